This is an optimization exercise on Yosys and OpenROAD, whose aim is small area, not a production implementation.
The RTL was checked by simulation tests, not by an equivalence proof against the original design.
The runs stand in the order in which they began. Some may have run side by side, so a run need not build on the results above it, and the first need not be the original design.
Not every run is shown, and edits may drop behaviour that the tests do not exercise.
No activity file was given, so power comes from the tool's default toggle rates.

$ cat flow/constraint.sdc
create_clock -name core_clock -period 15.0 [get_ports {clk}]
set_input_delay 3.0000 -clock core_clock [delete_from_list [all_inputs] [get_ports {clk}]]
set_output_delay 3.0000 -clock core_clock [all_outputs]
set_load 0.01 [all_outputs]
$ cat flow/design.v
`timescale 1ns/10ps
module instr_fetch(
	clk,
	reset,
	data_input,
	fsm_if_en,
	fsm_if_pc_modify,
	address_bus_if,
	if_of_pc,
	of_if_pc,
	if_fsm_num_bytes,
	if_fsm_instr_finish,
	instruction
);
input clk;
input reset;
input [7:0] data_input;
input fsm_if_en;
input fsm_if_pc_modify;
output reg [15:0] address_bus_if;
input [15:0] of_if_pc;
output reg [15:0] if_of_pc;
output reg if_fsm_instr_finish;
output reg [2:0] if_fsm_num_bytes;
output reg [31:0] instruction;
reg clock_counter;
always @(posedge clk or negedge reset) begin
	if (!reset) begin
		clock_counter <= 1'b0;
	end
	else if(fsm_if_en) begin
		clock_counter <= ~clock_counter;
	end
end
reg [15:0] pc;
reg [15:0] pc_plus;
always @(posedge clk or negedge reset) begin
	if (!reset) begin
		pc_plus <= 16'h0000;
	end
	else if ((clock_counter == 1'b1) && (fsm_if_en == 1'b1)) begin
		pc_plus <= pc + 16'h0001;
	end 
	else if(fsm_if_pc_modify) begin
		pc_plus <= of_if_pc;
	end
end
always @* begin
	case(fsm_if_pc_modify)
		1'b1: pc = of_if_pc;
		1'b0: pc = pc_plus;
	endcase
end
always @(posedge clk or negedge reset) begin
	if (!reset) begin
		if_of_pc <= 16'h0000;
	end
	else begin
		if_of_pc <= pc;
	end
end
always @(pc) begin
	address_bus_if = pc;
end
reg [2:0] fetch_stage;
parameter FETCH_INST                   = 3'b000;
parameter TWO_BYTE_INST                = 3'b001;
parameter THRER_BYTE_INST_TEMP         = 3'b010;
parameter THRER_BYTE_INST              = 3'b011;
parameter FOUR_BYTE_INST_1             = 3'b100;
parameter FOUR_BYTE_INST_2             = 3'b101;
parameter TWO_BYTE_INST_OR_MORE        = 3'b110;
always @(posedge clk or negedge reset) begin
	if (!reset) begin
		fetch_stage <= FETCH_INST;
		if_fsm_instr_finish <= 1'b0;
		if_fsm_num_bytes <= 3'b0;
		instruction <= 32'h00000000;
	end
	else if(clock_counter  == 1'b1) begin
		case(fetch_stage)
			FETCH_INST:begin
				if_fsm_num_bytes <= 3'd1;
				instruction[7:0] <= data_input;
				instruction[31:8] <= 24'h000000;
				case(data_input)
					8'h3e, 8'h06, 8'h0e, 8'h16, 8'h1e, 8'h26, 8'h2e, 8'h36,
					8'hc6, 8'hce, 8'hd6, 8'hde, 8'he6, 8'hee, 8'hf6, 8'hfe,
					8'hcb, 8'h18, 8'h20, 8'h28, 8'h30, 8'h38, 8'h10, 8'hd3,
					8'hdb: begin  
						fetch_stage <= TWO_BYTE_INST;
						if_fsm_instr_finish <= 1'b0;
					end
					8'hdd, 8'hfd, 8'hed:begin                       
						fetch_stage <= TWO_BYTE_INST_OR_MORE;
						if_fsm_instr_finish <= 1'b0;
					end
					8'h32, 8'h3a, 8'h01, 8'h11, 8'h21, 8'h31, 8'h22, 8'h2a,
					8'hc3, 8'hc2, 8'hca, 8'hd2, 8'hda, 8'he2, 8'hea, 8'hf2, 8'hfa,
					8'hcd, 8'hc4, 8'hcc, 8'hd4, 8'hdc, 8'he4, 8'hec, 8'hf4, 8'hfc: begin         
						fetch_stage <= THRER_BYTE_INST_TEMP;
						if_fsm_instr_finish <= 1'b0;
					end
					default: begin                                                 
						if_fsm_instr_finish <= 1'b1;
						fetch_stage <= FETCH_INST;
					end
				endcase	
			end
			TWO_BYTE_INST :begin
				if_fsm_num_bytes <= 3'd2;
				instruction[15:8] <= data_input;
				if_fsm_instr_finish <= 1'b1;
				fetch_stage <= FETCH_INST;
			end		
			TWO_BYTE_INST_OR_MORE:begin
				if_fsm_num_bytes <= 3'd2;
				instruction[15:8] <= data_input;
				case(data_input)
					8'h57, 8'h5f, 8'h47, 8'h4f, 8'he1, 8'he5, 8'hf9, 8'he3,
					8'h09, 8'h19, 8'h29, 8'h39, 8'h4a, 8'h5a, 8'h6a, 8'h7a,
					8'h42, 8'h52, 8'h62, 8'h23, 8'h2b, 8'h44,   
					8'h6f, 8'h67, 8'he9, 8'h4d, 8'h45,
					8'h40, 8'h48, 8'h50, 8'h58, 8'h60, 8'h68, 8'h78, 8'ha2, 8'hb2, 8'haa, 8'hba,  
					8'h41, 8'h49, 8'h51, 8'h59, 8'h61, 8'h69, 8'h79, 8'ha3, 8'hb3, 8'hab, 8'hbb,  
					8'ha0, 8'hb0, 8'ha8, 8'hb8,                                                   
					8'ha1, 8'hb1, 8'ha9, 8'hb9:begin    
						if_fsm_instr_finish <= 1'b1;
						fetch_stage <= FETCH_INST;
					end
					8'h7e, 8'h4e, 8'h66, 8'h6e,             
					8'h77, 8'h70, 8'h71, 8'h73, 8'h74, 8'h75,   
					8'h86, 8'h8e, 8'h96, 8'h9e, 8'ha6, 8'hae,
					8'hb6, 8'hbe, 8'h34, 8'h35:begin  
						if_fsm_instr_finish <= 1'b0;
						fetch_stage <= THRER_BYTE_INST;
					end
					8'h72, 8'h46, 8'h56, 8'h5e:begin
						if(instruction[7:0] == 8'hed)begin     
							if_fsm_instr_finish <= 1'b1;
							fetch_stage <= FETCH_INST;							
						end
						else begin                             
							if_fsm_instr_finish <= 1'b0;       
							fetch_stage <= THRER_BYTE_INST;							
						end
					end
					default:begin
						if_fsm_instr_finish <= 1'b0;
						fetch_stage <= FOUR_BYTE_INST_1;	               
					end
				endcase		
			end	
			THRER_BYTE_INST_TEMP:begin
				if_fsm_num_bytes <= 3'd2;
				instruction[15:8] <= data_input;
				if_fsm_instr_finish <= 1'b0;
				fetch_stage <= THRER_BYTE_INST;
			end
			THRER_BYTE_INST:begin
				if_fsm_num_bytes <= 3'd3;
				instruction[23:16] <= data_input;
				if_fsm_instr_finish <= 1'b1;
				fetch_stage <= FETCH_INST;
			end
			FOUR_BYTE_INST_1:begin
				if_fsm_num_bytes <= 3'd3;
				instruction[23:16] <= data_input;
				if_fsm_instr_finish <= 1'b0;
				fetch_stage <= FOUR_BYTE_INST_2;
			end
			FOUR_BYTE_INST_2:begin
				if_fsm_num_bytes <= 3'd4;
				instruction[31:24] <= data_input;
				if_fsm_instr_finish <= 1'b1;
				fetch_stage <= FETCH_INST;
			end
			default:begin
				if_fsm_num_bytes <= 3'd0;
				instruction <= 32'h00000000;
				if_fsm_instr_finish <= 1'b0;
				fetch_stage <= FETCH_INST;				
			end
		endcase			
	end
	else if(fsm_if_en == 1'b0) begin
		if_fsm_instr_finish <= 1'b0;  
		fetch_stage <= FETCH_INST;
	end
end
endmodule
`timescale 1ns/10ps
module fsm_control(
	clk,
	reset,
	int_n,
	nmi,
	halt_o,
	fsm_if_en,
	if_fsm_instr_finish,
	if_fsm_num_bytes,
	instruction,
	fsm_of_le_en,
	fsm_if_pc_modify,
	fsm_of_mem_rd,
	fsm_of_load_en,
	fsm_of_input,
	fsm_of_operation_type,
	fsm_of_des,
	fsm_of_sou,
	ie_fsm_flag_reg,
	fsm_ie_en,
	fsm_os_output,   
	fsm_os_mem_wr,
	fsm_os_IFF2,
	fsm_os_int
);
parameter FUN_WIDTH = 8;
input clk;
input reset;
input int_n;
input nmi;
output reg halt_o;
output reg fsm_if_en;
input if_fsm_instr_finish;
input [2:0] if_fsm_num_bytes;
input [31:0] instruction;
output reg fsm_of_le_en;
output reg fsm_if_pc_modify;
output reg fsm_of_mem_rd;
output reg fsm_of_load_en;
output reg fsm_of_input;
output reg [7:0] fsm_of_operation_type;
output reg [7:0] fsm_of_des;
output reg [7:0] fsm_of_sou;
output reg fsm_ie_en;
input [7:0] ie_fsm_flag_reg;
output reg fsm_os_output;
output reg fsm_os_mem_wr;
output reg fsm_os_IFF2;
output reg fsm_os_int;
reg IFF1;             
reg IFF2;             
reg [1:0] int_mode;   
parameter INT_MODE_0 = 2'd0;
parameter INT_MODE_1 = 2'd1;
parameter INT_MODE_2 = 2'd2;
reg nonmaskable_int;
reg maskable_int;
parameter NO_INTERRUPT  = 1'b0;
parameter NON_MASK_INT  = 1'b1;
parameter MASK_INT  = 1'b1;
reg carry;   
reg parity;  
reg zero;   
reg sign;   
always @* begin
	sign   = ie_fsm_flag_reg[7];
	parity = ie_fsm_flag_reg[2];
	zero   = ie_fsm_flag_reg[6];
	carry  = ie_fsm_flag_reg[0];
end
parameter NO_FUNCTION                = 8'd0;
parameter LOAD_REG2REG               = 8'd1;
parameter LOAD_MEM2REG_REG_IND_HL    = 8'd2;
parameter LOAD_MEM2REG_REG_IND_BC    = 8'd3;            
parameter LOAD_MEM2REG_REG_IND_DE    = 8'd4;
parameter LOAD_REG2MEM_REG_IND_HL    = 8'd5;
parameter LOAD_REG2MEM_REG_IND_BC    = 8'd6;
parameter LOAD_REG2MEM_REG_IND_DE    = 8'd7;
parameter LOAD_REG2IMP               = 8'd8;
parameter LOAD_IMP2REG               = 8'd9;
parameter LOAD_IMM2REG               = 8'd10;
parameter LOAD_IMM2MEM_REG_IND       = 8'd11;
parameter LOAD_MEM2REG_INDEXED_IX    = 8'd12;
parameter LOAD_MEM2REG_INDEXED_IY    = 8'd13;
parameter LOAD_REG2MEM_INDEXED_IX    = 8'd14;
parameter LOAD_REG2MEM_INDEXED_IY    = 8'd15;
parameter LOAD_MEM2REG_EXT           = 8'd16;
parameter LOAD_REG2MEM_EXT           = 8'd17;
parameter LOAD_IMM2MEM_INDEXED_IX    = 8'd18;
parameter LOAD_IMM2MEM_INDEXED_IY    = 8'd19;
parameter LOAD_16_BIT_HL2SP          = 8'd20;
parameter LOAD_16_BIT_IX2SP          = 8'd21;
parameter LOAD_16_BIT_IY2SP		     = 8'd22;
parameter LOAD_16_BIT_IMM2BC         = 8'd23;
parameter LOAD_16_BIT_IMM2DE         = 8'd24;
parameter LOAD_16_BIT_IMM2HL         = 8'd25;
parameter LOAD_16_BIT_IMM2SP         = 8'd26;
parameter LOAD_16_BIT_IMM2IX         = 8'd27;
parameter LOAD_16_BIT_IMM2IY         = 8'd28;
parameter LOAD_16_BIT_MEM2BC_EXT     = 8'd29;
parameter LOAD_16_BIT_MEM2DE_EXT     = 8'd30;
parameter LOAD_16_BIT_MEM2HL_EXT     = 8'd31;
parameter LOAD_16_BIT_MEM2SP_EXT     = 8'd32;
parameter LOAD_16_BIT_MEM2IX_EXT     = 8'd33;
parameter LOAD_16_BIT_MEM2IY_EXT     = 8'd34;
parameter LOAD_16_BIT_BC2MEM_EXT     = 8'd35;
parameter LOAD_16_BIT_DE2MEM_EXT     = 8'd36;
parameter LOAD_16_BIT_HL2MEM_EXT     = 8'd37;
parameter LOAD_16_BIT_SP2MEM_EXT     = 8'd38;
parameter LOAD_16_BIT_IX2MEM_EXT     = 8'd39;
parameter LOAD_16_BIT_IY2MEM_EXT     = 8'd40;
parameter PUSH                       = 8'd41;
parameter POP                        = 8'd42;
parameter REG_AF                     = 8'd1;    
parameter REG_BC                     = 8'd2;    
parameter REG_DE                     = 8'd3;    
parameter REG_HL                     = 8'd4;    
parameter REG_IX                     = 8'd5;    
parameter REG_IY                     = 8'd6;    
parameter EX_AF                      = 8'd43;
parameter EX_BC_DE_HL                = 8'd44;
parameter EX_HL_AND_DE               = 8'd45;
parameter EX_HL_AND_MEM_SP           = 8'd46;
parameter EX_IX_AND_MEM_SP           = 8'd47;
parameter EX_IY_AND_MEM_SP           = 8'd48;
parameter OE_REG                     = 8'd49;
parameter OE_MEM_HL                  = 8'd50;
parameter OE_MEM_HL_MEM              = 8'd51;
parameter OE_MEM_INDEX_IX            = 8'd52;
parameter OE_MEM_INDEX_IY            = 8'd53;
parameter OE_MEM_INDEX_MEM_IX        = 8'd54;
parameter OE_MEM_INDEX_MEM_IY        = 8'd55;
parameter OE_IMM                     = 8'd56;
parameter ADD_OP                     = 8'd1;   
parameter ADC_OP                     = 8'd2;   
parameter SUB_OP                     = 8'd3;   
parameter SBC_OP                     = 8'd4;   
parameter AND_OP                     = 8'd5;   
parameter XOR_OP                     = 8'd6;   
parameter OR_OP                      = 8'd7;   
parameter CP_OP                      = 8'd8;   
parameter INC_OP                     = 8'd9;   
parameter DEC_OP                     = 8'd10;  
parameter OE_ADD_16_BIT              = 8'd57;
parameter OE_ADC_16_BIT              = 8'd58;
parameter OE_SBC_16_BIT              = 8'd59;
parameter OE_INC_16_BIT              = 8'd60;
parameter OE_DEC_16_BIT              = 8'd61;
parameter REG_SP                     = 8'd7;     
parameter OE_CPL                     = 8'd62;
parameter OE_NEG                     = 8'd63;
parameter OE_CCF                     = 8'd64;
parameter OE_SCF                     = 8'd65;
parameter RS_REG_A                   = 8'd66;   
parameter RS_REG                     = 8'd67;
parameter RS_MEM_HL                  = 8'd68;
parameter RS_MEM_INDEX_IX            = 8'd69;
parameter RS_MEM_INDEX_IY            = 8'd70;
parameter RLC_OP                     = 8'd17;   
parameter RRC_OP                     = 8'd18;   
parameter RL_OP                      = 8'd19;   
parameter RR_OP                      = 8'd20;   
parameter SLA_OP                     = 8'd21;   
parameter SRA_OP                     = 8'd22;   
parameter SRL_OP                     = 8'd23;   
parameter RLD_OP                     = 8'd24;   
parameter RRD_OP                     = 8'd25;   
parameter BM_SET                     = 8'd71;
parameter BM_RESET                   = 8'd72;
parameter BM_TEST                    = 8'd73;
parameter BM_SET_RESET_MEM_HL        = 8'd74;
parameter BM_TEST_MEM_HL             = 8'd75;
parameter BM_SET_MEM_IX              = 8'd76;
parameter BM_RESET_MEM_IX            = 8'd77;
parameter BM_TEST_MEM_IX             = 8'd78;
parameter BM_SET_MEM_IY              = 8'd79;
parameter BM_RESET_MEM_IY            = 8'd80;
parameter BM_TEST_MEM_IY             = 8'd81;
parameter SET_BIT                    = 8'd26;  
parameter RESET_BIT                  = 8'd27;  
parameter NO_JUMP                    = 8'd82;   
parameter JUMP_IMM                   = 8'd83;
parameter JUMP_REG_IND               = 8'd84;
parameter JUMP_RELATIVE              = 8'd85;
parameter JUMP_DJNZ                  = 8'd86;
parameter NO_CALL                    = 8'd87;   
parameter CALL                       = 8'd88;
parameter NO_RETURN                  = 8'd89;   
parameter RETURN_FUNC                = 8'd90;
parameter RST                        = 8'd91;
parameter IN_MEM_EXTEND              = 8'd92;
parameter IN_MEM_REG_IND             = 8'd93;
parameter INI                        = 8'd94;
parameter INIR                       = 8'd95;
parameter IND                        = 8'd96;
parameter INDR                       = 8'd97;
parameter OUT_MEM_EXTEND             = 8'd98;
parameter OUT_MEM_REG_IND            = 8'd99;
parameter OUTI                       = 8'd100;
parameter OTIR                       = 8'd101;
parameter OUTD                       = 8'd102;
parameter OTDR                       = 8'd103;
parameter LDI                        = 8'd104;
parameter LDIR                       = 8'd105;
parameter LDD                        = 8'd106;
parameter LDDR                       = 8'd107;
parameter CPI                        = 8'd108;
parameter CPIR                       = 8'd109;
parameter CPD                        = 8'd110;
parameter CPDR                       = 8'd111;
parameter NOP                        = 8'd112;   
parameter HALT                       = 8'd113;   
parameter DINT                       = 8'd114;   
parameter EINT                       = 8'd115;   
parameter IM0                        = 8'd116;   
parameter IM1                        = 8'd117;   
parameter IM2                        = 8'd118;   
parameter NMI_INTERRUPT              = 8'd119;  
parameter INTERRUPT_MODE_0           = 8'd120;
parameter INTERRUPT_MODE_1           = 8'd121;
parameter INTERRUPT_MODE_2           = 8'd122;
parameter RETI                       = 8'd123;
parameter RETN                       = 8'd124;     
reg [7:0] ofos_operation_type;
reg [FUN_WIDTH-1:0] function_sel;
always @(instruction or if_fsm_num_bytes or zero or carry or parity or sign) begin
	case(if_fsm_num_bytes)
		3'd1: begin
			case(instruction[7:0])
				8'h40,8'h41,8'h42,8'h43,8'h44,8'h45,8'h47,
				8'h48,8'h49,8'h4a,8'h4b,8'h4c,8'h4d,8'h4f,
				8'h50,8'h51,8'h52,8'h53,8'h54,8'h55,8'h57,
				8'h58,8'h59,8'h5a,8'h5b,8'h5c,8'h5d,8'h5f,
				8'h60,8'h61,8'h62,8'h63,8'h64,8'h65,8'h67,
				8'h68,8'h69,8'h6a,8'h6b,8'h6c,8'h6d,8'h6f,
				8'h78,8'h79,8'h7a,8'h7b,8'h7c,8'h7d,8'h7f: 
				begin
					ofos_operation_type = LOAD_REG2REG;
					function_sel = LOAD_REG2REG;
					case(instruction[5:3])
						3'b111: fsm_of_des = 8'd0;   
						3'b000: fsm_of_des = 8'd1;   
						3'b001: fsm_of_des = 8'd2;   
						3'b010: fsm_of_des = 8'd3;   
						3'b011: fsm_of_des = 8'd4;   
						3'b100: fsm_of_des = 8'd6;   
						3'b101: fsm_of_des = 8'd7;   
						default: fsm_of_des = 8'd0;
					endcase
					case(instruction[2:0])
						3'b111: fsm_of_sou = 8'd0;     
						3'b000: fsm_of_sou = 8'd1;     
						3'b001: fsm_of_sou = 8'd2;     
						3'b010: fsm_of_sou = 8'd3;     
						3'b011: fsm_of_sou = 8'd4;     
						3'b100: fsm_of_sou = 8'd6;     
						3'b101: fsm_of_sou = 8'd7;     
						default: fsm_of_sou = 8'd0;
					endcase
				end
				8'h7e,8'h46,8'h4e,8'h56,8'h5e,8'h66,8'h6e: 
				begin
					ofos_operation_type = LOAD_MEM2REG_REG_IND_HL;
					function_sel = LOAD_MEM2REG_REG_IND_HL;
					case(instruction[5:3])
						3'b111: fsm_of_des = 8'd0;   
						3'b000: fsm_of_des = 8'd1;   
						3'b001: fsm_of_des = 8'd2;   
						3'b010: fsm_of_des = 8'd3;   
						3'b011: fsm_of_des = 8'd4;   
						3'b100: fsm_of_des = 8'd6;   
						3'b101: fsm_of_des = 8'd7;   
						default: fsm_of_des = 8'd0;
					endcase	
					fsm_of_sou = 8'd0;    
				end
				8'h0a: 
				begin
					ofos_operation_type = LOAD_MEM2REG_REG_IND_BC;
					function_sel = LOAD_MEM2REG_REG_IND_BC;
					fsm_of_des = 8'd0;   
					fsm_of_sou = 8'd0;    
				end
				8'h1a: 
				begin
					ofos_operation_type = LOAD_MEM2REG_REG_IND_DE;
					function_sel = LOAD_MEM2REG_REG_IND_DE;
					fsm_of_des = 8'd0;   
					fsm_of_sou = 8'd0;    
				end
				8'h70,8'h71,8'h72,8'h73,8'h74,8'h75,8'h77:
				begin
					ofos_operation_type = LOAD_REG2MEM_REG_IND_HL;
					function_sel = LOAD_REG2MEM_REG_IND_HL;
					case(instruction[2:0])
						3'b111: fsm_of_sou = 8'd0;     
						3'b000: fsm_of_sou = 8'd1;     
						3'b001: fsm_of_sou = 8'd2;     
						3'b010: fsm_of_sou = 8'd3;     
						3'b011: fsm_of_sou = 8'd4;     
						3'b100: fsm_of_sou = 8'd6;     
						3'b101: fsm_of_sou = 8'd7;     
						default: fsm_of_sou = 8'd0;
					endcase
					fsm_of_des = 8'd0;    
				end
				8'h02: begin
					ofos_operation_type = LOAD_REG2MEM_REG_IND_BC;
					function_sel = LOAD_REG2MEM_REG_IND_BC;
					fsm_of_sou = 8'd0;   
					fsm_of_des = 8'd0;    
				end
				8'h12:begin
					ofos_operation_type = LOAD_REG2MEM_REG_IND_DE;
					function_sel = LOAD_REG2MEM_REG_IND_DE;
					fsm_of_sou = 8'd0;   
					fsm_of_des = 8'd0;    
				end
				8'hf9:begin
					ofos_operation_type = LOAD_16_BIT_HL2SP;
					function_sel = LOAD_16_BIT_HL2SP;
					fsm_of_sou = 8'd0;    
					fsm_of_des = 8'd0;    
				end
				8'hf5,8'hc5,8'hd5,8'he5:begin
					case(instruction[5:4])
						2'b00: fsm_of_sou = REG_BC;
						2'b01: fsm_of_sou = REG_DE;
						2'b10: fsm_of_sou = REG_HL;
						2'b11: fsm_of_sou = REG_AF;
					endcase
					fsm_of_des = 8'd0;    
					ofos_operation_type = PUSH;
					function_sel = PUSH;
				end
				8'hf1,8'hc1,8'hd1,8'he1:begin
					case(instruction[5:4])
						2'b00: fsm_of_des = REG_BC;
						2'b01: fsm_of_des = REG_DE;
						2'b10: fsm_of_des = REG_HL;
						2'b11: fsm_of_des = REG_AF;
					endcase
					fsm_of_sou = 8'd0;    
					ofos_operation_type = POP;
					function_sel = POP;
				end
				8'h08:begin
					fsm_of_sou = 8'd0;    
					fsm_of_des = 8'd0;    
					ofos_operation_type = EX_AF;
					function_sel = EX_AF;						
				end	
				8'hd9:begin
					fsm_of_sou = 8'd0;    
					fsm_of_des = 8'd0;    
					ofos_operation_type = EX_BC_DE_HL;
					function_sel = EX_BC_DE_HL;						
				end	
				8'heb:begin
					fsm_of_sou = 8'd0;    
					fsm_of_des = 8'd0;    
					ofos_operation_type = EX_HL_AND_DE;
					function_sel = EX_HL_AND_DE;						
				end	
				8'he3:begin
					fsm_of_sou = 8'd0;    
					fsm_of_des = 8'd0;    
					ofos_operation_type = EX_HL_AND_MEM_SP;
					function_sel = EX_HL_AND_MEM_SP;						
				end
				8'h87, 8'h80, 8'h81, 8'h82, 8'h83, 8'h84, 8'h85,
				8'h8f, 8'h88, 8'h89, 8'h8a, 8'h8b, 8'h8c, 8'h8d,
				8'h97, 8'h90, 8'h91, 8'h92, 8'h93, 8'h94, 8'h95,
				8'h9f, 8'h98, 8'h99, 8'h9a, 8'h9b, 8'h9c, 8'h9d,
				8'ha7, 8'ha0, 8'ha1, 8'ha2, 8'ha3, 8'ha4, 8'ha5,
				8'haf, 8'ha8, 8'ha9, 8'haa, 8'hab, 8'hac, 8'had,
				8'hb7, 8'hb0, 8'hb1, 8'hb2, 8'hb3, 8'hb4, 8'hb5,
				8'hbf, 8'hb8, 8'hb9, 8'hba, 8'hbb, 8'hbc, 8'hbd:begin
					ofos_operation_type = OE_REG;
					function_sel = OE_REG;
					case(instruction[5:3])
						3'b000: fsm_of_des = ADD_OP;
						3'b001: fsm_of_des = ADC_OP;
						3'b010: fsm_of_des = SUB_OP;
						3'b011: fsm_of_des = SBC_OP;
						3'b100: fsm_of_des = AND_OP;
						3'b101: fsm_of_des = XOR_OP;
						3'b110: fsm_of_des = OR_OP;
						3'b111: fsm_of_des = CP_OP;
					endcase
					case(instruction[2:0])
						3'b111: fsm_of_sou = 8'd0;     
						3'b000: fsm_of_sou = 8'd1;     
						3'b001: fsm_of_sou = 8'd2;     
						3'b010: fsm_of_sou = 8'd3;     
						3'b011: fsm_of_sou = 8'd4;     
						3'b100: fsm_of_sou = 8'd6;     
						3'b101: fsm_of_sou = 8'd7;     
						default: fsm_of_sou = 8'd0;
					endcase
				end
				8'h3c, 8'h04, 8'h0c, 8'h14, 8'h1c, 8'h24, 8'h2c,
				8'h3d, 8'h05, 8'h0d, 8'h15, 8'h1d, 8'h25, 8'h2d:begin
					ofos_operation_type = OE_REG;
					function_sel = OE_REG;
					case(instruction[0])
						1'b0: fsm_of_des = INC_OP;
						1'b1: fsm_of_des = DEC_OP;
					endcase
					case(instruction[5:3])
						3'b111: fsm_of_sou = 8'd0;     
						3'b000: fsm_of_sou = 8'd1;     
						3'b001: fsm_of_sou = 8'd2;     
						3'b010: fsm_of_sou = 8'd3;     
						3'b011: fsm_of_sou = 8'd4;     
						3'b100: fsm_of_sou = 8'd6;     
						3'b101: fsm_of_sou = 8'd7;     
						default: fsm_of_sou = 8'd0;   
					endcase
				end
				8'h86, 8'h8e, 8'h96, 8'h9e, 8'ha6, 8'hae, 8'hb6, 
				8'hbe:begin
					ofos_operation_type = OE_MEM_HL;
					function_sel = OE_MEM_HL;
					fsm_of_sou = 8'd0;    
					case(instruction[5:3])
						3'b000: fsm_of_des = ADD_OP;
						3'b001: fsm_of_des = ADC_OP;
						3'b010: fsm_of_des = SUB_OP;
						3'b011: fsm_of_des = SBC_OP;
						3'b100: fsm_of_des = AND_OP;
						3'b101: fsm_of_des = XOR_OP;
						3'b110: fsm_of_des = OR_OP;
						3'b111: fsm_of_des = CP_OP;
					endcase
				end
				8'h34, 8'h35:begin
					ofos_operation_type = OE_MEM_HL_MEM;
					function_sel = OE_MEM_HL_MEM;
					fsm_of_sou = 8'd0;    
					case(instruction[0])
						1'b0: fsm_of_des = INC_OP;
						1'b1: fsm_of_des = DEC_OP;
					endcase						
				end
				8'h09, 8'h19, 8'h29, 8'h39:begin
					ofos_operation_type = OE_ADD_16_BIT;
					function_sel = OE_ADD_16_BIT;
					case(instruction[5:4])
						2'b00: fsm_of_sou = REG_BC;
						2'b01: fsm_of_sou = REG_DE;
						2'b10: fsm_of_sou = REG_HL;
						2'b11: fsm_of_sou = REG_SP;
					endcase
					fsm_of_des = REG_HL;                     
				end
				8'h03, 8'h13, 8'h23, 8'h33:begin
					ofos_operation_type = OE_INC_16_BIT;
					function_sel = OE_INC_16_BIT;
					case(instruction[5:4])
						2'b00:begin
							fsm_of_sou = REG_BC;
							fsm_of_des = REG_BC;
						end 
						2'b01:begin
							fsm_of_sou = REG_DE;
							fsm_of_des = REG_DE;
						end 
						2'b10:begin
							fsm_of_sou = REG_HL;
							fsm_of_des = REG_HL;
						end 
						2'b11:begin
							fsm_of_sou = REG_SP;
							fsm_of_des = REG_SP;
						end 
					endcase
				end
				8'h0b, 8'h1b, 8'h2b, 8'h3b:begin
					ofos_operation_type = OE_DEC_16_BIT;
					function_sel = OE_DEC_16_BIT;
					case(instruction[5:4])
						2'b00:begin
							fsm_of_sou = REG_BC;
							fsm_of_des = REG_BC;
						end 
						2'b01:begin
							fsm_of_sou = REG_DE;
							fsm_of_des = REG_DE;
						end 
						2'b10:begin
							fsm_of_sou = REG_HL;
							fsm_of_des = REG_HL;
						end 
						2'b11:begin
							fsm_of_sou = REG_SP;
							fsm_of_des = REG_SP;
						end 
					endcase
				end
				8'h2f:begin  
					fsm_of_sou = 8'd0;    
					fsm_of_des = 8'd0;    
					ofos_operation_type = OE_CPL;
					function_sel = OE_CPL;
				end
				8'h3f:begin  
					fsm_of_sou = 8'd0;    
					fsm_of_des = 8'd0;    
					ofos_operation_type = OE_CCF;
					function_sel = OE_CCF;
				end
				8'h37:begin  
					fsm_of_sou = 8'd0;    
					fsm_of_des = 8'd0;    
					ofos_operation_type = OE_SCF;
					function_sel = OE_SCF;
				end
				8'h07, 8'h0f, 8'h17, 8'h1f:begin
					fsm_of_sou = 8'd0;    
					case(instruction[4:3])
						2'b00: fsm_of_des = RLC_OP;
						2'b01: fsm_of_des = RRC_OP;
						2'b10: fsm_of_des = RL_OP;
						2'b11: fsm_of_des = RR_OP;
					endcase
					ofos_operation_type = RS_REG_A;
					function_sel = RS_REG_A;
				end
				8'he9:begin
					ofos_operation_type = JUMP_REG_IND;
					function_sel = JUMP_REG_IND;
					fsm_of_sou = REG_HL;
					fsm_of_des = 8'd0;    
				end
				8'hc9:begin
					fsm_of_sou = 8'd0;    
					fsm_of_des = 8'd0;    
					ofos_operation_type = RETURN_FUNC;
					function_sel = RETURN_FUNC;
				end
				8'hc0, 8'hc8:begin
					fsm_of_sou = 8'd0;    
					fsm_of_des = 8'd0;    
					case({instruction[3], zero})
						2'b01, 2'b10:begin   
							function_sel = NO_RETURN;
							ofos_operation_type = NO_FUNCTION;  
						end
						2'b00, 2'b11:begin
							ofos_operation_type = RETURN_FUNC;
							function_sel = RETURN_FUNC;
						end
					endcase	
				end
				8'hd0, 8'hd8:begin
					fsm_of_sou = 8'd0;    
					fsm_of_des = 8'd0;    
					case({instruction[3], carry})
						2'b01, 2'b10:begin   
							function_sel = NO_RETURN;
							ofos_operation_type = NO_FUNCTION;  
						end
						2'b00, 2'b11:begin
							ofos_operation_type = RETURN_FUNC;
							function_sel = RETURN_FUNC;
						end
					endcase	
				end
				8'he0, 8'he8:begin
					fsm_of_sou = 8'd0;    
					fsm_of_des = 8'd0;    
					case({instruction[3], parity})
						2'b01, 2'b10:begin   
							function_sel = NO_RETURN;
							ofos_operation_type = NO_FUNCTION;  
						end
						2'b00, 2'b11:begin
							ofos_operation_type = RETURN_FUNC;
							function_sel = RETURN_FUNC;
						end
					endcase	
				end
				8'hf0, 8'hf8:begin
					fsm_of_sou = 8'd0;    
					fsm_of_des = 8'd0;    
					case({instruction[3], sign})
						2'b01, 2'b10:begin   
							function_sel = NO_RETURN;
							ofos_operation_type = NO_FUNCTION;  
						end
						2'b00, 2'b11:begin
							ofos_operation_type = RETURN_FUNC;
							function_sel = RETURN_FUNC;
						end
					endcase	
				end
				8'hc7, 8'hcf, 8'hd7, 8'hdf, 8'he7, 8'hef, 8'hf7, 8'hff:begin
					ofos_operation_type = RST;
					function_sel = RST;
					case(instruction[5:3])
						3'b000: fsm_of_sou = 8'h00;
						3'b001: fsm_of_sou = 8'h08;
						3'b010: fsm_of_sou = 8'h10;
						3'b011: fsm_of_sou = 8'h18;
						3'b100: fsm_of_sou = 8'h20;
						3'b101: fsm_of_sou = 8'h28;
						3'b110: fsm_of_sou = 8'h30;
						3'b111: fsm_of_sou = 8'h38;
					endcase
					fsm_of_des = 8'd0;    
				end
				8'h00:begin
					ofos_operation_type = NO_FUNCTION;  
					function_sel = NOP;
					fsm_of_sou = 8'd0;    
					fsm_of_des = 8'd0;    
				end
				8'h76:begin
					ofos_operation_type = NO_FUNCTION;  
					function_sel = HALT;
					fsm_of_sou = 8'd0;    
					fsm_of_des = 8'd0;    
				end
				8'hf3:begin
					ofos_operation_type = NO_FUNCTION;  
					function_sel = DINT;
					fsm_of_sou = 8'd0;    
					fsm_of_des = 8'd0;    
				end
				8'hfb:begin
					ofos_operation_type = NO_FUNCTION;  
					function_sel = EINT;
					fsm_of_sou = 8'd0;    
					fsm_of_des = 8'd0;    
				end
				default:begin
					function_sel = NO_FUNCTION;
					ofos_operation_type = NO_FUNCTION;
					fsm_of_des = 8'b0;
					fsm_of_sou = 8'b0;
				end
			endcase
		end
		3'd2:begin
			case(instruction[15:0])
				16'h47ed:begin
					fsm_of_sou = 8'd0;  
					fsm_of_des = 8'd8;  
					ofos_operation_type = LOAD_REG2IMP;
					function_sel = LOAD_REG2IMP;
				end
				16'h4fed:begin
					fsm_of_sou = 8'd0;  
					fsm_of_des = 8'd9;  
					ofos_operation_type = LOAD_REG2IMP;
					function_sel = LOAD_REG2IMP;
				end
				16'h57ed:begin
					fsm_of_sou = 8'd8;  
					fsm_of_des = 8'd0;  
					ofos_operation_type = LOAD_IMP2REG;
					function_sel = LOAD_IMP2REG;
				end	
				16'h5fed:begin
					fsm_of_sou = 8'd9;  
					fsm_of_des = 8'd0;  
					ofos_operation_type = LOAD_IMP2REG;
					function_sel = LOAD_IMP2REG;
				end	
				16'hf9dd:begin
					fsm_of_sou = 8'd0;    
					fsm_of_des = 8'd0;    
					ofos_operation_type = LOAD_16_BIT_IX2SP;
					function_sel = LOAD_16_BIT_IX2SP;
				end
				16'hf9fd:begin
					fsm_of_sou = 8'd0;    
					fsm_of_des = 8'd0;    
					ofos_operation_type = LOAD_16_BIT_IY2SP;
					function_sel = LOAD_16_BIT_IY2SP;
				end
				16'he5dd, 16'he5fd:begin
					case(instruction[5])
						1'b0: fsm_of_sou = REG_IX;
						1'b1: fsm_of_sou = REG_IY;
					endcase
					fsm_of_des = 8'd0;    
					ofos_operation_type = PUSH;
					function_sel = PUSH;
				end
				16'he1dd, 16'he1fd:begin
					case(instruction[5])
						1'b0: fsm_of_des = REG_IX;
						1'b1: fsm_of_des = REG_IY;
					endcase
					fsm_of_sou = 8'd0;    
					ofos_operation_type = POP;
					function_sel = POP;
				end
				16'he3dd:begin
					fsm_of_sou = 8'd0;    
					fsm_of_des = 8'd0;    
					ofos_operation_type = EX_IX_AND_MEM_SP;
					function_sel = EX_IX_AND_MEM_SP;
				end
				16'he3fd:begin
					fsm_of_sou = 8'd0;    
					fsm_of_des = 8'd0;    
					ofos_operation_type = EX_IY_AND_MEM_SP;
					function_sel = EX_IY_AND_MEM_SP;
				end
				16'h09dd, 16'h19dd, 16'h29dd, 16'h39dd:begin
					ofos_operation_type = OE_ADD_16_BIT;
					function_sel = OE_ADD_16_BIT;
					fsm_of_des = REG_IX; 	 
					case(instruction[13:12])
						2'b00: fsm_of_sou = REG_BC;  
						2'b01: fsm_of_sou = REG_DE;  
						2'b10: fsm_of_sou = REG_IX;  
						2'b11: fsm_of_sou = REG_SP;  
					endcase
				end
				16'h09fd, 16'h19fd, 16'h29fd, 16'h39fd:begin
					ofos_operation_type = OE_ADD_16_BIT;
					function_sel = OE_ADD_16_BIT; 
					fsm_of_des = REG_IY; 	 
					case(instruction[13:12])
						2'b00: fsm_of_sou = REG_BC;  
						2'b01: fsm_of_sou = REG_DE;  
						2'b10: fsm_of_sou = REG_IY;  
						2'b11: fsm_of_sou = REG_SP;  
					endcase
				end
				16'h4aed, 16'h5aed, 16'h6aed, 16'h7aed:begin
					ofos_operation_type = OE_ADC_16_BIT;
					function_sel = OE_ADC_16_BIT;
					fsm_of_des = REG_HL;
					case(instruction[13:12])
						2'b00: fsm_of_sou = REG_BC;  
						2'b01: fsm_of_sou = REG_DE;  
						2'b10: fsm_of_sou = REG_HL;  
						2'b11: fsm_of_sou = REG_SP;  
					endcase
				end	
				16'h42ed, 16'h52ed, 16'h62ed, 16'h72ed:begin
					ofos_operation_type = OE_SBC_16_BIT;
					function_sel = OE_SBC_16_BIT;
					fsm_of_des = REG_HL;
					case(instruction[13:12])
						2'b00: fsm_of_sou = REG_BC;  
						2'b01: fsm_of_sou = REG_DE;  
						2'b10: fsm_of_sou = REG_HL;  
						2'b11: fsm_of_sou = REG_SP;  
					endcase						
				end
				16'h23dd, 16'h23fd:begin
					ofos_operation_type = OE_INC_16_BIT;
					function_sel = OE_INC_16_BIT;
					case(instruction[5])
						1'b0:begin
							fsm_of_des = REG_IX;  
							fsm_of_sou = REG_IX;  
						end 
						1'b1:begin
							fsm_of_des = REG_IY;  
							fsm_of_sou = REG_IY;  
						end 
					endcase						
				end
				16'h2bdd, 16'h2bfd:begin
					ofos_operation_type = OE_DEC_16_BIT;
					function_sel = OE_DEC_16_BIT;
					case(instruction[5])
						1'b0:begin
							fsm_of_des = REG_IX;  
							fsm_of_sou = REG_IX;  
						end 
						1'b1:begin
							fsm_of_des = REG_IY;  
							fsm_of_sou = REG_IY;  
						end 
					endcase						
				end
				16'h44ed:begin
					ofos_operation_type = OE_NEG;
					function_sel = OE_NEG;
					fsm_of_sou = 8'd0;    
					fsm_of_des = 8'd0;    
				end
				16'h06cb, 16'h0ecb, 16'h16cb, 16'h1ecb,
				16'h26cb, 16'h2ecb, 16'h3ecb:begin
					ofos_operation_type = RS_MEM_HL;
					function_sel = RS_MEM_HL;
					case(instruction[13:11])
						3'b000: fsm_of_des = RLC_OP;
						3'b001: fsm_of_des = RRC_OP;
						3'b010: fsm_of_des = RL_OP;
						3'b011: fsm_of_des = RR_OP;
						3'b100: fsm_of_des = SLA_OP;
						3'b101: fsm_of_des = SRA_OP;
						3'b111: fsm_of_des = SRL_OP;
						default: fsm_of_des = 8'd0;
					endcase	
					fsm_of_sou = 8'd0;    
				end
				16'h6fed, 16'h67ed:begin
					ofos_operation_type = RS_MEM_HL;
					function_sel = RS_MEM_HL;
					case(instruction[11])
						1'b0: fsm_of_des = RRD_OP;
						1'b1: fsm_of_des = RLD_OP;
					endcase
					fsm_of_sou = 8'd0;    
				end
				16'h40cb, 16'h41cb, 16'h42cb, 16'h43cb, 16'h44cb, 16'h45cb, 16'h47cb,
				16'h48cb, 16'h49cb, 16'h4acb, 16'h4bcb, 16'h4ccb, 16'h4dcb, 16'h4fcb,
				16'h50cb, 16'h51cb, 16'h52cb, 16'h53cb, 16'h54cb, 16'h55cb, 16'h57cb,
				16'h58cb, 16'h59cb, 16'h5acb, 16'h5bcb, 16'h5ccb, 16'h5dcb, 16'h5fcb,
				16'h60cb, 16'h61cb, 16'h62cb, 16'h63cb, 16'h64cb, 16'h65cb, 16'h67cb,
				16'h68cb, 16'h69cb, 16'h6acb, 16'h6bcb, 16'h6ccb, 16'h6dcb, 16'h6fcb,
				16'h70cb, 16'h71cb, 16'h72cb, 16'h73cb, 16'h74cb, 16'h75cb, 16'h77cb,
				16'h78cb, 16'h79cb, 16'h7acb, 16'h7bcb, 16'h7ccb, 16'h7dcb, 16'h7fcb,
				16'h80cb, 16'h81cb, 16'h82cb, 16'h83cb, 16'h84cb, 16'h85cb, 16'h87cb,
				16'h88cb, 16'h89cb, 16'h8acb, 16'h8bcb, 16'h8ccb, 16'h8dcb, 16'h8fcb,
				16'h90cb, 16'h91cb, 16'h92cb, 16'h93cb, 16'h94cb, 16'h95cb, 16'h97cb,
				16'h98cb, 16'h99cb, 16'h9acb, 16'h9bcb, 16'h9ccb, 16'h9dcb, 16'h9fcb,
				16'ha0cb, 16'ha1cb, 16'ha2cb, 16'ha3cb, 16'ha4cb, 16'ha5cb, 16'ha7cb,
				16'ha8cb, 16'ha9cb, 16'haacb, 16'habcb, 16'haccb, 16'hadcb, 16'hafcb,
				16'hb0cb, 16'hb1cb, 16'hb2cb, 16'hb3cb, 16'hb4cb, 16'hb5cb, 16'hb7cb,
				16'hb8cb, 16'hb9cb, 16'hbacb, 16'hbbcb, 16'hbccb, 16'hbdcb, 16'hbfcb,
				16'hc0cb, 16'hc1cb, 16'hc2cb, 16'hc3cb, 16'hc4cb, 16'hc5cb, 16'hc7cb,
				16'hc8cb, 16'hc9cb, 16'hcacb, 16'hcbcb, 16'hcccb, 16'hcdcb, 16'hcfcb,
				16'hd0cb, 16'hd1cb, 16'hd2cb, 16'hd3cb, 16'hd4cb, 16'hd5cb, 16'hd7cb,
				16'hd8cb, 16'hd9cb, 16'hdacb, 16'hdbcb, 16'hdccb, 16'hddcb, 16'hdfcb,
				16'he0cb, 16'he1cb, 16'he2cb, 16'he3cb, 16'he4cb, 16'he5cb, 16'he7cb,
				16'he8cb, 16'he9cb, 16'heacb, 16'hebcb, 16'heccb, 16'hedcb, 16'hefcb,
				16'hf0cb, 16'hf1cb, 16'hf2cb, 16'hf3cb, 16'hf4cb, 16'hf5cb, 16'hf7cb,
				16'hf8cb, 16'hf9cb, 16'hfacb, 16'hfbcb, 16'hfccb, 16'hfdcb, 16'hffcb:begin
					case(instruction[15:14])
						2'b01:begin
							function_sel = BM_TEST;
							ofos_operation_type = BM_TEST;
						end 
						2'b10:begin
							function_sel = BM_RESET;
							ofos_operation_type = BM_RESET;
						end 
						2'b11:begin
							function_sel = BM_SET;
							ofos_operation_type = BM_SET;
						end 
						default:begin
							function_sel = NO_FUNCTION;
							ofos_operation_type = NO_FUNCTION;							
						end
					endcase
					case(instruction[10:8])
						3'b111: fsm_of_des = 8'd0;     
						3'b000: fsm_of_des = 8'd1;     
						3'b001: fsm_of_des = 8'd2;     
						3'b010: fsm_of_des = 8'd3;     
						3'b011: fsm_of_des = 8'd4;     
						3'b100: fsm_of_des = 8'd6;     
						3'b101: fsm_of_des = 8'd7;     
						default: fsm_of_des = 8'd0;
					endcase
					fsm_of_sou = {5'b00000, instruction[13:11]};
				end
				16'h46cb, 16'h4ecb, 16'h56cb, 16'h5ecb, 16'h66cb, 16'h6ecb, 16'h76cb, 16'h7ecb,
				16'h86cb, 16'h8ecb, 16'h96cb, 16'h9ecb, 16'ha6cb, 16'haecb, 16'hb6cb, 16'hbecb,
				16'hc6cb, 16'hcecb, 16'hd6cb, 16'hdecb, 16'he6cb, 16'heecb, 16'hf6cb, 16'hfecb:begin
					case(instruction[15:14])
						2'b01:begin
							function_sel = BM_TEST_MEM_HL;
							ofos_operation_type = BM_TEST_MEM_HL;
							fsm_of_des = 8'd0;    
						end 
						2'b10:begin
							function_sel = BM_SET_RESET_MEM_HL;
							ofos_operation_type = BM_SET_RESET_MEM_HL;
							fsm_of_des = RESET_BIT;
						end 
						2'b11:begin
							function_sel = BM_SET_RESET_MEM_HL;
							ofos_operation_type = BM_SET_RESET_MEM_HL;
							fsm_of_des = SET_BIT;
						end 
						default:begin
							function_sel = NO_FUNCTION;
							ofos_operation_type = NO_FUNCTION;
							fsm_of_des = 8'd0;							
						end
					endcase	
					fsm_of_sou = {5'b00000, instruction[13:11]};					
				end
				16'he9fd, 16'he9dd:begin
					ofos_operation_type = JUMP_REG_IND;
					function_sel = JUMP_REG_IND;
					case(instruction[5])
						1'b0: fsm_of_sou = REG_IX;
						1'b1: fsm_of_sou = REG_IY;
					endcase
					fsm_of_des = 8'd0;    
				end
				16'h40ed, 16'h48ed, 16'h50ed, 16'h58ed, 16'h60ed, 16'h68ed, 16'h78ed:begin
					ofos_operation_type = IN_MEM_REG_IND;
					function_sel = IN_MEM_REG_IND;
					case(instruction[13:11])
						3'b111: fsm_of_des = 8'd0;     
						3'b000: fsm_of_des = 8'd1;     
						3'b001: fsm_of_des = 8'd2;     
						3'b010: fsm_of_des = 8'd3;     
						3'b011: fsm_of_des = 8'd4;     
						3'b100: fsm_of_des = 8'd6;     
						3'b101: fsm_of_des = 8'd7;     
						default: fsm_of_des = 8'd0;
					endcase
					fsm_of_sou = 8'd0;    
				end
				16'ha2ed:begin
					ofos_operation_type = INI;
					function_sel = INI;
					fsm_of_sou = 8'd0;    
					fsm_of_des = 8'd0;    
				end
				16'hb2ed:begin
					ofos_operation_type = INIR;
					function_sel = INIR;
					fsm_of_sou = 8'd0;    
					fsm_of_des = 8'd0;    
				end
				16'haaed:begin
					ofos_operation_type = IND;
					function_sel = IND;
					fsm_of_sou = 8'd0;    
					fsm_of_des = 8'd0;    
				end
				16'hbaed:begin
					ofos_operation_type = INDR;
					function_sel = INDR;
					fsm_of_sou = 8'd0;    
					fsm_of_des = 8'd0;    
				end
				16'h41ed, 16'h49ed, 16'h51ed, 16'h59ed, 16'h61ed, 16'h69ed, 16'h79ed:begin
					ofos_operation_type = OUT_MEM_REG_IND;
					function_sel = OUT_MEM_REG_IND;
					case(instruction[13:11])
						3'b111: fsm_of_sou = 8'd0;     
						3'b000: fsm_of_sou = 8'd1;     
						3'b001: fsm_of_sou = 8'd2;     
						3'b010: fsm_of_sou = 8'd3;     
						3'b011: fsm_of_sou = 8'd4;     
						3'b100: fsm_of_sou = 8'd6;     
						3'b101: fsm_of_sou = 8'd7;     
						default: fsm_of_sou = 8'd0;
					endcase	
					fsm_of_des = 8'd0;    
				end
				16'ha3ed:begin
					ofos_operation_type = OUTI;
					function_sel = OUTI;
					fsm_of_sou = 8'd0;    
					fsm_of_des = 8'd0;    
				end
				16'hb3ed:begin
					ofos_operation_type = OTIR;
					function_sel = OTIR;
					fsm_of_sou = 8'd0;    
					fsm_of_des = 8'd0;    
				end
				16'habed:begin
					ofos_operation_type = OUTD;
					function_sel = OUTD;
					fsm_of_sou = 8'd0;    
					fsm_of_des = 8'd0;    
				end
				16'hbbed:begin
					ofos_operation_type = OTDR;
					function_sel = OTDR;
					fsm_of_sou = 8'd0;    
					fsm_of_des = 8'd0;    
				end
				16'ha0ed:begin
					ofos_operation_type = LDI;
					function_sel = LDI;
					fsm_of_sou = 8'd0;    
					fsm_of_des = 8'd0;    
				end
				16'hb0ed:begin
					ofos_operation_type = LDIR;
					function_sel = LDIR;
					fsm_of_sou = 8'd0;    
					fsm_of_des = 8'd0;    
				end
				16'ha8ed:begin
					ofos_operation_type = LDD;
					function_sel = LDD;
					fsm_of_sou = 8'd0;    
					fsm_of_des = 8'd0;    
				end
				16'hb8ed:begin
					ofos_operation_type = LDDR;
					function_sel = LDDR;
					fsm_of_sou = 8'd0;    
					fsm_of_des = 8'd0;    
				end
				16'ha1ed:begin
					ofos_operation_type = CPI;
					function_sel = CPI;
					fsm_of_sou = 8'd0;    
					fsm_of_des = 8'd0;    
				end
				16'hb1ed:begin
					ofos_operation_type = CPIR;
					function_sel = CPIR;
					fsm_of_sou = 8'd0;    
					fsm_of_des = 8'd0;    
				end
				16'ha9ed:begin
					ofos_operation_type = CPD;
					function_sel = CPD;
					fsm_of_sou = 8'd0;    
					fsm_of_des = 8'd0;    
				end
				16'hb9ed:begin
					ofos_operation_type = CPDR;
					function_sel = CPDR;
					fsm_of_sou = 8'd0;    
					fsm_of_des = 8'd0;    
				end
				16'h46ed:begin
					function_sel = IM0;
					fsm_of_sou = 8'd0;    
					fsm_of_des = 8'd0;    
					ofos_operation_type = NO_FUNCTION;  
				end
				16'h56ed:begin
					function_sel = IM1;
					fsm_of_sou = 8'd0;    
					fsm_of_des = 8'd0;    
					ofos_operation_type = NO_FUNCTION;  
				end
				16'h5eed:begin
					function_sel = IM2;
					fsm_of_sou = 8'd0;    
					fsm_of_des = 8'd0;    
					ofos_operation_type = NO_FUNCTION;  
				end
				16'h4ded:begin
					function_sel = RETI;
					fsm_of_sou = 8'd0;    
					fsm_of_des = 8'd0;    
					ofos_operation_type = RETI;
				end
				16'h45ed:begin
					function_sel = RETN;
					ofos_operation_type = RETN;
					fsm_of_sou = 8'd0;    
					fsm_of_des = 8'd0;    
				end
				default:begin
					case(instruction[7:0])
						8'h3e,8'h06,8'h0e,8'h16,8'h1e,8'h26,8'h2e:
						begin
							ofos_operation_type = LOAD_IMM2REG;
							function_sel = LOAD_IMM2REG;
							case(instruction[5:3])
								3'b111: fsm_of_des = 8'd0;     
								3'b000: fsm_of_des = 8'd1;     
								3'b001: fsm_of_des = 8'd2;     
								3'b010: fsm_of_des = 8'd3;     
								3'b011: fsm_of_des = 8'd4;     
								3'b100: fsm_of_des = 8'd6;     
								3'b101: fsm_of_des = 8'd7;     
								default: fsm_of_des = 8'd0;
							endcase
							fsm_of_sou = instruction[15:8];
						end
						8'h36:begin
							ofos_operation_type = LOAD_IMM2MEM_REG_IND;
							function_sel = LOAD_IMM2MEM_REG_IND;
							fsm_of_sou = instruction[15:8];
							fsm_of_des = 8'd0;    
						end
						8'hc6, 8'hce, 8'hd6, 8'hde, 8'he6, 8'hee, 8'hf6, 8'hfe:begin
							ofos_operation_type = OE_IMM;
							function_sel = OE_IMM;			
							fsm_of_sou = instruction[15:8];
							case(instruction[5:3])
								3'b000: fsm_of_des = ADD_OP;
								3'b001: fsm_of_des = ADC_OP;
								3'b010: fsm_of_des = SUB_OP;
								3'b011: fsm_of_des = SBC_OP;
								3'b100: fsm_of_des = AND_OP;
								3'b101: fsm_of_des = XOR_OP;
								3'b110: fsm_of_des = OR_OP;
								3'b111: fsm_of_des = CP_OP;
							endcase					
						end
						8'hcb:begin
							ofos_operation_type = RS_REG;
							function_sel = RS_REG;
							case(instruction[13:11])
								3'b000: fsm_of_des = RLC_OP;
								3'b001: fsm_of_des = RRC_OP;
								3'b010: fsm_of_des = RL_OP;
								3'b011: fsm_of_des = RR_OP;
								3'b100: fsm_of_des = SLA_OP;
								3'b101: fsm_of_des = SRA_OP;
								3'b111: fsm_of_des = SRL_OP;
								default: fsm_of_des = 8'd0;
							endcase
							case(instruction[10:8])
								3'b111: fsm_of_sou = 8'd0;     
								3'b000: fsm_of_sou = 8'd1;     
								3'b001: fsm_of_sou = 8'd2;     
								3'b010: fsm_of_sou = 8'd3;     
								3'b011: fsm_of_sou = 8'd4;     
								3'b100: fsm_of_sou = 8'd6;     
								3'b101: fsm_of_sou = 8'd7;     
								default: fsm_of_sou = 8'd0;
							endcase
						end
						8'h18:begin   
							ofos_operation_type = JUMP_RELATIVE;
							function_sel = JUMP_RELATIVE;
							fsm_of_sou = instruction[15:8];
							fsm_of_des = 8'd0;    
						end
						8'h20, 8'h28, 8'h30, 8'h38:begin
							case({instruction[4:3], carry, zero})
								4'b0000, 4'b0010,
								4'b0101, 4'b0111,
								4'b1000, 4'b1001,
								4'b1110, 4'b1111:begin   
									ofos_operation_type = JUMP_RELATIVE;
									function_sel = JUMP_RELATIVE;
									fsm_of_sou = instruction[15:8];
									fsm_of_des = 8'd0;    
								end
								4'b0001, 4'b0011,
								4'b0100, 4'b0110,
								4'b1010, 4'b1011,
								4'b1100, 4'b1101:begin   
									ofos_operation_type = NO_JUMP;
									function_sel = NO_JUMP;
									fsm_of_sou = 8'd0;    
									fsm_of_des = 8'd0;    
								end
							endcase
						end
						8'h10:begin
							ofos_operation_type = JUMP_DJNZ;
							function_sel = JUMP_DJNZ;
							fsm_of_sou = instruction[15:8];
							fsm_of_des = 8'd0;    
						end
						8'hdb:begin
							ofos_operation_type = IN_MEM_EXTEND;
							function_sel = IN_MEM_EXTEND;
							fsm_of_sou = instruction[15:8];
							fsm_of_des = 8'd0;    
						end
						8'hd3:begin
							ofos_operation_type = OUT_MEM_EXTEND;
							function_sel = OUT_MEM_EXTEND;
							fsm_of_des = instruction[15:8];
							fsm_of_sou = 8'd0;    
						end
						default:begin
							function_sel = NO_FUNCTION;
							ofos_operation_type = NO_FUNCTION;
							fsm_of_des = 8'b0;
							fsm_of_sou = 8'b0;
						end
					endcase			
				end		
			endcase
		end
		3'd3: begin
			case(instruction[15:0])
				16'h7edd,16'h46dd,16'h4edd,16'h56dd,16'h5edd,16'h66dd,16'h6edd:begin
					fsm_of_sou = instruction[23:16];  
					case(instruction[13:11])
						3'b111: fsm_of_des = 8'd0;     
						3'b000: fsm_of_des = 8'd1;     
						3'b001: fsm_of_des = 8'd2;     
						3'b010: fsm_of_des = 8'd3;     
						3'b011: fsm_of_des = 8'd4;     
						3'b100: fsm_of_des = 8'd6;     
						3'b101: fsm_of_des = 8'd7;     
						default: fsm_of_des = 8'd0; 
					endcase
					ofos_operation_type = LOAD_MEM2REG_INDEXED_IX;
					function_sel = LOAD_MEM2REG_INDEXED_IX;
				end
				16'h7efd,16'h46fd,16'h4efd,16'h56fd,16'h5efd,16'h66fd,16'h6efd:begin
					fsm_of_sou = instruction[23:16];  
					case(instruction[13:11])
						3'b111: fsm_of_des = 8'd0;     
						3'b000: fsm_of_des = 8'd1;     
						3'b001: fsm_of_des = 8'd2;     
						3'b010: fsm_of_des = 8'd3;     
						3'b011: fsm_of_des = 8'd4;     
						3'b100: fsm_of_des = 8'd6;     
						3'b101: fsm_of_des = 8'd7;     
						default: fsm_of_des = 8'd0; 
					endcase
					ofos_operation_type = LOAD_MEM2REG_INDEXED_IY;
					function_sel = LOAD_MEM2REG_INDEXED_IY;		
				end
				16'h77dd,16'h70dd,16'h71dd,16'h72dd,16'h73dd,16'h74dd,16'h75dd:begin
					ofos_operation_type = LOAD_REG2MEM_INDEXED_IX;
					function_sel = LOAD_REG2MEM_INDEXED_IX;
					fsm_of_des = instruction[23:16];  
					case(instruction[10:8])
						3'b111: fsm_of_sou = 8'd0;     
						3'b000: fsm_of_sou = 8'd1;     
						3'b001: fsm_of_sou = 8'd2;     
						3'b010: fsm_of_sou = 8'd3;     
						3'b011: fsm_of_sou = 8'd4;     
						3'b100: fsm_of_sou = 8'd6;     
						3'b101: fsm_of_sou = 8'd7;     
						default: fsm_of_sou = 8'd0; 
					endcase					
				end
				16'h77fd,16'h70fd,16'h71fd,16'h72fd,16'h73fd,16'h74fd,16'h75fd:begin
					ofos_operation_type = LOAD_REG2MEM_INDEXED_IY;
					function_sel = LOAD_REG2MEM_INDEXED_IY;
					fsm_of_des = instruction[23:16];  
					case(instruction[10:8])
						3'b111: fsm_of_sou = 8'd0;     
						3'b000: fsm_of_sou = 8'd1;     
						3'b001: fsm_of_sou = 8'd2;     
						3'b010: fsm_of_sou = 8'd3;     
						3'b011: fsm_of_sou = 8'd4;     
						3'b100: fsm_of_sou = 8'd6;     
						3'b101: fsm_of_sou = 8'd7;     
						default: fsm_of_sou = 8'd0; 
					endcase					
				end
				16'h86dd,16'h8edd,16'h96dd,16'h9edd,16'ha6dd,16'haedd,16'hb6dd,16'hbedd:begin
					ofos_operation_type = OE_MEM_INDEX_IX;
					function_sel = OE_MEM_INDEX_IX;
					fsm_of_sou = instruction[23:16];  
					case(instruction[13:11])
						3'b000: fsm_of_des = ADD_OP;
						3'b001: fsm_of_des = ADC_OP;
						3'b010: fsm_of_des = SUB_OP;
						3'b011: fsm_of_des = SBC_OP;
						3'b100: fsm_of_des = AND_OP;
						3'b101: fsm_of_des = XOR_OP;
						3'b110: fsm_of_des = OR_OP;
						3'b111: fsm_of_des = CP_OP;
					endcase
				end
				16'h86fd,16'h8efd,16'h96fd,16'h9efd,16'ha6fd,16'haefd,16'hb6fd,16'hbefd:begin
					ofos_operation_type = OE_MEM_INDEX_IY;
					function_sel = OE_MEM_INDEX_IY;
					fsm_of_sou = instruction[23:16];  
					case(instruction[13:11])
						3'b000: fsm_of_des = ADD_OP;
						3'b001: fsm_of_des = ADC_OP;
						3'b010: fsm_of_des = SUB_OP;
						3'b011: fsm_of_des = SBC_OP;
						3'b100: fsm_of_des = AND_OP;
						3'b101: fsm_of_des = XOR_OP;
						3'b110: fsm_of_des = OR_OP;
						3'b111: fsm_of_des = CP_OP;
					endcase
				end
				16'h34dd, 16'h35dd:begin
					ofos_operation_type = OE_MEM_INDEX_MEM_IX;
					function_sel = OE_MEM_INDEX_MEM_IX;
					fsm_of_sou = instruction[23:16];  
					if (instruction[8]) begin
						fsm_of_des = DEC_OP;
					end
					else begin
						fsm_of_des = INC_OP;
					end	
				end
				16'h34fd, 16'h35fd:begin
					ofos_operation_type = OE_MEM_INDEX_MEM_IY;
					function_sel = OE_MEM_INDEX_MEM_IY;
					fsm_of_sou = instruction[23:16];  
					if (instruction[8]) begin
						fsm_of_des = DEC_OP;
					end
					else begin
						fsm_of_des = INC_OP;
					end					
				end
				default:begin
					fsm_of_sou = instruction[15:8];   
					fsm_of_des = instruction[23:16];  
					case(instruction[7:0])
						8'h3a: begin
							ofos_operation_type = LOAD_MEM2REG_EXT;
							function_sel = LOAD_MEM2REG_EXT;
						end
						8'h32: begin
							ofos_operation_type = LOAD_REG2MEM_EXT;
							function_sel = LOAD_REG2MEM_EXT;
						end
						8'h01: begin
							ofos_operation_type = LOAD_16_BIT_IMM2BC;
							function_sel = LOAD_16_BIT_IMM2BC;
						end
						8'h11: begin
							ofos_operation_type = LOAD_16_BIT_IMM2DE;
							function_sel = LOAD_16_BIT_IMM2DE;
						end
						8'h21: begin
							ofos_operation_type = LOAD_16_BIT_IMM2HL;
							function_sel = LOAD_16_BIT_IMM2HL;
						end
						8'h31: begin
							ofos_operation_type = LOAD_16_BIT_IMM2SP;
							function_sel = LOAD_16_BIT_IMM2SP;
						end
						8'h2a: begin
							ofos_operation_type = LOAD_16_BIT_MEM2HL_EXT;
							function_sel = LOAD_16_BIT_MEM2HL_EXT;
						end
						8'h22:begin
							ofos_operation_type = LOAD_16_BIT_HL2MEM_EXT;
							function_sel = LOAD_16_BIT_HL2MEM_EXT;
						end
						8'hc3:begin
							ofos_operation_type = JUMP_IMM;
							function_sel = JUMP_IMM;
						end
						8'hc2, 8'hca:begin
							case({instruction[3], zero})
								2'b01, 2'b10:begin   
									ofos_operation_type = NO_FUNCTION;   
									function_sel = NO_JUMP;
								end
								2'b00, 2'b11:begin
									ofos_operation_type = JUMP_IMM;
									function_sel = JUMP_IMM;
								end
							endcase
						end
						8'hd2, 8'hda:begin
							case({instruction[3], carry})
								2'b01, 2'b10:begin   
									ofos_operation_type = NO_FUNCTION;   
									function_sel = NO_JUMP;
								end
								2'b00, 2'b11:begin
									ofos_operation_type = JUMP_IMM;
									function_sel = JUMP_IMM;
								end
							endcase								
						end
						8'he2, 8'hea:begin
							case({instruction[3], parity})
								2'b01, 2'b10:begin   
									ofos_operation_type = NO_FUNCTION;   
									function_sel = NO_JUMP;
								end
								2'b00, 2'b11:begin
									ofos_operation_type = JUMP_IMM;
									function_sel = JUMP_IMM;
								end
							endcase								
						end
						8'hf2, 8'hfa:begin
							case({instruction[3], sign})
								2'b01, 2'b10:begin   
									ofos_operation_type = NO_FUNCTION;   
									function_sel = NO_JUMP;
								end
								2'b00, 2'b11:begin
									ofos_operation_type = JUMP_IMM;
									function_sel = JUMP_IMM;
								end
							endcase								
						end
						8'hcd:begin
							ofos_operation_type = CALL;
							function_sel = CALL;
						end
						8'hc4, 8'hcc:begin
							case({instruction[3], zero})
								2'b01, 2'b10:begin   
									ofos_operation_type = NO_FUNCTION;   
									function_sel = NO_CALL;
								end
								2'b00, 2'b11:begin
									ofos_operation_type = CALL;
									function_sel = CALL;
								end
							endcase								
						end
						8'hd4, 8'hdc:begin
							case({instruction[3], carry})
								2'b01, 2'b10:begin   
									ofos_operation_type = NO_FUNCTION;   
									function_sel = NO_CALL;
								end
								2'b00, 2'b11:begin
									ofos_operation_type = CALL;
									function_sel = CALL;
								end
							endcase								
						end
						8'he4, 8'hec:begin
							case({instruction[3], parity})
								2'b01, 2'b10:begin   
									ofos_operation_type = NO_FUNCTION;   
									function_sel = NO_CALL;
								end
								2'b00, 2'b11:begin
									ofos_operation_type = CALL;
									function_sel = CALL;
								end
							endcase								
						end	
						8'hf4, 8'hfc:begin
							case({instruction[3], sign})
								2'b01, 2'b10:begin   
									ofos_operation_type = NO_FUNCTION;   
									function_sel = NO_CALL;
								end
								2'b00, 2'b11:begin
									ofos_operation_type = CALL;
									function_sel = CALL;
								end
							endcase								
						end
						default:begin
							function_sel = NO_FUNCTION;
							ofos_operation_type = NO_FUNCTION;
						end	
					endcase
				end				
			endcase
		end
		3'd4: begin
			case(instruction[15:0])
				16'h36dd, 16'h36fd:begin
					fsm_of_sou = instruction[31:24];
					fsm_of_des = instruction[23:16];						
				end
				16'hcbdd, 16'hcbfd:begin   
					case(instruction[31:30])
						2'b00:begin 
							fsm_of_sou = instruction[23:16];
							case(instruction[29:27])
								3'b000: fsm_of_des = RLC_OP;
								3'b001: fsm_of_des = RRC_OP;
								3'b010: fsm_of_des = RL_OP;
								3'b011: fsm_of_des = RR_OP;
								3'b100: fsm_of_des = SLA_OP;
								3'b101: fsm_of_des = SRA_OP;
								3'b111: fsm_of_des = SRL_OP;
								default: fsm_of_des = 8'd0;
							endcase								
						end
						2'b01, 2'b10,
						2'b11:begin 
							fsm_of_sou = {5'b00000, instruction[29:27]};
							fsm_of_des = instruction[23:16];									
						end
					endcase	
				end
				default:begin
					fsm_of_sou = instruction[23:16];
					fsm_of_des = instruction[31:24];
				end
			endcase
			case(instruction[15:0])
				16'h36dd:begin
					ofos_operation_type = LOAD_IMM2MEM_INDEXED_IX;
					function_sel = LOAD_IMM2MEM_INDEXED_IX;
				end
				16'h36fd:begin
					ofos_operation_type = LOAD_IMM2MEM_INDEXED_IY;
					function_sel = LOAD_IMM2MEM_INDEXED_IY;
				end
				16'h21dd:begin
					ofos_operation_type = LOAD_16_BIT_IMM2IX;
					function_sel = LOAD_16_BIT_IMM2IX;
				end
				16'h21fd:begin
					ofos_operation_type = LOAD_16_BIT_IMM2IY;
					function_sel = LOAD_16_BIT_IMM2IY;
				end
				16'h4bed:begin
					ofos_operation_type = LOAD_16_BIT_MEM2BC_EXT;
					function_sel = LOAD_16_BIT_MEM2BC_EXT;
				end 
				16'h5bed:begin
					ofos_operation_type = LOAD_16_BIT_MEM2DE_EXT;
					function_sel = LOAD_16_BIT_MEM2DE_EXT;
				end 
				16'h7bed:begin
					ofos_operation_type = LOAD_16_BIT_MEM2SP_EXT;
					function_sel = LOAD_16_BIT_MEM2SP_EXT;
				end 
				16'h2add:begin
					ofos_operation_type = LOAD_16_BIT_MEM2IX_EXT;
					function_sel = LOAD_16_BIT_MEM2IX_EXT;
				end 
				16'h2afd:begin
					ofos_operation_type = LOAD_16_BIT_MEM2IY_EXT;
					function_sel = LOAD_16_BIT_MEM2IY_EXT;
				end
				16'h43ed:begin
					ofos_operation_type = LOAD_16_BIT_BC2MEM_EXT;
					function_sel = LOAD_16_BIT_BC2MEM_EXT;
				end 
				16'h53ed:begin
					ofos_operation_type = LOAD_16_BIT_DE2MEM_EXT;
					function_sel = LOAD_16_BIT_DE2MEM_EXT;
				end 
				16'h73ed:begin
					ofos_operation_type = LOAD_16_BIT_SP2MEM_EXT;
					function_sel = LOAD_16_BIT_SP2MEM_EXT;
				end 
				16'h22dd:begin
					ofos_operation_type = LOAD_16_BIT_IX2MEM_EXT;
					function_sel = LOAD_16_BIT_IX2MEM_EXT;
				end 
				16'h22fd:begin
					ofos_operation_type = LOAD_16_BIT_IY2MEM_EXT;
					function_sel = LOAD_16_BIT_IY2MEM_EXT;
				end
				16'hcbdd:begin
					case(instruction[31:30])
						2'b00:begin
							ofos_operation_type = RS_MEM_INDEX_IX;
							function_sel = RS_MEM_INDEX_IX;								
						end
						2'b01:begin
							ofos_operation_type = BM_TEST_MEM_IX;
							function_sel = BM_TEST_MEM_IX;
						end
						2'b10:begin
							ofos_operation_type = BM_RESET_MEM_IX;
							function_sel = BM_RESET_MEM_IX;
						end 
						2'b11:begin
							ofos_operation_type = BM_SET_MEM_IX;
							function_sel = BM_SET_MEM_IX;
						end
					endcase
				end
				16'hcbfd:begin
					case(instruction[31:30])
						2'b00:begin
							ofos_operation_type = RS_MEM_INDEX_IY;
							function_sel = RS_MEM_INDEX_IY;								
						end
						2'b01:begin
							ofos_operation_type = BM_TEST_MEM_IY;
							function_sel = BM_TEST_MEM_IY;								
						end
						2'b10:begin
							ofos_operation_type = BM_RESET_MEM_IY;
							function_sel = BM_RESET_MEM_IY;								
						end 
						2'b11:begin
							ofos_operation_type = BM_SET_MEM_IY;
							function_sel = BM_SET_MEM_IY;									
						end
					endcase
				end
				default:begin
					function_sel = NO_FUNCTION;
					ofos_operation_type = NO_FUNCTION;					
				end
			endcase
		end
		default:begin
			function_sel = NO_FUNCTION;
			ofos_operation_type = NO_FUNCTION;
			fsm_of_des = 8'b0;
			fsm_of_sou = 8'b0;
		end
	endcase
end
reg [7:0] nmi_int_ofos_operation_type;
reg fsm_nmi_int;
always @(posedge clk or negedge reset) begin
	if (!reset) begin
		nmi_int_ofos_operation_type <= 8'b0;
		fsm_nmi_int <= 1'b0;		
	end
	else begin
		case({nonmaskable_int, maskable_int})
			2'b00:begin
				if(fsm_nmi_int == 1'b1) begin
					if (if_fsm_instr_finish) begin
						fsm_nmi_int <= 1'b0;
					end
				end
				else begin
					fsm_nmi_int <= 1'b0;
				end
			end 
			2'b01:begin
				fsm_nmi_int <= 1'b1;
				case(int_mode)
					INT_MODE_0:begin
						nmi_int_ofos_operation_type <= INTERRUPT_MODE_0;
					end
					INT_MODE_1:begin
						nmi_int_ofos_operation_type <= INTERRUPT_MODE_1;
					end
					INT_MODE_2:begin
						nmi_int_ofos_operation_type <= INTERRUPT_MODE_2;
					end
					default: nmi_int_ofos_operation_type <= NO_FUNCTION;
				endcase
			end
			2'b10,2'b11:begin
				fsm_nmi_int <= 1'b1;
				nmi_int_ofos_operation_type <= NMI_INTERRUPT;
			end
		endcase
	end
end
always @(ofos_operation_type or nmi_int_ofos_operation_type or fsm_nmi_int) begin
	case(fsm_nmi_int)
		1'b0: fsm_of_operation_type = ofos_operation_type;
		1'b1: fsm_of_operation_type = nmi_int_ofos_operation_type;
	endcase
end
reg [7:0] current_state;
reg [7:0] next_state;
parameter RESET_STATE                     = 8'd0;
parameter INS_FETCH_INITIAL               = 8'd1;
parameter INS_FETCH_DECODE                = 8'd2;
parameter REGISTER_LOAD                   = 8'd4;
parameter MEM_READ_1_1                    = 8'd5;
parameter MEM_READ_1_2                    = 8'd6;
parameter MEM_WRITE_1_1                   = 8'd7;
parameter MEM_WRITE_1_2                   = 8'd8;
parameter LOAD_OPERAND                    = 8'd9;
parameter ALU_EXCUTION                    = 8'd10;
parameter MEM_READ_2_1_AND_ALU_EXCUTION   = 8'd11;
parameter MEM_READ_2_2_AND_LOAD_OPERAND   = 8'd12;
parameter MEM_WRITE_2_1_AND_ALU_EXCUTION  = 8'd13;
parameter MEM_WRITE_2_2_AND_LOAD_OPERAND  = 8'd14;
parameter MEM_WRITE_1_2_AND_REGISTER_LOAD = 8'd15;   
parameter MEM_READ_1_1_AND_ALU_EXCUTION   = 8'd16;
parameter MEM_READ_1_2_AND_LOAD_OPERAND   = 8'd17;
parameter MEM_READ_2_2                    = 8'd18;
parameter MEM_READ_2_1                    = 8'd19;
parameter MEM_WRITE_1_1_AND_REGISTER_LOAD = 8'd20;
parameter LOAD_OPERAND_AGAIN              = 8'd21;
parameter ALU_EXCUTION_AGAIN              = 8'd22;
parameter REGISTER_PC_LOAD                = 8'd23;
parameter REGISTER_LOAD_AND_ZERO_JUDGE    = 8'd24;
parameter LOAD_OPERAND_CLEAR              = 8'd25;
parameter MEM_WRITE_1_2_AND_REG_LOAD      = 8'd26;
parameter MEM_WRITE_1_1_AND_REG_PC_LOAD   = 8'd27;
parameter REG_PC_LOAD_AND_REG_LOAD        = 8'd28;
parameter INPUT_4                         = 8'd29;
parameter INPUT_3                         = 8'd30;
parameter INPUT_2                         = 8'd31;
parameter INPUT_1                         = 8'd32;
parameter INPUT_3_AND_LOAD_OPERAND        = 8'd33;
parameter INPUT_2_AND_ALU_EXCUTION        = 8'd34;
parameter INPUT_1_AND_REGISTER_LOAD       = 8'd35;
parameter MEM_WRITE_1_2_AND_LOAD_OPERAND  = 8'd36;
parameter MEM_WRITE_1_1_AND_ALU_EXCUTION  = 8'd37;
parameter REGISTER_LOAD_AND_REPEAT_JUDGE  = 8'd38;
parameter OUTPUT_4                        = 8'd39;
parameter OUTPUT_3                        = 8'd40;
parameter OUTPUT_2                        = 8'd41;
parameter OUTPUT_1                        = 8'd42;
parameter OUTPUT_4_AND_REGISTER_LOAD      = 8'd43;
parameter OUTPUT_3_AND_LOAD_OPERAND       = 8'd44;
parameter OUTPUT_2_AND_ALU_EXCUTION       = 8'd45;
parameter OUTPUT_1_AND_REGISTER_LOAD      = 8'd46;
parameter OUTPUT_1_AND_REG_LOAD_AND_REPEAT_JUDGE            = 8'd47;
parameter MEM_READ_1_1_AND_ALU_EXCUTION_AND_LOAD_OPERAND    = 8'd48;
parameter MEM_WRITE_1_2_AND_REGISTER_LOAD_AND_ALU_EXCUTION  = 8'd49;
parameter MEM_WRITE_1_1_AND_REGISTER_LOAD_AND_LOAD_OPERAND  = 8'd50;
parameter ALU_EXCUTION_THIRD_TIME                           = 8'd51;
parameter REGISTER_LOAD_THIRD_TIME                          = 8'd52;
parameter REGISTER_LOAD_AND_REPEAT_JUDGE_AND_LOAD_OPERAND   = 8'd53;
parameter ALU_EXCUTION_FOURTH_TIME                          = 8'd54;
parameter REGISTER_LOAD_AND_ALU_EXCUTION                    = 8'd55;
parameter REGISTER_LOAD_AND_LOAD_OPERAND                    = 8'd56;
parameter NOP_STATE                                         = 8'd57;
parameter HALT_STATE                                        = 8'd58;
parameter RESET_IFF                                         = 8'd59;
parameter SET_IFF                                           = 8'd60;
parameter NMI_LOAD_OPERAND                                  = 8'd61;
parameter NMI_ALU_EXCUTION_AND_IFF                          = 8'd62;
parameter NMI_INT_MEM_WRITE_2_2_AND_LOAD_OPERAND            = 8'd63;
parameter NMI_INT_MEM_WRITE_2_1_AND_ALU_EXCUTION            = 8'd64;
parameter NMI_INT_MEM_WRITE_1_2_AND_REGISTER_LOAD           = 8'd65;
parameter NMI_INT_MEM_WRITE_1_1_AND_REGISTER_PC_LOAD        = 8'd66;  
parameter INT_LOAD_OPERAND                                  = 8'd67;  
parameter INT_ALU_EXCUTION_AND_IFF                          = 8'd68; 
parameter INT_LOAD_OPERAND_AND_INPUT_4                      = 8'd69;
parameter INT_ALU_EXCUTION_AND_INPUT_3_AND_IFF              = 8'd70;
parameter INT_MEM_WRITE_2_2_AND_LOAD_OPERAND_AND_INPUT_2    = 8'd71;
parameter INT_MEM_WRITE_2_1_AND_ALU_EXCUTION_AND_INPUT_1    = 8'd72; 
parameter INT_INS_FETCH_INITIAL                             = 8'd73; 
parameter INT_MEM_WRITE_1_1                                 = 8'd74;   
parameter MEM_READ_2_2_AND_LOAD_OPERAND_AND_IFF             = 8'd75;  
parameter IDLE                 = 9'b0_00000_0_00;
parameter IF_DRIVER            = 9'b1_00000_0_00;
parameter ID                   = 9'b0_00000_0_00;
parameter AL                   = 9'b0_00000_1_00;    
parameter DATA2IE              = 9'b0_00010_0_00;    
parameter MEMWR                = 9'b0_00000_0_10;    
parameter MEMRD                = 9'b0_00100_0_00;    
parameter REGWR                = 9'b0_01000_0_00;    
parameter MEMRD_DATA2IE        = 9'b0_00110_0_00;    
parameter MEMRD_AL             = 9'b0_00100_1_00;    
parameter MEMWR_DATA2IE        = 9'b0_00010_0_10;    
parameter MEMWR_AL             = 9'b0_00000_1_10;    
parameter MEMWR_REGWR          = 9'b0_01000_0_10;    
parameter DATA2IF              = 9'b0_10000_0_00;    
parameter MEMWR_DATA2IF        = 9'b0_11000_0_10;    
parameter DATA2IF_REGWR        = 9'b0_11000_0_00;    
parameter IN_DRIVER            = 9'b0_00001_0_00;    
parameter IN_DATA2IE           = 9'b0_00011_0_00;    
parameter IN_AL                = 9'b0_00001_1_00;    
parameter IN_REGWR             = 9'b0_01001_0_00;    
parameter OUT_DRIVER           = 9'b0_00000_0_01;    
parameter OUT_REGWR            = 9'b0_01000_0_01;    
parameter OUT_DATA2IE          = 9'b0_00010_0_01;    
parameter OUT_AL               = 9'b0_00000_1_01;    
parameter MEMRD_AL_DATA2IE     = 9'b0_00110_1_00;    
parameter MEMWR_REGWR_AL       = 9'b0_01000_1_10;    
parameter MEMWR_REGWR_DATA2IE  = 9'b0_01010_0_10;    
parameter REGWR_DATA2IE        = 9'b0_01010_0_00;    
parameter REGWR_AL             = 9'b0_01000_1_00;    
parameter DATA2IE_IN           = 9'b0_00011_0_00;    
parameter AL_IN                = 9'b0_00001_1_00;    
parameter MEMWR_DATA2IE_IN     = 9'b0_00011_0_10;    
parameter MEMWR_AL_IN          = 9'b0_00001_1_10;    
parameter NO_MEM_RD            = 9'b1_11111_1_11;    
parameter NO_MEM_WR            = 9'b1_11111_1_11;    
always @(posedge clk or negedge reset) begin
	if(!reset) begin
		current_state <= RESET_STATE;
	end
	else begin
		case({nonmaskable_int, maskable_int})
			2'b00:begin
				current_state <= next_state;
			end 
			2'b01:begin
				case(int_mode)
					INT_MODE_0:begin
						current_state <= INT_LOAD_OPERAND;
					end
					INT_MODE_1:begin
						current_state <= INT_LOAD_OPERAND;
					end
					INT_MODE_2:begin
						current_state <= INT_LOAD_OPERAND_AND_INPUT_4;
					end
				endcase
			end
			2'b10,2'b11:begin
				current_state <= NMI_LOAD_OPERAND;
			end
		endcase
	end
end
wire decode_en;
assign decode_en = if_fsm_instr_finish;
always @(current_state or decode_en or function_sel or zero or parity or nmi_int_ofos_operation_type) begin
	case(current_state)
		RESET_STATE:begin
			{fsm_if_en, fsm_if_pc_modify, fsm_of_le_en, fsm_of_mem_rd, fsm_of_load_en, fsm_of_input, fsm_ie_en, fsm_os_mem_wr, fsm_os_output} = IDLE;
			next_state = INS_FETCH_INITIAL;		
		end
		INS_FETCH_INITIAL:begin
			{fsm_if_en, fsm_if_pc_modify, fsm_of_le_en, fsm_of_mem_rd, fsm_of_load_en, fsm_of_input, fsm_ie_en, fsm_os_mem_wr, fsm_os_output} = IF_DRIVER;
			next_state = INS_FETCH_DECODE;				
		end
		INS_FETCH_DECODE: begin
			case (decode_en)
			1'b1:begin
				{fsm_if_en, fsm_if_pc_modify, fsm_of_le_en, fsm_of_mem_rd, fsm_of_load_en, fsm_of_input, fsm_ie_en, fsm_os_mem_wr, fsm_os_output} = ID;
				case(function_sel)
					LOAD_REG2REG, LOAD_REG2IMP, LOAD_IMP2REG,
					LOAD_IMM2REG:begin
						next_state = REGISTER_LOAD;
					end
					LOAD_MEM2REG_REG_IND_DE, LOAD_MEM2REG_REG_IND_BC, LOAD_MEM2REG_REG_IND_HL,
					LOAD_MEM2REG_EXT:begin
						next_state = MEM_READ_1_2;
					end
					LOAD_REG2MEM_REG_IND_DE, LOAD_REG2MEM_REG_IND_BC, LOAD_REG2MEM_REG_IND_HL,
					LOAD_IMM2MEM_REG_IND,
					LOAD_REG2MEM_EXT:begin
						next_state = MEM_WRITE_1_2;
					end
					LOAD_MEM2REG_INDEXED_IX, 
					LOAD_MEM2REG_INDEXED_IY:begin
						next_state = LOAD_OPERAND;
					end
					LOAD_REG2MEM_INDEXED_IX, LOAD_REG2MEM_INDEXED_IY, LOAD_IMM2MEM_INDEXED_IX,
					LOAD_IMM2MEM_INDEXED_IY:begin
						next_state = LOAD_OPERAND;
					end
					LOAD_16_BIT_HL2SP, LOAD_16_BIT_IX2SP, LOAD_16_BIT_IY2SP, LOAD_16_BIT_IMM2BC,
					LOAD_16_BIT_IMM2DE, LOAD_16_BIT_IMM2HL, LOAD_16_BIT_IMM2SP, LOAD_16_BIT_IMM2IX,
					LOAD_16_BIT_IMM2IY:begin
						next_state = REGISTER_LOAD;
					end
					LOAD_16_BIT_MEM2BC_EXT, LOAD_16_BIT_MEM2DE_EXT, LOAD_16_BIT_MEM2HL_EXT, 
					LOAD_16_BIT_MEM2SP_EXT, LOAD_16_BIT_MEM2IX_EXT, 
					LOAD_16_BIT_MEM2IY_EXT:begin
						next_state = MEM_READ_2_2_AND_LOAD_OPERAND;
					end
					LOAD_16_BIT_BC2MEM_EXT, LOAD_16_BIT_DE2MEM_EXT, LOAD_16_BIT_HL2MEM_EXT, 
					LOAD_16_BIT_SP2MEM_EXT, LOAD_16_BIT_IX2MEM_EXT, 
					LOAD_16_BIT_IY2MEM_EXT:begin
						next_state = MEM_WRITE_2_2_AND_LOAD_OPERAND;
					end	
					PUSH:begin
						next_state = LOAD_OPERAND;
					end	
					POP:begin
						next_state = MEM_READ_2_2_AND_LOAD_OPERAND;
					end
					EX_AF, EX_BC_DE_HL, 
					EX_HL_AND_DE:begin
						next_state = REGISTER_LOAD;
					end	
					EX_HL_AND_MEM_SP, EX_IX_AND_MEM_SP,
					EX_IY_AND_MEM_SP:begin
						next_state = MEM_READ_2_2;
					end
					OE_REG:begin
						next_state = LOAD_OPERAND;
					end	
					OE_MEM_HL:begin
						next_state = MEM_READ_1_2;
					end	
					OE_MEM_HL_MEM:begin
						next_state = MEM_READ_1_2;
					end
					OE_MEM_INDEX_IX,
					OE_MEM_INDEX_IY:begin
						next_state = LOAD_OPERAND;
					end
					OE_MEM_INDEX_MEM_IX, 
					OE_MEM_INDEX_MEM_IY:begin
						next_state = LOAD_OPERAND;
					end
					OE_IMM:begin
						next_state = LOAD_OPERAND;
					end
					OE_ADD_16_BIT, OE_ADC_16_BIT, OE_SBC_16_BIT, OE_INC_16_BIT,
					OE_DEC_16_BIT:begin
						next_state = LOAD_OPERAND;
					end
					OE_CPL, OE_CCF,
					OE_SCF:begin
						next_state = REGISTER_LOAD;
					end
					OE_NEG: next_state = LOAD_OPERAND;
					RS_REG_A:begin
						next_state = REGISTER_LOAD;
					end
					RS_REG:begin
						next_state = LOAD_OPERAND;
					end
					RS_MEM_HL:begin
						next_state = MEM_READ_1_2;
					end
					RS_MEM_INDEX_IX,
					RS_MEM_INDEX_IY:begin
						next_state = LOAD_OPERAND;
					end
					BM_SET, BM_RESET,
					BM_TEST:begin
						next_state = LOAD_OPERAND;
					end
					BM_SET_RESET_MEM_HL:begin
						next_state = MEM_READ_1_2;
					end
					BM_TEST_MEM_HL:begin
						next_state = MEM_READ_1_2;
					end
					BM_SET_MEM_IX, BM_RESET_MEM_IX, BM_SET_MEM_IY,
					BM_RESET_MEM_IY:begin
						next_state = LOAD_OPERAND;
					end
					BM_TEST_MEM_IX, 
					BM_TEST_MEM_IY:begin
						next_state = LOAD_OPERAND;
					end
					NO_JUMP,
					NO_CALL,
					NO_RETURN:begin
						next_state = INS_FETCH_INITIAL;
					end	
					JUMP_IMM:begin
						next_state = REGISTER_PC_LOAD;
					end
					JUMP_REG_IND:begin
						next_state = REGISTER_PC_LOAD;
					end	
					JUMP_RELATIVE:begin
						next_state = LOAD_OPERAND;
					end	
					JUMP_DJNZ:begin
						next_state = LOAD_OPERAND;
					end
					CALL:begin
						next_state = LOAD_OPERAND;
					end
					RETURN_FUNC:begin
						next_state = MEM_READ_2_2_AND_LOAD_OPERAND;
					end
					RST:begin
						next_state = LOAD_OPERAND;
					end
					IN_MEM_EXTEND:begin
						next_state = INPUT_4;
					end
					IN_MEM_REG_IND:begin
						next_state = INPUT_4;
					end
					INI:begin
						next_state = INPUT_4;
					end
					INIR:begin
						next_state = INPUT_4;
					end
					IND:begin
						next_state = INPUT_4;
					end
					INDR:begin
						next_state = INPUT_4;
					end
					OUT_MEM_EXTEND:begin
						next_state = OUTPUT_4;
					end
					OUT_MEM_REG_IND:begin
						next_state = OUTPUT_4;
					end
					OUTI:begin
						next_state = MEM_READ_1_2_AND_LOAD_OPERAND;
					end
					OUTD:begin
						next_state = MEM_READ_1_2_AND_LOAD_OPERAND;
					end
					OTIR:begin
						next_state = MEM_READ_1_2_AND_LOAD_OPERAND;
					end
					OTDR:begin
						next_state = MEM_READ_1_2_AND_LOAD_OPERAND;
					end
					LDI,
					LDD:begin
						next_state = MEM_READ_1_2_AND_LOAD_OPERAND;
					end
					LDIR,
					LDDR:begin
						next_state = MEM_READ_1_2_AND_LOAD_OPERAND;
					end
					CPI, CPD, CPIR,
					CPDR:begin
						next_state = MEM_READ_1_2_AND_LOAD_OPERAND;
					end
					NOP:begin
						next_state = NOP_STATE;
					end
					HALT:begin
						next_state = HALT_STATE;
					end
					DINT:begin
						next_state = RESET_IFF;
					end
					EINT:begin
						next_state = SET_IFF;
					end
					IM0, IM1,
					IM2:begin
						next_state = INS_FETCH_INITIAL;
					end
					RETI:begin
						next_state = MEM_READ_2_2_AND_LOAD_OPERAND;
					end
					RETN:begin
						next_state = MEM_READ_2_2_AND_LOAD_OPERAND_AND_IFF;
					end
					default: next_state = INS_FETCH_DECODE;
				endcase				
			end
			1'b0:begin
				{fsm_if_en, fsm_if_pc_modify, fsm_of_le_en, fsm_of_mem_rd, fsm_of_load_en, fsm_of_input, fsm_ie_en, fsm_os_mem_wr, fsm_os_output} = IF_DRIVER;
				next_state = INS_FETCH_DECODE;
			end
			endcase
		end 
		REGISTER_LOAD:begin
			{fsm_if_en, fsm_if_pc_modify, fsm_of_le_en, fsm_of_mem_rd, fsm_of_load_en, fsm_of_input, fsm_ie_en, fsm_os_mem_wr, fsm_os_output} = REGWR;
			next_state = INS_FETCH_INITIAL;
		end
		MEM_READ_1_2:begin
			{fsm_if_en, fsm_if_pc_modify, fsm_of_le_en, fsm_of_mem_rd, fsm_of_load_en, fsm_of_input, fsm_ie_en, fsm_os_mem_wr, fsm_os_output} = MEMRD;
			next_state = MEM_READ_1_1;
		end
		MEM_READ_1_1:begin
			{fsm_if_en, fsm_if_pc_modify, fsm_of_le_en, fsm_of_mem_rd, fsm_of_load_en, fsm_of_input, fsm_ie_en, fsm_os_mem_wr, fsm_os_output} = MEMRD & NO_MEM_RD;
			case(function_sel)
				EX_HL_AND_MEM_SP, EX_IX_AND_MEM_SP,
				EX_IY_AND_MEM_SP:begin
					next_state = MEM_WRITE_1_2;
				end
				OE_MEM_HL, 
				OE_MEM_HL_MEM:begin
					next_state = LOAD_OPERAND;
				end
				OE_MEM_INDEX_IX, OE_MEM_INDEX_IY, OE_MEM_INDEX_MEM_IX,
				OE_MEM_INDEX_MEM_IY:begin
					next_state = LOAD_OPERAND_AGAIN;
				end
				RS_MEM_HL:begin
					next_state = LOAD_OPERAND;
				end
				RS_MEM_INDEX_IX,
				RS_MEM_INDEX_IY:begin
					next_state = LOAD_OPERAND_AGAIN;
				end
				BM_SET_RESET_MEM_HL,
				BM_TEST_MEM_HL:begin
					next_state = LOAD_OPERAND;
				end
				BM_SET_MEM_IX, BM_RESET_MEM_IX, BM_SET_MEM_IY,
				BM_RESET_MEM_IY:begin
					next_state = LOAD_OPERAND_AGAIN;
				end
				BM_TEST_MEM_IX, 
				BM_TEST_MEM_IY:begin
					next_state = LOAD_OPERAND_AGAIN;
				end
				default: next_state = REGISTER_LOAD;
			endcase
		end
		MEM_WRITE_1_2:begin
			{fsm_if_en, fsm_if_pc_modify, fsm_of_le_en, fsm_of_mem_rd, fsm_of_load_en, fsm_of_input, fsm_ie_en, fsm_os_mem_wr, fsm_os_output} = MEMWR;
			case(function_sel)
				EX_HL_AND_MEM_SP, EX_IX_AND_MEM_SP,
				EX_IY_AND_MEM_SP:begin
					next_state = MEM_WRITE_1_1_AND_REGISTER_LOAD;
				end
				RST:begin
					next_state = MEM_WRITE_1_1_AND_REG_PC_LOAD;
				end	
				default: next_state = MEM_WRITE_1_1;				
			endcase
		end
		MEM_WRITE_1_1:begin
			{fsm_if_en, fsm_if_pc_modify, fsm_of_le_en, fsm_of_mem_rd, fsm_of_load_en, fsm_of_input, fsm_ie_en, fsm_os_mem_wr, fsm_os_output} = MEMWR & NO_MEM_WR;
			next_state = INS_FETCH_INITIAL;
		end
		LOAD_OPERAND:begin
			{fsm_if_en, fsm_if_pc_modify, fsm_of_le_en, fsm_of_mem_rd, fsm_of_load_en, fsm_of_input, fsm_ie_en, fsm_os_mem_wr, fsm_os_output} = DATA2IE;
			next_state = ALU_EXCUTION;
		end
		ALU_EXCUTION:begin
			{fsm_if_en, fsm_if_pc_modify, fsm_of_le_en, fsm_of_mem_rd, fsm_of_load_en, fsm_of_input, fsm_ie_en, fsm_os_mem_wr, fsm_os_output} = AL;
			case(function_sel)
				LOAD_REG2MEM_INDEXED_IX, LOAD_REG2MEM_INDEXED_IY, LOAD_IMM2MEM_INDEXED_IX,
				LOAD_IMM2MEM_INDEXED_IY:begin
					next_state = MEM_WRITE_1_2;
				end
				PUSH:begin
					next_state = MEM_WRITE_2_2_AND_LOAD_OPERAND;
				end
				OE_REG,
				OE_MEM_HL:begin
					next_state = REGISTER_LOAD;
				end
				OE_MEM_HL_MEM:begin
					next_state = MEM_WRITE_1_2_AND_REGISTER_LOAD;
				end
				OE_MEM_INDEX_IX, OE_MEM_INDEX_IY, OE_MEM_INDEX_MEM_IX,
				OE_MEM_INDEX_MEM_IY:begin
					next_state = MEM_READ_1_2;
				end
				OE_IMM:begin
					next_state = REGISTER_LOAD;
				end
				OE_ADD_16_BIT, OE_ADC_16_BIT, OE_SBC_16_BIT, OE_INC_16_BIT,
				OE_DEC_16_BIT:begin
					next_state = REGISTER_LOAD;
				end
				OE_NEG: next_state = REGISTER_LOAD;
				RS_REG:begin
					next_state = REGISTER_LOAD;
				end
				RS_MEM_HL:begin
					next_state = MEM_WRITE_1_2_AND_REGISTER_LOAD;
				end
				BM_TEST, BM_RESET,
				BM_SET:begin
					next_state = REGISTER_LOAD;
				end
				BM_SET_RESET_MEM_HL:begin
					next_state = MEM_WRITE_1_2;
				end
				BM_TEST_MEM_HL:begin
					next_state = REGISTER_LOAD;
				end
				JUMP_RELATIVE:begin
					next_state = REGISTER_PC_LOAD;
				end
				JUMP_DJNZ:begin
					next_state = REGISTER_LOAD_AND_ZERO_JUDGE;
				end
				CALL:begin
					next_state = MEM_WRITE_2_2_AND_LOAD_OPERAND;
				end
				RST:begin
					next_state = MEM_WRITE_2_2_AND_LOAD_OPERAND;
				end
				INIR,
				INDR:begin
					next_state = REGISTER_PC_LOAD;
				end
				OTIR,
				OTDR:begin
					next_state = REGISTER_PC_LOAD;
				end
				default: next_state = MEM_READ_1_2;
			endcase
		end
		MEM_READ_2_2_AND_LOAD_OPERAND:begin
			{fsm_if_en, fsm_if_pc_modify, fsm_of_le_en, fsm_of_mem_rd, fsm_of_load_en, fsm_of_input, fsm_ie_en, fsm_os_mem_wr, fsm_os_output} = MEMRD_DATA2IE;
			next_state = MEM_READ_2_1_AND_ALU_EXCUTION;
		end
		MEM_READ_2_1_AND_ALU_EXCUTION:begin
			{fsm_if_en, fsm_if_pc_modify, fsm_of_le_en, fsm_of_mem_rd, fsm_of_load_en, fsm_of_input, fsm_ie_en, fsm_os_mem_wr, fsm_os_output} = MEMRD_AL & NO_MEM_RD;
			case(function_sel)
				POP: next_state = MEM_READ_1_2_AND_LOAD_OPERAND;
				RETURN_FUNC: next_state = MEM_READ_1_2_AND_LOAD_OPERAND;
				RETI,
				RETN:begin
					next_state = MEM_READ_1_2_AND_LOAD_OPERAND;
				end
				default: next_state = MEM_READ_1_2;
			endcase
		end
		MEM_WRITE_2_2_AND_LOAD_OPERAND:begin
			{fsm_if_en, fsm_if_pc_modify, fsm_of_le_en, fsm_of_mem_rd, fsm_of_load_en, fsm_of_input, fsm_ie_en, fsm_os_mem_wr, fsm_os_output} = MEMWR_DATA2IE;
			next_state = MEM_WRITE_2_1_AND_ALU_EXCUTION;
		end
		MEM_WRITE_2_1_AND_ALU_EXCUTION:begin
			{fsm_if_en, fsm_if_pc_modify, fsm_of_le_en, fsm_of_mem_rd, fsm_of_load_en, fsm_of_input, fsm_ie_en, fsm_os_mem_wr, fsm_os_output} = MEMWR_AL & NO_MEM_WR;
			case(function_sel)
				PUSH:begin
					next_state = MEM_WRITE_1_2_AND_REGISTER_LOAD;
				end
				EX_HL_AND_MEM_SP, EX_IX_AND_MEM_SP,
				EX_IY_AND_MEM_SP:begin
					next_state = MEM_READ_1_2;
				end
				CALL:begin
					next_state = MEM_WRITE_1_2_AND_REG_LOAD;
				end
				RST:begin
					next_state = MEM_WRITE_1_2;
				end
				default: next_state = MEM_WRITE_1_2;
			endcase
		end
		MEM_WRITE_1_2_AND_REGISTER_LOAD:begin
			{fsm_if_en, fsm_if_pc_modify, fsm_of_le_en, fsm_of_mem_rd, fsm_of_load_en, fsm_of_input, fsm_ie_en, fsm_os_mem_wr, fsm_os_output} = MEMWR_REGWR;
			next_state = MEM_WRITE_1_1;
		end
		MEM_READ_1_2_AND_LOAD_OPERAND:begin
			{fsm_if_en, fsm_if_pc_modify, fsm_of_le_en, fsm_of_mem_rd, fsm_of_load_en, fsm_of_input, fsm_ie_en, fsm_os_mem_wr, fsm_os_output} = MEMRD_DATA2IE;
			case(function_sel)
				LDI, LDD, LDIR,
				LDDR:begin
					next_state = MEM_READ_1_1_AND_ALU_EXCUTION_AND_LOAD_OPERAND;
				end
				CPI, CPIR, CPD,
				CPDR:begin
					next_state = MEM_READ_1_1_AND_ALU_EXCUTION_AND_LOAD_OPERAND;
				end
				default: next_state = MEM_READ_1_1_AND_ALU_EXCUTION;
			endcase
		end
		MEM_READ_1_1_AND_ALU_EXCUTION:begin
			{fsm_if_en, fsm_if_pc_modify, fsm_of_le_en, fsm_of_mem_rd, fsm_of_load_en, fsm_of_input, fsm_ie_en, fsm_os_mem_wr, fsm_os_output} = MEMRD_AL & NO_MEM_RD;
			case(function_sel)
				RETURN_FUNC: next_state = REG_PC_LOAD_AND_REG_LOAD;
				OUTI, OUTD, OTIR,
				OTDR:begin
					next_state = OUTPUT_4_AND_REGISTER_LOAD;
				end
				RETI,
				RETN:begin
					next_state = REG_PC_LOAD_AND_REG_LOAD;
				end
				default: next_state = REGISTER_LOAD;
			endcase
		end
		MEM_READ_2_2:begin
			{fsm_if_en, fsm_if_pc_modify, fsm_of_le_en, fsm_of_mem_rd, fsm_of_load_en, fsm_of_input, fsm_ie_en, fsm_os_mem_wr, fsm_os_output} = MEMRD;
			next_state = MEM_READ_2_1;
		end
		MEM_READ_2_1:begin
			{fsm_if_en, fsm_if_pc_modify, fsm_of_le_en, fsm_of_mem_rd, fsm_of_load_en, fsm_of_input, fsm_ie_en, fsm_os_mem_wr, fsm_os_output} = MEMRD & NO_MEM_RD;
			next_state = MEM_WRITE_2_2_AND_LOAD_OPERAND;
		end
		MEM_WRITE_1_1_AND_REGISTER_LOAD:begin
			{fsm_if_en, fsm_if_pc_modify, fsm_of_le_en, fsm_of_mem_rd, fsm_of_load_en, fsm_of_input, fsm_ie_en, fsm_os_mem_wr, fsm_os_output} = MEMWR_REGWR & NO_MEM_WR;
			next_state = INS_FETCH_INITIAL;
		end
		LOAD_OPERAND_AGAIN:begin
			{fsm_if_en, fsm_if_pc_modify, fsm_of_le_en, fsm_of_mem_rd, fsm_of_load_en, fsm_of_input, fsm_ie_en, fsm_os_mem_wr, fsm_os_output} = DATA2IE;
			next_state = ALU_EXCUTION_AGAIN;	
		end
		ALU_EXCUTION_AGAIN:begin
			{fsm_if_en, fsm_if_pc_modify, fsm_of_le_en, fsm_of_mem_rd, fsm_of_load_en, fsm_of_input, fsm_ie_en, fsm_os_mem_wr, fsm_os_output} = AL;
			case(function_sel)
				OE_MEM_INDEX_MEM_IX,
				OE_MEM_INDEX_MEM_IY:begin
					next_state = MEM_WRITE_1_2_AND_REGISTER_LOAD;
				end
				RS_MEM_INDEX_IX, 
				RS_MEM_INDEX_IY:begin
					next_state = MEM_WRITE_1_2_AND_REGISTER_LOAD;
				end
				BM_SET_MEM_IX, BM_RESET_MEM_IX, BM_SET_MEM_IY,
				BM_RESET_MEM_IY:begin
					next_state = MEM_WRITE_1_2;
				end
				BM_TEST_MEM_IX,
				BM_TEST_MEM_IY:begin
					next_state = REGISTER_LOAD;
				end
				JUMP_DJNZ:begin
					next_state = REGISTER_PC_LOAD;
				end
				default: next_state = REGISTER_LOAD;
			endcase
		end
		REGISTER_PC_LOAD:begin
			{fsm_if_en, fsm_if_pc_modify, fsm_of_le_en, fsm_of_mem_rd, fsm_of_load_en, fsm_of_input, fsm_ie_en, fsm_os_mem_wr, fsm_os_output} = DATA2IF;
			next_state = INS_FETCH_INITIAL;
		end
		REGISTER_LOAD_AND_ZERO_JUDGE:begin
			{fsm_if_en, fsm_if_pc_modify, fsm_of_le_en, fsm_of_mem_rd, fsm_of_load_en, fsm_of_input, fsm_ie_en, fsm_os_mem_wr, fsm_os_output} = REGWR;
			case(zero)
				1'b1: next_state = LOAD_OPERAND_CLEAR;
				1'b0: next_state = LOAD_OPERAND_AGAIN; 
			endcase
		end
		LOAD_OPERAND_CLEAR:begin
			{fsm_if_en, fsm_if_pc_modify, fsm_of_le_en, fsm_of_mem_rd, fsm_of_load_en, fsm_of_input, fsm_ie_en, fsm_os_mem_wr, fsm_os_output} = DATA2IE;
			next_state = INS_FETCH_INITIAL;
		end
		MEM_WRITE_1_2_AND_REG_LOAD:begin
			{fsm_if_en, fsm_if_pc_modify, fsm_of_le_en, fsm_of_mem_rd, fsm_of_load_en, fsm_of_input, fsm_ie_en, fsm_os_mem_wr, fsm_os_output} = MEMWR_REGWR;
			next_state = MEM_WRITE_1_1_AND_REG_PC_LOAD;
		end
		MEM_WRITE_1_1_AND_REG_PC_LOAD:begin
			{fsm_if_en, fsm_if_pc_modify, fsm_of_le_en, fsm_of_mem_rd, fsm_of_load_en, fsm_of_input, fsm_ie_en, fsm_os_mem_wr, fsm_os_output} = MEMWR_DATA2IF & NO_MEM_WR;
			next_state = INS_FETCH_INITIAL;				
		end
		REG_PC_LOAD_AND_REG_LOAD:begin
			{fsm_if_en, fsm_if_pc_modify, fsm_of_le_en, fsm_of_mem_rd, fsm_of_load_en, fsm_of_input, fsm_ie_en, fsm_os_mem_wr, fsm_os_output} = DATA2IF_REGWR;
			next_state = INS_FETCH_INITIAL;				
		end
		INPUT_4:begin
			{fsm_if_en, fsm_if_pc_modify, fsm_of_le_en, fsm_of_mem_rd, fsm_of_load_en, fsm_of_input, fsm_ie_en, fsm_os_mem_wr, fsm_os_output} = IN_DRIVER;
			case(function_sel)
				INI, INIR, IND,
				INDR:begin
					next_state = INPUT_3_AND_LOAD_OPERAND;
				end 
				default: next_state = INPUT_3;
			endcase			
		end
		INPUT_3:begin
			{fsm_if_en, fsm_if_pc_modify, fsm_of_le_en, fsm_of_mem_rd, fsm_of_load_en, fsm_of_input, fsm_ie_en, fsm_os_mem_wr, fsm_os_output} = IN_DRIVER;
			next_state = INPUT_2;				
		end
		INPUT_2:begin
			{fsm_if_en, fsm_if_pc_modify, fsm_of_le_en, fsm_of_mem_rd, fsm_of_load_en, fsm_of_input, fsm_ie_en, fsm_os_mem_wr, fsm_os_output} = IN_DRIVER;
			next_state = INPUT_1;				
		end
		INPUT_1:begin
			{fsm_if_en, fsm_if_pc_modify, fsm_of_le_en, fsm_of_mem_rd, fsm_of_load_en, fsm_of_input, fsm_ie_en, fsm_os_mem_wr, fsm_os_output} = IN_DRIVER;
			next_state = REGISTER_LOAD;				
		end
		INPUT_3_AND_LOAD_OPERAND:begin
			{fsm_if_en, fsm_if_pc_modify, fsm_of_le_en, fsm_of_mem_rd, fsm_of_load_en, fsm_of_input, fsm_ie_en, fsm_os_mem_wr, fsm_os_output} = IN_DATA2IE;
			next_state = INPUT_2_AND_ALU_EXCUTION;				
		end
		INPUT_2_AND_ALU_EXCUTION:begin
			{fsm_if_en, fsm_if_pc_modify, fsm_of_le_en, fsm_of_mem_rd, fsm_of_load_en, fsm_of_input, fsm_ie_en, fsm_os_mem_wr, fsm_os_output} = IN_AL;
			next_state = INPUT_1_AND_REGISTER_LOAD;				
		end
		INPUT_1_AND_REGISTER_LOAD:begin
			{fsm_if_en, fsm_if_pc_modify, fsm_of_le_en, fsm_of_mem_rd, fsm_of_load_en, fsm_of_input, fsm_ie_en, fsm_os_mem_wr, fsm_os_output} = IN_REGWR;
			next_state = MEM_WRITE_1_2_AND_LOAD_OPERAND;				
		end
		MEM_WRITE_1_2_AND_LOAD_OPERAND:begin
			{fsm_if_en, fsm_if_pc_modify, fsm_of_le_en, fsm_of_mem_rd, fsm_of_load_en, fsm_of_input, fsm_ie_en, fsm_os_mem_wr, fsm_os_output} = MEMWR_DATA2IE;
			next_state = MEM_WRITE_1_1_AND_ALU_EXCUTION;				
		end
		MEM_WRITE_1_1_AND_ALU_EXCUTION:begin
			{fsm_if_en, fsm_if_pc_modify, fsm_of_le_en, fsm_of_mem_rd, fsm_of_load_en, fsm_of_input, fsm_ie_en, fsm_os_mem_wr, fsm_os_output} = MEMWR_AL & NO_MEM_WR;
			case(function_sel)
				INIR, 
				INDR:begin
					next_state = REGISTER_LOAD_AND_REPEAT_JUDGE;
				end 
				default: next_state = REGISTER_LOAD;
			endcase				
		end
		REGISTER_LOAD_AND_REPEAT_JUDGE:begin
			{fsm_if_en, fsm_if_pc_modify, fsm_of_le_en, fsm_of_mem_rd, fsm_of_load_en, fsm_of_input, fsm_ie_en, fsm_os_mem_wr, fsm_os_output} = REGWR;
			case(zero)
				1'b0: next_state = LOAD_OPERAND;
				1'b1: next_state = LOAD_OPERAND_CLEAR;
			endcase
		end
		OUTPUT_4:begin
			{fsm_if_en, fsm_if_pc_modify, fsm_of_le_en, fsm_of_mem_rd, fsm_of_load_en, fsm_of_input, fsm_ie_en, fsm_os_mem_wr, fsm_os_output} = OUT_DRIVER;
			next_state = OUTPUT_3;
		end
		OUTPUT_3:begin
			{fsm_if_en, fsm_if_pc_modify, fsm_of_le_en, fsm_of_mem_rd, fsm_of_load_en, fsm_of_input, fsm_ie_en, fsm_os_mem_wr, fsm_os_output} = OUT_DRIVER;
			next_state = OUTPUT_2;
		end
		OUTPUT_2:begin
			{fsm_if_en, fsm_if_pc_modify, fsm_of_le_en, fsm_of_mem_rd, fsm_of_load_en, fsm_of_input, fsm_ie_en, fsm_os_mem_wr, fsm_os_output} = OUT_DRIVER;
			next_state = OUTPUT_1;
		end
		OUTPUT_1:begin
			{fsm_if_en, fsm_if_pc_modify, fsm_of_le_en, fsm_of_mem_rd, fsm_of_load_en, fsm_of_input, fsm_ie_en, fsm_os_mem_wr, fsm_os_output} = OUT_DRIVER;
			next_state = INS_FETCH_INITIAL;
		end
		OUTPUT_4_AND_REGISTER_LOAD:begin
			{fsm_if_en, fsm_if_pc_modify, fsm_of_le_en, fsm_of_mem_rd, fsm_of_load_en, fsm_of_input, fsm_ie_en, fsm_os_mem_wr, fsm_os_output} = OUT_REGWR;
			next_state = OUTPUT_3_AND_LOAD_OPERAND;
		end
		OUTPUT_3_AND_LOAD_OPERAND:begin
			{fsm_if_en, fsm_if_pc_modify, fsm_of_le_en, fsm_of_mem_rd, fsm_of_load_en, fsm_of_input, fsm_ie_en, fsm_os_mem_wr, fsm_os_output} = OUT_DATA2IE;
			next_state = OUTPUT_2_AND_ALU_EXCUTION;
		end
		OUTPUT_2_AND_ALU_EXCUTION:begin
			{fsm_if_en, fsm_if_pc_modify, fsm_of_le_en, fsm_of_mem_rd, fsm_of_load_en, fsm_of_input, fsm_ie_en, fsm_os_mem_wr, fsm_os_output} = OUT_AL;
			case(function_sel)
				OTIR,
				OTDR:begin
					next_state = OUTPUT_1_AND_REG_LOAD_AND_REPEAT_JUDGE;
				end 
				default: next_state = OUTPUT_1_AND_REGISTER_LOAD;
			endcase
		end
		OUTPUT_1_AND_REGISTER_LOAD:begin
			{fsm_if_en, fsm_if_pc_modify, fsm_of_le_en, fsm_of_mem_rd, fsm_of_load_en, fsm_of_input, fsm_ie_en, fsm_os_mem_wr, fsm_os_output} = OUT_REGWR;
			next_state = INS_FETCH_INITIAL;
		end
		OUTPUT_1_AND_REG_LOAD_AND_REPEAT_JUDGE:begin
			{fsm_if_en, fsm_if_pc_modify, fsm_of_le_en, fsm_of_mem_rd, fsm_of_load_en, fsm_of_input, fsm_ie_en, fsm_os_mem_wr, fsm_os_output} = OUT_REGWR;
			case(zero)
				1'b0: next_state = LOAD_OPERAND;
				1'b1: next_state = LOAD_OPERAND_CLEAR;
			endcase				
		end
		MEM_READ_1_1_AND_ALU_EXCUTION_AND_LOAD_OPERAND:begin
			{fsm_if_en, fsm_if_pc_modify, fsm_of_le_en, fsm_of_mem_rd, fsm_of_load_en, fsm_of_input, fsm_ie_en, fsm_os_mem_wr, fsm_os_output} = MEMRD_AL_DATA2IE & NO_MEM_RD;
			case(function_sel)
				CPI, CPIR, CPD,
				CPDR:begin
					next_state = REGISTER_LOAD_AND_ALU_EXCUTION;
				end
				default: next_state = MEM_WRITE_1_2_AND_REGISTER_LOAD_AND_ALU_EXCUTION;
			endcase
		end
		MEM_WRITE_1_2_AND_REGISTER_LOAD_AND_ALU_EXCUTION:begin
			{fsm_if_en, fsm_if_pc_modify, fsm_of_le_en, fsm_of_mem_rd, fsm_of_load_en, fsm_of_input, fsm_ie_en, fsm_os_mem_wr, fsm_os_output} = MEMWR_REGWR_AL;
			next_state = MEM_WRITE_1_1_AND_REGISTER_LOAD_AND_LOAD_OPERAND;
		end
		MEM_WRITE_1_1_AND_REGISTER_LOAD_AND_LOAD_OPERAND:begin
			{fsm_if_en, fsm_if_pc_modify, fsm_of_le_en, fsm_of_mem_rd, fsm_of_load_en, fsm_of_input, fsm_ie_en, fsm_os_mem_wr, fsm_os_output} = MEMWR_REGWR_DATA2IE & NO_MEM_WR;
			next_state = ALU_EXCUTION_THIRD_TIME;
		end
		ALU_EXCUTION_THIRD_TIME:begin
			{fsm_if_en, fsm_if_pc_modify, fsm_of_le_en, fsm_of_mem_rd, fsm_of_load_en, fsm_of_input, fsm_ie_en, fsm_os_mem_wr, fsm_os_output} = AL;
			case(function_sel)
				LDIR, 
				LDDR:begin
					next_state = REGISTER_LOAD_AND_REPEAT_JUDGE_AND_LOAD_OPERAND;
				end
				CPIR,
				CPDR:begin
					next_state = REGISTER_LOAD_AND_REPEAT_JUDGE_AND_LOAD_OPERAND;
				end
				default: next_state = REGISTER_LOAD_THIRD_TIME;
			endcase
		end
		REGISTER_LOAD_THIRD_TIME:begin
			{fsm_if_en, fsm_if_pc_modify, fsm_of_le_en, fsm_of_mem_rd, fsm_of_load_en, fsm_of_input, fsm_ie_en, fsm_os_mem_wr, fsm_os_output} = REGWR;
			next_state = INS_FETCH_INITIAL;
		end
		REGISTER_LOAD_AND_REPEAT_JUDGE_AND_LOAD_OPERAND:begin
			{fsm_if_en, fsm_if_pc_modify, fsm_of_le_en, fsm_of_mem_rd, fsm_of_load_en, fsm_of_input, fsm_ie_en, fsm_os_mem_wr, fsm_os_output} = REGWR_DATA2IE;
			case(function_sel)
				CPIR, 
				CPDR:begin
					case({zero, parity})
						2'b01: next_state = ALU_EXCUTION_FOURTH_TIME;
						default: next_state = INS_FETCH_INITIAL;
					endcase
				end
				default:begin
					case(parity)  
						1'b1: next_state = ALU_EXCUTION_FOURTH_TIME;  
						1'b0: next_state = INS_FETCH_INITIAL;
					endcase						
				end
			endcase
		end
		ALU_EXCUTION_FOURTH_TIME:begin
			{fsm_if_en, fsm_if_pc_modify, fsm_of_le_en, fsm_of_mem_rd, fsm_of_load_en, fsm_of_input, fsm_ie_en, fsm_os_mem_wr, fsm_os_output} = AL;
			next_state = REGISTER_PC_LOAD;
		end
		REGISTER_LOAD_AND_ALU_EXCUTION:begin
			{fsm_if_en, fsm_if_pc_modify, fsm_of_le_en, fsm_of_mem_rd, fsm_of_load_en, fsm_of_input, fsm_ie_en, fsm_os_mem_wr, fsm_os_output} = REGWR_AL;
			next_state = REGISTER_LOAD_AND_LOAD_OPERAND;
		end
		REGISTER_LOAD_AND_LOAD_OPERAND:begin
			{fsm_if_en, fsm_if_pc_modify, fsm_of_le_en, fsm_of_mem_rd, fsm_of_load_en, fsm_of_input, fsm_ie_en, fsm_os_mem_wr, fsm_os_output} = REGWR_DATA2IE; 
			next_state = ALU_EXCUTION_THIRD_TIME;
		end
		NOP_STATE:begin
			{fsm_if_en, fsm_if_pc_modify, fsm_of_le_en, fsm_of_mem_rd, fsm_of_load_en, fsm_of_input, fsm_ie_en, fsm_os_mem_wr, fsm_os_output} = IDLE; 
			next_state = INS_FETCH_INITIAL;				
		end
		HALT_STATE:begin
			{fsm_if_en, fsm_if_pc_modify, fsm_of_le_en, fsm_of_mem_rd, fsm_of_load_en, fsm_of_input, fsm_ie_en, fsm_os_mem_wr, fsm_os_output} = IDLE; 
			next_state = HALT_STATE;				
		end
		RESET_IFF:begin
			{fsm_if_en, fsm_if_pc_modify, fsm_of_le_en, fsm_of_mem_rd, fsm_of_load_en, fsm_of_input, fsm_ie_en, fsm_os_mem_wr, fsm_os_output} = IDLE; 
			next_state = INS_FETCH_INITIAL;
		end
		SET_IFF:begin
			{fsm_if_en, fsm_if_pc_modify, fsm_of_le_en, fsm_of_mem_rd, fsm_of_load_en, fsm_of_input, fsm_ie_en, fsm_os_mem_wr, fsm_os_output} = IDLE; 
			next_state = INS_FETCH_INITIAL;
		end
		NMI_LOAD_OPERAND:begin
			{fsm_if_en, fsm_if_pc_modify, fsm_of_le_en, fsm_of_mem_rd, fsm_of_load_en, fsm_of_input, fsm_ie_en, fsm_os_mem_wr, fsm_os_output} = DATA2IE;
			next_state = NMI_ALU_EXCUTION_AND_IFF;
		end
		NMI_ALU_EXCUTION_AND_IFF:begin
			{fsm_if_en, fsm_if_pc_modify, fsm_of_le_en, fsm_of_mem_rd, fsm_of_load_en, fsm_of_input, fsm_ie_en, fsm_os_mem_wr, fsm_os_output} = AL;
			next_state = NMI_INT_MEM_WRITE_2_2_AND_LOAD_OPERAND;
		end
		NMI_INT_MEM_WRITE_2_2_AND_LOAD_OPERAND:begin
			{fsm_if_en, fsm_if_pc_modify, fsm_of_le_en, fsm_of_mem_rd, fsm_of_load_en, fsm_of_input, fsm_ie_en, fsm_os_mem_wr, fsm_os_output} = MEMWR_DATA2IE;
			next_state = NMI_INT_MEM_WRITE_2_1_AND_ALU_EXCUTION;
		end
		NMI_INT_MEM_WRITE_2_1_AND_ALU_EXCUTION:begin
			{fsm_if_en, fsm_if_pc_modify, fsm_of_le_en, fsm_of_mem_rd, fsm_of_load_en, fsm_of_input, fsm_ie_en, fsm_os_mem_wr, fsm_os_output} = MEMWR_AL & NO_MEM_WR;
			next_state = NMI_INT_MEM_WRITE_1_2_AND_REGISTER_LOAD;
		end
		NMI_INT_MEM_WRITE_1_2_AND_REGISTER_LOAD:begin
			{fsm_if_en, fsm_if_pc_modify, fsm_of_le_en, fsm_of_mem_rd, fsm_of_load_en, fsm_of_input, fsm_ie_en, fsm_os_mem_wr, fsm_os_output} = MEMWR_REGWR;
			case(nmi_int_ofos_operation_type)
				INTERRUPT_MODE_0: next_state = INT_MEM_WRITE_1_1;
				default: next_state = NMI_INT_MEM_WRITE_1_1_AND_REGISTER_PC_LOAD;
			endcase
		end
		NMI_INT_MEM_WRITE_1_1_AND_REGISTER_PC_LOAD:begin
			{fsm_if_en, fsm_if_pc_modify, fsm_of_le_en, fsm_of_mem_rd, fsm_of_load_en, fsm_of_input, fsm_ie_en, fsm_os_mem_wr, fsm_os_output} = MEMWR_DATA2IF & NO_MEM_WR;
			next_state = INS_FETCH_INITIAL;
		end
		INT_LOAD_OPERAND:begin
			{fsm_if_en, fsm_if_pc_modify, fsm_of_le_en, fsm_of_mem_rd, fsm_of_load_en, fsm_of_input, fsm_ie_en, fsm_os_mem_wr, fsm_os_output} = DATA2IE;
			next_state = INT_ALU_EXCUTION_AND_IFF;
		end
		INT_ALU_EXCUTION_AND_IFF:begin
			{fsm_if_en, fsm_if_pc_modify, fsm_of_le_en, fsm_of_mem_rd, fsm_of_load_en, fsm_of_input, fsm_ie_en, fsm_os_mem_wr, fsm_os_output} = AL;
			next_state = NMI_INT_MEM_WRITE_2_2_AND_LOAD_OPERAND;
		end
		INT_LOAD_OPERAND_AND_INPUT_4:begin
			{fsm_if_en, fsm_if_pc_modify, fsm_of_le_en, fsm_of_mem_rd, fsm_of_load_en, fsm_of_input, fsm_ie_en, fsm_os_mem_wr, fsm_os_output} = DATA2IE_IN;
			next_state = INT_ALU_EXCUTION_AND_INPUT_3_AND_IFF;
		end
		INT_ALU_EXCUTION_AND_INPUT_3_AND_IFF:begin
			{fsm_if_en, fsm_if_pc_modify, fsm_of_le_en, fsm_of_mem_rd, fsm_of_load_en, fsm_of_input, fsm_ie_en, fsm_os_mem_wr, fsm_os_output} = AL_IN;				
			next_state = INT_MEM_WRITE_2_2_AND_LOAD_OPERAND_AND_INPUT_2;
		end
		INT_MEM_WRITE_2_2_AND_LOAD_OPERAND_AND_INPUT_2:begin
			{fsm_if_en, fsm_if_pc_modify, fsm_of_le_en, fsm_of_mem_rd, fsm_of_load_en, fsm_of_input, fsm_ie_en, fsm_os_mem_wr, fsm_os_output} = MEMWR_DATA2IE_IN;
			next_state = INT_MEM_WRITE_2_1_AND_ALU_EXCUTION_AND_INPUT_1;
		end
		INT_MEM_WRITE_2_1_AND_ALU_EXCUTION_AND_INPUT_1:begin
			{fsm_if_en, fsm_if_pc_modify, fsm_of_le_en, fsm_of_mem_rd, fsm_of_load_en, fsm_of_input, fsm_ie_en, fsm_os_mem_wr, fsm_os_output} = MEMWR_AL_IN & NO_MEM_WR;
			next_state = NMI_INT_MEM_WRITE_1_2_AND_REGISTER_LOAD;
		end
		INT_MEM_WRITE_1_1:begin
			{fsm_if_en, fsm_if_pc_modify, fsm_of_le_en, fsm_of_mem_rd, fsm_of_load_en, fsm_of_input, fsm_ie_en, fsm_os_mem_wr, fsm_os_output} = MEMWR & NO_MEM_WR;
			next_state = INT_INS_FETCH_INITIAL;
		end
		INT_INS_FETCH_INITIAL:begin
			{fsm_if_en, fsm_if_pc_modify, fsm_of_le_en, fsm_of_mem_rd, fsm_of_load_en, fsm_of_input, fsm_ie_en, fsm_os_mem_wr, fsm_os_output} = IF_DRIVER;
			next_state = INS_FETCH_DECODE;
		end
		MEM_READ_2_2_AND_LOAD_OPERAND_AND_IFF:begin
			{fsm_if_en, fsm_if_pc_modify, fsm_of_le_en, fsm_of_mem_rd, fsm_of_load_en, fsm_of_input, fsm_ie_en, fsm_os_mem_wr, fsm_os_output} = MEMRD_DATA2IE;
			next_state = MEM_READ_2_1_AND_ALU_EXCUTION;
		end
		default:begin
			{fsm_if_en, fsm_if_pc_modify, fsm_of_le_en, fsm_of_mem_rd, fsm_of_load_en, fsm_of_input, fsm_ie_en, fsm_os_mem_wr, fsm_os_output} = IDLE;
			next_state = INS_FETCH_INITIAL;		
		end
	endcase		
end
always @(posedge clk or negedge reset) begin
	if (!reset) begin
		halt_o <= 1'b1;
	end
	else if (current_state == HALT_STATE) begin
		halt_o <= 1'b0;
	end else begin
		halt_o <= 1'b1;
	end
end
always @(posedge clk or negedge reset) begin
	if (!reset) begin
		IFF1 <= 1'b0;
		IFF2 <= 1'b0;		
	end
	else begin
		case(current_state)
			SET_IFF:begin
				IFF1 <= 1'b1;
				IFF2 <= 1'b1;
			end
			RESET_IFF:begin 
				IFF1 <= 1'b0;
				IFF2 <= 1'b0;
			end
			NMI_ALU_EXCUTION_AND_IFF:begin
				IFF1 <= 1'b0;
				IFF2 <= IFF1;
			end
			INT_ALU_EXCUTION_AND_IFF:begin
				IFF1 <= 1'b0;
				IFF2 <= 1'b0;
			end
			INT_ALU_EXCUTION_AND_INPUT_3_AND_IFF:begin
				IFF1 <= 1'b0;
				IFF2 <= 1'b0;				
			end
			MEM_READ_2_2_AND_LOAD_OPERAND_AND_IFF:begin
				IFF1 <= IFF2;
			end
			default:begin
				IFF1 <= IFF1;
				IFF2 <= IFF2;
			end
		endcase	
	end
end
always @(IFF2) begin
	fsm_os_IFF2 = IFF2;
end
always @(posedge clk or negedge reset) begin
	if (!reset) begin
		int_mode <= INT_MODE_0;
	end
	else begin
		case(function_sel)
			IM0:begin
				int_mode <= INT_MODE_0;
			end
			IM1:begin
				int_mode <= INT_MODE_1;
			end
			IM2:begin
				int_mode <= INT_MODE_2;
			end	
			default: int_mode <= int_mode;
		endcase	
	end
end
always @(nonmaskable_int or maskable_int) begin
	fsm_os_int = nonmaskable_int | maskable_int;
end
wire end_of_instr;
assign end_of_instr = (next_state == INS_FETCH_INITIAL || next_state == HALT_STATE);
wire nmi_sample_en;
assign nmi_sample_en = end_of_instr;
reg nonmaskable_int_temp;
always @(posedge clk or negedge reset) begin
	if (!reset) begin
		nonmaskable_int_temp <= NO_INTERRUPT;
	end
	else if(nmi == 1'b0) begin
		nonmaskable_int_temp <= NON_MASK_INT;
	end
	else begin
		nonmaskable_int_temp <= NO_INTERRUPT;
	end
end
always @(nonmaskable_int_temp or nmi_sample_en) begin
	nonmaskable_int = nonmaskable_int_temp & nmi_sample_en;
end
reg [7:0] function_sel_last;  
always @(posedge clk or negedge reset) begin
	if (!reset) begin
		function_sel_last <= NO_FUNCTION;
	end
	else if (end_of_instr) begin  
		function_sel_last <= function_sel;
	end
end
wire int_sample_en;
assign int_sample_en = IFF1 && end_of_instr && (function_sel != EINT) && (function_sel_last != EINT);
reg maskable_int_temp;
always @(posedge clk or negedge reset) begin
	if(!reset)begin
		maskable_int_temp <= NO_INTERRUPT;
	end 
	else if(int_n == 1'b0) begin
		maskable_int_temp <= MASK_INT;
	end
	else begin
		maskable_int_temp <= NO_INTERRUPT;
	end
end
always @(maskable_int_temp or int_sample_en) begin
	maskable_int = maskable_int_temp & int_sample_en;
end
endmodule 
`timescale 1ns/10ps
module opera_fetch_opera_store(
	clk,
	reset,
	fsm_of_le_en,
	fsm_of_mem_rd,
	fsm_of_load_en,
	fsm_of_input,
	fsm_of_operation_type,
	fsm_of_des,
	fsm_of_sou,
	of_ie_operand_des,
	of_ie_operand_des_high,
	of_ie_operand_sou,
	of_ie_operand_sou_high,
	of_ie_flag_reg,
	of_ie_operation,
	address_input,
	address_bus_of,
	data_bus_of,
	if_of_pc,
	of_if_pc,
	fsm_os_mem_wr,
	fsm_os_IFF2,
	fsm_os_int,
	ie_os_result,
	ie_os_result_high,
	ie_os_flag_reg,
	address_output,
	address_bus_os,
	data_output,
	data_bus_os
);
input clk;
input reset;
input fsm_of_le_en;
input fsm_of_mem_rd;
input fsm_of_load_en;
input fsm_of_input;
input [7:0] fsm_of_operation_type;
input [7:0] fsm_of_des;
input [7:0] fsm_of_sou;
output reg [7:0] of_ie_operand_des;
output reg [7:0] of_ie_operand_des_high;
output reg [7:0] of_ie_operand_sou;
output reg [7:0] of_ie_operand_sou_high;
output reg [7:0] of_ie_flag_reg;
output reg [4:0] of_ie_operation;
output reg [15:0] address_input;
output reg [15:0] address_bus_of;
input [7:0] data_bus_of;
input [15:0] if_of_pc;
output reg [15:0] of_if_pc;
input fsm_os_mem_wr;
input fsm_os_IFF2;
input fsm_os_int;
input [7:0] ie_os_result;
input [7:0] ie_os_result_high;
input [7:0] ie_os_flag_reg;
output reg [15:0] address_output;
output reg [15:0] address_bus_os;
output reg [7:0] data_output;
output reg [7:0] data_bus_os;
reg [7:0] A;   
reg [7:0] B;   
reg [7:0] C;   
reg [7:0] D;   
reg [7:0] E;   
reg [7:0] F;   
reg [7:0] H;   
reg [7:0] L;   
reg [7:0] I;   
reg [7:0] R;   
reg [15:0] IX;  
reg [15:0] IY;  
reg [15:0] SP;  
reg [7:0] A_SKIM;   
reg [7:0] B_SKIM;   
reg [7:0] C_SKIM;   
reg [7:0] D_SKIM;   
reg [7:0] E_SKIM;   
reg [7:0] F_SKIM;   
reg [7:0] H_SKIM;   
reg [7:0] L_SKIM;   
always @* begin
	of_ie_flag_reg = F;
end
reg [7:0] io_fetch_data;
reg [7:0] mem_fetch_data;
reg [7:0] mem_fetch_data_high;   
reg [7:0] ie_result_backup;
reg [7:0] ie_result_high_backup;
parameter LOAD_REG2REG               = 8'd1;
parameter LOAD_MEM2REG_REG_IND_HL    = 8'd2;
parameter LOAD_MEM2REG_REG_IND_BC    = 8'd3;            
parameter LOAD_MEM2REG_REG_IND_DE    = 8'd4;
parameter LOAD_REG2MEM_REG_IND_HL    = 8'd5;
parameter LOAD_REG2MEM_REG_IND_BC    = 8'd6;
parameter LOAD_REG2MEM_REG_IND_DE    = 8'd7;
parameter LOAD_REG2IMP               = 8'd8;
parameter LOAD_IMP2REG               = 8'd9;
parameter LOAD_IMM2REG               = 8'd10;
parameter LOAD_IMM2MEM_REG_IND       = 8'd11;
parameter LOAD_MEM2REG_INDEXED_IX    = 8'd12;
parameter LOAD_MEM2REG_INDEXED_IY    = 8'd13;
parameter LOAD_REG2MEM_INDEXED_IX    = 8'd14;
parameter LOAD_REG2MEM_INDEXED_IY    = 8'd15;
parameter LOAD_MEM2REG_EXT           = 8'd16;
parameter LOAD_REG2MEM_EXT           = 8'd17;
parameter LOAD_IMM2MEM_INDEXED_IX    = 8'd18;
parameter LOAD_IMM2MEM_INDEXED_IY    = 8'd19;
parameter LOAD_16_BIT_HL2SP          = 8'd20;
parameter LOAD_16_BIT_IX2SP          = 8'd21;
parameter LOAD_16_BIT_IY2SP		     = 8'd22;
parameter LOAD_16_BIT_IMM2BC         = 8'd23;
parameter LOAD_16_BIT_IMM2DE         = 8'd24;
parameter LOAD_16_BIT_IMM2HL         = 8'd25;
parameter LOAD_16_BIT_IMM2SP         = 8'd26;
parameter LOAD_16_BIT_IMM2IX         = 8'd27;
parameter LOAD_16_BIT_IMM2IY         = 8'd28;
parameter LOAD_16_BIT_MEM2BC_EXT     = 8'd29;
parameter LOAD_16_BIT_MEM2DE_EXT     = 8'd30;
parameter LOAD_16_BIT_MEM2HL_EXT     = 8'd31;
parameter LOAD_16_BIT_MEM2SP_EXT     = 8'd32;
parameter LOAD_16_BIT_MEM2IX_EXT     = 8'd33;
parameter LOAD_16_BIT_MEM2IY_EXT     = 8'd34;
parameter LOAD_16_BIT_BC2MEM_EXT     = 8'd35;
parameter LOAD_16_BIT_DE2MEM_EXT     = 8'd36;
parameter LOAD_16_BIT_HL2MEM_EXT     = 8'd37;
parameter LOAD_16_BIT_SP2MEM_EXT     = 8'd38;
parameter LOAD_16_BIT_IX2MEM_EXT     = 8'd39;
parameter LOAD_16_BIT_IY2MEM_EXT     = 8'd40;
parameter PUSH                       = 8'd41;
parameter POP                        = 8'd42;
parameter REG_AF                     = 8'd1;    
parameter REG_BC                     = 8'd2;    
parameter REG_DE                     = 8'd3;    
parameter REG_HL                     = 8'd4;    
parameter REG_IX                     = 8'd5;    
parameter REG_IY                     = 8'd6;    
parameter EX_AF                      = 8'd43;
parameter EX_BC_DE_HL                = 8'd44;
parameter EX_HL_AND_DE               = 8'd45;
parameter EX_HL_AND_MEM_SP           = 8'd46;
parameter EX_IX_AND_MEM_SP           = 8'd47;
parameter EX_IY_AND_MEM_SP           = 8'd48;
parameter OE_REG                     = 8'd49;
parameter OE_MEM_HL                  = 8'd50;
parameter OE_MEM_HL_MEM              = 8'd51;
parameter OE_MEM_INDEX_IX            = 8'd52;
parameter OE_MEM_INDEX_IY            = 8'd53;
parameter OE_MEM_INDEX_MEM_IX        = 8'd54;
parameter OE_MEM_INDEX_MEM_IY        = 8'd55;
parameter OE_IMM                     = 8'd56;
parameter INC_OP                     = 8'd9;   
parameter DEC_OP                     = 8'd10;  
parameter OE_ADD_16_BIT              = 8'd57;
parameter OE_ADC_16_BIT              = 8'd58;
parameter OE_SBC_16_BIT              = 8'd59;
parameter OE_INC_16_BIT              = 8'd60;
parameter OE_DEC_16_BIT              = 8'd61;
parameter REG_SP                     = 8'd7;     
parameter OE_CPL                     = 8'd62;
parameter OE_NEG                     = 8'd63;
parameter OE_CCF                     = 8'd64;
parameter OE_SCF                     = 8'd65;
parameter RS_REG_A                   = 8'd66;   
parameter RS_REG                     = 8'd67;
parameter RS_MEM_HL                  = 8'd68;
parameter RS_MEM_INDEX_IX            = 8'd69;
parameter RS_MEM_INDEX_IY            = 8'd70;
parameter RLC                        = 8'd17;   
parameter RRC                        = 8'd18;   
parameter RL                         = 8'd19;   
parameter RR                         = 8'd20;   
parameter RLD_OP                     = 8'd24;   
parameter RRD_OP                     = 8'd25;   
parameter BM_SET                     = 8'd71;
parameter BM_RESET                   = 8'd72;
parameter BM_TEST                    = 8'd73;
parameter BM_SET_RESET_MEM_HL        = 8'd74;
parameter BM_TEST_MEM_HL             = 8'd75;
parameter BM_SET_MEM_IX              = 8'd76;
parameter BM_RESET_MEM_IX            = 8'd77;
parameter BM_TEST_MEM_IX             = 8'd78;
parameter BM_SET_MEM_IY              = 8'd79;
parameter BM_RESET_MEM_IY            = 8'd80;
parameter BM_TEST_MEM_IY             = 8'd81;
parameter JUMP_IMM                   = 8'd83;
parameter JUMP_REG_IND               = 8'd84;
parameter JUMP_RELATIVE              = 8'd85;
parameter JUMP_DJNZ                  = 8'd86;
parameter CALL                       = 8'd88;
parameter RETURN_FUNC                     = 8'd90;
parameter RST                        = 8'd91;
parameter IN_MEM_EXTEND              = 8'd92;
parameter IN_MEM_REG_IND             = 8'd93;
parameter INI                        = 8'd94;
parameter INIR                       = 8'd95;
parameter IND                        = 8'd96;
parameter INDR                       = 8'd97;
parameter OUT_MEM_EXTEND             = 8'd98;
parameter OUT_MEM_REG_IND            = 8'd99;
parameter OUTI                       = 8'd100;
parameter OTIR                       = 8'd101;
parameter OUTD                       = 8'd102;
parameter OTDR                       = 8'd103;
parameter LDI                        = 8'd104;
parameter LDIR                       = 8'd105;
parameter LDD                        = 8'd106;
parameter LDDR                       = 8'd107;
parameter CPI                        = 8'd108;
parameter CPIR                       = 8'd109;
parameter CPD                        = 8'd110;
parameter CPDR                       = 8'd111;
parameter NMI_INTERRUPT              = 8'd119;  
parameter INTERRUPT_MODE_0           = 8'd120;
parameter INTERRUPT_MODE_1           = 8'd121;
parameter INTERRUPT_MODE_2           = 8'd122;
parameter RETI                       = 8'd123;
parameter RETN                       = 8'd124;   
reg of_byte_counter;
reg mem_read_clock_counter;
always @(posedge clk or negedge reset) begin
	if (!reset) begin
		mem_read_clock_counter <= 1'b0;	
	end
	else if (fsm_of_mem_rd) begin
		mem_read_clock_counter <= ~mem_read_clock_counter;
	end
end
always @(posedge clk or negedge reset) begin
	if (!reset) begin
		of_byte_counter <= 1'b0;
	end
	else if (mem_read_clock_counter) begin
		case(fsm_of_operation_type)  
			LOAD_16_BIT_MEM2DE_EXT, LOAD_16_BIT_MEM2HL_EXT, LOAD_16_BIT_MEM2SP_EXT, 
			LOAD_16_BIT_MEM2IX_EXT, LOAD_16_BIT_MEM2IY_EXT, LOAD_16_BIT_MEM2BC_EXT,
			POP, EX_HL_AND_MEM_SP, EX_IX_AND_MEM_SP, EX_IY_AND_MEM_SP, RETURN_FUNC, RETI,
			RETN:begin
				case(of_byte_counter)
					1'b0: of_byte_counter <= 1'b1;
					1'b1: of_byte_counter <= 1'b0;
				endcase
			end
			default: of_byte_counter <= 1'b0;
		endcase		
	end
end
always @ (posedge clk or negedge reset) begin
	if (!reset) begin
		mem_fetch_data <= 8'b0;
		mem_fetch_data_high <= 8'b0;
	end
	else if(mem_read_clock_counter) begin
		case(of_byte_counter)
			1'b0: mem_fetch_data <= data_bus_of;
			1'b1: mem_fetch_data_high <= data_bus_of;
		endcase
	end
end
wire of_byte_order;
assign of_byte_order = of_byte_counter;  
always @* begin
		case(fsm_of_operation_type)
			LOAD_MEM2REG_REG_IND_DE:begin
				address_bus_of = {D, E};
			end 
			LOAD_MEM2REG_REG_IND_BC:begin
				address_bus_of = {B, C};
			end
			LOAD_MEM2REG_REG_IND_HL:begin
				address_bus_of = {H, L};
			end
			LOAD_MEM2REG_INDEXED_IX,
			LOAD_MEM2REG_INDEXED_IY:begin
				address_bus_of  = {ie_os_result_high, ie_os_result};
			end
			LOAD_MEM2REG_EXT:begin
				address_bus_of = {fsm_of_des, fsm_of_sou};
			end
			LOAD_16_BIT_MEM2DE_EXT, LOAD_16_BIT_MEM2HL_EXT, LOAD_16_BIT_MEM2SP_EXT, 
			LOAD_16_BIT_MEM2IX_EXT, LOAD_16_BIT_MEM2IY_EXT,					
			LOAD_16_BIT_MEM2BC_EXT:begin
				case(of_byte_order)
					1'b0: address_bus_of = {fsm_of_des, fsm_of_sou};
					1'b1: address_bus_of = {ie_os_result_high, ie_os_result};
				endcase
			end
			POP:begin
				case(of_byte_order)
					1'b0:begin
						address_bus_of = SP;
					end
					1'b1:begin
						address_bus_of = {ie_os_result_high, ie_os_result};  
					end
				endcase
			end
			EX_HL_AND_MEM_SP, EX_IX_AND_MEM_SP,
			EX_IY_AND_MEM_SP:begin
				case(of_byte_order)
					1'b0:begin
						address_bus_of = SP;
					end
					1'b1:begin
						address_bus_of = {ie_os_result_high, ie_os_result};  
					end
				endcase						
			end
			OE_MEM_HL:begin
				address_bus_of = {H, L};
			end
			OE_MEM_HL_MEM:begin
				address_bus_of = {H, L};
			end
			OE_MEM_INDEX_IX, OE_MEM_INDEX_IY, OE_MEM_INDEX_MEM_IX,
			OE_MEM_INDEX_MEM_IY:begin
				address_bus_of = {ie_os_result_high, ie_os_result};
			end
			RS_MEM_HL:begin
				address_bus_of = {H, L};
			end
			RS_MEM_INDEX_IX, 
			RS_MEM_INDEX_IY:begin
				address_bus_of = {ie_os_result_high, ie_os_result};
			end
			BM_SET_RESET_MEM_HL,
			BM_TEST_MEM_HL:begin
				address_bus_of = {H, L};
			end
			BM_SET_MEM_IX, BM_RESET_MEM_IX, BM_SET_MEM_IY,
			BM_RESET_MEM_IY:begin
				address_bus_of = {ie_os_result_high, ie_os_result};
			end
			BM_TEST_MEM_IX,
			BM_TEST_MEM_IY:begin
				address_bus_of = {ie_os_result_high, ie_os_result};
			end
			RETURN_FUNC:begin
				case(of_byte_order)
					1'b0:begin
						address_bus_of = SP;
					end
					1'b1:begin
						address_bus_of = {ie_os_result_high, ie_os_result};  
					end
				endcase						
			end
			OUTI, OTIR, OUTD,
			OTDR:begin
				address_bus_of = {H, L};
			end
			LDI, LDIR, LDD, 
			LDDR:begin
				address_bus_of = {H, L};
			end
			CPI, CPIR, CPD,
			CPDR:begin
				address_bus_of = {H, L};
			end
			RETI,
			RETN:begin
				case(of_byte_order)
					1'b0:begin
						address_bus_of = SP;
					end
					1'b1:begin
						address_bus_of = {ie_os_result_high, ie_os_result};  
					end
				endcase							
			end
			default: address_bus_of = 16'h0000; 
		endcase
end
reg os_byte_counter;
reg mem_write_clock_counter;
always @ (posedge clk or negedge reset) begin
	if (!reset) begin
		mem_write_clock_counter <= 1'b0;
	end
	else if(fsm_os_mem_wr) begin
		mem_write_clock_counter <= ~mem_write_clock_counter;
	end
end
always @(posedge clk or negedge reset) begin
	if (!reset) begin
		os_byte_counter <= 1'b0;
	end
	else if (mem_write_clock_counter) begin
		case(fsm_of_operation_type)  
			LOAD_16_BIT_BC2MEM_EXT, LOAD_16_BIT_DE2MEM_EXT, LOAD_16_BIT_HL2MEM_EXT, 
			LOAD_16_BIT_SP2MEM_EXT, LOAD_16_BIT_IX2MEM_EXT, LOAD_16_BIT_IY2MEM_EXT,
			PUSH, EX_HL_AND_MEM_SP, EX_IX_AND_MEM_SP, EX_IY_AND_MEM_SP, CALL, RST,
			NMI_INTERRUPT, INTERRUPT_MODE_1, INTERRUPT_MODE_2,
			INTERRUPT_MODE_0:begin
				case(os_byte_counter)
					1'b0: os_byte_counter <= 1'b1;
					1'b1: os_byte_counter <= 1'b0;
				endcase
			end
			default: os_byte_counter <= 1'b0;
		endcase		
	end
end
wire os_byte_order;
assign os_byte_order = os_byte_counter;   
always @* begin
		case(fsm_of_operation_type)
			LOAD_REG2MEM_REG_IND_DE:begin
				address_bus_os = {D, E};
				data_bus_os = A;
			end
			LOAD_REG2MEM_REG_IND_BC:begin
				address_bus_os = {B, C};
				data_bus_os = A;
			end
			LOAD_REG2MEM_REG_IND_HL:begin
				address_bus_os = {H, L};
				case(fsm_of_sou)
					8'd0: data_bus_os = A;
					8'd1: data_bus_os = B;
					8'd2: data_bus_os = C;
					8'd3: data_bus_os = D;
					8'd4: data_bus_os = E;
					8'd6: data_bus_os = H;
					8'd7: data_bus_os = L;
					default: data_bus_os = 8'd0;
				endcase						
			end
			LOAD_IMM2MEM_REG_IND:begin
				address_bus_os = {H, L};
				data_bus_os = fsm_of_sou;
			end
			LOAD_REG2MEM_INDEXED_IX,
			LOAD_REG2MEM_INDEXED_IY:begin
				address_bus_os = {ie_os_result_high, ie_os_result};
				case(fsm_of_sou)
					8'd0: data_bus_os = A;
					8'd1: data_bus_os = B;
					8'd2: data_bus_os = C;
					8'd3: data_bus_os = D;
					8'd4: data_bus_os = E;
					8'd6: data_bus_os = H;
					8'd7: data_bus_os = L;
					default: data_bus_os = 8'd0;
				endcase	 
			end
			LOAD_REG2MEM_EXT:begin
				address_bus_os = {fsm_of_des, fsm_of_sou};
				data_bus_os = A;
			end
			LOAD_IMM2MEM_INDEXED_IX, 
			LOAD_IMM2MEM_INDEXED_IY:begin
				address_bus_os = {ie_os_result_high, ie_os_result};
				data_bus_os = fsm_of_sou;						
			end
			LOAD_16_BIT_BC2MEM_EXT:begin
				case(os_byte_order)
					1'b0:begin
						address_bus_os = {fsm_of_des, fsm_of_sou};
						data_bus_os = C;
					end
					1'b1:begin
						address_bus_os = {ie_os_result_high, ie_os_result};
						data_bus_os = B;								
					end
				endcase
			end
			LOAD_16_BIT_DE2MEM_EXT:begin
				case(os_byte_order)
					1'b0:begin
						address_bus_os = {fsm_of_des, fsm_of_sou};
						data_bus_os = E;
					end
					1'b1:begin
						address_bus_os = {ie_os_result_high, ie_os_result};
						data_bus_os = D;								
					end
				endcase
			end
			LOAD_16_BIT_HL2MEM_EXT:begin
				case(os_byte_order)
					1'b0:begin
						address_bus_os = {fsm_of_des, fsm_of_sou};
						data_bus_os = L;
					end
					1'b1:begin
						address_bus_os = {ie_os_result_high, ie_os_result};
						data_bus_os = H;								
					end
				endcase
			end
			LOAD_16_BIT_SP2MEM_EXT:begin
				case(os_byte_order)
					1'b0:begin
						address_bus_os = {fsm_of_des, fsm_of_sou};
						data_bus_os = SP[7:0];
					end
					1'b1:begin
						address_bus_os = {ie_os_result_high, ie_os_result};
						data_bus_os = SP[15:8];								
					end
				endcase
			end
			LOAD_16_BIT_IX2MEM_EXT:begin
				case(os_byte_order)
					1'b0:begin
						address_bus_os = {fsm_of_des, fsm_of_sou};
						data_bus_os = IX[7:0];
					end
					1'b1:begin
						address_bus_os = {ie_os_result_high, ie_os_result};
						data_bus_os = IX[15:8];								
					end
				endcase
			end
			LOAD_16_BIT_IY2MEM_EXT:begin
				case(os_byte_order)
					1'b0:begin
						address_bus_os = {fsm_of_des, fsm_of_sou};
						data_bus_os = IY[7:0];
					end
					1'b1:begin
						address_bus_os = {ie_os_result_high, ie_os_result};
						data_bus_os = IY[15:8];								
					end
				endcase
			end
			PUSH:begin
				address_bus_os = {ie_os_result_high, ie_os_result};
				case(os_byte_order)
					1'b0:begin
						case(fsm_of_sou)
							REG_AF: data_bus_os = A;
							REG_BC: data_bus_os = B;
							REG_DE: data_bus_os = D;
							REG_HL: data_bus_os = H;
							REG_IX: data_bus_os = IX[15:8];
							REG_IY: data_bus_os = IY[15:8];
							default: data_bus_os = 8'd0;									
						endcase
					end
					1'b1:begin
						case(fsm_of_sou)
							REG_AF: data_bus_os = F;
							REG_BC: data_bus_os = C;
							REG_DE: data_bus_os = E;
							REG_HL: data_bus_os = L;
							REG_IX: data_bus_os = IX[7:0];
							REG_IY: data_bus_os = IY[7:0];	
							default: data_bus_os = 8'd0;								
						endcase								
					end
				endcase
			end
			EX_HL_AND_MEM_SP:begin
				case(os_byte_order)
					1'b0:begin
						address_bus_os = SP;
						data_bus_os = L;
					end
					1'b1:begin
						address_bus_os = {ie_os_result_high, ie_os_result};  
						data_bus_os = H;								
					end
				endcase
			end
			EX_IX_AND_MEM_SP:begin
				case(os_byte_order)
					1'b0:begin
						address_bus_os = SP;
						data_bus_os = IX[7:0];
					end
					1'b1:begin
						address_bus_os = {ie_os_result_high, ie_os_result};  
						data_bus_os = IX[15:8];								
					end
				endcase
			end
			EX_IY_AND_MEM_SP:begin
				case(os_byte_order)
					1'b0:begin
						address_bus_os = SP;
						data_bus_os = IY[7:0];
					end
					1'b1:begin
						address_bus_os = {ie_os_result_high, ie_os_result};  
						data_bus_os = IY[15:8];								
					end
				endcase						
			end
			OE_MEM_HL_MEM:begin
				address_bus_os = {H, L};
				data_bus_os = ie_os_result;
			end
			OE_MEM_INDEX_MEM_IX, 
			OE_MEM_INDEX_MEM_IY:begin
				address_bus_os = {ie_result_high_backup, ie_result_backup};
				data_bus_os = ie_os_result;
			end
			RS_MEM_HL:begin
				address_bus_os = {H, L};
				data_bus_os = ie_os_result;						
			end
			RS_MEM_INDEX_IX, 
			RS_MEM_INDEX_IY:begin
				address_bus_os = {ie_result_high_backup, ie_result_backup};
				data_bus_os = ie_os_result;
			end
			BM_SET_RESET_MEM_HL:begin
				address_bus_os = {H, L};
				data_bus_os = ie_os_result;						
			end
			BM_SET_MEM_IX, BM_RESET_MEM_IX, BM_SET_MEM_IY, 
			BM_RESET_MEM_IY:begin
				address_bus_os = {ie_result_high_backup, ie_result_backup};
				data_bus_os = ie_os_result;						
			end
			CALL:begin
				case(os_byte_order)
					1'b0:begin
						address_bus_os = {ie_os_result_high, ie_os_result};
						data_bus_os = if_of_pc[15:8];  
					end
					1'b1:begin
						address_bus_os = {ie_os_result_high, ie_os_result};
						data_bus_os = if_of_pc[7:0];  
					end
				endcase
			end
			RST:begin
				case(os_byte_order)
					1'b0:begin
						address_bus_os = {ie_os_result_high, ie_os_result};
						data_bus_os = if_of_pc[15:8];  
					end
					1'b1:begin
						address_bus_os = {ie_os_result_high, ie_os_result};
						data_bus_os = if_of_pc[7:0];  
					end
				endcase						
			end
			INI, INIR, IND,
			INDR:begin
				address_bus_os = {H, L};
				data_bus_os = io_fetch_data;						
			end
			LDI, LDIR, LDD,
			LDDR:begin
				address_bus_os = {D, E};
				data_bus_os = mem_fetch_data;						
			end
			NMI_INTERRUPT, INTERRUPT_MODE_1, INTERRUPT_MODE_2,
			INTERRUPT_MODE_0:begin
				case(os_byte_order)
					1'b0:begin
						address_bus_os = {ie_os_result_high, ie_os_result};
						data_bus_os = if_of_pc[15:8];  
					end
					1'b1:begin
						address_bus_os = {ie_os_result_high, ie_os_result};
						data_bus_os = if_of_pc[7:0];  
					end
				endcase						
			end
			default:begin
				address_bus_os = 16'h0000;
				data_bus_os = 8'h00;
			end
		endcase
end
parameter FIRST_CLOCK  = 2'b00;
parameter SECOND_CLOCK = 2'b01;
parameter THIRD_CLOCK  = 2'b10;
parameter FOURTH_CLOCK = 2'b11;
reg [1:0] input_cycles_counter;
reg [1:0] input_cycles_counter_next;
always @(posedge clk or negedge reset) begin
	if (!reset) begin
		input_cycles_counter <= FIRST_CLOCK;
	end
	else if(fsm_of_input) begin
		input_cycles_counter <= input_cycles_counter_next;
	end
end
always @* begin
	case(input_cycles_counter)
		FIRST_CLOCK:begin
			input_cycles_counter_next = SECOND_CLOCK;
			io_fetch_data = 8'b0;
		end
		SECOND_CLOCK:begin
			input_cycles_counter_next = THIRD_CLOCK;
			io_fetch_data = 8'b0;
		end
		THIRD_CLOCK:begin
			input_cycles_counter_next = FOURTH_CLOCK;
			io_fetch_data = data_bus_of;
		end
		FOURTH_CLOCK:begin
			input_cycles_counter_next = FIRST_CLOCK;
			io_fetch_data = 8'b0;
		end
	endcase	
end
always @(posedge clk or negedge reset) begin
	if (!reset) begin
		address_input <= 16'b0;		
	end
	else begin
		case(fsm_of_operation_type)
			IN_MEM_EXTEND: address_input <= {A, fsm_of_sou};
			IN_MEM_REG_IND: address_input <= {B, C};
			INI, INIR, IND, 
			INDR: address_input <= {B, C};
			default: address_input <= 16'h0000;
		endcase
	end
end
always @(posedge clk or negedge reset) begin
	if (!reset) begin
		address_output <= 16'b0;	
	end
	else begin
		case(fsm_of_operation_type)
			OUT_MEM_EXTEND: address_output <= {A, fsm_of_des};
			OUT_MEM_REG_IND: address_output <= {B, C};
			OUTI, OTIR, OUTD, 
			OTDR: address_output <= {B, C};
			default: address_output <= 16'h0000;
		endcase
	end
end
always @(posedge clk or negedge reset) begin
	if (!reset) begin
		data_output <= 8'b0;
	end
	else begin
		case(fsm_of_operation_type)
			OUT_MEM_EXTEND: data_output <= A;
			OUT_MEM_REG_IND: begin
				case(fsm_of_sou)
						8'd0: data_output <= A;
						8'd1: data_output <= B;
						8'd2: data_output <= C;
						8'd3: data_output <= D;
						8'd4: data_output <= E;
						8'd6: data_output <= H;   
						8'd7: data_output <= L;
						default: data_output <= 8'd0;
				endcase
			end
			OUTI, OTIR, OUTD, 
			OTDR: data_output <= mem_fetch_data;
			default: data_output <= 8'h00;
		endcase
	end
end
always @* begin
		case(fsm_of_operation_type)
			JUMP_REG_IND:begin
				case(fsm_of_sou)
					REG_HL: of_if_pc = {H, L};
					REG_IX: of_if_pc = IX;
					REG_IY: of_if_pc = IY;
					default: of_if_pc = 16'h0000;
				endcase
			end
			JUMP_RELATIVE,
			JUMP_DJNZ:begin
				of_if_pc = {ie_os_result_high, ie_os_result};
			end
			JUMP_IMM:begin
				of_if_pc = {fsm_of_des, fsm_of_sou};
			end
			CALL:begin
				of_if_pc = {fsm_of_des, fsm_of_sou};
			end
			RETURN_FUNC:begin
				of_if_pc = {mem_fetch_data_high, mem_fetch_data};
			end
			RST:begin
				of_if_pc = {8'h00, fsm_of_sou};
			end
			INIR:begin
				of_if_pc = {ie_os_result_high, ie_os_result};
			end			
			INDR:begin
				of_if_pc = {ie_os_result_high, ie_os_result};
			end
			OTIR,
			OTDR:begin
				of_if_pc = {ie_os_result_high, ie_os_result};
			end
			LDIR,
			LDDR:begin
				of_if_pc = {ie_os_result_high, ie_os_result};
			end
			CPIR,
			CPDR:begin
				of_if_pc = {ie_os_result_high, ie_os_result};
			end
			NMI_INTERRUPT:begin
				of_if_pc = 16'h0066;
			end
			INTERRUPT_MODE_1:begin
				of_if_pc = 16'h0038;
			end
			INTERRUPT_MODE_2:begin
				of_if_pc = {I, io_fetch_data};
			end
			RETI,
			RETN:begin
				of_if_pc = {mem_fetch_data_high, mem_fetch_data};
			end
			default: of_if_pc = 16'h0000;
		endcase
end
parameter SUB_ALU                    = 5'd3;
parameter ADD_16BIT_ALU              = 5'd11;
parameter ADC_16BIT_ALU              = 5'd12;
parameter SBC_16BIT_ALU              = 5'd13;
parameter INC_16BIT_ALU              = 5'd14;   
parameter DEC_16BIT_ALU              = 5'd15;   
parameter SUB_AF_ALU                 = 5'd16;
parameter SET_BIT_ALU                = 5'd26;
parameter RESET_BIT_ALU              = 5'd27;
parameter TEST_BIT_ALU               = 5'd28;
parameter ADD_16BIT_NONE_AFFECT_ALU  = 5'd29;
parameter ADD_16BIT_BLOCK_TRANS_ALU  = 5'd30;
parameter BLOCK_SEARCH_COMPARE_ALU   = 5'd31;
reg load_ie_counter;
reg load_ie_counter_2;
always @(posedge clk or negedge reset) begin
	if (!reset) begin
		of_ie_operand_des <= 8'b0;
		of_ie_operand_sou <= 8'b0;
		of_ie_operand_des_high <= 8'b0;
		of_ie_operand_sou_high <= 8'b0;
		of_ie_operation <= 5'b0;
		load_ie_counter <= 1'b0;
		load_ie_counter_2 <= 1'b0;
		ie_result_backup <= 8'b0;
		ie_result_high_backup <= 8'b0;
	end
	else if(fsm_of_load_en) begin
		case(fsm_of_operation_type)
			LOAD_MEM2REG_INDEXED_IX:begin
				of_ie_operation <= ADD_16BIT_ALU;
				{of_ie_operand_des_high, of_ie_operand_des} <= IX;
				{of_ie_operand_sou_high, of_ie_operand_sou} <= {8'b0, fsm_of_sou};
			end
			LOAD_MEM2REG_INDEXED_IY:begin
				of_ie_operation <= ADD_16BIT_ALU;
				{of_ie_operand_des_high, of_ie_operand_des} <= IY;
				{of_ie_operand_sou_high, of_ie_operand_sou} <= {8'b0, fsm_of_sou};				
			end
			LOAD_REG2MEM_INDEXED_IX:begin
				of_ie_operation <= ADD_16BIT_ALU;
				{of_ie_operand_des_high, of_ie_operand_des} <= IX;
				{of_ie_operand_sou_high, of_ie_operand_sou} <= {8'b0, fsm_of_des};				
			end
			LOAD_REG2MEM_INDEXED_IY:begin
				of_ie_operation <= ADD_16BIT_ALU;
				{of_ie_operand_des_high, of_ie_operand_des} <= IY;
				{of_ie_operand_sou_high, of_ie_operand_sou} <= {8'b0, fsm_of_des};				
			end
			LOAD_IMM2MEM_INDEXED_IX:begin
				of_ie_operation <= ADD_16BIT_ALU;
				{of_ie_operand_des_high, of_ie_operand_des} <= IX;
				{of_ie_operand_sou_high, of_ie_operand_sou} <= {8'b0, fsm_of_des};
			end
			LOAD_IMM2MEM_INDEXED_IY:begin
				of_ie_operation <= ADD_16BIT_ALU;
				{of_ie_operand_des_high, of_ie_operand_des} <= IY;
				{of_ie_operand_sou_high, of_ie_operand_sou} <= {8'b0, fsm_of_des};				
			end
			LOAD_16_BIT_MEM2DE_EXT, LOAD_16_BIT_MEM2HL_EXT, LOAD_16_BIT_MEM2SP_EXT, 
			LOAD_16_BIT_MEM2IX_EXT, LOAD_16_BIT_MEM2IY_EXT, LOAD_16_BIT_MEM2BC_EXT,
			LOAD_16_BIT_BC2MEM_EXT, LOAD_16_BIT_DE2MEM_EXT, LOAD_16_BIT_HL2MEM_EXT, 
			LOAD_16_BIT_SP2MEM_EXT, LOAD_16_BIT_IX2MEM_EXT, 
			LOAD_16_BIT_IY2MEM_EXT:begin
				of_ie_operation <= ADD_16BIT_ALU;
				{of_ie_operand_des_high, of_ie_operand_des} <= {fsm_of_des, fsm_of_sou};
				{of_ie_operand_sou_high, of_ie_operand_sou} <= 16'd1;
			end
			PUSH:begin
				of_ie_operation <= ADD_16BIT_ALU;
				case(load_ie_counter)
					1'b0:begin   
						{of_ie_operand_des_high, of_ie_operand_des} <= SP;
						{of_ie_operand_sou_high, of_ie_operand_sou} <= 16'hffff;    
						load_ie_counter <= 1'b1;
					end
					1'b1:begin   
						{of_ie_operand_des_high, of_ie_operand_des} <= SP;
						{of_ie_operand_sou_high, of_ie_operand_sou} <= 16'hfffe;    
						load_ie_counter <= 1'b0;					
					end
				endcase
			end
			POP:begin
				of_ie_operation <= ADD_16BIT_ALU;
				case(load_ie_counter)
					1'b0:begin   
						{of_ie_operand_des_high, of_ie_operand_des} <= SP;
						{of_ie_operand_sou_high, of_ie_operand_sou} <= 16'h0001;    
						load_ie_counter <= 1'b1;
					end
					1'b1:begin   
						{of_ie_operand_des_high, of_ie_operand_des} <= SP;
						{of_ie_operand_sou_high, of_ie_operand_sou} <= 16'h0002;    
						load_ie_counter <= 1'b0;					
					end
				endcase				
			end
			EX_HL_AND_MEM_SP, EX_IX_AND_MEM_SP,
			EX_IY_AND_MEM_SP:begin
				of_ie_operation <= ADD_16BIT_ALU;
				{of_ie_operand_des_high, of_ie_operand_des} <= SP;
				{of_ie_operand_sou_high, of_ie_operand_sou} <= 16'h0001;    
			end
			OE_REG:begin
				of_ie_operation <= fsm_of_des[4:0];
				of_ie_operand_des <= A;
				case(fsm_of_sou)
					8'd0: of_ie_operand_sou <= A;
					8'd1: of_ie_operand_sou <= B;
					8'd2: of_ie_operand_sou <= C;
					8'd3: of_ie_operand_sou <= D;
					8'd4: of_ie_operand_sou <= E;
					8'd6: of_ie_operand_sou <= H;
					8'd7: of_ie_operand_sou <= L;
				endcase	
			end
			OE_MEM_HL:begin
				of_ie_operation <= fsm_of_des[4:0];
				of_ie_operand_des <= A;
				of_ie_operand_sou <= mem_fetch_data;			
			end
			OE_MEM_HL_MEM:begin
				of_ie_operation <= fsm_of_des[4:0];    
				of_ie_operand_sou <= mem_fetch_data;
			end
			OE_MEM_INDEX_IX,
			OE_MEM_INDEX_MEM_IX:begin
				case(load_ie_counter)
					1'b0:begin
						of_ie_operation <= ADD_16BIT_ALU;
						{of_ie_operand_des_high, of_ie_operand_des} <= IX;
						{of_ie_operand_sou_high, of_ie_operand_sou} <= {8'b0, fsm_of_sou};
						load_ie_counter <= 1'b1;
					end
					1'b1:begin
						{ie_result_high_backup, ie_result_backup} <= {ie_os_result_high, ie_os_result};
						of_ie_operand_sou <= mem_fetch_data;
						of_ie_operand_des <= A;   
						of_ie_operation <= fsm_of_des[4:0];
						load_ie_counter <= 1'b0;
					end
				endcase
			end
			OE_MEM_INDEX_IY,
			OE_MEM_INDEX_MEM_IY:begin
				case(load_ie_counter)
					1'b0:begin
						of_ie_operation <= ADD_16BIT_ALU;
						{of_ie_operand_des_high, of_ie_operand_des} <= IY;
						{of_ie_operand_sou_high, of_ie_operand_sou} <= {8'b0, fsm_of_sou};
						load_ie_counter <= 1'b1;
					end
					1'b1:begin
						{ie_result_high_backup, ie_result_backup} <= {ie_os_result_high, ie_os_result};
						of_ie_operand_sou <= mem_fetch_data;
						of_ie_operand_des <= A;  
						of_ie_operation <= fsm_of_des[4:0];
						load_ie_counter <= 1'b0;
					end
				endcase
			end
			OE_IMM:begin
				of_ie_operation <= fsm_of_des[4:0];
				of_ie_operand_sou <= fsm_of_sou;
				of_ie_operand_des <= A;
			end
			OE_ADD_16_BIT:begin
				of_ie_operation <= ADD_16BIT_ALU;
				case(fsm_of_sou)
					REG_BC: {of_ie_operand_sou_high, of_ie_operand_sou} <= {B, C};
					REG_DE: {of_ie_operand_sou_high, of_ie_operand_sou} <= {D, E};
					REG_HL: {of_ie_operand_sou_high, of_ie_operand_sou} <= {H, L};
					REG_SP: {of_ie_operand_sou_high, of_ie_operand_sou} <= SP;
					REG_IX: {of_ie_operand_sou_high, of_ie_operand_sou} <= IX;
					REG_IY: {of_ie_operand_sou_high, of_ie_operand_sou} <= IY;
				endcase
				case(fsm_of_des)
					REG_HL: {of_ie_operand_des_high, of_ie_operand_des} <= {H, L};	
					REG_IX: {of_ie_operand_des_high, of_ie_operand_des} <= {IX};	
					REG_IY: {of_ie_operand_des_high, of_ie_operand_des} <= {IY};	
				endcase		
			end
			OE_ADC_16_BIT:begin
				of_ie_operation <= ADC_16BIT_ALU;
				{of_ie_operand_des_high, of_ie_operand_des} <= {H, L};
				case(fsm_of_sou)
					REG_BC: {of_ie_operand_sou_high, of_ie_operand_sou} <= {B, C};
					REG_DE: {of_ie_operand_sou_high, of_ie_operand_sou} <= {D, E};
					REG_HL: {of_ie_operand_sou_high, of_ie_operand_sou} <= {H, L};
					REG_SP: {of_ie_operand_sou_high, of_ie_operand_sou} <= SP;
				endcase
			end
			OE_SBC_16_BIT:begin
				of_ie_operation <= SBC_16BIT_ALU;
				{of_ie_operand_des_high, of_ie_operand_des} <= {H, L};
				case(fsm_of_sou)
					REG_BC: {of_ie_operand_sou_high, of_ie_operand_sou} <= {B, C};
					REG_DE: {of_ie_operand_sou_high, of_ie_operand_sou} <= {D, E};
					REG_HL: {of_ie_operand_sou_high, of_ie_operand_sou} <= {H, L};
					REG_SP: {of_ie_operand_sou_high, of_ie_operand_sou} <= SP;
				endcase
			end
			OE_INC_16_BIT:begin
				of_ie_operation <= INC_16BIT_ALU;
				case(fsm_of_sou)
					REG_BC: {of_ie_operand_sou_high, of_ie_operand_sou} <= {B, C};
					REG_DE: {of_ie_operand_sou_high, of_ie_operand_sou} <= {D, E};
					REG_HL: {of_ie_operand_sou_high, of_ie_operand_sou} <= {H, L};
					REG_SP: {of_ie_operand_sou_high, of_ie_operand_sou} <= SP;
					REG_IX: {of_ie_operand_sou_high, of_ie_operand_sou} <= IX;
					REG_IY: {of_ie_operand_sou_high, of_ie_operand_sou} <= IY;
				endcase				
			end
			OE_DEC_16_BIT:begin
				of_ie_operation <= DEC_16BIT_ALU;
				case(fsm_of_sou)
					REG_BC: {of_ie_operand_sou_high, of_ie_operand_sou} <= {B, C};
					REG_DE: {of_ie_operand_sou_high, of_ie_operand_sou} <= {D, E};
					REG_HL: {of_ie_operand_sou_high, of_ie_operand_sou} <= {H, L};
					REG_SP: {of_ie_operand_sou_high, of_ie_operand_sou} <= SP;
					REG_IX: {of_ie_operand_sou_high, of_ie_operand_sou} <= IX;
					REG_IY: {of_ie_operand_sou_high, of_ie_operand_sou} <= IY;
				endcase				
			end
			OE_NEG:begin
				of_ie_operation <= SUB_AF_ALU;
				of_ie_operand_des <= 8'b0;
				of_ie_operand_sou <= A;
			end
			RS_REG:begin
				of_ie_operation <= fsm_of_des[4:0];
				case(fsm_of_sou)
					8'd0: of_ie_operand_des <= A;   
					8'd1: of_ie_operand_des <= B;
					8'd2: of_ie_operand_des <= C;
					8'd3: of_ie_operand_des <= D;
					8'd4: of_ie_operand_des <= E;
					8'd6: of_ie_operand_des <= H;
					8'd7: of_ie_operand_des <= L;
				endcase
			end
			RS_MEM_HL:begin
				of_ie_operation <= fsm_of_des[4:0];
				of_ie_operand_sou <= A;    
				of_ie_operand_des <= mem_fetch_data;
			end
			RS_MEM_INDEX_IX:begin
				case(load_ie_counter)
					1'b0:begin
						of_ie_operation <= ADD_16BIT_ALU;
						{of_ie_operand_des_high, of_ie_operand_des} <= IX;
						{of_ie_operand_sou_high, of_ie_operand_sou} <= {8'b0, fsm_of_sou};
						load_ie_counter <= 1'b1;
					end
					1'b1:begin
						{ie_result_high_backup, ie_result_backup} <= {ie_os_result_high, ie_os_result};
						of_ie_operand_des <= mem_fetch_data; 
						of_ie_operation <= fsm_of_des[4:0];
						load_ie_counter <= 1'b0;
					end
				endcase
			end
			RS_MEM_INDEX_IY:begin
				case(load_ie_counter)
					1'b0:begin
						of_ie_operation <= ADD_16BIT_ALU;
						{of_ie_operand_des_high, of_ie_operand_des} <= IY;
						{of_ie_operand_sou_high, of_ie_operand_sou} <= {8'b0, fsm_of_sou};
						load_ie_counter <= 1'b1;
					end
					1'b1:begin
						{ie_result_high_backup, ie_result_backup} <= {ie_os_result_high, ie_os_result};
						of_ie_operand_des <= mem_fetch_data; 
						of_ie_operation <= fsm_of_des[4:0];
						load_ie_counter <= 1'b0;
					end
				endcase				
			end
			BM_TEST:begin
				of_ie_operation <= TEST_BIT_ALU;
				of_ie_operand_sou <= fsm_of_sou;   
				case(fsm_of_des)
					8'd0: of_ie_operand_des <= A; 
					8'd1: of_ie_operand_des <= B;
					8'd2: of_ie_operand_des <= C;
					8'd3: of_ie_operand_des <= D;
					8'd4: of_ie_operand_des <= E;
					8'd6: of_ie_operand_des <= H;
					8'd7: of_ie_operand_des <= L;
				endcase
			end
			BM_SET:begin
				of_ie_operation <= SET_BIT_ALU;
				of_ie_operand_sou <= fsm_of_sou;   
				case(fsm_of_des)
					8'd0: of_ie_operand_des <= A; 
					8'd1: of_ie_operand_des <= B;
					8'd2: of_ie_operand_des <= C;
					8'd3: of_ie_operand_des <= D;
					8'd4: of_ie_operand_des <= E;
					8'd6: of_ie_operand_des <= H;
					8'd7: of_ie_operand_des <= L;
				endcase						
			end
			BM_RESET:begin
				of_ie_operation <= RESET_BIT_ALU;
				of_ie_operand_sou <= fsm_of_sou;   
				case(fsm_of_des)
					8'd0: of_ie_operand_des <= A; 
					8'd1: of_ie_operand_des <= B;
					8'd2: of_ie_operand_des <= C;
					8'd3: of_ie_operand_des <= D;
					8'd4: of_ie_operand_des <= E;
					8'd6: of_ie_operand_des <= H;
					8'd7: of_ie_operand_des <= L;
				endcase
			end
			BM_SET_RESET_MEM_HL:begin
				of_ie_operation <= fsm_of_des[4:0];
				of_ie_operand_des <= mem_fetch_data;
				of_ie_operand_sou <= fsm_of_sou;   
			end
			BM_TEST_MEM_HL:begin
				of_ie_operation <= TEST_BIT_ALU;
				of_ie_operand_des <= mem_fetch_data;
				of_ie_operand_sou <= fsm_of_sou;   
			end
			BM_SET_MEM_IX:begin
				case(load_ie_counter)
					1'b0:begin
						of_ie_operation <= ADD_16BIT_ALU;
						{of_ie_operand_des_high, of_ie_operand_des} <= IX;
						{of_ie_operand_sou_high, of_ie_operand_sou} <= {8'b0, fsm_of_des};
						load_ie_counter <= 1'b1;
					end
					1'b1:begin
						{ie_result_high_backup, ie_result_backup} <= {ie_os_result_high, ie_os_result};
						of_ie_operation <= SET_BIT_ALU;
						of_ie_operand_des <= mem_fetch_data; 
						of_ie_operand_sou <= fsm_of_sou;
						load_ie_counter <= 1'b0;
					end
				endcase
			end
			BM_RESET_MEM_IX:begin
				case(load_ie_counter)
					1'b0:begin
						of_ie_operation <= ADD_16BIT_ALU;
						{of_ie_operand_des_high, of_ie_operand_des} <= IX;
						{of_ie_operand_sou_high, of_ie_operand_sou} <= {8'b0, fsm_of_des};
						load_ie_counter <= 1'b1;
					end
					1'b1:begin
						{ie_result_high_backup, ie_result_backup} <= {ie_os_result_high, ie_os_result};
						of_ie_operation <= RESET_BIT_ALU;
						of_ie_operand_des <= mem_fetch_data; 
						of_ie_operand_sou <= fsm_of_sou;
						load_ie_counter <= 1'b0;
					end
				endcase
			end
			BM_SET_MEM_IY:begin
				case(load_ie_counter)
					1'b0:begin
						of_ie_operation <= ADD_16BIT_ALU;
						{of_ie_operand_des_high, of_ie_operand_des} <= IY;
						{of_ie_operand_sou_high, of_ie_operand_sou} <= {8'b0, fsm_of_des};
						load_ie_counter <= 1'b1;
					end
					1'b1:begin
						{ie_result_high_backup, ie_result_backup} <= {ie_os_result_high, ie_os_result};
						of_ie_operation <= SET_BIT_ALU;
						of_ie_operand_des <= mem_fetch_data; 
						of_ie_operand_sou <= fsm_of_sou;
						load_ie_counter <= 1'b0;
					end
				endcase				
			end
			BM_RESET_MEM_IY:begin
				case(load_ie_counter)
					1'b0:begin
						of_ie_operation <= ADD_16BIT_ALU;
						{of_ie_operand_des_high, of_ie_operand_des} <= IY;
						{of_ie_operand_sou_high, of_ie_operand_sou} <= {8'b0, fsm_of_des};
						load_ie_counter <= 1'b1;
					end
					1'b1:begin
						{ie_result_high_backup, ie_result_backup} <= {ie_os_result_high, ie_os_result};
						of_ie_operation <= RESET_BIT_ALU;
						of_ie_operand_des <= mem_fetch_data; 
						of_ie_operand_sou <= fsm_of_sou;
						load_ie_counter <= 1'b0;
					end
				endcase				
			end
			BM_TEST_MEM_IX:begin
				case(load_ie_counter)
					1'b0:begin
						of_ie_operation <= ADD_16BIT_ALU;
						{of_ie_operand_des_high, of_ie_operand_des} <= IX;
						{of_ie_operand_sou_high, of_ie_operand_sou} <= {8'b0, fsm_of_des};
						load_ie_counter <= 1'b1;
					end
					1'b1:begin
						{ie_result_high_backup, ie_result_backup} <= {ie_os_result_high, ie_os_result};
						of_ie_operation <= TEST_BIT_ALU;
						of_ie_operand_des <= mem_fetch_data; 
						of_ie_operand_sou <= fsm_of_sou;
						load_ie_counter <= 1'b0;
					end
				endcase				
			end
			BM_TEST_MEM_IY:begin
				case(load_ie_counter)
					1'b0:begin
						of_ie_operation <= ADD_16BIT_ALU;
						{of_ie_operand_des_high, of_ie_operand_des} <= IY;
						{of_ie_operand_sou_high, of_ie_operand_sou} <= {8'b0, fsm_of_des};
						load_ie_counter <= 1'b1;
					end
					1'b1:begin
						of_ie_operation <= TEST_BIT_ALU;
						of_ie_operand_des <= mem_fetch_data; 
						of_ie_operand_sou <= fsm_of_sou;
						load_ie_counter <= 1'b0;
					end
				endcase					
			end
			JUMP_RELATIVE:begin
				of_ie_operation <= ADD_16BIT_ALU;
				{of_ie_operand_des_high, of_ie_operand_des} <= if_of_pc;
				{of_ie_operand_sou_high, of_ie_operand_sou} <= {8'b0, fsm_of_sou};
			end
			JUMP_DJNZ:begin
				case(load_ie_counter)
					1'b0:begin
						of_ie_operation <= SUB_ALU;
						of_ie_operand_des <= B;
						of_ie_operand_sou <= 8'd1;
						load_ie_counter <= 1'b1;
					end
					1'b1:begin
						of_ie_operation <= ADD_16BIT_ALU;
						{of_ie_operand_des_high, of_ie_operand_des} <= if_of_pc;
						{of_ie_operand_sou_high, of_ie_operand_sou} <= {8'b0, fsm_of_sou};
						load_ie_counter <= 1'b0;
					end
				endcase					
			end
			CALL:begin
				case(load_ie_counter)
					1'b0:begin
						of_ie_operation <= ADD_16BIT_ALU;
						{of_ie_operand_des_high, of_ie_operand_des} <= SP;
						{of_ie_operand_sou_high, of_ie_operand_sou} <= 16'hffff;   
						load_ie_counter <= 1'b1;
					end
					1'b1:begin
						of_ie_operation <= ADD_16BIT_ALU;
						{of_ie_operand_des_high, of_ie_operand_des} <= SP;
						{of_ie_operand_sou_high, of_ie_operand_sou} <= 16'hfffe;   
						load_ie_counter <= 1'b0;
					end
				endcase				
			end
			RETURN_FUNC:begin
				case(load_ie_counter)
					1'b0:begin
						of_ie_operation <= ADD_16BIT_ALU;
						{of_ie_operand_des_high, of_ie_operand_des} <= SP;
						{of_ie_operand_sou_high, of_ie_operand_sou} <= 16'h0001;   
						load_ie_counter <= 1'b1;
					end
					1'b1:begin
						of_ie_operation <= ADD_16BIT_ALU;
						{of_ie_operand_des_high, of_ie_operand_des} <= SP;
						{of_ie_operand_sou_high, of_ie_operand_sou} <= 16'h0002;   
						load_ie_counter <= 1'b0;
					end
				endcase					
			end
			RST:begin
				case(load_ie_counter)
					1'b0:begin
						of_ie_operation <= ADD_16BIT_ALU;
						{of_ie_operand_des_high, of_ie_operand_des} <= SP;
						{of_ie_operand_sou_high, of_ie_operand_sou} <= 16'hffff;   
						load_ie_counter <= 1'b1;
					end
					1'b1:begin
						of_ie_operation <= ADD_16BIT_ALU;
						{of_ie_operand_des_high, of_ie_operand_des} <= SP;
						{of_ie_operand_sou_high, of_ie_operand_sou} <= 16'hfffe;   
						load_ie_counter <= 1'b0;
					end
				endcase					
			end
			INI:begin
				case(load_ie_counter)
					1'b0:begin
						of_ie_operation <= SUB_ALU;
						of_ie_operand_des <= B;
						of_ie_operand_sou <= 8'd1; 
						load_ie_counter <= 1'b1;
					end
					1'b1:begin
						of_ie_operation <= ADD_16BIT_NONE_AFFECT_ALU;
						{of_ie_operand_des_high, of_ie_operand_des} <= {H, L};
						{of_ie_operand_sou_high, of_ie_operand_sou} <= 16'h0001;
						load_ie_counter <= 1'b0;
					end
				endcase					
			end
			INIR:begin
				case({load_ie_counter_2, load_ie_counter})
					2'b00:begin
						of_ie_operation <= SUB_ALU;
						of_ie_operand_des <= B;
						of_ie_operand_sou <= 8'd1; 
						{load_ie_counter_2, load_ie_counter} <= 2'b01;
					end
					2'b01:begin
						of_ie_operation <= ADD_16BIT_NONE_AFFECT_ALU;
						{of_ie_operand_des_high, of_ie_operand_des} <= {H, L};
						{of_ie_operand_sou_high, of_ie_operand_sou} <= 16'h0001;
						{load_ie_counter_2, load_ie_counter} <= 2'b10;
					end
					2'b10:begin
						of_ie_operation <= ADD_16BIT_NONE_AFFECT_ALU;
						{of_ie_operand_des_high, of_ie_operand_des} <= if_of_pc;
						{of_ie_operand_sou_high, of_ie_operand_sou} <= 16'hfffe;  
						{load_ie_counter_2, load_ie_counter} <= 2'b00;						
					end
					default:begin
						of_ie_operation <= 5'd0;
						{of_ie_operand_des_high, of_ie_operand_des} <= 16'h0000; 
						{of_ie_operand_sou_high, of_ie_operand_sou} <= 16'h0000; 	
						{load_ie_counter_2, load_ie_counter} <= 2'b00;						
					end
				endcase				
			end
			IND:begin
				case(load_ie_counter)
					1'b0:begin
						of_ie_operation <= SUB_ALU;
						of_ie_operand_des <= B;
						of_ie_operand_sou <= 8'd1; 
						load_ie_counter <= 1'b1;
					end
					1'b1:begin
						of_ie_operation <= ADD_16BIT_NONE_AFFECT_ALU;
						{of_ie_operand_des_high, of_ie_operand_des} <= {H, L};
						{of_ie_operand_sou_high, of_ie_operand_sou} <= 16'hffff;   
						load_ie_counter <= 1'b0;
					end
				endcase					
			end
			INDR:begin
				case({load_ie_counter_2, load_ie_counter})
					2'b00:begin
						of_ie_operation <= SUB_ALU;
						of_ie_operand_des <= B;
						of_ie_operand_sou <= 8'd1; 
						{load_ie_counter_2, load_ie_counter} <= 2'b01;
					end
					2'b01:begin
						of_ie_operation <= ADD_16BIT_NONE_AFFECT_ALU;
						{of_ie_operand_des_high, of_ie_operand_des} <= {H, L};
						{of_ie_operand_sou_high, of_ie_operand_sou} <= 16'hffff;  
						{load_ie_counter_2, load_ie_counter} <= 2'b10;
					end
					2'b10:begin
						of_ie_operation <= ADD_16BIT_NONE_AFFECT_ALU;
						{of_ie_operand_des_high, of_ie_operand_des} <= if_of_pc;
						{of_ie_operand_sou_high, of_ie_operand_sou} <= 16'hfffe;  
						{load_ie_counter_2, load_ie_counter} <= 2'b00;						
					end
				endcase				
			end
			OUTI:begin
				case(load_ie_counter)
					1'b0:begin
						of_ie_operation <= ADD_16BIT_NONE_AFFECT_ALU;
						{of_ie_operand_des_high, of_ie_operand_des} <= {H, L};
						{of_ie_operand_sou_high, of_ie_operand_sou} <= 16'h0001;
						load_ie_counter <= 1'b1;
					end
					1'b1:begin
						of_ie_operation <= SUB_ALU;
						of_ie_operand_des <= B;
						of_ie_operand_sou <= 8'd1; 
						load_ie_counter <= 1'b0;
					end
				endcase					
			end
			OTIR:begin
				case({load_ie_counter_2, load_ie_counter})
					2'b00:begin
						of_ie_operation <= ADD_16BIT_NONE_AFFECT_ALU;
						{of_ie_operand_des_high, of_ie_operand_des} <= {H, L};
						{of_ie_operand_sou_high, of_ie_operand_sou} <= 16'h0001;
						{load_ie_counter_2, load_ie_counter} <= 2'b01;
					end
					2'b01:begin
						of_ie_operation <= SUB_ALU;
						of_ie_operand_des <= B;
						of_ie_operand_sou <= 8'd1; 						
						{load_ie_counter_2, load_ie_counter} <= 2'b10;
					end
					2'b10:begin
						of_ie_operation <= ADD_16BIT_NONE_AFFECT_ALU;
						{of_ie_operand_des_high, of_ie_operand_des} <= if_of_pc;
						{of_ie_operand_sou_high, of_ie_operand_sou} <= 16'hfffe;  
						{load_ie_counter_2, load_ie_counter} <= 2'b00;						
					end
				endcase				
			end
			OUTD:begin
				case(load_ie_counter)
					1'b0:begin
						of_ie_operation <= ADD_16BIT_NONE_AFFECT_ALU;
						{of_ie_operand_des_high, of_ie_operand_des} <= {H, L};
						{of_ie_operand_sou_high, of_ie_operand_sou} <= 16'hffff;   
						load_ie_counter <= 1'b1;
					end
					1'b1:begin
						of_ie_operation <= SUB_ALU;
						of_ie_operand_des <= B;
						of_ie_operand_sou <= 8'd1; 
						load_ie_counter <= 1'b0;
					end
				endcase					
			end
			OTDR:begin
				case({load_ie_counter_2, load_ie_counter})
					2'b00:begin
						of_ie_operation <= ADD_16BIT_NONE_AFFECT_ALU;
						{of_ie_operand_des_high, of_ie_operand_des} <= {H, L};
						{of_ie_operand_sou_high, of_ie_operand_sou} <= 16'hffff;  
						{load_ie_counter_2, load_ie_counter} <= 2'b01;
					end
					2'b01:begin
						of_ie_operation <= SUB_ALU;
						of_ie_operand_des <= B;
						of_ie_operand_sou <= 8'd1; 						
						{load_ie_counter_2, load_ie_counter} <= 2'b10;
					end
					2'b10:begin
						of_ie_operation <= ADD_16BIT_NONE_AFFECT_ALU;
						{of_ie_operand_des_high, of_ie_operand_des} <= if_of_pc;
						{of_ie_operand_sou_high, of_ie_operand_sou} <= 16'hfffe;  
						{load_ie_counter_2, load_ie_counter} <= 2'b00;						
					end
				endcase				
			end
			LDI:begin
				case({load_ie_counter_2, load_ie_counter})
					2'b00:begin
						of_ie_operation <= ADD_16BIT_BLOCK_TRANS_ALU;
						{of_ie_operand_des_high, of_ie_operand_des} <= {B, C};
						{of_ie_operand_sou_high, of_ie_operand_sou} <= 16'hffff;  
						{load_ie_counter_2, load_ie_counter} <= 2'b01;
					end
					2'b01:begin
						of_ie_operation <= ADD_16BIT_NONE_AFFECT_ALU;
						{of_ie_operand_des_high, of_ie_operand_des} <= {H, L};
						{of_ie_operand_sou_high, of_ie_operand_sou} <= 16'h0001;  
						{load_ie_counter_2, load_ie_counter} <= 2'b10;
					end
					2'b10:begin
						of_ie_operation <= ADD_16BIT_NONE_AFFECT_ALU;
						{of_ie_operand_des_high, of_ie_operand_des} <= {D, E};
						{of_ie_operand_sou_high, of_ie_operand_sou} <= 16'h0001;  
						{load_ie_counter_2, load_ie_counter} <= 2'b00;						
					end
				endcase				
			end
			LDIR:begin
				case({load_ie_counter_2, load_ie_counter})
					2'b00:begin
						of_ie_operation <= ADD_16BIT_BLOCK_TRANS_ALU;
						{of_ie_operand_des_high, of_ie_operand_des} <= {B, C};
						{of_ie_operand_sou_high, of_ie_operand_sou} <= 16'hffff;  
						{load_ie_counter_2, load_ie_counter} <= 2'b01;
					end
					2'b01:begin
						of_ie_operation <= ADD_16BIT_NONE_AFFECT_ALU;
						{of_ie_operand_des_high, of_ie_operand_des} <= {H, L};
						{of_ie_operand_sou_high, of_ie_operand_sou} <= 16'h0001;  
						{load_ie_counter_2, load_ie_counter} <= 2'b10;
					end
					2'b10:begin
						of_ie_operation <= ADD_16BIT_NONE_AFFECT_ALU;
						{of_ie_operand_des_high, of_ie_operand_des} <= {D, E};
						{of_ie_operand_sou_high, of_ie_operand_sou} <= 16'h0001;  
						{load_ie_counter_2, load_ie_counter} <= 2'b11;						
					end
					2'b11:begin
						of_ie_operation <= ADD_16BIT_NONE_AFFECT_ALU;
						{of_ie_operand_des_high, of_ie_operand_des} <= if_of_pc;
						{of_ie_operand_sou_high, of_ie_operand_sou} <= 16'hfffe;  
						{load_ie_counter_2, load_ie_counter} <= 2'b00;						
					end
				endcase				
			end
			LDD:begin
				case({load_ie_counter_2, load_ie_counter})
					2'b00:begin
						of_ie_operation <= ADD_16BIT_BLOCK_TRANS_ALU;
						{of_ie_operand_des_high, of_ie_operand_des} <= {B, C};
						{of_ie_operand_sou_high, of_ie_operand_sou} <= 16'hffff;  
						{load_ie_counter_2, load_ie_counter} <= 2'b01;
					end
					2'b01:begin
						of_ie_operation <= ADD_16BIT_NONE_AFFECT_ALU;
						{of_ie_operand_des_high, of_ie_operand_des} <= {H, L};
						{of_ie_operand_sou_high, of_ie_operand_sou} <= 16'hffff;  
						{load_ie_counter_2, load_ie_counter} <= 2'b10;
					end
					2'b10:begin
						of_ie_operation <= ADD_16BIT_NONE_AFFECT_ALU;
						{of_ie_operand_des_high, of_ie_operand_des} <= {D, E};
						{of_ie_operand_sou_high, of_ie_operand_sou} <= 16'hffff;  
						{load_ie_counter_2, load_ie_counter} <= 2'b00;						
					end
				endcase				
			end
			LDDR:begin
				case({load_ie_counter_2, load_ie_counter})
					2'b00:begin
						of_ie_operation <= ADD_16BIT_BLOCK_TRANS_ALU;
						{of_ie_operand_des_high, of_ie_operand_des} <= {B, C};
						{of_ie_operand_sou_high, of_ie_operand_sou} <= 16'hffff;  
						{load_ie_counter_2, load_ie_counter} <= 2'b01;
					end
					2'b01:begin
						of_ie_operation <= ADD_16BIT_NONE_AFFECT_ALU;
						{of_ie_operand_des_high, of_ie_operand_des} <= {H, L};
						{of_ie_operand_sou_high, of_ie_operand_sou} <= 16'hffff;  
						{load_ie_counter_2, load_ie_counter} <= 2'b10;
					end
					2'b10:begin
						of_ie_operation <= ADD_16BIT_NONE_AFFECT_ALU;
						{of_ie_operand_des_high, of_ie_operand_des} <= {D, E};
						{of_ie_operand_sou_high, of_ie_operand_sou} <= 16'hffff;  
						{load_ie_counter_2, load_ie_counter} <= 2'b11;						
					end
					2'b11:begin
						of_ie_operation <= ADD_16BIT_NONE_AFFECT_ALU;
						{of_ie_operand_des_high, of_ie_operand_des} <= if_of_pc;
						{of_ie_operand_sou_high, of_ie_operand_sou} <= 16'hfffe;  
						{load_ie_counter_2, load_ie_counter} <= 2'b00;						
					end
				endcase				
			end
			CPI:begin
				case({load_ie_counter_2, load_ie_counter})
					2'b00:begin
						of_ie_operation <= ADD_16BIT_BLOCK_TRANS_ALU;
						{of_ie_operand_des_high, of_ie_operand_des} <= {B, C};
						{of_ie_operand_sou_high, of_ie_operand_sou} <= 16'hffff;  
						{load_ie_counter_2, load_ie_counter} <= 2'b01;
					end
					2'b01:begin
						of_ie_operation <= ADD_16BIT_NONE_AFFECT_ALU;
						{of_ie_operand_des_high, of_ie_operand_des} <= {H, L};
						{of_ie_operand_sou_high, of_ie_operand_sou} <= 16'h0001;  
						{load_ie_counter_2, load_ie_counter} <= 2'b10;
					end
					2'b10:begin
						of_ie_operation <= BLOCK_SEARCH_COMPARE_ALU;
						of_ie_operand_des <= A;
						of_ie_operand_sou <= mem_fetch_data;
						{load_ie_counter_2, load_ie_counter} <= 2'b00;						
					end
				endcase				
			end
			CPIR:begin
				case({load_ie_counter_2, load_ie_counter})
					2'b00:begin
						of_ie_operation <= ADD_16BIT_BLOCK_TRANS_ALU;
						{of_ie_operand_des_high, of_ie_operand_des} <= {B, C};
						{of_ie_operand_sou_high, of_ie_operand_sou} <= 16'hffff;  
						{load_ie_counter_2, load_ie_counter} <= 2'b01;
					end
					2'b01:begin
						of_ie_operation <= ADD_16BIT_NONE_AFFECT_ALU;
						{of_ie_operand_des_high, of_ie_operand_des} <= {H, L};
						{of_ie_operand_sou_high, of_ie_operand_sou} <= 16'h0001;  
						{load_ie_counter_2, load_ie_counter} <= 2'b10;
					end
					2'b10:begin
						of_ie_operation <= BLOCK_SEARCH_COMPARE_ALU;
						of_ie_operand_des <= A;
						of_ie_operand_sou <= mem_fetch_data;
						{load_ie_counter_2, load_ie_counter} <= 2'b11;						
					end
					2'b11:begin
						of_ie_operation <= ADD_16BIT_NONE_AFFECT_ALU;
						{of_ie_operand_des_high, of_ie_operand_des} <= if_of_pc;
						{of_ie_operand_sou_high, of_ie_operand_sou} <= 16'hfffe;  
						{load_ie_counter_2, load_ie_counter} <= 2'b00;						
					end
				endcase				
			end
			CPD:begin
				case({load_ie_counter_2, load_ie_counter})
					2'b00:begin
						of_ie_operation <= ADD_16BIT_BLOCK_TRANS_ALU;
						{of_ie_operand_des_high, of_ie_operand_des} <= {B, C};
						{of_ie_operand_sou_high, of_ie_operand_sou} <= 16'hffff;  
						{load_ie_counter_2, load_ie_counter} <= 2'b01;
					end
					2'b01:begin
						of_ie_operation <= ADD_16BIT_NONE_AFFECT_ALU;
						{of_ie_operand_des_high, of_ie_operand_des} <= {H, L};
						{of_ie_operand_sou_high, of_ie_operand_sou} <= 16'hffff;  
						{load_ie_counter_2, load_ie_counter} <= 2'b10;
					end
					2'b10:begin
						of_ie_operation <= BLOCK_SEARCH_COMPARE_ALU;
						of_ie_operand_des <= A;
						of_ie_operand_sou <= mem_fetch_data;
						{load_ie_counter_2, load_ie_counter} <= 2'b00;						
					end
				endcase				
			end
			CPDR:begin
				case({load_ie_counter_2, load_ie_counter})
					2'b00:begin
						of_ie_operation <= ADD_16BIT_BLOCK_TRANS_ALU;
						{of_ie_operand_des_high, of_ie_operand_des} <= {B, C};
						{of_ie_operand_sou_high, of_ie_operand_sou} <= 16'hffff;  
						{load_ie_counter_2, load_ie_counter} <= 2'b01;
					end
					2'b01:begin
						of_ie_operation <= ADD_16BIT_NONE_AFFECT_ALU;
						{of_ie_operand_des_high, of_ie_operand_des} <= {H, L};
						{of_ie_operand_sou_high, of_ie_operand_sou} <= 16'hffff;  
						{load_ie_counter_2, load_ie_counter} <= 2'b10;
					end
					2'b10:begin
						of_ie_operation <= BLOCK_SEARCH_COMPARE_ALU;
						of_ie_operand_des <= A;
						of_ie_operand_sou <= mem_fetch_data;
						{load_ie_counter_2, load_ie_counter} <= 2'b11;						
					end
					2'b11:begin
						of_ie_operation <= ADD_16BIT_NONE_AFFECT_ALU;
						{of_ie_operand_des_high, of_ie_operand_des} <= if_of_pc;
						{of_ie_operand_sou_high, of_ie_operand_sou} <= 16'hfffe;  
						{load_ie_counter_2, load_ie_counter} <= 2'b00;						
					end
				endcase				
			end
			NMI_INTERRUPT, INTERRUPT_MODE_1, INTERRUPT_MODE_2,
			INTERRUPT_MODE_0:begin
				case(load_ie_counter)
					1'b0:begin
						of_ie_operation <= ADD_16BIT_ALU;
						{of_ie_operand_des_high, of_ie_operand_des} <= SP;
						{of_ie_operand_sou_high, of_ie_operand_sou} <= 16'hffff;   
						load_ie_counter <= 1'b1;
					end
					1'b1:begin
						of_ie_operation <= ADD_16BIT_ALU;
						{of_ie_operand_des_high, of_ie_operand_des} <= SP;
						{of_ie_operand_sou_high, of_ie_operand_sou} <= 16'hfffe;   
						load_ie_counter <= 1'b0;
					end
				endcase				
			end
			RETI,
			RETN:begin
				case(load_ie_counter)
					1'b0:begin
						of_ie_operation <= ADD_16BIT_ALU;
						{of_ie_operand_des_high, of_ie_operand_des} <= SP;
						{of_ie_operand_sou_high, of_ie_operand_sou} <= 16'h0001;   
						load_ie_counter <= 1'b1;
					end
					1'b1:begin
						of_ie_operation <= ADD_16BIT_ALU;
						{of_ie_operand_des_high, of_ie_operand_des} <= SP;
						{of_ie_operand_sou_high, of_ie_operand_sou} <= 16'h0002;   
						load_ie_counter <= 1'b0;
					end
				endcase					
			end
			default:begin
				of_ie_operation <= 5'd0;
				{of_ie_operand_des_high, of_ie_operand_des} <= 16'h0000;
				{of_ie_operand_sou_high, of_ie_operand_sou} <= 16'h0000;  
			end
 		endcase
	end
end
reg le_counter;
reg le_counter_2;
always @(posedge clk or negedge reset) begin  
	if (!reset) begin
		A <= 8'd0;
		B <= 8'd1;
		C <= 8'd2;
		D <= 8'd3;
		E <= 8'd4;
		F <= 8'd0;
		H <= 8'd6;
		L <= 8'd7;
		I <= 8'd8;
		R <= 8'd9;
		IX <= 16'b0;
		IY <= 16'b0;
		SP <= 16'b0;
		A_SKIM <= 8'd0;
		B_SKIM <= 8'd1;
		C_SKIM <= 8'd2;
		D_SKIM <= 8'd3;
		E_SKIM <= 8'd4;
		F_SKIM <= 8'd0;
		H_SKIM <= 8'd6;
		L_SKIM <= 8'd7;
		le_counter <= 1'b0;
		le_counter_2 <= 1'b0;
	end
	else if(fsm_of_le_en || fsm_os_int) begin
		case(fsm_of_operation_type)
			LOAD_REG2REG:begin
				case({fsm_of_des[3:0], fsm_of_sou[3:0]})
					8'h00: A <= A;
					8'h01: A <= B;
					8'h02: A <= C;
					8'h03: A <= D;
					8'h04: A <= E;
					8'h06: A <= H;
					8'h07: A <= L;
					8'h10: B <= A;
					8'h11: B <= B;
					8'h12: B <= C;
					8'h13: B <= D;
					8'h14: B <= E;
					8'h16: B <= H;
					8'h17: B <= L;
				    8'h20: C <= A;
					8'h21: C <= B;
					8'h22: C <= C;
					8'h23: C <= D;
					8'h24: C <= E;
					8'h26: C <= H;
					8'h27: C <= L;
					8'h30: D <= A;
					8'h31: D <= B;
					8'h32: D <= C;
					8'h33: D <= D;
					8'h34: D <= E;
					8'h36: D <= H;
					8'h37: D <= L;
					8'h40: E <= A;
					8'h41: E <= B;
					8'h42: E <= C;
					8'h43: E <= D;
					8'h44: E <= E;
					8'h46: E <= H;
					8'h47: E <= L;
					8'h60: H <= A;
					8'h61: H <= B;
					8'h62: H <= C;
					8'h63: H <= D;
					8'h64: H <= E;
					8'h66: H <= H;
					8'h67: H <= L;
					8'h70: L <= A;
					8'h71: L <= B;
					8'h72: L <= C;
					8'h73: L <= D;
					8'h74: L <= E;
					8'h76: L <= H;
					8'h77: L <= L;
					default:begin
						A <= 8'd0;
						B <= 8'd0;
						C <= 8'd0;
						D <= 8'd0;
						E <= 8'd0;
						F <= 8'd0;
						H <= 8'd0;
						L <= 8'd0;						
					end
				endcase
			end
			LOAD_MEM2REG_REG_IND_DE,
			LOAD_MEM2REG_REG_IND_BC:begin
				A <= mem_fetch_data;
			end
			LOAD_MEM2REG_REG_IND_HL:begin
				case(fsm_of_des)
					8'd0: A <= mem_fetch_data;
					8'd1: B <= mem_fetch_data;
					8'd2: C <= mem_fetch_data;
					8'd3: D <= mem_fetch_data;
					8'd4: E <= mem_fetch_data;
					8'd6: H <= mem_fetch_data;
					8'd7: L <= mem_fetch_data;
				endcase
			end
			LOAD_REG2IMP:begin
				case(fsm_of_des)
					8'd8: I <= A;
					8'd9: R <= A;
					default:begin
						I <= 8'h00;
						R <= 8'h00;
					end
				endcase
			end
			LOAD_IMP2REG:begin
				case(fsm_of_sou)
					8'd8:begin
						A <= I;
						F[7] <= I[7];            
						F[6] <= (I == 8'b0);     
						F[4] <= 1'b0;            
						F[2] <= fsm_os_IFF2 & (~fsm_os_int);     
						F[1] <= 1'b0;            
					end 
					8'd9:begin
						A <= R;
						F[7] <= R[7];            
						F[6] <= (R == 8'b0);     
						F[4] <= 1'b0;            
						F[2] <= fsm_os_IFF2 & (~fsm_os_int);     
						F[1] <= 1'b0;            
					end 
				endcase		
			end
			LOAD_IMM2REG:begin
				case(fsm_of_des)
					8'd0: A <= fsm_of_sou;
					8'd1: B <= fsm_of_sou;
					8'd2: C <= fsm_of_sou;
					8'd3: D <= fsm_of_sou;
					8'd4: E <= fsm_of_sou;
					8'd6: H <= fsm_of_sou;
					8'd7: L <= fsm_of_sou;
				endcase				
			end
			LOAD_MEM2REG_INDEXED_IX,
			LOAD_MEM2REG_INDEXED_IY:begin
				case(fsm_of_des)
					8'd0: A <= mem_fetch_data;
					8'd1: B <= mem_fetch_data;
					8'd2: C <= mem_fetch_data;
					8'd3: D <= mem_fetch_data;
					8'd4: E <= mem_fetch_data;
					8'd6: H <= mem_fetch_data;
					8'd7: L <= mem_fetch_data;
				endcase	
			end
			LOAD_MEM2REG_EXT:begin
				A <= mem_fetch_data;
			end
			LOAD_16_BIT_HL2SP:begin
				SP <= {H, L};
			end   
			LOAD_16_BIT_IX2SP:begin
				SP <= IX;
			end
			LOAD_16_BIT_IY2SP:begin
				SP <= IY;
			end
			LOAD_16_BIT_IMM2BC:begin
				{B, C} <= {fsm_of_des, fsm_of_sou};
			end 
			LOAD_16_BIT_IMM2DE:begin
				{D, E} <= {fsm_of_des, fsm_of_sou};
			end  
			LOAD_16_BIT_IMM2HL:begin
				{H, L} <= {fsm_of_des, fsm_of_sou};
			end 
			LOAD_16_BIT_IMM2SP:begin
				SP <= {fsm_of_des, fsm_of_sou};
			end 
			LOAD_16_BIT_IMM2IX:begin
				IX <= {fsm_of_des, fsm_of_sou};
			end 
			LOAD_16_BIT_IMM2IY :begin
				IY <= {fsm_of_des, fsm_of_sou};
			end
			LOAD_16_BIT_MEM2BC_EXT:begin
				{B, C} <= {mem_fetch_data_high, mem_fetch_data};
			end	
			LOAD_16_BIT_MEM2DE_EXT:begin
				{D, E} <= {mem_fetch_data_high, mem_fetch_data};
			end 
			LOAD_16_BIT_MEM2HL_EXT:begin
				{H, L} <= {mem_fetch_data_high, mem_fetch_data};
			end 
			LOAD_16_BIT_MEM2SP_EXT:begin
				SP <= {mem_fetch_data_high, mem_fetch_data};
			end 
			LOAD_16_BIT_MEM2IX_EXT:begin
				IX <= {mem_fetch_data_high, mem_fetch_data};
			end 
			LOAD_16_BIT_MEM2IY_EXT:begin
				IY <= {mem_fetch_data_high, mem_fetch_data};
			end	
			PUSH:begin
				SP <= {ie_os_result_high, ie_os_result};
			end	
			POP:begin
				SP <= {ie_os_result_high, ie_os_result};
				case(fsm_of_des)
					REG_AF: {A, F} <= {mem_fetch_data_high, mem_fetch_data};
					REG_BC: {B, C} <= {mem_fetch_data_high, mem_fetch_data};
					REG_DE: {D, E} <= {mem_fetch_data_high, mem_fetch_data};
					REG_HL: {H, L} <= {mem_fetch_data_high, mem_fetch_data};
					REG_IX: IX <= {mem_fetch_data_high, mem_fetch_data};
					REG_IY: IY <= {mem_fetch_data_high, mem_fetch_data};
					default:begin
						{A, F} <= {mem_fetch_data_high, mem_fetch_data};
						{B, C} <= {mem_fetch_data_high, mem_fetch_data};
						{D, E} <= {mem_fetch_data_high, mem_fetch_data};
						{H, L} <= {mem_fetch_data_high, mem_fetch_data};
						IX <= {mem_fetch_data_high, mem_fetch_data};
						IY <= {mem_fetch_data_high, mem_fetch_data};
					end					
				endcase
			end
			EX_AF:begin
				{A,F} <= {A_SKIM,F_SKIM};
				{A_SKIM,F_SKIM} <= {A,F};
			end
			EX_BC_DE_HL:begin
				{B,C} <= {B_SKIM,C_SKIM};
				{B_SKIM,C_SKIM} <= {B,C};	
				{D,E} <= {D_SKIM,E_SKIM};
				{D_SKIM,E_SKIM} <= {D,E};
				{H,L} <= {H_SKIM,L_SKIM};
				{H_SKIM,L_SKIM} <= {H,L};			
			end
			EX_HL_AND_DE:begin
				{D,E} <= {H,L};
				{H,L} <= {D,E};				
			end	
			EX_HL_AND_MEM_SP:begin
				{H, L} <= {mem_fetch_data_high, mem_fetch_data};
			end
			EX_IX_AND_MEM_SP:begin
				IX <= {mem_fetch_data_high, mem_fetch_data};
			end
			EX_IY_AND_MEM_SP:begin
				IY <= {mem_fetch_data_high, mem_fetch_data};
			end
			OE_REG:begin
				case(fsm_of_des)
					INC_OP,
					DEC_OP:begin
						case(fsm_of_sou)
							8'd0: A <= ie_os_result;
							8'd1: B <= ie_os_result;
							8'd2: C <= ie_os_result;
							8'd3: D <= ie_os_result;
							8'd4: E <= ie_os_result;
							8'd6: H <= ie_os_result;
							8'd7: L <= ie_os_result;
						endcase
					end
					default: A <= ie_os_result;
				endcase
				F <= ie_os_flag_reg;
			end
			OE_MEM_HL:begin
				A <= ie_os_result;
				F <= ie_os_flag_reg;
			end
			OE_MEM_HL_MEM:begin
				F <= ie_os_flag_reg;
			end
			OE_MEM_INDEX_IX,
			OE_MEM_INDEX_IY:begin
				A <= ie_os_result;
				F <= ie_os_flag_reg;
			end
			OE_MEM_INDEX_MEM_IX,
			OE_MEM_INDEX_MEM_IY:begin
				F <= ie_os_flag_reg;
			end
			OE_IMM:begin
				A <= ie_os_result;
				F <= ie_os_flag_reg;
			end
			OE_ADD_16_BIT:begin
				case(fsm_of_des)
					REG_HL: {H, L} <= {ie_os_result_high, ie_os_result};	
					REG_IX: {IX} <= {ie_os_result_high, ie_os_result};
					REG_IY: {IY} <= {ie_os_result_high, ie_os_result};	
				endcase	
				F <= ie_os_flag_reg;				
			end
			OE_ADC_16_BIT:begin
				{H, L} <= {ie_os_result_high, ie_os_result};
				F <= ie_os_flag_reg;
			end
			OE_SBC_16_BIT:begin
				{H, L} <= {ie_os_result_high, ie_os_result};
				F <= ie_os_flag_reg;				
			end
			OE_INC_16_BIT, 
			OE_DEC_16_BIT:begin
				case(fsm_of_sou)
					REG_BC: {B, C} <= {ie_os_result_high, ie_os_result};
					REG_DE: {D, E} <= {ie_os_result_high, ie_os_result};
					REG_HL: {H, L} <= {ie_os_result_high, ie_os_result};
					REG_SP: SP <= {ie_os_result_high, ie_os_result};
					REG_IX: IX <= {ie_os_result_high, ie_os_result};
					REG_IY: IY <= {ie_os_result_high, ie_os_result};
				endcase					
			end
			OE_CPL:begin
				A <= ~A;
				F[4] <= 1'b1;   
				F[1] <= 1'b1;   
			end
			OE_CCF:begin
				F[4] <= F[0];   
				F[1] <= 1'b0;   
				F[0] <= ~F[0];  
			end
			OE_SCF:begin
				F[4] <= 1'b0;   
				F[1] <= 1'b0;   
				F[0] <= 1'b1;   
			end
			OE_NEG:begin
				F <= ie_os_flag_reg;
				A <= ie_os_result;				
			end
			RS_REG_A:begin
				case(fsm_of_des)
					RLC: A <= {A[6:0], A[7]};
					RRC: A <= {A[0], A[7:1]};
					RL:  A <= {A[6:0], F[0]};
					RR:  A <= {F[0], A[7:1]};
				endcase
				case(fsm_of_des)
					RLC, 
					RL:begin
						F[0] <= A[7];      
						F[4] <= 1'b0;   
						F[1] <= 1'b0;   
					end
					RRC,
					RR:begin
						F[0] <= A[0];     
						F[4] <= 1'b0;   
						F[1] <= 1'b0;   
					end
				endcase
			end
			RS_REG:begin
				case(fsm_of_sou)
					8'd0: A <= ie_os_result;
					8'd1: B <= ie_os_result;
					8'd2: C <= ie_os_result;
					8'd3: D <= ie_os_result;
					8'd4: E <= ie_os_result;
					8'd6: H <= ie_os_result;
					8'd7: L <= ie_os_result;
				endcase
				F <= ie_os_flag_reg;
			end
			RS_MEM_HL:begin
				case(fsm_of_des)
					RLD_OP,
					RRD_OP:begin
						A <= ie_os_result_high;
					end
				endcase
				F <= ie_os_flag_reg;
			end
			RS_MEM_INDEX_IX,
			RS_MEM_INDEX_IY:begin
				F <= ie_os_flag_reg;
			end
			BM_TEST:begin
				F <= ie_os_flag_reg; 
			end
			BM_RESET, 
			BM_SET:begin
				case(fsm_of_des)
					8'd0: A <= ie_os_result;
					8'd1: B <= ie_os_result;
					8'd2: C <= ie_os_result;
					8'd3: D <= ie_os_result;
					8'd4: E <= ie_os_result;
					8'd6: H <= ie_os_result;
					8'd7: L <= ie_os_result;
				endcase				
			end
			BM_TEST_MEM_HL, BM_TEST_MEM_IX,
			BM_TEST_MEM_IY:begin
				F <= ie_os_flag_reg;
			end
			JUMP_DJNZ:begin
				B <= ie_os_result;
			end
			CALL:begin
				SP <= {ie_os_result_high, ie_os_result};
			end
			RETURN_FUNC:begin
				SP <= {ie_os_result_high, ie_os_result};
			end
			IN_MEM_EXTEND:begin
				A <= io_fetch_data;
			end
			IN_MEM_REG_IND:begin
				case(fsm_of_des)
					8'd0: A <= io_fetch_data;
					8'd1: B <= io_fetch_data;
					8'd2: C <= io_fetch_data;
					8'd3: D <= io_fetch_data;
					8'd4: E <= io_fetch_data;
					8'd6: H <= io_fetch_data;
					8'd7: L <= io_fetch_data;
				endcase	
			end
			INI, INIR, IND,
			INDR:begin
				case(le_counter)
					1'b0:begin
						B <= ie_os_result;
						F <= ie_os_flag_reg;
						le_counter <= 1'b1;
					end 
					1'b1:begin
						{H, L} <= {ie_os_result_high, ie_os_result};
						le_counter <= 1'b0;
					end 
				endcase
			end
			OUTI, OTIR, OUTD,
			OTDR:begin
				case(le_counter)
					1'b0:begin
						{H, L} <= {ie_os_result_high, ie_os_result};
						le_counter <= 1'b1;
					end 
					1'b1:begin
						B <= ie_os_result;
						F <= ie_os_flag_reg;
						le_counter <= 1'b0;
					end 
				endcase
			end
			LDI, LDIR, LDD,
			LDDR:begin
				case({le_counter_2, le_counter})
					2'b00:begin
						{B, C} <= {ie_os_result_high, ie_os_result};
						F <= ie_os_flag_reg;
						{le_counter_2, le_counter} <= 2'b01;
					end
					2'b01:begin
						{H, L} <= {ie_os_result_high, ie_os_result};
						{le_counter_2, le_counter} <= 2'b10;
					end
					2'b10:begin
						{D, E} <= {ie_os_result_high, ie_os_result};
						{le_counter_2, le_counter} <= 2'b00;
					end
					default:begin
						{le_counter_2, le_counter} <= 2'b00;
					end
				endcase
			end
			CPI, CPIR, CPD,
			CPDR:begin
				case({le_counter_2, le_counter})
					2'b00:begin
						{B, C} <= {ie_os_result_high, ie_os_result};
						F <= ie_os_flag_reg;
						{le_counter_2, le_counter} <= 2'b01;
					end
					2'b01:begin
						{H, L} <= {ie_os_result_high, ie_os_result};
						{le_counter_2, le_counter} <= 2'b10;
					end
					2'b10:begin
						F <= ie_os_flag_reg;
						{le_counter_2, le_counter} <= 2'b00;
					end
					default:begin
						{le_counter_2, le_counter} <= 2'b00;
					end
				endcase
			end
			NMI_INTERRUPT, INTERRUPT_MODE_1, INTERRUPT_MODE_2,
			INTERRUPT_MODE_0:begin
				SP <= {ie_os_result_high, ie_os_result};
			end
			RETI,
			RETN:begin
				SP <= {ie_os_result_high, ie_os_result};
			end
			default:begin
				le_counter <= 1'b0;
				le_counter_2 <= 1'b0;				
			end
		endcase
	end
end
endmodule
`timescale 1ns/10ps
module instr_excute(
	clk,
	reset,
	fsm_ie_en,	
	of_ie_operand_des,
	of_ie_operand_des_high,
	of_ie_operand_sou,
	of_ie_operand_sou_high,
	of_ie_flag_reg,
	of_ie_operation,
	ie_os_result,
	ie_os_result_high,
	ie_os_flag_reg,
	ie_fsm_flag_reg
);
input clk;
input reset;
input fsm_ie_en;
input [4:0] of_ie_operation;
input [7:0] of_ie_operand_des;
input [7:0] of_ie_operand_sou;
input [7:0] of_ie_operand_des_high;
input [7:0] of_ie_operand_sou_high;
input [7:0] of_ie_flag_reg;
output reg [7:0] ie_os_result;
output reg [7:0] ie_os_result_high;
output reg [7:0] ie_os_flag_reg;
output reg [7:0] ie_fsm_flag_reg;
parameter ADD_ALU                    = 5'd1;
parameter ADC_ALU                    = 5'd2;
parameter SUB_ALU                    = 5'd3;
parameter SBC_ALU                    = 5'd4;
parameter AND_ALU                    = 5'd5;
parameter XOR_ALU                    = 5'd6;
parameter OR_ALU                     = 5'd7;
parameter CP_ALU                     = 5'd8;
parameter INC_ALU                    = 5'd9;
parameter DEC_ALU                    = 5'd10;
parameter ADD_16BIT_ALU              = 5'd11;
parameter ADC_16BIT_ALU              = 5'd12;
parameter SBC_16BIT_ALU              = 5'd13;
parameter INC_16BIT_ALU              = 5'd14;   
parameter DEC_16BIT_ALU              = 5'd15;   
parameter SUB_AF_ALU                 = 5'd16;
parameter RLC_ALU                    = 5'd17;
parameter RRC_ALU                    = 5'd18;
parameter RL_ALU                     = 5'd19;
parameter RR_ALU                     = 5'd20;
parameter SLA_ALU                    = 5'd21;
parameter SRA_ALU                    = 5'd22;
parameter SRL_ALU                    = 5'd23;
parameter RLD_ALU                    = 5'd24;
parameter RRD_ALU                    = 5'd25;
parameter SET_BIT_ALU                = 5'd26;
parameter RESET_BIT_ALU              = 5'd27;
parameter TEST_BIT_ALU               = 5'd28;
parameter ADD_16BIT_NONE_AFFECT_ALU  = 5'd29;
parameter ADD_16BIT_BLOCK_TRANS_ALU  = 5'd30;
parameter BLOCK_SEARCH_COMPARE_ALU   = 5'd31;
parameter AND = 2'h0;
parameter OR  = 2'h1;
parameter XOR = 2'h2;
parameter NON = 2'h3;
wire C;        
wire N;        
wire P_V;      
wire H;        
wire Z;        
wire S;        
wire X_1;      
wire X_2;      
assign {S, Z, X_1, H, X_2, P_V, N, C} = of_ie_flag_reg;
reg [7:0] oper_a_low;
reg [7:0] oper_a_high;
reg [7:0] oper_b_low;
reg [7:0] oper_b_high;
reg       adder_en;
reg       add_sub;
reg       carry_in;
reg       word_adder_en;
reg       logic_en;
reg [1:0] logic_type;
always @* begin
	case(of_ie_operation)
		ADD_ALU:begin
			oper_a_low = of_ie_operand_des;
			oper_b_low = of_ie_operand_sou;
			oper_a_high = of_ie_operand_des_high;
			oper_b_high = of_ie_operand_sou_high;
			adder_en = 1'b1;
			add_sub = 1'b0;
			carry_in = 1'b0;
			word_adder_en = 1'b0;
			logic_en = 1'b0;
			logic_type = NON;
		end
		ADC_ALU:begin
			oper_a_low = of_ie_operand_des;
			oper_b_low = of_ie_operand_sou;
			oper_a_high = of_ie_operand_des_high;
			oper_b_high = of_ie_operand_sou_high;
			adder_en = 1'b1;
			add_sub = 1'b0;
			carry_in = C;
			word_adder_en = 1'b0;
			logic_en = 1'b0;
			logic_type = NON;
		end
		SUB_ALU:begin
			oper_a_low = of_ie_operand_des;
			oper_b_low = of_ie_operand_sou;
			oper_a_high = of_ie_operand_des_high;
			oper_b_high = of_ie_operand_sou_high;
			adder_en = 1'b1;
			add_sub = 1'b1;
			carry_in = 1'b0;
			word_adder_en = 1'b0;
			logic_en = 1'b0;
			logic_type = NON;
		end
		SBC_ALU:begin
			oper_a_low = of_ie_operand_des;
			oper_b_low = of_ie_operand_sou;
			oper_a_high = of_ie_operand_des_high;
			oper_b_high = of_ie_operand_sou_high;
			adder_en = 1'b1;
			add_sub = 1'b1;
			carry_in = C;
			word_adder_en = 1'b0;
			logic_en = 1'b0;
			logic_type = NON;
		end
		AND_ALU:begin
			oper_a_low = of_ie_operand_des;
			oper_b_low = of_ie_operand_sou;
			oper_a_high = of_ie_operand_des_high;  
			oper_b_high = of_ie_operand_sou_high;  
			adder_en = 1'b0;
			add_sub = 1'b0;
			carry_in = 1'b0;
			word_adder_en = 1'b0;
			logic_en = 1'b1;
			logic_type = AND;
		end
		XOR_ALU:begin
			oper_a_low = of_ie_operand_des;
			oper_b_low = of_ie_operand_sou;
			oper_a_high = of_ie_operand_des_high;  
			oper_b_high = of_ie_operand_sou_high;  
			adder_en = 1'b0;
			add_sub = 1'b0;
			carry_in = 1'b0;
			word_adder_en = 1'b0;
			logic_en = 1'b1;
			logic_type = XOR;	
		end
		OR_ALU:begin
			oper_a_low = of_ie_operand_des;
			oper_b_low = of_ie_operand_sou;
			oper_a_high = of_ie_operand_des_high;  
			oper_b_high = of_ie_operand_sou_high;  
			adder_en = 1'b0;
			add_sub = 1'b0;
			carry_in = 1'b0;
			word_adder_en = 1'b0;
			logic_en = 1'b1;
			logic_type = OR;				
		end
		CP_ALU:begin  
			oper_a_low = of_ie_operand_des;
			oper_b_low = of_ie_operand_sou;
			oper_a_high = of_ie_operand_des_high;  
			oper_b_high = of_ie_operand_sou_high;  
			adder_en = 1'b1;
			add_sub = 1'b1;
			carry_in = 1'b0;	
			word_adder_en = 1'b0;
			logic_en = 1'b0;
			logic_type = NON;			
		end
		INC_ALU:begin
			oper_a_low = of_ie_operand_sou;
			oper_b_low = 8'h01;
			oper_a_high = of_ie_operand_des_high;  
			oper_b_high = of_ie_operand_sou_high;  
			adder_en = 1'b1;
			add_sub = 1'b0;
			carry_in = 1'b0;
			word_adder_en = 1'b0;
			logic_en = 1'b0;
			logic_type = NON;			
		end
		DEC_ALU:begin
			oper_a_low = of_ie_operand_sou;
			oper_b_low = 8'h01;
			oper_a_high = of_ie_operand_des_high;  
			oper_b_high = of_ie_operand_sou_high;  
			adder_en = 1'b1;
			add_sub = 1'b1;
			carry_in = 1'b0;
			word_adder_en = 1'b0;
			logic_en = 1'b0;
			logic_type = NON;					
		end
		ADD_16BIT_ALU:begin
			oper_a_low = of_ie_operand_des;
			oper_b_low = of_ie_operand_sou;
			oper_a_high = of_ie_operand_des_high;
			oper_b_high = of_ie_operand_sou_high;
			adder_en = 1'b1;
			add_sub = 1'b0;
			carry_in = 1'b0;
			word_adder_en = 1'b1;
			logic_en = 1'b0;
			logic_type = NON;
		end
		ADC_16BIT_ALU:begin
			oper_a_low = of_ie_operand_des;
			oper_b_low = of_ie_operand_sou;
			oper_a_high = of_ie_operand_des_high;
			oper_b_high = of_ie_operand_sou_high;
			adder_en = 1'b1;
			add_sub = 1'b0;
			carry_in = C;
			word_adder_en = 1'b1;
			logic_en = 1'b0;
			logic_type = NON;
		end
		SBC_16BIT_ALU:begin
			oper_a_low = of_ie_operand_des;
			oper_b_low = of_ie_operand_sou;
			oper_a_high = of_ie_operand_des_high;
			oper_b_high = of_ie_operand_sou_high;
			adder_en = 1'b1;
			add_sub = 1'b1;
			carry_in = C;
			word_adder_en = 1'b1;
			logic_en = 1'b0;
			logic_type = NON;										   
		end
		INC_16BIT_ALU:begin
			oper_a_low = 8'h01;
			oper_b_low = of_ie_operand_sou;
			oper_a_high = 8'h00;
			oper_b_high = of_ie_operand_sou_high;
			adder_en = 1'b1;
			add_sub = 1'b0;
			carry_in = 1'b0;
			word_adder_en = 1'b1;
			logic_en = 1'b0;
			logic_type = NON;
		end
		DEC_16BIT_ALU:begin
			oper_a_low = of_ie_operand_sou;
			oper_b_low = 8'h01;
			oper_a_high = of_ie_operand_sou_high;
			oper_b_high = 8'h00;
			adder_en = 1'b1;
			add_sub = 1'b1;
			carry_in = 1'b0;
			word_adder_en = 1'b1;
			logic_en = 1'b0;
			logic_type = NON;
		end
		SUB_AF_ALU:begin
			oper_a_low = of_ie_operand_des;
			oper_b_low = of_ie_operand_sou;
			oper_a_high = of_ie_operand_des_high;   
			oper_b_high = of_ie_operand_sou_high;   
			adder_en = 1'b1;
			add_sub = 1'b1;
			carry_in = 1'b0;
			word_adder_en = 1'b0;
			logic_en = 1'b0;
			logic_type = NON;				
		end
		SET_BIT_ALU:begin
			oper_a_low = of_ie_operand_des;
			oper_a_high = of_ie_operand_des_high;   
			oper_b_high = of_ie_operand_sou_high;   
			adder_en = 1'b0;
			add_sub = 1'b0;
			carry_in = 1'b0;
			word_adder_en = 1'b0;
			logic_en = 1'b1;
			logic_type = OR;
			case(of_ie_operand_sou)
				8'd0: oper_b_low = 8'd1;     
				8'd1: oper_b_low = 8'd2;     
				8'd2: oper_b_low = 8'd4;     
				8'd3: oper_b_low = 8'd8;     
				8'd4: oper_b_low = 8'd16;     
				8'd5: oper_b_low = 8'd32;     
				8'd6: oper_b_low = 8'd64;     
				8'd7: oper_b_low = 8'd128;     
				default: oper_b_low = 8'd0;     
			endcase
		end
		RESET_BIT_ALU:begin
			oper_a_low = of_ie_operand_des;
			oper_a_high = of_ie_operand_des_high;   
			oper_b_high = of_ie_operand_sou_high;   
			adder_en = 1'b0;
			add_sub = 1'b0;
			carry_in = 1'b0;
			word_adder_en = 1'b0;
			logic_en = 1'b1;
			logic_type = AND;
			case(of_ie_operand_sou)
				8'd0: oper_b_low = 8'b1111_1110;     
				8'd1: oper_b_low = 8'b1111_1101;     
				8'd2: oper_b_low = 8'b1111_1011;     
				8'd3: oper_b_low = 8'b1111_0111;     
				8'd4: oper_b_low = 8'b1110_1111;     
				8'd5: oper_b_low = 8'b1101_1111;     
				8'd6: oper_b_low = 8'b1011_1111;     
				8'd7: oper_b_low = 8'b0111_1111;     
				default: oper_b_low = 8'b1111_1111;     
			endcase
		end
		ADD_16BIT_NONE_AFFECT_ALU:begin
			oper_a_low = of_ie_operand_des;
			oper_b_low = of_ie_operand_sou;
			oper_a_high = of_ie_operand_des_high;   
			oper_b_high = of_ie_operand_sou_high;   
			adder_en = 1'b1;
			add_sub = 1'b0;
			carry_in = 1'b0;
			word_adder_en = 1'b1;
			logic_en = 1'b0;
			logic_type = NON;
		end
		ADD_16BIT_BLOCK_TRANS_ALU:begin
			oper_a_low = of_ie_operand_des;
			oper_b_low = of_ie_operand_sou;
			oper_a_high = of_ie_operand_des_high;   
			oper_b_high = of_ie_operand_sou_high;   
			adder_en = 1'b1;
			add_sub = 1'b0;
			carry_in = 1'b0;
			word_adder_en = 1'b1;
			logic_en = 1'b0;
			logic_type = NON;
		end
		BLOCK_SEARCH_COMPARE_ALU:begin
			oper_a_low = of_ie_operand_des;
			oper_b_low = of_ie_operand_sou;
			oper_a_high = of_ie_operand_des_high;   
			oper_b_high = of_ie_operand_sou_high;   
			adder_en = 1'b1;
			add_sub = 1'b1;
			carry_in = 1'b0;
			word_adder_en = 1'b0;
			logic_en = 1'b0;
			logic_type = NON;
		end
		default:begin
			oper_a_low = of_ie_operand_des;
			oper_b_low = of_ie_operand_sou;
			oper_a_high = of_ie_operand_des_high;   
			oper_b_high = of_ie_operand_sou_high;   
			adder_en = 1'b0;
			add_sub = 1'b0;
			carry_in = 1'b0;
			word_adder_en = 1'b0;
			logic_en = 1'b0;
			logic_type = NON;			
		end
	endcase
end
reg [7:0] sum_low;
reg       half_carry_low;
reg       carry_low_;
reg       carry_low;
reg       overflow_low;
reg       zero_low;
reg       sign_low;
always @(adder_en or add_sub or oper_a_low or oper_b_low or carry_in)
begin
	if (adder_en) begin
		if (add_sub) begin  
			{half_carry_low, sum_low[3:0]} = oper_a_low[3:0] - oper_b_low[3:0] - {3'h0, carry_in};
			{carry_low_, sum_low[6:4]} = oper_a_low[6:4] - oper_b_low[6:4] - {2'h0, half_carry_low};
			{carry_low, sum_low[7]}    = oper_a_low[7]   - oper_b_low[7]   - carry_low_;		
		end
		else begin          
			{half_carry_low, sum_low[3:0]} = oper_a_low[3:0] + oper_b_low[3:0] + {3'h0, carry_in};
			{carry_low_, sum_low[6:4]} = oper_a_low[6:4] + oper_b_low[6:4] + {2'h0, half_carry_low};
			{carry_low, sum_low[7]}    = oper_a_low[7]   + oper_b_low[7]   + carry_low_;			
		end
		overflow_low = carry_low_ ^ carry_low; 
		zero_low = ~|sum_low; 
		sign_low = sum_low[7];
	end
	else begin
		sum_low = 8'h0;
		half_carry_low = 1'b0;
		carry_low_ = 1'b0;
		carry_low = 1'b0;
		overflow_low = 1'b0;
		zero_low = 1'b0;
		sign_low = 1'b0;
	end
end
reg [7:0] sum_high;
reg       half_carry_high;
reg       carry_high_;
reg       carry_high;
reg       overflow_high;
reg       zero_high;
reg       sign_high;
always @(word_adder_en or add_sub or oper_a_high or oper_b_high or carry_low)
begin
	if (word_adder_en) begin
		if (add_sub) begin   
			{half_carry_high, sum_high[3:0]} = {1'b0, oper_a_high[3:0]} - {1'b0, oper_b_high[3:0]} - {4'h0, carry_low};
			{carry_high_, sum_high[6:4]} = {1'b0, oper_a_high[6:4]} - {1'b0, oper_b_high[6:4]} - {3'h0, half_carry_high};
			{carry_high, sum_high[7]}    = {1'b0, oper_a_high[7]}   - {1'b0, oper_b_high[7]}   - {1'b0, carry_high_};				
		end
		else begin           
			{half_carry_high, sum_high[3:0]} = {1'b0, oper_a_high[3:0]} + {1'b0, oper_b_high[3:0]} + {4'h0, carry_low};
			{carry_high_, sum_high[6:4]} = {1'b0, oper_a_high[6:4]} + {1'b0, oper_b_high[6:4]} + {3'h0, half_carry_high};
			{carry_high, sum_high[7]}    = {1'b0, oper_a_high[7]}   + {1'b0, oper_b_high[7]}   + {1'b0, carry_high_};			
		end
		overflow_high = carry_high_ ^ carry_high; 
		zero_high = ~|sum_high; 
		sign_high = sum_high[7];		
	end
	else begin
		sum_high = 8'h0;
		half_carry_high = 1'b0;
		carry_high_ = 1'b0;
		carry_high = 1'b0;
		overflow_high = 1'b0;
		zero_high = 1'b0;
		sign_high = 1'b0;
	end
end
reg [7:0] logic_result;
reg       logic_half_carry;
reg       logic_carry;
reg       logic_parity_overlfow;
reg       logic_zero;
reg       logic_sign;
always @(logic_en or logic_type or oper_a_low or oper_b_low) begin
	if (logic_en) begin
		case(logic_type)
			AND: logic_result = oper_b_low & oper_b_low;
			XOR: logic_result = oper_b_low ^ oper_b_low;
			OR:  logic_result = oper_b_low | oper_b_low;
			NON: logic_result =	8'h00;
		endcase	
		case(logic_type)
			AND: logic_half_carry = 1'b1;
			default: logic_half_carry = 1'b0;
		endcase
		case(logic_type)
			XOR: logic_parity_overlfow =  ~^logic_result;                                                   
			default: logic_parity_overlfow = ((oper_a_low[7] & oper_b_low[7] & !logic_result[7]) |          
												(!oper_a_low[7] & !oper_b_low[7] & logic_result[7]));
		endcase
		logic_carry = 1'b0;
		logic_zero = ~|logic_result;
		logic_sign = logic_result[7];
	end
	else begin
		logic_result = 8'h00;
		logic_half_carry = 1'b0;
		logic_carry = 1'b0;
		logic_parity_overlfow= 1'b0;
		logic_zero = 1'b0;
		logic_sign = 1'b0;
	end
end
reg [7:0] result_low;
reg [7:0] result_high;
reg [7:0] result_flag;
reg       result_carry;
reg       result_add_sub;
reg       result_parity_overflow;
reg       result_half_carry;
reg       result_zero;
reg       result_sign;
always @* begin
	result_low = 8'h00;
	result_high = 8'h00;
	result_carry = 1'b0;
	result_add_sub = 1'b0;
	result_parity_overflow = 1'b0;
	result_half_carry = 1'b0;
	result_zero = 1'b0;
	result_sign = 1'b0;
	case(of_ie_operation)
		ADD_ALU, ADC_ALU, SUB_ALU,
		SBC_ALU:begin
			result_low = sum_low;
			result_high = 8'h00;  
			result_carry = carry_low;
			result_add_sub = add_sub;
			result_parity_overflow = overflow_low;
			result_half_carry = half_carry_low;
			result_zero = zero_low;
			result_sign = sign_low;
		end
		AND_ALU, XOR_ALU,
		OR_ALU:begin
			result_low = logic_result;
			result_high = 8'h00;  
			result_carry = logic_carry;
			result_add_sub = add_sub;
			result_parity_overflow = logic_parity_overlfow;
			result_half_carry = logic_half_carry;
			result_zero = logic_zero;
			result_sign = logic_zero;
		end
		CP_ALU:begin
			result_low = of_ie_operand_des;  
			result_high = 8'h00;  
			result_carry = carry_low;
			result_add_sub = add_sub;
			result_parity_overflow = overflow_low;
			result_half_carry = half_carry_low;
			result_zero = zero_low;
			result_sign = sign_low;			
		end
		INC_ALU,
		DEC_ALU:begin
			result_low = sum_low;
			result_high = 8'h00;  
			result_carry = C;        
			result_add_sub = add_sub;
			result_parity_overflow = overflow_low;
			result_half_carry = half_carry_low;
			result_zero = zero_low;
			result_sign = sign_low;
		end
		ADD_16BIT_ALU:begin
			result_low = sum_low;
			result_high = 8'h00;  
			result_carry = carry_high;  
			result_add_sub = add_sub;
			result_parity_overflow = P_V;  
			result_half_carry = half_carry_high;  
			result_zero = Z;  
			result_sign = S;  
		end
		ADC_16BIT_ALU, 
		SBC_16BIT_ALU:begin
			result_low = sum_low;
			result_high = 8'h00;  
			result_carry = carry_high;
			result_add_sub = add_sub;
			result_parity_overflow = overflow_high;
			result_half_carry = half_carry_high;
			result_zero = zero_high;
			result_sign = sign_high;
		end
		INC_16BIT_ALU, 
		DEC_16BIT_ALU:begin
			result_low = sum_low;
			result_high = 8'h00;  
			result_carry = C;  
			result_add_sub = N;  
			result_parity_overflow = P_V;  
			result_half_carry = H;  
			result_zero = Z;  
			result_sign = S;  
		end
		SUB_AF_ALU:begin
			result_low = sum_low;
			result_high = 8'h00;  
			result_carry = carry_low;
			result_add_sub = add_sub;
			result_parity_overflow = overflow_low;
			result_half_carry = half_carry_low;
			result_zero = zero_low;
			result_sign = sign_low;				
		end
		RLC_ALU, RRC_ALU, RL_ALU, RR_ALU, SLA_ALU, SRA_ALU,
		SRL_ALU:begin
			case(of_ie_operation[2:0])     
				3'b001: result_low = {of_ie_operand_des[6:0], of_ie_operand_des[7]};   
				3'b010: result_low = {of_ie_operand_des[0], of_ie_operand_des[7:1]};   
				3'b011: result_low = {of_ie_operand_des[6:0], C};                      
				3'b100: result_low = {C, of_ie_operand_des[7:1]};                      
				3'b101: result_low = {of_ie_operand_des[6:0], 1'b0};                   
				3'b110: result_low = {of_ie_operand_des[7], of_ie_operand_des[7:1]};   
				3'b111: result_low = {1'b0, of_ie_operand_des[7:1]};                   
				default: result_low = 8'h00;
			endcase
			case(of_ie_operation[2:0])     
				3'b001: result_carry = of_ie_operand_des[7];   
				3'b010: result_carry = of_ie_operand_des[0];   
				3'b011: result_carry = of_ie_operand_des[7];   
				3'b100: result_carry = of_ie_operand_des[0];   
				3'b101: result_carry = of_ie_operand_des[7];   
				3'b110: result_carry = of_ie_operand_des[0];   
				3'b111: result_carry = of_ie_operand_des[0];   
				default: result_carry = 8'h00;
			endcase
			case(of_ie_operation[2:0])     
				3'b111: result_sign = 1'b0;   
				default: result_sign = result_low[7];
			endcase			
			result_high = 8'h00;  
			result_half_carry = 1'b0;
			result_add_sub = 1'b0;
			result_parity_overflow =  ~^result_low;   
			result_zero = ~|result_low;
		end
		RLD_ALU, 
		RRD_ALU:begin
			case(of_ie_operation[0])     
				1'b0:begin
					result_low = {of_ie_operand_des[3:0], of_ie_operand_sou[3:0]};        
					result_high = {of_ie_operand_sou[7:4], of_ie_operand_des[7:4]};       
				end
				1'b1:begin
					result_low = {of_ie_operand_sou[3:0], of_ie_operand_des[7:4]};        
					result_high = {of_ie_operand_sou[7:4], of_ie_operand_des[3:0]};       
				end
			endcase
			result_carry = C;
			result_half_carry = 1'b0;
			result_add_sub = 1'b0;
			result_parity_overflow =  ~^result_high;   
			result_sign = result_high[7];
			result_zero = ~|result_high;					
		end
		SET_BIT_ALU,
		RESET_BIT_ALU:begin
			result_low = logic_result;
			result_high = 8'h00;  
			result_carry = C;  
			result_add_sub = N;  
			result_parity_overflow = P_V;  
			result_half_carry = H;  
			result_zero = Z;  
			result_sign = S;  
		end
		TEST_BIT_ALU:begin
			result_low = 8'h00;
			result_high = 8'h00;  
			result_carry = C;  
			result_add_sub = 1'b0;
			result_parity_overflow = P_V;  
			result_half_carry = 1'b1;
			result_sign = S;  
			case(of_ie_operand_sou[2:0])
				3'd0: result_zero = ~of_ie_operand_des[0];
				3'd1: result_zero = ~of_ie_operand_des[1];
				3'd2: result_zero = ~of_ie_operand_des[2];
				3'd3: result_zero = ~of_ie_operand_des[3];
				3'd4: result_zero = ~of_ie_operand_des[4];
				3'd5: result_zero = ~of_ie_operand_des[5];
				3'd6: result_zero = ~of_ie_operand_des[6];
				3'd7: result_zero = ~of_ie_operand_des[7];
			endcase			
		end
		ADD_16BIT_NONE_AFFECT_ALU:begin
			result_low = sum_low;
			result_high = sum_high;
			result_carry = C;  
			result_add_sub = N;  
			result_parity_overflow = P_V;  
			result_half_carry = H;  
			result_zero = Z;  
			result_sign = S;  
		end
		ADD_16BIT_BLOCK_TRANS_ALU:begin
			result_low = sum_low;
			result_high = sum_high;
			result_carry = C;  
			result_add_sub = 1'b0;
			result_parity_overflow = |{sum_high, sum_low};  
			result_half_carry = 1'b0;
			result_zero = Z;  
			result_sign = S;  
		end
		BLOCK_SEARCH_COMPARE_ALU:begin
			result_low = sum_low;
			result_high = 8'h00;  
			result_carry = C;  
			result_add_sub = 1'b1;
			result_parity_overflow = |{sum_high, sum_low};  
			result_half_carry = half_carry_low;
			result_zero = ~|sum_low;
			result_sign = sign_low;
		end
	endcase
	result_flag = {result_sign, result_zero, X_1, result_half_carry, X_2, result_parity_overflow, result_add_sub, result_carry};
end
always @(posedge clk or negedge reset) begin
	if (!reset) begin
		ie_os_result <= 8'b0;
		ie_os_result_high <= 8'b0;
		ie_os_flag_reg <= 8'b0;
		ie_fsm_flag_reg <= 8'b0;	
	end
	else if (fsm_ie_en) begin
		ie_os_result <= result_low;
		ie_os_result_high <= result_high;
		ie_os_flag_reg <= result_flag;
		ie_fsm_flag_reg <= result_flag;	
	end
end
endmodule
`timescale 1ns/10ps
module z80_cpu(
	clk,
	reset,
	nmi,
	int_n,
	data_input,
	data_output_output,
	data_bus_os,
	address,
	m1,
	wr,
	rd,
	mreq,
	iorq,
	halt
);
input clk;
input reset;
input nmi;
input int_n;
input [7:0] data_input;
output [7:0] data_output_output;
output [7:0] data_bus_os;
output reg [15:0] address;
output reg m1;
output reg wr;
output reg rd;
output reg mreq;
output reg iorq;
output halt; 
wire       fsm_if_en;
wire       fsm_if_pc_modify;
wire       if_fsm_instr_finish;
wire [2:0] if_fsm_num_bytes;
wire       fsm_of_le_en;
wire       fsm_of_mem_rd;
wire       fsm_of_load_en;
wire       fsm_of_input;
wire [7:0] fsm_of_operation_type;
wire [7:0] fsm_of_des;
wire [7:0] fsm_of_sou;
wire [7:0] ie_fsm_flag_reg;
wire fsm_ie_en;
wire fsm_os_output;
wire fsm_os_mem_wr;
wire fsm_os_IFF2;
wire fsm_os_int;
wire [15:0] if_of_pc;
wire [15:0] of_if_pc;
wire [31:0] instruction;
wire [7:0] of_ie_operand_des;
wire [7:0] of_ie_operand_des_high;
wire [7:0] of_ie_operand_sou;
wire [7:0] of_ie_operand_sou_high;
wire [7:0] of_ie_flag_reg;
wire [4:0] of_ie_operation;
wire [7:0] ie_os_result;
wire [7:0] ie_os_result_high;
wire [7:0] ie_os_flag_reg;
wire [15:0] address_bus_if;
wire [15:0] address_bus_of;
wire [15:0] address_input;
wire [15:0] address_bus_os;
wire [15:0] address_output;
instr_fetch if_0(
	.clk(clk),
	.reset(reset),
	.data_input(data_input),
	.fsm_if_en(fsm_if_en),
	.fsm_if_pc_modify(fsm_if_pc_modify),
	.address_bus_if(address_bus_if),
	.if_of_pc(if_of_pc),
	.of_if_pc(of_if_pc),
	.if_fsm_num_bytes(if_fsm_num_bytes),
	.if_fsm_instr_finish(if_fsm_instr_finish),
	.instruction(instruction)
);
fsm_control fsm_0(
	.clk(clk),
	.reset(reset),
	.int_n(int_n),
	.nmi(nmi),
	.halt_o(halt),
	.fsm_if_en(fsm_if_en),
	.if_fsm_instr_finish(if_fsm_instr_finish),
	.if_fsm_num_bytes(if_fsm_num_bytes),
	.instruction(instruction),
	.ie_fsm_flag_reg(ie_fsm_flag_reg),
	.fsm_of_le_en(fsm_of_le_en),
	.fsm_if_pc_modify(fsm_if_pc_modify),
	.fsm_of_mem_rd(fsm_of_mem_rd),
	.fsm_of_load_en(fsm_of_load_en),
	.fsm_of_input(fsm_of_input),
	.fsm_of_operation_type(fsm_of_operation_type),
	.fsm_of_des(fsm_of_des),
	.fsm_of_sou(fsm_of_sou),	
	.fsm_ie_en(fsm_ie_en),
	.fsm_os_output(fsm_os_output),
	.fsm_os_mem_wr(fsm_os_mem_wr),
	.fsm_os_IFF2(fsm_os_IFF2),
	.fsm_os_int(fsm_os_int)
);
opera_fetch_opera_store of_os_0(
	.clk(clk),
	.reset(reset),
	.fsm_of_le_en(fsm_of_le_en),
	.fsm_of_mem_rd(fsm_of_mem_rd),
	.fsm_of_load_en(fsm_of_load_en),
	.fsm_of_input(fsm_of_input),
	.fsm_of_operation_type(fsm_of_operation_type),
	.fsm_of_des(fsm_of_des),
	.fsm_of_sou(fsm_of_sou),
	.of_ie_operand_des(of_ie_operand_des),
	.of_ie_operand_des_high(of_ie_operand_des_high),
	.of_ie_operand_sou(of_ie_operand_sou),
	.of_ie_operand_sou_high(of_ie_operand_sou_high),
	.of_ie_flag_reg(of_ie_flag_reg),
	.of_ie_operation(of_ie_operation),
	.address_input(address_input),
	.address_bus_of(address_bus_of),
	.data_bus_of(data_input),
	.if_of_pc(if_of_pc),
	.of_if_pc(of_if_pc),
	.fsm_os_mem_wr(fsm_os_mem_wr),
	.fsm_os_IFF2(fsm_os_IFF2),
	.fsm_os_int(fsm_os_int),
	.ie_os_result(ie_os_result),
	.ie_os_result_high(ie_os_result_high),
	.ie_os_flag_reg(ie_os_flag_reg),
	.address_output(address_output),
	.address_bus_os(address_bus_os),
	.data_output(data_output_output),
	.data_bus_os(data_bus_os)
);
instr_excute ie_0(
	.clk(clk),
	.reset(reset),
	.fsm_ie_en(fsm_ie_en),	
	.of_ie_operand_des(of_ie_operand_des),
	.of_ie_operand_des_high(of_ie_operand_des_high),
	.of_ie_operand_sou(of_ie_operand_sou),
	.of_ie_operand_sou_high(of_ie_operand_sou_high),
	.of_ie_flag_reg(of_ie_flag_reg),
	.of_ie_operation(of_ie_operation),
	.ie_os_result(ie_os_result),
	.ie_os_result_high(ie_os_result_high),
	.ie_os_flag_reg(ie_os_flag_reg),
	.ie_fsm_flag_reg(ie_fsm_flag_reg)
);
always @* begin
	case({fsm_if_en, fsm_of_mem_rd, fsm_of_input, fsm_os_mem_wr, fsm_os_output})
		5'b10000:begin   
			iorq = 1'b1;   
			m1   = 1'b0;   
			wr   = 1'b1;   
			rd   = 1'b0;   
			mreq = 1'b0;   
			address = address_bus_if;
		end
		5'b01000:begin   
			iorq = 1'b1;   
			m1   = 1'b1;   
			wr   = 1'b1;   
			rd   = 1'b0;   
			mreq = 1'b0;   
			address = address_bus_of;
		end
		5'b00100:begin   
			iorq = 1'b0;   
			m1   = 1'b1;   
			wr   = 1'b1;   
			rd   = 1'b0;   
			mreq = 1'b1;   
			address = address_input;
		end
		5'b00010:begin   
			iorq = 1'b1;   
			m1   = 1'b1;   
			wr   = 1'b0;   
			rd   = 1'b1;   
			mreq = 1'b0;   
			address = address_bus_os;
		end
		5'b00001:begin   
			iorq = 1'b0;   
			m1   = 1'b1;   
			wr   = 1'b0;   
			rd   = 1'b1;   
			mreq = 1'b1;   
			address = address_output;
		end
		default:begin
			iorq = 1'b1;   
			m1   = 1'b1;   
			wr   = 1'b1;   
			rd   = 1'b1;   
			mreq = 1'b1;   
			address = 16'h0000;		
		end
	endcase
end
endmodule
$ cat flow/run.sh
#!/bin/bash
# synth_recipe.tcl (not shown) runs the flow's synth.tcl, then flattens the netlist and writes it again
# the make line also repeats each setting of config.mk as NAME=value (left out here)
make -C /OpenROAD-flow-scripts/flow DESIGN_CONFIG=/design/flow/config.mk WORK_HOME=/design/flow/orfs CLKGATE_MAP_FILE= SYNTH_SCRIPT=/design/flow/synth_recipe.tcl finish
$ cat flow/config.mk
export PLATFORM = sky130hd
export DESIGN_NAME = z80_cpu
export DESIGN_NICKNAME = z80_cpu
export VERILOG_FILES = /design/flow/design.v
export SDC_FILE = /design/flow/constraint.sdc
export NUM_CORES = 4
export LEC_CHECK = 0
export CAP_MARGIN = 20
export CORE_MARGIN = 2
export CORE_UTILIZATION = 30
export GPL_ROUTABILITY_DRIVEN = 1
export PLACE_DENSITY = 0.45
export SLEW_MARGIN = 20
==> flow_summary_export.csv, run 1 <==
group,metric,value,unit
die,start_util,0.3028,
timing,final-hold-violation-count,0,
drt,ant_nets,0,
pwr,leakage,20.78,nW
worst_hold_path,hold_depth,2,
placed_design,io_buffers,49,
logic_synthesis,synthXorXnorAreaFrac,0.01152,
worst_hold_path,hold_class,"reg -> reg",
worst_setup_path,arrival,9.69,ns
placed_design,gp_congestion,1.090,
logic_synthesis,synth_top_family_by_area,"compound AO/OA/AOI/OAI gates",
logic_synthesis,yosysUniqueCellTypes,128,
logic_synthesis,yosysSeqAreaShare,0.2238,
placed_design,placed_area,52490,um2
timing,slew_headroom,0.09752,
worst_setup_path,required,12.00,ns
worst_setup_path,rr_worst_depth,39,
logic_synthesis,synthArstFlopShare,1.000,
grt,grt-ovfl-total,0,
logic_synthesis,syn_nets,6692,
timing,tightest_slew,1.354,ns
final_layout,fin_nets,6538,
timing,setup_ws,2.306,ns
logic_synthesis,synth_edf_count,0,
clock_tree,clk_latency,0.80,ns
drt,via_per_inst,7.419,
timing,setup_viol,0,
worst_hold_path,worstHoldStart,"of_os_0.ie_result_backup[1]",
die,ios,50,
final_layout,final_cell_mix,"nand2_1 (863), nor2_1 (514), a21oi_1 (442)",
placed_design,hpwlAfterDp,293400,um
placed_design,post-place-ws,3.489,ns
logic_synthesis,synthMuxAreaShare,0.07479,
worst_setup_path,r2r_setup_slack,3.83,ns
die,die_w,406.8,um
logic_synthesis,syn_inst,6581,
die,rows,147,
clock_tree,cts_tree,"yes",
outcome,outcome,"no timing/DRC/antenna violations",
worst_setup_path,start_kind,"flop",
final_layout,design_area,54750,um2
logic_synthesis,synthFlopType,"dfrtp_1",
clock_tree,cts.repair.resized,0,
final_layout,syn2layout_area_growth,12.48,%
final_layout,final_common_cell,"nand2_1",
logic_synthesis,yosysWarnings,5,
logic_synthesis,synthAdderAreaFrac,0.02874,
clock_tree,max-clock-path-buffers,3,
worst_setup_path,critical_path.startpoint,"if_0.instruction[5]",
clock_tree,cts.clk_slew.worst_paths,0.06,ns
final_layout,final_core_util,0.3406,
timing,fmax,0.07878,GHz
timing,finClkSkew,0.1410,ns
die,core_area,160800,um2
timing,rsz0062_at_grt,"no",
clock_tree,cts_root_buf,"clkbuf_16",
timing,fin_crit_sh,0.8463,
logic_synthesis,synth_area,48670,um2
grt,antenna_found_initial,47,
worst_setup_path,cp_max_fo,17,
grt,grt_pass1_vias,58820,
final_layout,layout-drive-gt1-share,0.1368,
clock_tree,numCtsBuffers,59,
drt,avgRoutedWirePerCell,46.37,um
clock_tree,cts_setup_buffers,0,
worst_setup_path,r2r_end,"ie_0.ie_os_flag_reg[2]",
clock_tree,cts-hold-fix-buffers,0,
worst_setup_path,r2r-start,"of_os_0.of_ie_operation[0]",
die,die_area,165500,um2
die,die_h,406.8,um
logic_synthesis,synth_compound_area_frac,0.3572,
clock_tree,htree_levels,2,
grt,grt_pass1_wl,535700,um
grt,track_usage,0.4694,
flow_run,max-cap-violations,0,
worst_setup_path,crit_path_end_kind,"output port",
drt,dr.first_iter.drc_count,11360,
timing,period_needed,12.69,ns
timing,finalMaxSlewViolations,0,
logic_synthesis,synth-simple-area-share,0.2396,
final_layout,top_register,"if_0.instruction",
logic_synthesis,synth_seq_cells,434,
timing,totalNegativeSetupSlack,0,ns
drt,firstDrtPassIters,13,
logic_synthesis,synth_area_per_cell,7.395,um2
pwr,ir_worst_vdd,0.0001771,V
drt,post-route-drc-count,0,
drt,wirelength,402200,um
worst_hold_path,min_to,"of_os_0.ie_result_backup[1]",
pwr,pwr_density_cell,263.4,nW/um2
worst_setup_path,critPathKind,"reg -> out",
final_layout,largest_register_ffs,32,
clock_tree,numClockSinks,434,
drt,vias,64350,
grt,grt_max_degree,154,
==> routing by layer <==
metal  vias to the layer above  GRT usage  wire (um)  share of wire
li1                      25060          -          -              -
met1                     32170     0.5979     158200           0.39
met2                      5603     0.6266     153600           0.38
met3                      1483     0.2227      58760           0.15
met4                        38     0.2936      31340          0.078
met5                         -   0.004460        328        0.00082
==> worst max-delay path: stages, from the launching register on <==
cell and delay (ns):
dfrtp_1 0.75, nand4b_1 0.80, nor4_1 1.14, nor2_1 0.23
nand2_1 0.30, or3_4 0.32, nand3_1 0.22, a2111o_1 0.58
a21oi_1 0.88, nand2_1 0.24, a21oi_1 0.29, a2111o_1 1.03
or4b_1 0.23, o41a_1 0.82, a222oi_1 0.20, o211ai_1 0.25
clkdlybuf4s50_1 0.63
==> power breakdown <==
| group | switching (W) | internal [W] | total, W |
|---|---|---|---|
| logic | 0.00796 | 0.00264 | 0.0106 |
| clock network | 0.000683 | 0.000927 | 0.00161 |
| registers | 0.000734 | 0.00148 | 0.00221 |
==> area by class of cell <==
type / count / area (um2)
inverters: 131 / 493.0
well taps: 2160 / 2703
repair buffers: 440 / 3448
fillers: 17420 / 106000
clock inverters: 25 / 422.9
flip-flops and latches: 434 / 10900
clock buffers: 86 / 1698
multi-input cells: 5361 / 34990
diodes: 36 / 90.09
==> cells in the mapped netlist (118+ instances only) <==
cell,n,area share
clkbuf_1,500,0.039
nand3_1,226,0.023
o21ai_0,430,0.044
nor3_1,161,0.017
a21oi_1,449,0.046
inv_1,128,0.0099
a22oi_1,263,0.041
dfrtp_1,410,0.21
mux2_2,167,0.039
mux2i_1,118,0.024
nand2_1,864,0.067
nor2_1,534,0.041
a221oi_1,156,0.028
==> through the flow <==
| stage | hold WS (ns) | std cells | total power (W) |
|---|---|---|---|
| floorplan | 0.4498 | 6581 | 0.007020 |
| CTS | 0.4853 | 8635 | 0.01358 |
| global route | 0.5014 | 8639 | 0.01442 |
| global placement | 0.4627 | 8524 | 0.01202 |
| finish | 0.4849 | 8673 | 0.01442 |
| detailed placement | 0.4721 | 8524 | 0.01195 |
==> worst max path at each step <==
stage | endpoint | slack [ns]
CTS | address[14] | 2.70
detailed placement | address[14] | 3.49
global route | address[14] | 2.29
floorplan | ie_0.ie_os_flag_reg[2] | 6.57
global placement | address[14] | 3.46
finish | address[1] | 2.31
==> cell families (layout without fill, tap and decap cells) <==
group / after synthesis / after routing
compound gates: 2445 / 2445
xor+xnor: 64 / 64
fa+ha+maj: 100 / 100
buf+inv: 786 / 682
flops: 434 / 434
mux: 333 / 333
other cells: 0 / 36
simple gates: 2419 / 2419
==> inputs of run 2 (changes only) <==
--- a/flow/config.mk
+++ b/flow/config.mk
@@ -5,9 +5,10 @@
 export SDC_FILE = /design/flow/constraint.sdc
 export NUM_CORES = 4
 export LEC_CHECK = 0
+export ABC_AREA = 1
 export CAP_MARGIN = 20
 export CORE_MARGIN = 2
-export CORE_UTILIZATION = 30
+export CORE_UTILIZATION = 55
 export GPL_ROUTABILITY_DRIVEN = 1
-export PLACE_DENSITY = 0.45
+export PLACE_DENSITY = 0.65
 export SLEW_MARGIN = 20
==> run 2 against run 1 <==
Compared with the run above:
- the flow now stops in global routing
- synthesized cell count rose by 31%
- synthesized area rose by 4.7%
==> flow_summary_export.csv, run 2 <==
group,metric,value,unit
outcome,outcome,"aborted with a tool error",
outcome,stop_stage,"global routing",
outcome,tool.error,"[ERROR GRT-0116] Global routing finished with congestion. Check the congestion regions in the DRC Viewer.",
logic_synthesis,synth_seq_cells,434,
placed_design,io_buffers,49,
logic_synthesis,syn_inst,8591,
logic_synthesis,yosysTopAreaCellShare,0.2014,
die,die_h,308.4,um
logic_synthesis,synthArstFlopShare,1.000,
die,rows,111,
placed_design,gp_congestion,1.491,
logic_synthesis,synth_most_common_cell,"nand2_1",
clock_tree,htree_levels,2,
clock_tree,cts_root_buf,"clkbuf_16",
placed_design,hpwlAfterDp,271000,um
logic_synthesis,yosysWarnings,5,
logic_synthesis,synth_area,50950,um2
logic_synthesis,syn_nets,8702,
die,start_util,0.5558,
logic_synthesis,yosysSeqAreaShare,0.2138,
die,die_w,308.4,um
clock_tree,cts-hold-fix-buffers,0,
logic_synthesis,netlist_top_cells_count,"nand2_1 (2285), nor2_1 (954), inv_1 (798)",
clock_tree,numCtsBuffers,54,
grt,grt_max_degree,97,
clock_tree,max-clock-path-buffers,3,
clock_tree,cts_setup_buffers,0,
die,ios,50,
logic_synthesis,netlist_top_cells_area,"dfrtp_1 (20%), nand2_1 (17%), o21ai_0 (7.1%)",
logic_synthesis,synth_area_per_cell,5.930,um2
logic_synthesis,synthFlopType,"dfrtp_1",
logic_synthesis,synth.largest_area_cell,"dfrtp_1",
logic_synthesis,synth_edf_count,0,
clock_tree,cts.repair.resized,0,
logic_synthesis,yosysUniqueCellTypes,86,
clock_tree,numClockSinks,434,
[run 2: cells by family after synthesis]
logic type,count (synthesis),synth area share
adders and majority gates,99,0.02726
and+or+nand+nor,4458,0.3785
muxes,1,0.0001965
AOI/OAI and AO/OA,2256,0.2728
buffers and inverters,1310,0.1018
DFF,434,0.2138
xor gates and xnor gates,33,0.005673
[run 2: worst max-delay path by stage]
stage | end | depth (start not counted)
floorplan | ie_0.ie_os_flag_reg[2] | 46
CTS | address[5] | 29
global placement | address[5] | 25
detailed placement | address[5] | 29
[run 2: metrics by stage]
| step | setup slack, ns | cell area [um2] | utilization | std cells |
|---|---|---|---|---|
| floorplan | 6.575 | 50950 | - | 8591 |
| global placement | 4.591 | 52810 | 0.5761 | 9627 |
| detailed placement | 4.694 | 52830 | 0.5764 | 9629 |
| CTS | 3.964 | 54700 | 0.5968 | 9731 |
--- run 3: outline of the changes from run 2 ---
flow/design.v: 5984 -> 3993 lines; modules unchanged: 2
  opera_fetch_opera_store: edited, 2232 -> 807 lines, shown in part
  instr_excute: edited, 707 -> 147 lines
  z80_cpu: edited, 202 -> 196 lines
==> module opera_fetch_opera_store, changes in run 3, first 78 of 2837 lines <==
@@ -14,8 +14,10 @@
 	of_ie_operand_sou_high,
 	of_ie_flag_reg,
 	of_ie_operation,
-	address_input,
-	address_bus_of,
+	fsm_if_en,
+	fsm_os_output,
+	address_bus_if,
+	address,
 	data_bus_of,
 	if_of_pc,
 	of_if_pc,
@@ -25,8 +27,6 @@
 	ie_os_result,
 	ie_os_result_high,
 	ie_os_flag_reg,
-	address_output,
-	address_bus_os,
 	data_output,
 	data_bus_os
 );
@@ -43,10 +43,13 @@
 output reg [7:0] of_ie_operand_des_high;
 output reg [7:0] of_ie_operand_sou;
 output reg [7:0] of_ie_operand_sou_high;
-output reg [7:0] of_ie_flag_reg;
+output [7:0] of_ie_flag_reg;
 output reg [4:0] of_ie_operation;
-output reg [15:0] address_input;
-output reg [15:0] address_bus_of;
+input fsm_if_en;
+input fsm_os_output;
+input [15:0] address_bus_if;
+output reg [15:0] address;
+reg [15:0] address_input;
 input [7:0] data_bus_of;
 input [15:0] if_of_pc;
 output reg [15:0] of_if_pc;
@@ -56,782 +59,491 @@
 input [7:0] ie_os_result;
 input [7:0] ie_os_result_high;
 input [7:0] ie_os_flag_reg;
-output reg [15:0] address_output;
-output reg [15:0] address_bus_os;
+reg [15:0] address_output;
 output reg [7:0] data_output;
 output reg [7:0] data_bus_os;
-reg [7:0] A;   
-reg [7:0] B;   
-reg [7:0] C;   
-reg [7:0] D;   
-reg [7:0] E;   
-reg [7:0] F;   
-reg [7:0] H;   
-reg [7:0] L;   
-reg [7:0] I;   
-reg [7:0] R;   
-reg [15:0] IX;  
-reg [15:0] IY;  
-reg [15:0] SP;  
-reg [7:0] A_SKIM;   
-reg [7:0] B_SKIM;   
-reg [7:0] C_SKIM;   
-reg [7:0] D_SKIM;   
-reg [7:0] E_SKIM;   
-reg [7:0] F_SKIM;   
-reg [7:0] H_SKIM;   
-reg [7:0] L_SKIM;   
-always @* begin
-	of_ie_flag_reg = F;
-end
-reg [7:0] io_fetch_data;
-reg [7:0] mem_fetch_data;
-reg [7:0] mem_fetch_data_high;   
-reg [7:0] ie_result_backup;
-reg [7:0] ie_result_high_backup;
-parameter LOAD_REG2REG               = 8'd1;
==> module instr_excute as of run 3 <==
module instr_excute(
	clk,
	reset,
	fsm_ie_en,
	of_ie_operand_des,
	of_ie_operand_des_high,
	of_ie_operand_sou,
	of_ie_operand_sou_high,
	of_ie_flag_reg,
	of_ie_operation,
	ie_os_result,
	ie_os_result_high,
	ie_os_flag_reg,
	ie_fsm_flag_reg
);
input clk;
input reset;
input fsm_ie_en;
input [4:0] of_ie_operation;
input [7:0] of_ie_operand_des;
input [7:0] of_ie_operand_sou;
input [7:0] of_ie_operand_des_high;
input [7:0] of_ie_operand_sou_high;
input [7:0] of_ie_flag_reg;
output reg [7:0] ie_os_result;
output reg [7:0] ie_os_result_high;
output reg [7:0] ie_os_flag_reg;
output [7:0] ie_fsm_flag_reg;
assign ie_fsm_flag_reg = ie_os_flag_reg;
wire [4:0] op = of_ie_operation;
wire [7:0] des = of_ie_operand_des;
wire [7:0] sou = of_ie_operand_sou;
wire [7:0] F = of_ie_flag_reg;
wire inc_dec = (op == 5'd9) | (op == 5'd10) | (op == 5'd14) | (op == 5'd15);
wire sub = (op == 5'd3) | (op == 5'd4) | (op == 5'd8) | (op == 5'd10) |
           (op == 5'd13) | (op == 5'd15) | (op == 5'd16) | (op == 5'd31);
wire use_c = (op == 5'd2) | (op == 5'd4) | (op == 5'd12) | (op == 5'd13);
wire [7:0] a_lo = inc_dec ? sou : des;
wire [7:0] b_lo = inc_dec ? 8'h01 : sou;
wire [7:0] bx_lo = b_lo ^ {8{sub}};
wire [7:0] bx_hi = of_ie_operand_sou_high ^ {8{sub}};
wire [7:0] a_hi = of_ie_operand_des_high;
wire c0 = (use_c & F[0]) ^ sub;
wire c4, c7, c8, c12, c15, c16;
wire [7:0] s_lo, s_hi;
assign {c4, s_lo[3:0]} = {1'b0, a_lo[3:0]} + {1'b0, bx_lo[3:0]} + {4'b0, c0};
assign {c7, s_lo[6:4]} = {1'b0, a_lo[6:4]} + {1'b0, bx_lo[6:4]} + {3'b0, c4};
assign {c8, s_lo[7]}   = {1'b0, a_lo[7]} + {1'b0, bx_lo[7]} + {1'b0, c7};
assign {c12, s_hi[3:0]} = {1'b0, a_hi[3:0]} + {1'b0, bx_hi[3:0]} + {4'b0, c8};
assign {c15, s_hi[6:4]} = {1'b0, a_hi[6:4]} + {1'b0, bx_hi[6:4]} + {3'b0, c12};
assign {c16, s_hi[7]}   = {1'b0, a_hi[7]} + {1'b0, bx_hi[7]} + {1'b0, c15};
wire hc_lo = c4 ^ sub;
wire cy_lo = c8 ^ sub;
wire ov_lo = c7 ^ c8;
wire hc_hi = c12 ^ sub;
wire cy_hi = c16 ^ sub;
wire ov_hi = c15 ^ c16;
wire z_lo = ~|s_lo;
wire z_hi = ~|s_hi;
reg [7:0] rot;
reg rot_c;
always @* begin
	case(op[2:0])
		3'b001: begin rot = {des[6:0], des[7]}; rot_c = des[7]; end
		3'b010: begin rot = {des[0], des[7:1]}; rot_c = des[0]; end
		3'b011: begin rot = {des[6:0], F[0]};   rot_c = des[7]; end
		3'b100: begin rot = {F[0], des[7:1]};   rot_c = des[0]; end
		3'b101: begin rot = {des[6:0], 1'b0};   rot_c = des[7]; end
		3'b110: begin rot = {des[7], des[7:1]}; rot_c = des[0]; end
		3'b111: begin rot = {1'b0, des[7:1]};   rot_c = des[0]; end
		default: begin rot = 8'h00; rot_c = 1'b0; end
	endcase
end
wire [7:0] onehot = (sou[7:3] == 5'd0) ? (8'd1 << sou[2:0]) : 8'd0;
wire [7:0] rd_hi = op[0] ? {sou[7:4], des[3:0]} : {sou[7:4], des[7:4]};
wire [7:0] rd_lo = op[0] ? {sou[3:0], des[7:4]} : {des[3:0], sou[3:0]};
reg [7:0] r_lo, r_hi;
reg fS, fZ, fH, fP, fN, fC;
always @* begin
	r_lo = 8'h00; r_hi = 8'h00;
	fS = F[7]; fZ = F[6]; fH = F[4]; fP = F[2]; fN = F[1]; fC = F[0];
	case(op)
		5'd1, 5'd2, 5'd3, 5'd4, 5'd8, 5'd16, 5'd9, 5'd10: begin
			r_lo = (op == 5'd8) ? des : s_lo;
			fS = s_lo[7]; fZ = z_lo; fH = hc_lo; fP = ov_lo; fN = sub;
			if (!((op == 5'd9) | (op == 5'd10))) fC = cy_lo;
		end
		5'd5, 5'd7: begin
			r_lo = sou;
			fS = ~|sou; fZ = ~|sou; fH = (op == 5'd5); fP = 1'b0; fN = 1'b0; fC = 1'b0;
		end
		5'd6: begin
			fS = 1'b1; fZ = 1'b1; fH = 1'b0; fP = 1'b1; fN = 1'b0; fC = 1'b0;
		end
		5'd11: begin
			r_lo = s_lo;
			fH = hc_hi; fN = 1'b0; fC = cy_hi;
		end
		5'd12, 5'd13: begin
			r_lo = s_lo;
			fS = s_hi[7]; fZ = z_hi; fH = hc_hi; fP = ov_hi; fN = sub; fC = cy_hi;
		end
		5'd14, 5'd15: begin
			r_lo = s_lo;
		end
		5'd17, 5'd18, 5'd19, 5'd20, 5'd21, 5'd22, 5'd23: begin
			r_lo = rot;
			fS = rot[7]; fZ = ~|rot; fH = 1'b0; fP = ~^rot; fN = 1'b0; fC = rot_c;
		end
		5'd24, 5'd25: begin
			r_lo = rd_lo; r_hi = rd_hi;
			fS = rd_hi[7]; fZ = ~|rd_hi; fH = 1'b0; fP = ~^rd_hi; fN = 1'b0;
		end
		5'd26: r_lo = onehot;
		5'd27: r_lo = ~onehot;
		5'd28: begin
			fZ = ~des[sou[2:0]]; fH = 1'b1; fN = 1'b0;
		end
		5'd29: begin
			r_lo = s_lo; r_hi = s_hi;
		end
		5'd30: begin
			r_lo = s_lo; r_hi = s_hi;
			fP = ~(z_lo & z_hi); fH = 1'b0; fN = 1'b0;
		end
		5'd31: begin
			r_lo = s_lo;
			fS = s_lo[7]; fZ = z_lo; fH = hc_lo; fP = ~z_lo; fN = 1'b1;
		end
		default: begin
			fS = 1'b0; fZ = 1'b0; fH = 1'b0; fP = 1'b0; fN = 1'b0; fC = 1'b0;
		end
	endcase
end
always @(posedge clk or negedge reset) begin
	if (!reset) begin
		ie_os_result <= 8'b0;
		ie_os_result_high <= 8'b0;
		ie_os_flag_reg <= 8'b0;
	end
	else if (fsm_ie_en) begin
		ie_os_result <= r_lo;
		ie_os_result_high <= r_hi;
		ie_os_flag_reg <= {fS, fZ, F[5], fH, F[3], fP, fN, fC};
	end
end
endmodule
==> module z80_cpu, changes in run 3 <==
@@ -21,7 +21,7 @@
 input [7:0] data_input;
 output [7:0] data_output_output;
 output [7:0] data_bus_os;
-output reg [15:0] address;
+output [15:0] address;
 output reg m1;
 output reg wr;
 output reg rd;
@@ -116,8 +116,10 @@
 	.of_ie_operand_sou_high(of_ie_operand_sou_high),
 	.of_ie_flag_reg(of_ie_flag_reg),
 	.of_ie_operation(of_ie_operation),
-	.address_input(address_input),
-	.address_bus_of(address_bus_of),
+	.fsm_if_en(fsm_if_en),
+	.fsm_os_output(fsm_os_output),
+	.address_bus_if(address_bus_if),
+	.address(address),
 	.data_bus_of(data_input),
 	.if_of_pc(if_of_pc),
 	.of_if_pc(of_if_pc),
@@ -127,8 +129,6 @@
 	.ie_os_result(ie_os_result),
 	.ie_os_result_high(ie_os_result_high),
 	.ie_os_flag_reg(ie_os_flag_reg),
-	.address_output(address_output),
-	.address_bus_os(address_bus_os),
 	.data_output(data_output_output),
 	.data_bus_os(data_bus_os)
 );
@@ -155,7 +155,6 @@
 			wr   = 1'b1;   
 			rd   = 1'b0;   
 			mreq = 1'b0;   
-			address = address_bus_if;
 		end
 		5'b01000:begin   
 			iorq = 1'b1;   
@@ -163,7 +162,6 @@
 			wr   = 1'b1;   
 			rd   = 1'b0;   
 			mreq = 1'b0;   
-			address = address_bus_of;
 		end
 		5'b00100:begin   
 			iorq = 1'b0;   
@@ -171,7 +169,6 @@
 			wr   = 1'b1;   
 			rd   = 1'b0;   
 			mreq = 1'b1;   
-			address = address_input;
 		end
 		5'b00010:begin   
 			iorq = 1'b1;   
@@ -179,7 +176,6 @@
 			wr   = 1'b0;   
 			rd   = 1'b1;   
 			mreq = 1'b0;   
-			address = address_bus_os;
 		end
 		5'b00001:begin   
 			iorq = 1'b0;   
@@ -187,7 +183,6 @@
 			wr   = 1'b0;   
 			rd   = 1'b1;   
 			mreq = 1'b1;   
-			address = address_output;
 		end
 		default:begin
 			iorq = 1'b1;   
@@ -195,7 +190,6 @@
 			wr   = 1'b1;   
 			rd   = 1'b1;   
 			mreq = 1'b1;   
-			address = 16'h0000;		
 		end
 	endcase
 end
==> flow/config.mk (replaced) <==
export PLATFORM = sky130hd
export DESIGN_NAME = z80_cpu
export DESIGN_NICKNAME = z80_cpu
export VERILOG_FILES = /design/flow/design.v
export SDC_FILE = /design/flow/constraint.sdc
export NUM_CORES = 4
export LEC_CHECK = 0
export CAP_MARGIN = 20
export CORE_MARGIN = 2
export CORE_UTILIZATION = 45
export GPL_ROUTABILITY_DRIVEN = 1
export PLACE_DENSITY = 0.55
export SLEW_MARGIN = 20
==> run 3 against run 2 <==
Compared with the run above:
- the run now finishes clean
- synthesized area is 16% lower
- synthesized cell count is 36% lower
==> flow_summary_export.csv, run 3 <==
group,metric,value,unit
grt,grt_pass1_vias,47530,
clock_tree,cts-hold-fix-buffers,0,
grt,grt_pass1_wl,374400,um
final_layout,fill_cells,9172,
die,rows,112,
pwr,clkPwrFrac,0.113,
logic_synthesis,yosysTopAreaCellShare,0.2406,
final_layout,top_register,"if_0.instruction",
worst_setup_path,path_delay_family,"simple AND/OR/NAND/NOR gates",
pwr,combPwrFrac,0.710,
logic_synthesis,yosysSeqAreaShare,0.2554,
timing,tightest_slew,1.342,ns
logic_synthesis,synth_compound_area_frac,0.3211,
timing,final-hold-violation-count,0,
clock_tree,cts_root_buf,"clkbuf_16",
pwr,p_int,0.004578,W
logic_synthesis,synthFlopType,"dfrtp_1",
worst_setup_path,r2r-start,"if_0.instruction[3]",
clock_tree,cts.repair.resized,0,
drt,firstDrtPassIters,13,
worst_setup_path,r2r_setup_slack,5.59,ns
drt,ant_nets,0,
worst_hold_path,hold_class,"reg -> reg",
drt,vias,52640,
worst_setup_path,cp_max_fo,43,
pwr,p_seq_frac,0.176,
timing,fmax,0.08612,GHz
timing,rsz0062_at_grt,"no",
drt,dr.first_iter.drc_count,11210,
logic_synthesis,synthXorXnorAreaFrac,0.01500,
logic_synthesis,syn_inst,5457,
final_layout,layout-drive-gt1-share,0.1496,
pwr,pwr_density_cell,255.5,nW/um2
grt,track_usage,0.5345,
final_layout,syn2layout_area_growth,9.989,%
logic_synthesis,syn_nets,5532,
worst_setup_path,critPathBufInv,2,
worst_setup_path,required,12.00,ns
final_layout,final_cell_mix,"nand2_1 (667), dfrtp_1 (410), nor2_1 (409)",
logic_synthesis,synth-simple-area-share,0.2134,
clock_tree,cts_setup_buffers,0,
grt,grt_max_degree,149,
timing,totalNegativeSetupSlack,0,ns
pwr,power_switching_share,0.6180,
clock_tree,numClockSinks,434,
logic_synthesis,synth_seq_cells,434,
final_layout,final_core_util,0.5010,
die,die_w,311.8,um
worst_setup_path,critPathKind,"reg -> out",
placed_design,hpwlAfterDp,191100,um
die,start_util,0.4555,
clock_tree,cts_tree,"yes",
pwr,power_switching,0.007406,W
die,die_area,97230,um2
logic_synthesis,netlist_top_cells_count,"nand2_1 (668), nor2_1 (414), dfrtp_1 (410)",
worst_setup_path,rr_worst_depth,21,
logic_synthesis,yosysWarnings,5,
logic_synthesis,synth_area,42640,um2
flow_run,max-cap-violations,0,
worst_setup_path,cp.depth,17,
worst_setup_path,cp_slowest_stage_delay,0.89,ns
placed_design,dp_cells,6504,
worst_setup_path,r2r_end,"of_os_0.IY[1]",
worst_setup_path,critical_path.startpoint,"if_0.instruction[1]",
logic_synthesis,synthAdderAreaFrac,0.02025,
logic_synthesis,synthArstFlopShare,1.000,
final_layout,fin_cells,6653,
worst_setup_path,crit_path_end_kind,"output port",
logic_synthesis,synth_area_per_cell,7.813,um2
die,die_h,311.8,um
drt,wirelength,269200,um
clock_tree,max-clock-path-buffers,3,
logic_synthesis,netlist_top_cells_area,"dfrtp_1 (24%), mux2_2 (6.3%), nand2_1 (5.9%)",
drt,avgRoutedWirePerCell,40.47,um
timing,finalMaxSlewViolations,0,
pwr,leakage,18.45,nW
die,ios,50,
final_layout,largest_register_ffs,32,
clock_tree,clk_latency,0.74,ns
placed_design,io_buffers,49,
drt,via_per_inst,7.913,
logic_synthesis,synth_edf_count,0,
timing,fin_crit_sh,0.7741,
logic_synthesis,synth_top_family_by_area,"compound AO/OA/AOI/OAI gates",
grt,antenna_found_initial,35,
final_layout,final_common_cell,"nand2_1",
clock_tree,numCtsBuffers,52,
grt,grt-ovfl-total,0,
timing,period_needed,11.61,ns
drt,post-route-drc-count,0,
timing,slew_headroom,0.1054,
clock_tree,cts.clk_slew.worst_paths,0.06,ns
worst_setup_path,cp-endpoint,"address[0]",
clock_tree,htree_levels,2,
logic_synthesis,synth.largest_area_cell,"dfrtp_1",
timing,setup_viol,0,
logic_synthesis,yosysUniqueCellTypes,124,
worst_setup_path,path_cells,"buf_4 -> nand4b_1 -> nor2_1 -> and3_1 -> or4_4 -> or4b_4 -> o41ai_2 -> o211a_1 -> and3_1 -> nand2_1 -> o22ai_1 -> a21oi_1 -> nor2_2 -> a221oi_1 -> nand2_1 -> a221o_1 -> clkdlybuf4s50_1",
worst_setup_path,arrival,8.61,ns
logic_synthesis,synthMuxAreaShare,0.1148,
final_layout,fin_nets,5388,
worst_setup_path,start_kind,"flop",
outcome,outcome,"no timing/DRC/antenna violations",
pwr,ir_worst_vdd,0.0001488,V
die,core_area,93610,um2
worst_setup_path,critPathSlowestCell,"nor2_2",
logic_synthesis,synth_most_common_cell,"nand2_1",
timing,finClkSkew,0.06803,ns
placed_design,gp_congestion,1.169,
## run 3: area by class of cell
cell class	count	area, um2	share of cell area
flip-flops and latches	434	10890	0.2322
diodes	43	107.6	0.002294
repair buffers	322	2590	0.05523
well taps	1254	1569	0.03346
clock inverters	29	355.3	0.007577
multi-input cells	4387	29550	0.6301
inverters	116	435.4	0.009285
clock buffers	68	1401	0.02988
## run 3: worst min-delay path by stage
stage / end / slack [ns] / depth (start not counted) / start
final: fsm_0.function_sel_last[2] / 0.47 / 2 / fsm_0.function_sel_last[2]
after global routing: of_os_0.A_SKIM[3] / 0.50 / 1 / of_os_0.A_SKIM[3]
after CTS: fsm_0.function_sel_last[2] / 0.48 / 2 / fsm_0.function_sel_last[2]
after detailed placement: fsm_0.function_sel_last[2] / 0.46 / 2 / fsm_0.function_sel_last[2]
after global placement: fsm_0.function_sel_last[2] / 0.45 / 2 / fsm_0.function_sel_last[2]
after floorplan: fsm_0.function_sel_last[2] / 0.44 / 2 / fsm_0.function_sel_last[2]
## run 3: metal layers
layer | GRT usage | up-vias | wire [um]
li1 | - | 20670 | -
met1 | 0.6242 | 25060 | 93150
met5 | 0.0009881 | - | 103
met4 | 0.4254 | 12 | 28850
met2 | 0.7334 | 5188 | 105000
met3 | 0.2681 | 1715 | 42120
## run 3: power groups by stage
stage,Sequential (W),Combinational (W),Clock [W]
after floorplan,0.00165,0.00471,0
after global placement,0.00205,0.00780,0
after detailed placement,0.00204,0.00781,0
after CTS,0.00202,0.00785,0.00135
after global routing,0.00207,0.00862,0.00140
final,0.00211,0.00851,0.00136
## run 3: per-stage QoR
stage	hold WS [ns]	setup WS, ns	power [W]	cell area, um2
finish	0.4721	3.389	0.01198	46900
global route	0.5030	3.333	0.01209	46790
CTS	0.4753	3.795	0.01122	46630
detailed placement	0.4615	4.549	0.009856	44880
global placement	0.4550	4.533	0.009851	44870
floorplan	0.4412	6.677	0.006356	42640
## run 3: worst min-delay path: cells and delay by family (launching register included)
kind            cells  cell delay, ns
compound gates      1            0.06
flops               1            0.33
simple gates        1            0.05
## run 3: logic make-up (layout without fill, tap and decap cells)
family          count (synthesis)  count (layout)
compound gates               1915            1915
xor+xnor                       73              73
fa+ha+maj                      63              63
buf+inv                       636             535
flops                         434             434
mux                           446             446
other cells                     0              43
simple gates                 1890            1890
## Run 4: large edit since run 3, in outline
flow/design.v: 3993 -> 12964 lines; modules unchanged: 0
  z80_cpu: edited, 196 -> 12963 lines, shown in part
  removed: instr_fetch, fsm_control, opera_fetch_opera_store, instr_excute
  code outside the modules changed too, not shown
==> module z80_cpu as of run 4, first 103 of 12963 lines <==
module z80_cpu(clk, reset, nmi, int_n, data_input, data_output_output, data_bus_os, address, m1, wr, rd, mreq, iorq, halt);
  input clk;
  wire clk;
  input reset;
  wire reset;
  input nmi;
  wire nmi;
  input int_n;
  wire int_n;
  input [7:0] data_input;
  wire [7:0] data_input;
  output [7:0] data_output_output;
  reg [7:0] data_output_output;
  output [7:0] data_bus_os;
  wire [7:0] data_bus_os;
  output [15:0] address;
  wire [15:0] address;
  output m1;
  wire m1;
  output wr;
  wire wr;
  output rd;
  wire rd;
  output mreq;
  wire mreq;
  output iorq;
  wire iorq;
  output halt;
  reg halt;
  wire _00000_;
  wire _00001_;
  wire _00002_;
  wire _00003_;
  wire _00004_;
  wire _00005_;
  wire _00006_;
  wire _00007_;
  wire _00008_;
  wire _00009_;
  wire _00010_;
  wire _00011_;
  wire _00012_;
  wire _00013_;
  wire _00014_;
  wire _00015_;
  wire _00016_;
  wire _00017_;
  wire _00018_;
  wire _00019_;
  wire _00020_;
  wire _00021_;
  wire _00022_;
  wire _00023_;
  wire _00024_;
  wire _00025_;
  wire _00026_;
  wire _00027_;
  wire _00028_;
  wire _00029_;
  wire _00030_;
  wire _00031_;
  wire _00032_;
  wire _00033_;
  wire _00034_;
  wire _00035_;
  wire _00036_;
  wire _00037_;
  wire _00038_;
  wire _00039_;
  wire _00040_;
  wire _00041_;
  wire _00042_;
  wire _00043_;
  wire _00044_;
  wire _00045_;
  wire _00046_;
  wire _00047_;
  wire _00048_;
  wire _00049_;
  wire _00050_;
  wire _00051_;
  wire _00052_;
  wire _00053_;
  wire _00054_;
  wire _00055_;
  wire _00056_;
  wire _00057_;
  wire _00058_;
  wire _00059_;
  wire _00060_;
  wire _00061_;
  wire _00062_;
  wire _00063_;
  wire _00064_;
  wire _00065_;
  wire _00066_;
  wire _00067_;
  wire _00068_;
  wire _00069_;
  wire _00070_;
  wire _00071_;
  wire _00072_;
  wire _00073_;
--- a/flow/config.mk
+++ b/flow/config.mk
@@ -5,6 +5,7 @@
 export SDC_FILE = /design/flow/constraint.sdc
 export NUM_CORES = 4
 export LEC_CHECK = 0
+export ABC_AREA = 1
 export CAP_MARGIN = 20
 export CORE_MARGIN = 2
 export CORE_UTILIZATION = 45
==> run 4 against run 3 <==
Compared with the run above:
- register-to-register slack worse by 2.5 ns
- largest cell class unchanged
- sequential share of layout area is 4.2 points higher
- synthesized cell count is 2.1% higher
- fmax fell by 3.6%
- wire length decreased by 10%
- still clean on timing, DRC and antenna
==> flow_summary_export.csv, run 4 <==
group,metric,value,unit
clock_tree,htree_levels,2,
die,die_area,82070,um2
clock_tree,cts.repair.resized,0,
logic_synthesis,yosysUniqueCellTypes,84,
final_layout,fin_nets,5698,
clock_tree,cts_setup_buffers,0,
outcome,outcome,"no timing/DRC/antenna violations",
final_layout,fill_cells,8119,
placed_design,gp_congestion,1.207,
worst_setup_path,cp_max_fo,18,
logic_synthesis,synthFlopType,"dfrtp_1",
die,core_area,79000,um2
worst_hold_path,hold_class,"reg -> reg",
logic_synthesis,synth_seq_cells,434,
logic_synthesis,synth_area,35910,um2
logic_synthesis,synth_edf_count,0,
final_layout,multi_input_area,21530,um2
die,die_h,286.5,um
logic_synthesis,syn_nets,5654,
timing,final-hold-violation-count,0,
drt,dr.first_iter.drc_count,9965,
drt,wirelength,241600,um
logic_synthesis,synth.largest_area_cell,"dfrtp_1",
drt,vias,48120,
grt,grt_max_degree,158,
grt,grt-ovfl-total,0,
worst_setup_path,cp_slowest_stage_delay,1.02,ns
die,start_util,0.4545,
final_layout,final_cell_mix,"nand2_1 (1399), inv_1 (659), nor2_1 (628)",
clock_tree,cts.clk_slew.worst_paths,0.06,ns
clock_tree,cts_tree,"yes",
die,rows,103,
clock_tree,numClockSinks,434,
clock_tree,cts_root_buf,"clkbuf_16",
timing,fmax,0.08305,GHz
timing,tightest_slew,1.390,ns
final_layout,syn2layout_area_growth,10.70,%
worst_setup_path,start_kind,"flop",
clock_tree,clk_latency,0.67,ns
drt,firstDrtPassIters,11,
timing,totalNegativeSetupSlack,0,ns
clock_tree,max-clock-path-buffers,3,
drt,ant_nets,0,
logic_synthesis,syn_inst,5571,
drt,post-route-drc-count,0,
drt,via_per_inst,7.134,
die,ios,50,
grt,track_usage,0.5709,
worst_setup_path,crit_path_end_kind,"output port",
logic_synthesis,synthArstFlopShare,1.000,
placed_design,io_buffers,49,
grt,grt_pass1_vias,43040,
logic_synthesis,netlist_top_cells_area,"dfrtp_1 (29%), nand2_1 (15%), inv_1 (6.9%)",
grt,grt_pass1_wl,331200,um
final_layout,top_register,"fsm_0_instruction",
timing,whs,0.4848,ns
final_layout,seqCellArea,10890,um2
timing,finClkSkew,0.04089,ns
timing,setup_viol,0,
worst_setup_path,path_cells,"inv_2 -> nor2_2 -> inv_1 -> nor3_2 -> nand4_1 -> nand4_1 -> nor2_2 -> nand4_1 -> nor2_1 -> nand2_1 -> nand3_1 -> inv_1 -> buf_4 -> nand2_1 -> nor2_2 -> buf_4 -> inv_1 -> o22ai_1 -> a211oi_1 -> o31ai_1 -> a21oi_1 -> o21ai_0 -> clkdlybuf4s50_1",
logic_synthesis,netlist_top_cells_count,"nand2_1 (1399), inv_1 (659), nor2_1 (629)",
final_layout,largest_register_ffs,32,
logic_synthesis,yosysSeqAreaShare,0.3033,
timing,slew_headroom,0.06351,
clock_tree,cts-hold-fix-buffers,0,
flow_run,max-cap-violations,0,
timing,rsz0062_at_grt,"no",
worst_setup_path,critPathSlowestCell,"dfrtp_1",
worst_setup_path,required,12.00,ns
worst_setup_path,arrival,9.04,ns
logic_synthesis,yosysTopAreaCellShare,0.2857,
placed_design,hpwlAfterDp,185900,um
worst_setup_path,r2r_setup_slack,3.06,ns
logic_synthesis,synth_area_per_cell,6.445,um2
grt,antenna_found_initial,23,
die,die_w,286.5,um
timing,fin_crit_sh,0.8027,
timing,period_needed,12.04,ns
drt,avgRoutedWirePerCell,35.82,um
final_layout,layout-drive-gt1-share,0.07441,
clock_tree,numCtsBuffers,53,
logic_synthesis,yosysWarnings,1,
timing,finalMaxSlewViolations,0,
worst_setup_path,critPathKind,"reg -> out",
logic_synthesis,synth_most_common_cell,"nand2_1",
final_layout,final_common_cell,"nand2_1",
-- run 4: cell types whose count changed after synthesis, moves of 130 or more --
cell,previous run,this run
nand3_1,180,352
nand2_1,668,1399
mux2_2,240,1
inv_1,111,659
clkbuf_1,372,94
o22ai_1,92,222
mux2i_1,162,4
nor2_1,414,629
-- run 4: cell type report --
| cell class | instances | share of cell area |
|---|---|---|
| Antenna cell | 36 | 0.002266 |
| Clock buffer | 66 | 0.03585 |
| Clock inverter | 32 | 0.01099 |
| Inverter | 733 | 0.06922 |
| Multi-Input combinational cell | 4236 | 0.5415 |
| Sequential cell | 434 | 0.2740 |
| Tap cell | 1050 | 0.03305 |
| Timing Repair Buffer | 157 | 0.03311 |
-- run 4: logic make-up after synthesis --
logic type	Yosys count	share of synthesized area
AOI/OAI and AO/OA	1420	0.2400
muxes	5	0.001429
and+or+nand+nor	2700	0.3205
DFF	434	0.3033
adders and majority gates	71	0.02662
buffers and inverters	901	0.09840
xor gates and xnor gates	40	0.009757
-- run 4: final timing paths --
| path | start | endpoint | depth (start not counted) |
|---|---|---|---|
| max | fsm_0_instruction[14] | address[5] | 23 |
| min | fsm_0_function_sel_last_reg_5_ | fsm_0_function_sel_last_reg_5_ | 2 |
| max reg2reg | ie_0_of_ie_operation[0] | fsm_0_parity | 54 |
| min reg2reg | fsm_0_function_sel_last_reg_5_ | fsm_0_function_sel_last_reg_5_ | 2 |
| max in group asynchronous | reset | of_os_0_A_SKIM[2] | 3 |
| min in group asynchronous | reset | fsm_0_maskable_int_temp | 1 |
-- run 4: worst max-delay path, delay by kind of cell, from the launching register on --
kind	cells	cell delay (ns)
flops	1	1.02
simple gates	11	3.00
buf+inv	7	2.26
compound gates	5	2.01
-- run 4: layer usage --
metal  part of all wire  GRT usage  routed length, um
met4              0.096     0.3914              23190
met2               0.36     0.7364              87590
met1               0.35     0.6982              85030
met5            0.00099    0.04012                239
met3               0.19     0.3344              45540
-- run 4: stage by stage --
stage	cell area (um2)	worst slack, ns	cells	util
floorplan	35910	4.753	5571	-
global placement	37770	3.335	6609	0.4782
detailed placement	37780	3.238	6610	0.4782
CTS	39640	3.214	6708	0.5018
global route	39660	2.010	6708	0.5020
finish	39750	2.959	6744	0.5032
Power of run 4 is not shown: the default activity estimate is doubtful for this run.

static timing again, ports no longer ideal:
How much do the figures lean on ideal ports? The routed layouts below were timed once more, with nothing changed but the port constraints. Step 1 sets driving cells, clkbuf_16 on the clock port and buf_2 on the other inputs (assumed; they add their load-dependent delay and slew). Step 2, shift: input delay + t, output delay - t, t = (earliest + latest rising clock arrival at the registers) / 2. This alone moves slack from input paths to output paths. a / b / c = ideal ports / drivers / drivers and shift; a / b = the first two.
run | t (ns) | slack for setup (ns) | worst setup path after step 2 | slew at the worst register clock pin (ns) | worst data-port slew with drivers (ns)
run 1 | 0.801 | 2.306 / 2.229 / 3.031 | register to output | 0.08 / 0.08 | 0.05
run 3 | 0.805 | 3.389 / 3.288 / 4.093 | register to output | 0.08 / 0.08 | 0.13
run 4 | 0.724 | 2.959 / 2.884 / 3.058 | register to register | 0.08 / 0.08 | 0.05
After both steps setup and hold are still met in every run listed.
